Context: an optimization exercise on an open-source flow, tuned for small area and a short achievable clock period. The choices shown serve that exercise and are no tape-out recipe. At most, simulation tests tie the RTL to the original design; equivalence was not proved. Order is by start time. A run may have started before the one above it ended, and the first run may already hold edits. Some runs may be left out. An edit can pass the tests and still lose a function that they never use. Function not checked in runs 2, 4, 19 and 24: the RTL went through the layout flow alone.

$ cat flow/design.v
`timescale 1ns / 1ps
module fmac #(
    parameter GRPSIZE = 16,
    parameter FPEXPSIZE = 8,
    parameter FPMANSIZE = 23+1,
    parameter BFPEXPSIZE = 8,
    parameter BFPMANSIZE = 3+1
) (
    input  i_clk, 
    input  i_reset_n,
    input  i_sel,
    input  [BFPEXPSIZE-1:0] i_Act_E,
    input  [GRPSIZE-1:0][BFPMANSIZE-1:0] i_Act_M,
    input  [BFPEXPSIZE-1:0] i_Weight_E,
    input  [GRPSIZE-1:0][BFPMANSIZE-1:0] i_Weight_M,
    input  [FPEXPSIZE-1:0]  i_ACC_E,
    input  [FPMANSIZE-1:0]  i_ACC_M,
    output logic [BFPEXPSIZE-1:0] o_Weight_E,
    output logic [GRPSIZE-1:0][BFPMANSIZE-1:0] o_Weight_M,
    output logic [BFPEXPSIZE-1:0] o_Act_E,
    output logic [GRPSIZE-1:0][BFPEXPSIZE-1:0] o_Act_M,
    output logic [FPEXPSIZE-1:0]  o_ACC_E,
    output logic [FPMANSIZE-1:0]  o_ACC_M
    );
    parameter levels = $clog2(GRPSIZE);
    parameter MULBFPMANSIZE = ((BFPMANSIZE-1)*2)+1;      
    logic [(BFPEXPSIZE+1)-1:0] exp_rslt;                 
    logic [BFPEXPSIZE-1:0] fp_exp;
    logic [MULBFPMANSIZE-1:0] mul_rslt [0:GRPSIZE-1];
    logic [(MULBFPMANSIZE+levels)-1:0] tmp_rslt [1:GRPSIZE-1];   
    logic [FPMANSIZE-1:0] tmp_fp_man;
    logic [FPMANSIZE-1:0] fp_man;
    always @ (*) begin
        exp_rslt = i_Act_E + i_Weight_E;
    end
    genvar mul;
    generate
        for(mul=0; mul<2**levels; mul=mul+1) begin
            always @ (*) begin
                mul_rslt[mul][MULBFPMANSIZE-1] = i_Act_M[mul][BFPMANSIZE-1] ^ i_Weight_M[mul][BFPMANSIZE-1];             
                mul_rslt[mul][MULBFPMANSIZE-2:0] = i_Act_M[mul][BFPMANSIZE-2:0] * i_Weight_M[mul][BFPMANSIZE-2:0];       
            end
        end
    endgenerate
    genvar lv, add;
    generate
        for(lv=levels-1; lv>=0; lv=lv-1) begin : level
            for(add=0; add<2**lv; add=add+1) begin : add_man
                always @ (*) begin
                    if(lv == levels-1) begin
                        if((mul_rslt[add*2][MULBFPMANSIZE-1] == 0) && (mul_rslt[add*2+1][MULBFPMANSIZE-1] == 1)) begin  
                            if(mul_rslt[add*2][MULBFPMANSIZE-2:0] >= mul_rslt[add*2+1][MULBFPMANSIZE-2:0]) begin
                                tmp_rslt[2**lv+add][(MULBFPMANSIZE+levels)-1] = 0;                                                                                            
                                tmp_rslt[2**lv+add][(MULBFPMANSIZE+levels)-2:0] = mul_rslt[add*2][MULBFPMANSIZE-2:0] - mul_rslt[add*2+1][MULBFPMANSIZE-2:0];
                            end
                            else begin
                                tmp_rslt[2**lv+add][(MULBFPMANSIZE+levels)-1] = 1;                                                                                           
                                tmp_rslt[2**lv+add][(MULBFPMANSIZE+levels)-2:0] = mul_rslt[add*2+1][MULBFPMANSIZE-2:0] - mul_rslt[add*2][MULBFPMANSIZE-2:0];
                            end
                        end
                        else if((mul_rslt[add*2][MULBFPMANSIZE-1] == 1) && (mul_rslt[add*2+1][MULBFPMANSIZE-1] == 0)) begin  
                            if(mul_rslt[add*2][MULBFPMANSIZE-2:0] >= mul_rslt[add*2+1][MULBFPMANSIZE-2:0]) begin      
                                tmp_rslt[2**lv+add][(MULBFPMANSIZE+levels)-1] = 1;                                                                                            
                                tmp_rslt[2**lv+add][(MULBFPMANSIZE+levels)-2:0] = mul_rslt[add*2][MULBFPMANSIZE-2:0] - mul_rslt[add*2+1][MULBFPMANSIZE-2:0];
                            end
                            else begin   
                                tmp_rslt[2**lv+add][(MULBFPMANSIZE+levels)-1] = 0;                                                                                           
                                tmp_rslt[2**lv+add][(MULBFPMANSIZE+levels)-2:0] = mul_rslt[add*2+1][MULBFPMANSIZE-2:0] - mul_rslt[add*2][MULBFPMANSIZE-2:0];
                            end
                        end
                        else begin
                            tmp_rslt[2**lv+add][(MULBFPMANSIZE+levels)-1] = mul_rslt[add*2][MULBFPMANSIZE-1];                                                             
                            tmp_rslt[2**lv+add][(MULBFPMANSIZE+levels)-2:0] = mul_rslt[add*2][MULBFPMANSIZE-2:0] + mul_rslt[add*2+1][MULBFPMANSIZE-2:0];
                        end
                    end
                    else begin
                        if(tmp_rslt[2**(lv+1)+add*2][(MULBFPMANSIZE+levels)-1] == 0 && tmp_rslt[2**(lv+1)+add*2+1][(MULBFPMANSIZE+levels)-1] == 1) begin    
                            if(tmp_rslt[2**(lv+1)+add*2][(MULBFPMANSIZE+levels)-2:0] >= tmp_rslt[2**(lv+1)+add*2+1][(MULBFPMANSIZE+levels)-2:0]) begin    
                                tmp_rslt[2**lv+add][(MULBFPMANSIZE+levels)-1] = 0;                                                                        
                                tmp_rslt[2**lv+add][(MULBFPMANSIZE+levels)-2:0] = tmp_rslt[2**(lv+1)+add*2][(MULBFPMANSIZE+levels)-2:0] - tmp_rslt[2**(lv+1)+add*2+1][(MULBFPMANSIZE+levels)-2:0];
                            end
                            else begin      
                                tmp_rslt[2**lv+add][(MULBFPMANSIZE+levels)-1] = 1;                                                                        
                                tmp_rslt[2**lv+add][(MULBFPMANSIZE+levels)-2:0] = tmp_rslt[2**(lv+1)+add*2+1][(MULBFPMANSIZE+levels)-2:0] - tmp_rslt[2**(lv+1)+add*2][(MULBFPMANSIZE+levels)-2:0];
                            end
                        end
                        else if(tmp_rslt[2**(lv+1)+add*2][(MULBFPMANSIZE+levels)-1] == 1 && tmp_rslt[2**(lv+1)+add*2+1][(MULBFPMANSIZE+levels)-1] == 0) begin 
                            if(tmp_rslt[2**(lv+1)+add*2][(MULBFPMANSIZE+levels)-2:0] >= tmp_rslt[2**(lv+1)+add*2+1][(MULBFPMANSIZE+levels)-2:0]) begin
                                tmp_rslt[2**lv+add][(MULBFPMANSIZE+levels)-1] = 1;                                                                        
                                tmp_rslt[2**lv+add][(MULBFPMANSIZE+levels)-2:0] = tmp_rslt[2**(lv+1)+add*2][(MULBFPMANSIZE+levels)-2:0] - tmp_rslt[2**(lv+1)+add*2+1][(MULBFPMANSIZE+levels)-2:0];
                            end
                            else begin     
                                tmp_rslt[2**lv+add][(MULBFPMANSIZE+levels)-1] = 0;                                                                        
                                tmp_rslt[2**lv+add][(MULBFPMANSIZE+levels)-2:0] = tmp_rslt[2**(lv+1)+add*2+1][(MULBFPMANSIZE+levels)-2:0] - tmp_rslt[2**(lv+1)+add*2][(MULBFPMANSIZE+levels)-2:0];
                            end
                        end
                        else begin
                            tmp_rslt[2**lv+add][(MULBFPMANSIZE+levels)-1] = tmp_rslt[2**(lv+1)+add*2][(MULBFPMANSIZE+levels)-1];                                          
                            tmp_rslt[2**lv+add][(MULBFPMANSIZE+levels)-2:0] = tmp_rslt[2**(lv+1)+add*2][(MULBFPMANSIZE+levels)-2:0] + tmp_rslt[2**(lv+1)+add*2+1][(MULBFPMANSIZE+levels)-2:0];
                        end
                    end
                end
            end
        end
    endgenerate
    always @ (*) begin
        if(tmp_rslt[1][(MULBFPMANSIZE+levels)-2] == 1'b1) begin
            if((exp_rslt + 3) > 9'b0_1111_1110) begin
                fp_exp = 8'b1111_1111;
                fp_man = 0;
            end
            else begin
                fp_exp = exp_rslt + 3;
                fp_man[23] = tmp_rslt[1][(MULBFPMANSIZE+levels)-1];
                fp_man[22:22-(MULBFPMANSIZE+levels-1)+1] = tmp_rslt[1][(MULBFPMANSIZE+levels)-2:0] << 1;
                fp_man[22-(MULBFPMANSIZE+levels-1):0] = 0;
            end
        end
        else if(tmp_rslt[1][(MULBFPMANSIZE+levels)-3] == 1'b1) begin
            if((exp_rslt + 2) > 9'b0_1111_1110) begin
                fp_exp = 8'b1111_1111;
                fp_man = 0;
            end
            else begin
                fp_exp = exp_rslt + 2;
                fp_man[23] = tmp_rslt[1][(MULBFPMANSIZE+levels)-1];
                fp_man[22:22-(MULBFPMANSIZE+levels-1)+1] = tmp_rslt[1][(MULBFPMANSIZE+levels)-2:0] << 2;
                fp_man[22-(MULBFPMANSIZE+levels-1):0] = 0;
            end
        end
        else if(tmp_rslt[1][(MULBFPMANSIZE+levels)-4] == 1'b1) begin
            if((exp_rslt + 1) > 9'b0_1111_1110) begin
                fp_exp = 8'b1111_1111;
                fp_man = 0;
            end
            else begin
                fp_exp = exp_rslt + 1;
                fp_man[23] = tmp_rslt[1][(MULBFPMANSIZE+levels)-1];
                fp_man[22:22-(MULBFPMANSIZE+levels-1)+1] = tmp_rslt[1][(MULBFPMANSIZE+levels)-2:0] << 3;
                fp_man[22-(MULBFPMANSIZE+levels-1):0] = 0;
            end
        end
        else if(tmp_rslt[1][(MULBFPMANSIZE+levels)-5] == 1'b1) begin
            if(exp_rslt > 9'b0_1111_1110) begin
                fp_exp = 8'b1111_1111;
                fp_man = 0;
            end
            else begin
                fp_exp = exp_rslt;
                fp_man[23] = tmp_rslt[1][(MULBFPMANSIZE+levels)-1];
                fp_man[22:22-(MULBFPMANSIZE+levels-1)+1] = tmp_rslt[1][(MULBFPMANSIZE+levels)-2:0] << 4;
                fp_man[22-(MULBFPMANSIZE+levels-1):0] = 0;
            end
        end
        else if(tmp_rslt[1][(MULBFPMANSIZE+levels)-6] == 1'b1) begin
            if(({1'b1, exp_rslt} - 1) > 10'b10_1111_1110) begin
                fp_exp = 8'b1111_1111;
                fp_man = 0;
            end
            else begin
                if(({1'b1, exp_rslt} - 1) < 10'b10_0000_0000) begin
                    fp_exp = 8'b0000_0000;
                    fp_man[23] = tmp_rslt[1][(MULBFPMANSIZE+levels)-1];
                    fp_man[22:22-(MULBFPMANSIZE+levels-1)+1] = tmp_rslt[1][(MULBFPMANSIZE+levels)-2:0] << exp_rslt;
                    fp_man[22-(MULBFPMANSIZE+levels-1):0] = 0;
                end
                else begin
                    fp_exp = exp_rslt - 1;
                    fp_man[23] = tmp_rslt[1][(MULBFPMANSIZE+levels)-1];
                    fp_man[22:22-(MULBFPMANSIZE+levels-1)+1] = tmp_rslt[1][(MULBFPMANSIZE+levels)-2:0] << 5;
                    fp_man[22-(MULBFPMANSIZE+levels-1):0] = 0;
                end
            end
        end
        else if(tmp_rslt[1][(MULBFPMANSIZE+levels)-7] == 1'b1) begin
            if(({1'b1, exp_rslt} - 2) > 10'b10_1111_1110) begin
                fp_exp = 8'b1111_1111;
                fp_man = 0;
            end
            else begin
                if(({1'b1, exp_rslt} - 2) < 10'b10_0000_0000) begin
                    fp_exp = 8'b0000_0000;
                    fp_man[23] = tmp_rslt[1][(MULBFPMANSIZE+levels)-1];
                    fp_man[22:22-(MULBFPMANSIZE+levels-1)+1] = tmp_rslt[1][(MULBFPMANSIZE+levels)-2:0] << exp_rslt;
                    fp_man[22-(MULBFPMANSIZE+levels-1):0] = 0;
                end
                else begin
                    fp_exp = exp_rslt - 2;
                    fp_man[23] = tmp_rslt[1][(MULBFPMANSIZE+levels)-1];
                    fp_man[22:22-(MULBFPMANSIZE+levels-1)+1] = tmp_rslt[1][(MULBFPMANSIZE+levels)-2:0] << 6;
                    fp_man[22-(MULBFPMANSIZE+levels-1):0] = 0;
                end
            end
        end
        else if(tmp_rslt[1][(MULBFPMANSIZE+levels)-8] == 1'b1) begin
            if(({1'b1, exp_rslt} - 3) > 10'b10_1111_1110) begin
                fp_exp = 8'b1111_1111;
                fp_man = 0;
            end
            else begin
                if(({1'b1, exp_rslt} - 3) < 10'b10_0000_0000) begin
                    fp_exp = 8'b0000_0000;
                    fp_man[23] = tmp_rslt[1][(MULBFPMANSIZE+levels)-1];
                    fp_man[22:22-(MULBFPMANSIZE+levels-1)+1] = tmp_rslt[1][(MULBFPMANSIZE+levels)-2:0] << exp_rslt;
                    fp_man[22-(MULBFPMANSIZE+levels-1):0] = 0;
                end
                else begin
                    fp_exp = exp_rslt - 3;
                    fp_man[23] = tmp_rslt[1][(MULBFPMANSIZE+levels)-1];
                    fp_man[22:22-(MULBFPMANSIZE+levels-1)+1] = tmp_rslt[1][(MULBFPMANSIZE+levels)-2:0] << 7;
                    fp_man[22-(MULBFPMANSIZE+levels-1):0] = 0;
                end
            end
        end
        else if(tmp_rslt[1][(MULBFPMANSIZE+levels)-9] == 1'b1) begin
            if(({1'b1, exp_rslt} - 4) > 10'b10_1111_1110) begin
                fp_exp = 8'b1111_1111;
                fp_man = 0;
            end
            else begin
                if(({1'b1, exp_rslt} - 4) < 10'b10_0000_0000) begin
                    fp_exp = 8'b0000_0000;
                    fp_man[23] = tmp_rslt[1][(MULBFPMANSIZE+levels)-1];
                    fp_man[22:22-(MULBFPMANSIZE+levels-1)+1] = tmp_rslt[1][(MULBFPMANSIZE+levels)-2:0] << exp_rslt;
                    fp_man[22-(MULBFPMANSIZE+levels-1):0] = 0;
                end
                else begin
                    fp_exp = exp_rslt - 4;
                    fp_man[23] = tmp_rslt[1][(MULBFPMANSIZE+levels)-1];
                    fp_man[22:22-(MULBFPMANSIZE+levels-1)+1] = tmp_rslt[1][(MULBFPMANSIZE+levels)-2:0] << 8;
                    fp_man[22-(MULBFPMANSIZE+levels-1):0] = 0;
                end
            end
        end
        else if(tmp_rslt[1][(MULBFPMANSIZE+levels)-10] == 1'b1) begin
            if(({1'b1, exp_rslt} - 5) > 10'b10_1111_1110) begin
                fp_exp = 8'b1111_1111;
                fp_man = 0;
            end
            else begin
                if(({1'b1, exp_rslt} - 5) < 10'b10_0000_0000) begin
                    fp_exp = 8'b0000_0000;
                    fp_man[23] = tmp_rslt[1][(MULBFPMANSIZE+levels)-1];
                    fp_man[22:22-(MULBFPMANSIZE+levels-1)+1] = tmp_rslt[1][(MULBFPMANSIZE+levels)-2:0] << exp_rslt;
                    fp_man[22-(MULBFPMANSIZE+levels-1):0] = 0;
                end
                else begin
                    fp_exp = exp_rslt - 5;
                    fp_man[23] = tmp_rslt[1][(MULBFPMANSIZE+levels)-1];
                    fp_man[22:22-(MULBFPMANSIZE+levels-1)+1] = tmp_rslt[1][(MULBFPMANSIZE+levels)-2:0] << 9;
                    fp_man[22-(MULBFPMANSIZE+levels-1):0] = 0;     
                end
            end
        end
        else if(tmp_rslt[1][(MULBFPMANSIZE+levels)-11] == 1'b1) begin
            if(({1'b1, exp_rslt} - 6) > 10'b10_1111_1110) begin
                fp_exp = 8'b1111_1111;
                fp_man = 0;
            end
            else begin
                if(({1'b1, exp_rslt} - 6) < 10'b10_0000_0000) begin
                    fp_exp = 8'b0000_0000;
                    fp_man[23] = tmp_rslt[1][(MULBFPMANSIZE+levels)-1];
                    fp_man[22:22-(MULBFPMANSIZE+levels-1)+1] = tmp_rslt[1][(MULBFPMANSIZE+levels)-2:0] << exp_rslt;
                    fp_man[22-(MULBFPMANSIZE+levels-1):0] = 0;
                end
                else begin
                    fp_exp = exp_rslt - 6;
                    fp_man[23] = tmp_rslt[1][(MULBFPMANSIZE+levels)-1];
                    fp_man[22:22-(MULBFPMANSIZE+levels-1)+1] = tmp_rslt[1][(MULBFPMANSIZE+levels)-2:0] << 10;
                    fp_man[22-(MULBFPMANSIZE+levels-1):0] = 0;     
                end
            end
        end
        else begin
            fp_exp = exp_rslt;
            fp_man[23] = tmp_rslt[1][(MULBFPMANSIZE+levels)-1];
            fp_man[22:22-(MULBFPMANSIZE+levels-1)+1] = tmp_rslt[1][(MULBFPMANSIZE+levels)-2:0];
            fp_man[22-(MULBFPMANSIZE+levels-1):0] = 0;
        end
    end
    always_ff @ (posedge i_clk or negedge i_reset_n) begin
        if(~i_reset_n) begin
            o_Act_E <= 0;
            o_Weight_E <= 0;
            o_ACC_E <= 0;
            o_ACC_M <= 0;
        end
        else begin
            o_Act_E <= i_Act_E;
            o_Weight_E <= i_Weight_E;
            o_ACC_E <= fp_exp;
            o_ACC_M <= fp_man;
        end
    end
    genvar out;
    generate
        for(out=0; out<GRPSIZE; out=out+1) begin
            always_ff @ (posedge i_clk or negedge i_reset_n) begin
                if(~i_reset_n) begin
                    o_Act_M[out] <= 0;
                    o_Weight_M[out] <= 0;
                end
                else begin
                    o_Act_M[out] <= i_Act_M[out];
                    o_Weight_M[out] <= i_Weight_M[out];
                end
            end
        end
    endgenerate
endmodule
module fmac_top (
    input          i_clk,
    input          i_reset_n,
    input          i_sel,
    input  [7:0]   i_Act_E,
    input  [63:0]  i_Act_M,
    input  [7:0]   i_Weight_E,
    input  [63:0]  i_Weight_M,
    input  [7:0]   i_ACC_E,
    input  [23:0]  i_ACC_M,
    output [7:0]   o_Weight_E,
    output [63:0]  o_Weight_M,
    output [7:0]   o_Act_E,
    output [127:0] o_Act_M,
    output [7:0]   o_ACC_E,
    output [23:0]  o_ACC_M
);
    fmac u_fmac (
        .i_clk      (i_clk),
        .i_reset_n  (i_reset_n),
        .i_sel      (i_sel),
        .i_Act_E    (i_Act_E),
        .i_Act_M    (i_Act_M),
        .i_Weight_E (i_Weight_E),
        .i_Weight_M (i_Weight_M),
        .i_ACC_E    (i_ACC_E),
        .i_ACC_M    (i_ACC_M),
        .o_Weight_E (o_Weight_E),
        .o_Weight_M (o_Weight_M),
        .o_Act_E    (o_Act_E),
        .o_Act_M    (o_Act_M),
        .o_ACC_E    (o_ACC_E),
        .o_ACC_M    (o_ACC_M)
    );
endmodule
$ cat flow/run.sh
#!/bin/bash
# synth_recipe.tcl (not shown) runs the flow's synth.tcl, then flattens the netlist and writes it again
# the make line also repeats each setting of config.mk as NAME=value (left out here)
make -C /OpenROAD-flow-scripts/flow DESIGN_CONFIG=/design/flow/config.mk WORK_HOME=/design/flow/orfs CLKGATE_MAP_FILE= SYNTH_SCRIPT=/design/flow/synth_recipe.tcl finish
$ cat flow/config.mk
export PLATFORM = sky130hd
export DESIGN_NAME = fmac_top
export DESIGN_NICKNAME = fmac_top
export VERILOG_FILES = /design/flow/design.v
export SDC_FILE = /design/flow/constraint.sdc
export NUM_CORES = 4
export LEC_CHECK = 0
export CAP_MARGIN = 20
export CORE_MARGIN = 2
export CORE_UTILIZATION = 40
export SLEW_MARGIN = 20
$ cat flow/constraint.sdc
create_clock -name core_clock -period 18.0 [get_ports {i_clk}]
set_input_delay 3.6000 -clock core_clock [delete_from_list [all_inputs] [get_ports {i_clk}]]
set_output_delay 3.6000 -clock core_clock [all_outputs]
set_load 0.01 [all_outputs]
==> results of run 1 <==
[what timing repair did]
action / 4_1_cts / 5_1_grt
gates resized for setup: 0 / 11
setup buffers: 0 / 5
setup endpoints to repair: 0 / 19
[cells by family (layout without fill, tap and decap cells)]
family	Yosys count	after routing
AOI/OAI and AO/OA	786	786
xor gates and xnor gates	190	190
adders and majority gates	509	509
buffers and inverters	530	835
DFF	163	163
muxes	161	161
other	1	77
and+or+nand+nor	767	767
[cells in the mapped netlist, types with 15 or more instances]
master / number / share of area (%)
sky130_fd_sc_hd__nand3_1: 37 / 0.72
sky130_fd_sc_hd__clkbuf_1: 70 / 1.0
sky130_fd_sc_hd__buf_4: 77 / 2.3
sky130_fd_sc_hd__nand2_1: 207 / 3.0
sky130_fd_sc_hd__o21ai_0: 146 / 2.8
sky130_fd_sc_hd__o22ai_1: 15 / 0.37
sky130_fd_sc_hd__xnor2_1: 128 / 4.4
sky130_fd_sc_hd__a221oi_1: 20 / 0.68
sky130_fd_sc_hd__and2_1: 96 / 2.3
sky130_fd_sc_hd__mux2i_1: 126 / 4.9
sky130_fd_sc_hd__nor3_1: 42 / 0.82
sky130_fd_sc_hd__a21oi_1: 222 / 4.3
sky130_fd_sc_hd__nand2b_1: 18 / 0.44
sky130_fd_sc_hd__a211oi_1: 16 / 0.47
sky130_fd_sc_hd__nor2b_1: 27 / 0.66
sky130_fd_sc_hd__nor2_1: 264 / 3.9
sky130_fd_sc_hd__o21a_1: 22 / 0.64
sky130_fd_sc_hd__dfrtp_1: 163 / 16
sky130_fd_sc_hd__o21bai_1: 62 / 1.8
sky130_fd_sc_hd__o31ai_1: 17 / 0.50
sky130_fd_sc_hd__a31oi_1: 27 / 0.66
sky130_fd_sc_hd__ha_1: 431 / 21
sky130_fd_sc_hd__fa_1: 78 / 6.1
sky130_fd_sc_hd__o211ai_1: 20 / 0.59
sky130_fd_sc_hd__mux2_2: 25 / 1.1
sky130_fd_sc_hd__inv_1: 351 / 5.1
sky130_fd_sc_hd__xor2_1: 57 / 1.9
sky130_fd_sc_hd__a21o_1: 67 / 2.0
[path summary, 6_finish.rpt]
check	startpoint	end	slack (ns)	cells after the start
setup / recovery	i_Act_M[4]	u_fmac.o_ACC_M[13]	1.16	57
hold / removal	i_reset_n	u_fmac.o_Act_E[2]	3.06	1
max in group asynchronous	i_reset_n	u_fmac.o_Act_M[43]	13.74	2
min in group core_clock	i_Weight_E[0]	u_fmac.o_Weight_E[0]	3.61	1
[stage by stage]
stage / worst slack [ns] / std cells / utilization, % / hold WS, ns / cell area [um2]
floorplan: 1.66 / 3183 / - / 3.30 / 25900
global placement: 0.245 / 4298 / 47.7 / 3.58 / 30100
detailed placement: 0.259 / 4298 / 47.7 / 3.58 / 30100
CTS: 0.738 / 4329 / 48.6 / 3.03 / 30700
global route: 0.0131 / 4334 / 48.7 / 3.07 / 30800
finish: 1.16 / 4334 / 48.7 / 3.06 / 30800
[state kept, by name, summed over array words and instances (netlist names)]
register           flops
u_fmac.o_Act_E         8
u_fmac.o_ACC_E         8
u_fmac.o_Weight_M     64
u_fmac.o_ACC_M        11
u_fmac.o_Act_M        64
u_fmac.o_Weight_E      8
[metal layers]
layer	routed length (um)	track usage, %	vias to the layer above
li1	-	-	11300
met2	32900	35.2	651
met1	31600	27.4	10600
met5	0	0	-
met3	4000	3.61	97
met4	1490	5.89	0
[layout make-up]
| cell class | count | share of cell area [%] |
|---|---|---|
| multi-input cells | 2490 | 63.7 |
| repair buffers | 447 | 13.4 |
| flip-flops and latches | 163 | 13.3 |
| inverters | 357 | 4.35 |
| well taps | 846 | 3.44 |
| clock buffers | 21 | 1.50 |
| clock inverters | 10 | 0.325 |
==> impl_results.rst, run 1 <==
.. list-table::
   :header-rows: 1

   * - Metric
     - Value
   * - Result of the run
     - timing/DRC/antenna clean
   * - Vias per std cell
     - 5.22
   * - CP startpoint kind
     - input port
   * - Total CTS buffers
     - 17
   * - Die Outline Area
     - approximately 0.066 mm2
   * - Routed length per placed instance
     - 16.2 um
   * - Initial cell density of the core
     - between 40% and 50%
   * - DRT iter0 DRCs
     - 1254
   * - Post-synthesis area per instance
     - 8.26 um2
   * - Largest stage delay on the critical path
     - around 0.62 ns
   * - Hold violation total from the final report
     - 0
   * - # port buffers
     - ~310
   * - Fraction of layout instances using a drive strength above 1
     - roughly 7.5%
   * - Number of different library cells in the post-synthesis netlist
     - 97
   * - Total detailed-routing wirelength
     - 70000 um
   * - Multiplexer area fraction after synthesis
     - ~6.9%
   * - Max Cap Violations
     - 0
   * - Share of synthesized flip-flops with an asynchronous set or reset
     - 100%
   * - Total of flip-flops plus latches after synthesis
     - approximately 160
   * - Fmax
     - around 59 MHz
   * - Classification of the worst setup path
     - input port to register
   * - Basic-gate share of the synthesized area counting and, or, nand and nor cells
     - 14.2%
   * - Data arrival time of the worst path
     - 17.20 ns
   * - Area growth from synthesis to layout
     - 20.0%
   * - Setup repair after global routing missed its margin
     - false
   * - Critical Path Fanout Max
     - 11
   * - Max-slew headroom at the worst pin
     - 32.3%
   * - Total area of sequential cells
     - 0.00408 mm2
   * - Vias
     - 22600
   * - DRC Markers
     - 0
   * - Critical Path Slowest Stage Cell
     - sky130_fd_sc_hd__or4_4
   * - Number of fillers in the final layout
     - 6146
   * - Instance count of the mapped netlist
     - a little over 3000
   * - Number of hold-repair buffers added at the cts stage
     - 0
   * - Adder and majority cell fraction of the synthesized area
     - a little over a quarter
   * - Crit path max-delay family
     - compound AO/OA/AOI/OAI gates
   * - Measured slew at the worst slew-check pin
     - 1.01 ns
   * - Count of clock tree sinks
     - approximately 160
   * - Highest-count cells in the layout ignoring fill and taps
     - sky130_fd_sc_hd__ha_1, sky130_fd_sc_hd__inv_1, sky130_fd_sc_hd__clkdlybuf4s50_1
   * - Initial DRT Pass Iterations
     - 6
   * - Global route overflow
     - 0
   * - Post-Synth XOR/XNOR Area
     - under 10%
   * - Root Buffer
     - sky130_fd_sc_hd__clkbuf_16
   * - Ant diodes
     - 0
   * - CTS tree
     - yes
   * - Buffer levels on the longest clock path
     - 2
   * - H-tree depth reported by CTS
     - 4
   * - Final Setup Violations
     - 0
   * - Number of enable flip-flop cells after synthesis
     - 0
   * - Placement Rows
     - approximately 90
   * - CORE AREA
     - 0.0632 mm2
   * - Number of max-slew violations in the final report
     - 0
   * - Global-route wire length before repair
     - 114000 um
   * - Commonest non-fill, non-tap cell in the layout
     - sky130_fd_sc_hd__ha_1
   * - Routability congestion estimate from global placement
     - 0.950
   * - Nature of the critical path endpoint
     - register
   * - Post-CTS clock slew at the launch and capture registers of the worst setup and hold paths
     - 0.07 ns
   * - Clock period minus final worst setup slack
     - around 17 ns
   * - Antenna viol nets, final
     - 0
   * - Global routing usage summed across all routing layers
     - a little over a fifth
   * - Nets@finish
     - approximately 4200
   * - Horizontal die dimension
     - between 200 and 300 um
   * - Main synth FF type
     - sky130_fd_sc_hd__dfrtp_1
   * - Required time at the worst-slack endpoint
     - 18.37 ns
   * - Classification of the worst-slack hold path
     - input port to async pin
   * - Antenna violations before repair
     - 0
   * - Compound-cell area share of the yosys netlist
     - between 20% and 30%
   * - Height of the die
     - between 200 and 300 um
   * - Fin Setup TNS
     - 0 ns
   * - Pin count of the biggest net entering global routing
     - 64
   * - Dominant combinational cell family by area after synthesis
     - adder cells
   * - Part of the Yosys area used for sequential elements
     - 15.9%
   * - Synthesis warning total
     - 3
   * - Total I/O pin count
     - 419
   * - Netlist Area Pre-Place
     - about 0.026 mm2
   * - Via count of the first global-routing pass
     - 22200
   * - Final Cycle Share
     - 93.5%
   * - Bufs and invs on worst path
     - 9
   * - Area taken by multi-input logic gates
     - 0.0196 mm2
   * - Detailed-placement wirelength estimate
     - 57300 um
Power of run 1 is not shown: default switching activity piles up to over one toggle a cycle in this logic, so the estimate is an artifact.
==> run 2: changes to the inputs <==
==> flow/design.v (replaced) <==
`timescale 1ns / 1ps
module fmac (
    input  i_clk,
    input  i_reset_n,
    input  i_sel,
    input  [7:0] i_Act_E,
    input  [15:0][3:0] i_Act_M,
    input  [7:0] i_Weight_E,
    input  [15:0][3:0] i_Weight_M,
    input  [7:0]  i_ACC_E,
    input  [23:0] i_ACC_M,
    output logic [7:0] o_Weight_E,
    output logic [15:0][3:0] o_Weight_M,
    output logic [7:0] o_Act_E,
    output logic [15:0][7:0] o_Act_M,
    output logic [7:0]  o_ACC_E,
    output logic [23:0] o_ACC_M
    );
    wire sg0_1 = i_Act_M[0][3] ^ i_Weight_M[0][3];
    wire nsg0_2 = ~sg0_1;
    wire pp0_3 = i_Act_M[0][0] & i_Weight_M[0][0];
    wire pp0_4 = i_Act_M[0][0] & i_Weight_M[0][1];
    wire pp0_5 = i_Act_M[0][0] & i_Weight_M[0][2];
    wire pp0_6 = i_Act_M[0][1] & i_Weight_M[0][0];
    wire pp0_7 = i_Act_M[0][1] & i_Weight_M[0][1];
    wire pp0_8 = i_Act_M[0][1] & i_Weight_M[0][2];
    wire pp0_9 = i_Act_M[0][2] & i_Weight_M[0][0];
    wire pp0_10 = i_Act_M[0][2] & i_Weight_M[0][1];
    wire pp0_11 = i_Act_M[0][2] & i_Weight_M[0][2];
    wire h12 = pp0_4 ^ pp0_6;
    wire k13 = pp0_4 & pp0_6;
    wire s14 = pp0_5 ^ pp0_7 ^ pp0_9;
    wire c15 = (pp0_5 & pp0_7) | (pp0_9 & (pp0_5 ^ pp0_7));
    wire h16 = k13 ^ s14;
    wire k17 = k13 & s14;
    wire s18 = pp0_8 ^ pp0_10 ^ c15;
    wire c19 = (pp0_8 & pp0_10) | (c15 & (pp0_8 ^ pp0_10));
    wire h20 = k17 ^ s18;
    wire k21 = k17 & s18;
    wire s22 = pp0_11 ^ c19 ^ k21;
    wire c23 = (pp0_11 & c19) | (k21 & (pp0_11 ^ c19));
    wire x0_24 = h12 ^ sg0_1;
    wire x0_25 = h16 ^ sg0_1;
    wire x0_26 = h20 ^ sg0_1;
    wire x0_27 = s22 ^ sg0_1;
    wire x0_28 = c23 ^ sg0_1;
    wire sg1_29 = i_Act_M[1][3] ^ i_Weight_M[1][3];
    wire nsg1_30 = ~sg1_29;
    wire pp1_31 = i_Act_M[1][0] & i_Weight_M[1][0];
    wire pp1_32 = i_Act_M[1][0] & i_Weight_M[1][1];
    wire pp1_33 = i_Act_M[1][0] & i_Weight_M[1][2];
    wire pp1_34 = i_Act_M[1][1] & i_Weight_M[1][0];
    wire pp1_35 = i_Act_M[1][1] & i_Weight_M[1][1];
    wire pp1_36 = i_Act_M[1][1] & i_Weight_M[1][2];
    wire pp1_37 = i_Act_M[1][2] & i_Weight_M[1][0];
    wire pp1_38 = i_Act_M[1][2] & i_Weight_M[1][1];
    wire pp1_39 = i_Act_M[1][2] & i_Weight_M[1][2];
    wire h40 = pp1_32 ^ pp1_34;
    wire k41 = pp1_32 & pp1_34;
    wire s42 = pp1_33 ^ pp1_35 ^ pp1_37;
    wire c43 = (pp1_33 & pp1_35) | (pp1_37 & (pp1_33 ^ pp1_35));
    wire h44 = k41 ^ s42;
    wire k45 = k41 & s42;
    wire s46 = pp1_36 ^ pp1_38 ^ c43;
    wire c47 = (pp1_36 & pp1_38) | (c43 & (pp1_36 ^ pp1_38));
    wire h48 = k45 ^ s46;
    wire k49 = k45 & s46;
    wire s50 = pp1_39 ^ c47 ^ k49;
    wire c51 = (pp1_39 & c47) | (k49 & (pp1_39 ^ c47));
    wire x1_52 = h40 ^ sg1_29;
    wire x1_53 = h44 ^ sg1_29;
    wire x1_54 = h48 ^ sg1_29;
    wire x1_55 = s50 ^ sg1_29;
    wire x1_56 = c51 ^ sg1_29;
    wire sg2_57 = i_Act_M[2][3] ^ i_Weight_M[2][3];
    wire nsg2_58 = ~sg2_57;
    wire pp2_59 = i_Act_M[2][0] & i_Weight_M[2][0];
    wire pp2_60 = i_Act_M[2][0] & i_Weight_M[2][1];
    wire pp2_61 = i_Act_M[2][0] & i_Weight_M[2][2];
    wire pp2_62 = i_Act_M[2][1] & i_Weight_M[2][0];
    wire pp2_63 = i_Act_M[2][1] & i_Weight_M[2][1];
    wire pp2_64 = i_Act_M[2][1] & i_Weight_M[2][2];
    wire pp2_65 = i_Act_M[2][2] & i_Weight_M[2][0];
    wire pp2_66 = i_Act_M[2][2] & i_Weight_M[2][1];
    wire pp2_67 = i_Act_M[2][2] & i_Weight_M[2][2];
    wire h68 = pp2_60 ^ pp2_62;
    wire k69 = pp2_60 & pp2_62;
    wire s70 = pp2_61 ^ pp2_63 ^ pp2_65;
    wire c71 = (pp2_61 & pp2_63) | (pp2_65 & (pp2_61 ^ pp2_63));
    wire h72 = k69 ^ s70;
    wire k73 = k69 & s70;
    wire s74 = pp2_64 ^ pp2_66 ^ c71;
    wire c75 = (pp2_64 & pp2_66) | (c71 & (pp2_64 ^ pp2_66));
    wire h76 = k73 ^ s74;
    wire k77 = k73 & s74;
    wire s78 = pp2_67 ^ c75 ^ k77;
    wire c79 = (pp2_67 & c75) | (k77 & (pp2_67 ^ c75));
    wire x2_80 = h68 ^ sg2_57;
    wire x2_81 = h72 ^ sg2_57;
    wire x2_82 = h76 ^ sg2_57;
    wire x2_83 = s78 ^ sg2_57;
    wire x2_84 = c79 ^ sg2_57;
    wire sg3_85 = i_Act_M[3][3] ^ i_Weight_M[3][3];
    wire nsg3_86 = ~sg3_85;
    wire pp3_87 = i_Act_M[3][0] & i_Weight_M[3][0];
    wire pp3_88 = i_Act_M[3][0] & i_Weight_M[3][1];
    wire pp3_89 = i_Act_M[3][0] & i_Weight_M[3][2];
    wire pp3_90 = i_Act_M[3][1] & i_Weight_M[3][0];
    wire pp3_91 = i_Act_M[3][1] & i_Weight_M[3][1];
    wire pp3_92 = i_Act_M[3][1] & i_Weight_M[3][2];
    wire pp3_93 = i_Act_M[3][2] & i_Weight_M[3][0];
    wire pp3_94 = i_Act_M[3][2] & i_Weight_M[3][1];
    wire pp3_95 = i_Act_M[3][2] & i_Weight_M[3][2];
    wire h96 = pp3_88 ^ pp3_90;
    wire k97 = pp3_88 & pp3_90;
    wire s98 = pp3_89 ^ pp3_91 ^ pp3_93;
    wire c99 = (pp3_89 & pp3_91) | (pp3_93 & (pp3_89 ^ pp3_91));
    wire h100 = k97 ^ s98;
    wire k101 = k97 & s98;
    wire s102 = pp3_92 ^ pp3_94 ^ c99;
    wire c103 = (pp3_92 & pp3_94) | (c99 & (pp3_92 ^ pp3_94));
    wire h104 = k101 ^ s102;
    wire k105 = k101 & s102;
    wire s106 = pp3_95 ^ c103 ^ k105;
    wire c107 = (pp3_95 & c103) | (k105 & (pp3_95 ^ c103));
    wire x3_108 = h96 ^ sg3_85;
    wire x3_109 = h100 ^ sg3_85;
    wire x3_110 = h104 ^ sg3_85;
    wire x3_111 = s106 ^ sg3_85;
    wire x3_112 = c107 ^ sg3_85;
    wire sg4_113 = i_Act_M[4][3] ^ i_Weight_M[4][3];
    wire nsg4_114 = ~sg4_113;
    wire pp4_115 = i_Act_M[4][0] & i_Weight_M[4][0];
    wire pp4_116 = i_Act_M[4][0] & i_Weight_M[4][1];
    wire pp4_117 = i_Act_M[4][0] & i_Weight_M[4][2];
    wire pp4_118 = i_Act_M[4][1] & i_Weight_M[4][0];
    wire pp4_119 = i_Act_M[4][1] & i_Weight_M[4][1];
    wire pp4_120 = i_Act_M[4][1] & i_Weight_M[4][2];
    wire pp4_121 = i_Act_M[4][2] & i_Weight_M[4][0];
    wire pp4_122 = i_Act_M[4][2] & i_Weight_M[4][1];
    wire pp4_123 = i_Act_M[4][2] & i_Weight_M[4][2];
    wire h124 = pp4_116 ^ pp4_118;
    wire k125 = pp4_116 & pp4_118;
    wire s126 = pp4_117 ^ pp4_119 ^ pp4_121;
    wire c127 = (pp4_117 & pp4_119) | (pp4_121 & (pp4_117 ^ pp4_119));
    wire h128 = k125 ^ s126;
    wire k129 = k125 & s126;
    wire s130 = pp4_120 ^ pp4_122 ^ c127;
    wire c131 = (pp4_120 & pp4_122) | (c127 & (pp4_120 ^ pp4_122));
    wire h132 = k129 ^ s130;
    wire k133 = k129 & s130;
    wire s134 = pp4_123 ^ c131 ^ k133;
    wire c135 = (pp4_123 & c131) | (k133 & (pp4_123 ^ c131));
    wire x4_136 = h124 ^ sg4_113;
    wire x4_137 = h128 ^ sg4_113;
    wire x4_138 = h132 ^ sg4_113;
    wire x4_139 = s134 ^ sg4_113;
    wire x4_140 = c135 ^ sg4_113;
    wire sg5_141 = i_Act_M[5][3] ^ i_Weight_M[5][3];
    wire nsg5_142 = ~sg5_141;
    wire pp5_143 = i_Act_M[5][0] & i_Weight_M[5][0];
    wire pp5_144 = i_Act_M[5][0] & i_Weight_M[5][1];
    wire pp5_145 = i_Act_M[5][0] & i_Weight_M[5][2];
    wire pp5_146 = i_Act_M[5][1] & i_Weight_M[5][0];
    wire pp5_147 = i_Act_M[5][1] & i_Weight_M[5][1];
    wire pp5_148 = i_Act_M[5][1] & i_Weight_M[5][2];
    wire pp5_149 = i_Act_M[5][2] & i_Weight_M[5][0];
    wire pp5_150 = i_Act_M[5][2] & i_Weight_M[5][1];
    wire pp5_151 = i_Act_M[5][2] & i_Weight_M[5][2];
    wire h152 = pp5_144 ^ pp5_146;
    wire k153 = pp5_144 & pp5_146;
    wire s154 = pp5_145 ^ pp5_147 ^ pp5_149;
    wire c155 = (pp5_145 & pp5_147) | (pp5_149 & (pp5_145 ^ pp5_147));
    wire h156 = k153 ^ s154;
    wire k157 = k153 & s154;
    wire s158 = pp5_148 ^ pp5_150 ^ c155;
    wire c159 = (pp5_148 & pp5_150) | (c155 & (pp5_148 ^ pp5_150));
    wire h160 = k157 ^ s158;
    wire k161 = k157 & s158;
    wire s162 = pp5_151 ^ c159 ^ k161;
    wire c163 = (pp5_151 & c159) | (k161 & (pp5_151 ^ c159));
    wire x5_164 = h152 ^ sg5_141;
    wire x5_165 = h156 ^ sg5_141;
    wire x5_166 = h160 ^ sg5_141;
    wire x5_167 = s162 ^ sg5_141;
    wire x5_168 = c163 ^ sg5_141;
    wire sg6_169 = i_Act_M[6][3] ^ i_Weight_M[6][3];
    wire nsg6_170 = ~sg6_169;
    wire pp6_171 = i_Act_M[6][0] & i_Weight_M[6][0];
    wire pp6_172 = i_Act_M[6][0] & i_Weight_M[6][1];
    wire pp6_173 = i_Act_M[6][0] & i_Weight_M[6][2];
    wire pp6_174 = i_Act_M[6][1] & i_Weight_M[6][0];
    wire pp6_175 = i_Act_M[6][1] & i_Weight_M[6][1];
    wire pp6_176 = i_Act_M[6][1] & i_Weight_M[6][2];
    wire pp6_177 = i_Act_M[6][2] & i_Weight_M[6][0];
    wire pp6_178 = i_Act_M[6][2] & i_Weight_M[6][1];
    wire pp6_179 = i_Act_M[6][2] & i_Weight_M[6][2];
    wire h180 = pp6_172 ^ pp6_174;
    wire k181 = pp6_172 & pp6_174;
    wire s182 = pp6_173 ^ pp6_175 ^ pp6_177;
    wire c183 = (pp6_173 & pp6_175) | (pp6_177 & (pp6_173 ^ pp6_175));
    wire h184 = k181 ^ s182;
    wire k185 = k181 & s182;
    wire s186 = pp6_176 ^ pp6_178 ^ c183;
    wire c187 = (pp6_176 & pp6_178) | (c183 & (pp6_176 ^ pp6_178));
    wire h188 = k185 ^ s186;
    wire k189 = k185 & s186;
    wire s190 = pp6_179 ^ c187 ^ k189;
    wire c191 = (pp6_179 & c187) | (k189 & (pp6_179 ^ c187));
    wire x6_192 = h180 ^ sg6_169;
    wire x6_193 = h184 ^ sg6_169;
    wire x6_194 = h188 ^ sg6_169;
    wire x6_195 = s190 ^ sg6_169;
    wire x6_196 = c191 ^ sg6_169;
    wire sg7_197 = i_Act_M[7][3] ^ i_Weight_M[7][3];
    wire nsg7_198 = ~sg7_197;
    wire pp7_199 = i_Act_M[7][0] & i_Weight_M[7][0];
    wire pp7_200 = i_Act_M[7][0] & i_Weight_M[7][1];
    wire pp7_201 = i_Act_M[7][0] & i_Weight_M[7][2];
    wire pp7_202 = i_Act_M[7][1] & i_Weight_M[7][0];
    wire pp7_203 = i_Act_M[7][1] & i_Weight_M[7][1];
    wire pp7_204 = i_Act_M[7][1] & i_Weight_M[7][2];
    wire pp7_205 = i_Act_M[7][2] & i_Weight_M[7][0];
    wire pp7_206 = i_Act_M[7][2] & i_Weight_M[7][1];
    wire pp7_207 = i_Act_M[7][2] & i_Weight_M[7][2];
    wire h208 = pp7_200 ^ pp7_202;
    wire k209 = pp7_200 & pp7_202;
    wire s210 = pp7_201 ^ pp7_203 ^ pp7_205;
    wire c211 = (pp7_201 & pp7_203) | (pp7_205 & (pp7_201 ^ pp7_203));
    wire h212 = k209 ^ s210;
    wire k213 = k209 & s210;
    wire s214 = pp7_204 ^ pp7_206 ^ c211;
    wire c215 = (pp7_204 & pp7_206) | (c211 & (pp7_204 ^ pp7_206));
    wire h216 = k213 ^ s214;
    wire k217 = k213 & s214;
    wire s218 = pp7_207 ^ c215 ^ k217;
    wire c219 = (pp7_207 & c215) | (k217 & (pp7_207 ^ c215));
    wire x7_220 = h208 ^ sg7_197;
    wire x7_221 = h212 ^ sg7_197;
    wire x7_222 = h216 ^ sg7_197;
    wire x7_223 = s218 ^ sg7_197;
    wire x7_224 = c219 ^ sg7_197;
    wire sg8_225 = i_Act_M[8][3] ^ i_Weight_M[8][3];
    wire nsg8_226 = ~sg8_225;
    wire pp8_227 = i_Act_M[8][0] & i_Weight_M[8][0];
    wire pp8_228 = i_Act_M[8][0] & i_Weight_M[8][1];
    wire pp8_229 = i_Act_M[8][0] & i_Weight_M[8][2];
    wire pp8_230 = i_Act_M[8][1] & i_Weight_M[8][0];
    wire pp8_231 = i_Act_M[8][1] & i_Weight_M[8][1];
    wire pp8_232 = i_Act_M[8][1] & i_Weight_M[8][2];
    wire pp8_233 = i_Act_M[8][2] & i_Weight_M[8][0];
    wire pp8_234 = i_Act_M[8][2] & i_Weight_M[8][1];
    wire pp8_235 = i_Act_M[8][2] & i_Weight_M[8][2];
    wire h236 = pp8_228 ^ pp8_230;
    wire k237 = pp8_228 & pp8_230;
    wire s238 = pp8_229 ^ pp8_231 ^ pp8_233;
    wire c239 = (pp8_229 & pp8_231) | (pp8_233 & (pp8_229 ^ pp8_231));
    wire h240 = k237 ^ s238;
    wire k241 = k237 & s238;
    wire s242 = pp8_232 ^ pp8_234 ^ c239;
    wire c243 = (pp8_232 & pp8_234) | (c239 & (pp8_232 ^ pp8_234));
    wire h244 = k241 ^ s242;
    wire k245 = k241 & s242;
    wire s246 = pp8_235 ^ c243 ^ k245;
    wire c247 = (pp8_235 & c243) | (k245 & (pp8_235 ^ c243));
    wire x8_248 = h236 ^ sg8_225;
    wire x8_249 = h240 ^ sg8_225;
    wire x8_250 = h244 ^ sg8_225;
    wire x8_251 = s246 ^ sg8_225;
    wire x8_252 = c247 ^ sg8_225;
    wire sg9_253 = i_Act_M[9][3] ^ i_Weight_M[9][3];
    wire nsg9_254 = ~sg9_253;
    wire pp9_255 = i_Act_M[9][0] & i_Weight_M[9][0];
    wire pp9_256 = i_Act_M[9][0] & i_Weight_M[9][1];
    wire pp9_257 = i_Act_M[9][0] & i_Weight_M[9][2];
    wire pp9_258 = i_Act_M[9][1] & i_Weight_M[9][0];
    wire pp9_259 = i_Act_M[9][1] & i_Weight_M[9][1];
    wire pp9_260 = i_Act_M[9][1] & i_Weight_M[9][2];
    wire pp9_261 = i_Act_M[9][2] & i_Weight_M[9][0];
    wire pp9_262 = i_Act_M[9][2] & i_Weight_M[9][1];
    wire pp9_263 = i_Act_M[9][2] & i_Weight_M[9][2];
    wire h264 = pp9_256 ^ pp9_258;
    wire k265 = pp9_256 & pp9_258;
    wire s266 = pp9_257 ^ pp9_259 ^ pp9_261;
    wire c267 = (pp9_257 & pp9_259) | (pp9_261 & (pp9_257 ^ pp9_259));
    wire h268 = k265 ^ s266;
    wire k269 = k265 & s266;
    wire s270 = pp9_260 ^ pp9_262 ^ c267;
    wire c271 = (pp9_260 & pp9_262) | (c267 & (pp9_260 ^ pp9_262));
    wire h272 = k269 ^ s270;
    wire k273 = k269 & s270;
    wire s274 = pp9_263 ^ c271 ^ k273;
    wire c275 = (pp9_263 & c271) | (k273 & (pp9_263 ^ c271));
    wire x9_276 = h264 ^ sg9_253;
    wire x9_277 = h268 ^ sg9_253;
    wire x9_278 = h272 ^ sg9_253;
    wire x9_279 = s274 ^ sg9_253;
    wire x9_280 = c275 ^ sg9_253;
    wire sg10_281 = i_Act_M[10][3] ^ i_Weight_M[10][3];
    wire nsg10_282 = ~sg10_281;
    wire pp10_283 = i_Act_M[10][0] & i_Weight_M[10][0];
    wire pp10_284 = i_Act_M[10][0] & i_Weight_M[10][1];
    wire pp10_285 = i_Act_M[10][0] & i_Weight_M[10][2];
    wire pp10_286 = i_Act_M[10][1] & i_Weight_M[10][0];
    wire pp10_287 = i_Act_M[10][1] & i_Weight_M[10][1];
    wire pp10_288 = i_Act_M[10][1] & i_Weight_M[10][2];
    wire pp10_289 = i_Act_M[10][2] & i_Weight_M[10][0];
    wire pp10_290 = i_Act_M[10][2] & i_Weight_M[10][1];
    wire pp10_291 = i_Act_M[10][2] & i_Weight_M[10][2];
    wire h292 = pp10_284 ^ pp10_286;
    wire k293 = pp10_284 & pp10_286;
    wire s294 = pp10_285 ^ pp10_287 ^ pp10_289;
    wire c295 = (pp10_285 & pp10_287) | (pp10_289 & (pp10_285 ^ pp10_287));
    wire h296 = k293 ^ s294;
    wire k297 = k293 & s294;
    wire s298 = pp10_288 ^ pp10_290 ^ c295;
    wire c299 = (pp10_288 & pp10_290) | (c295 & (pp10_288 ^ pp10_290));
    wire h300 = k297 ^ s298;
    wire k301 = k297 & s298;
    wire s302 = pp10_291 ^ c299 ^ k301;
    wire c303 = (pp10_291 & c299) | (k301 & (pp10_291 ^ c299));
    wire x10_304 = h292 ^ sg10_281;
    wire x10_305 = h296 ^ sg10_281;
    wire x10_306 = h300 ^ sg10_281;
    wire x10_307 = s302 ^ sg10_281;
    wire x10_308 = c303 ^ sg10_281;
    wire sg11_309 = i_Act_M[11][3] ^ i_Weight_M[11][3];
    wire nsg11_310 = ~sg11_309;
    wire pp11_311 = i_Act_M[11][0] & i_Weight_M[11][0];
    wire pp11_312 = i_Act_M[11][0] & i_Weight_M[11][1];
    wire pp11_313 = i_Act_M[11][0] & i_Weight_M[11][2];
    wire pp11_314 = i_Act_M[11][1] & i_Weight_M[11][0];
    wire pp11_315 = i_Act_M[11][1] & i_Weight_M[11][1];
    wire pp11_316 = i_Act_M[11][1] & i_Weight_M[11][2];
    wire pp11_317 = i_Act_M[11][2] & i_Weight_M[11][0];
    wire pp11_318 = i_Act_M[11][2] & i_Weight_M[11][1];
    wire pp11_319 = i_Act_M[11][2] & i_Weight_M[11][2];
    wire h320 = pp11_312 ^ pp11_314;
    wire k321 = pp11_312 & pp11_314;
    wire s322 = pp11_313 ^ pp11_315 ^ pp11_317;
    wire c323 = (pp11_313 & pp11_315) | (pp11_317 & (pp11_313 ^ pp11_315));
    wire h324 = k321 ^ s322;
    wire k325 = k321 & s322;
    wire s326 = pp11_316 ^ pp11_318 ^ c323;
    wire c327 = (pp11_316 & pp11_318) | (c323 & (pp11_316 ^ pp11_318));
    wire h328 = k325 ^ s326;
    wire k329 = k325 & s326;
    wire s330 = pp11_319 ^ c327 ^ k329;
    wire c331 = (pp11_319 & c327) | (k329 & (pp11_319 ^ c327));
    wire x11_332 = h320 ^ sg11_309;
    wire x11_333 = h324 ^ sg11_309;
    wire x11_334 = h328 ^ sg11_309;
    wire x11_335 = s330 ^ sg11_309;
    wire x11_336 = c331 ^ sg11_309;
    wire sg12_337 = i_Act_M[12][3] ^ i_Weight_M[12][3];
    wire nsg12_338 = ~sg12_337;
    wire pp12_339 = i_Act_M[12][0] & i_Weight_M[12][0];
    wire pp12_340 = i_Act_M[12][0] & i_Weight_M[12][1];
    wire pp12_341 = i_Act_M[12][0] & i_Weight_M[12][2];
    wire pp12_342 = i_Act_M[12][1] & i_Weight_M[12][0];
    wire pp12_343 = i_Act_M[12][1] & i_Weight_M[12][1];
    wire pp12_344 = i_Act_M[12][1] & i_Weight_M[12][2];
    wire pp12_345 = i_Act_M[12][2] & i_Weight_M[12][0];
    wire pp12_346 = i_Act_M[12][2] & i_Weight_M[12][1];
    wire pp12_347 = i_Act_M[12][2] & i_Weight_M[12][2];
    wire h348 = pp12_340 ^ pp12_342;
    wire k349 = pp12_340 & pp12_342;
    wire s350 = pp12_341 ^ pp12_343 ^ pp12_345;
    wire c351 = (pp12_341 & pp12_343) | (pp12_345 & (pp12_341 ^ pp12_343));
    wire h352 = k349 ^ s350;
    wire k353 = k349 & s350;
    wire s354 = pp12_344 ^ pp12_346 ^ c351;
    wire c355 = (pp12_344 & pp12_346) | (c351 & (pp12_344 ^ pp12_346));
    wire h356 = k353 ^ s354;
    wire k357 = k353 & s354;
    wire s358 = pp12_347 ^ c355 ^ k357;
    wire c359 = (pp12_347 & c355) | (k357 & (pp12_347 ^ c355));
    wire x12_360 = h348 ^ sg12_337;
    wire x12_361 = h352 ^ sg12_337;
    wire x12_362 = h356 ^ sg12_337;
    wire x12_363 = s358 ^ sg12_337;
    wire x12_364 = c359 ^ sg12_337;
    wire sg13_365 = i_Act_M[13][3] ^ i_Weight_M[13][3];
    wire nsg13_366 = ~sg13_365;
    wire pp13_367 = i_Act_M[13][0] & i_Weight_M[13][0];
    wire pp13_368 = i_Act_M[13][0] & i_Weight_M[13][1];
    wire pp13_369 = i_Act_M[13][0] & i_Weight_M[13][2];
    wire pp13_370 = i_Act_M[13][1] & i_Weight_M[13][0];
    wire pp13_371 = i_Act_M[13][1] & i_Weight_M[13][1];
    wire pp13_372 = i_Act_M[13][1] & i_Weight_M[13][2];
    wire pp13_373 = i_Act_M[13][2] & i_Weight_M[13][0];
    wire pp13_374 = i_Act_M[13][2] & i_Weight_M[13][1];
    wire pp13_375 = i_Act_M[13][2] & i_Weight_M[13][2];
    wire h376 = pp13_368 ^ pp13_370;
    wire k377 = pp13_368 & pp13_370;
    wire s378 = pp13_369 ^ pp13_371 ^ pp13_373;
    wire c379 = (pp13_369 & pp13_371) | (pp13_373 & (pp13_369 ^ pp13_371));
    wire h380 = k377 ^ s378;
    wire k381 = k377 & s378;
    wire s382 = pp13_372 ^ pp13_374 ^ c379;
    wire c383 = (pp13_372 & pp13_374) | (c379 & (pp13_372 ^ pp13_374));
    wire h384 = k381 ^ s382;
    wire k385 = k381 & s382;
    wire s386 = pp13_375 ^ c383 ^ k385;
    wire c387 = (pp13_375 & c383) | (k385 & (pp13_375 ^ c383));
    wire x13_388 = h376 ^ sg13_365;
    wire x13_389 = h380 ^ sg13_365;
    wire x13_390 = h384 ^ sg13_365;
    wire x13_391 = s386 ^ sg13_365;
    wire x13_392 = c387 ^ sg13_365;
    wire sg14_393 = i_Act_M[14][3] ^ i_Weight_M[14][3];
    wire nsg14_394 = ~sg14_393;
    wire pp14_395 = i_Act_M[14][0] & i_Weight_M[14][0];
    wire pp14_396 = i_Act_M[14][0] & i_Weight_M[14][1];
    wire pp14_397 = i_Act_M[14][0] & i_Weight_M[14][2];
    wire pp14_398 = i_Act_M[14][1] & i_Weight_M[14][0];
    wire pp14_399 = i_Act_M[14][1] & i_Weight_M[14][1];
    wire pp14_400 = i_Act_M[14][1] & i_Weight_M[14][2];
    wire pp14_401 = i_Act_M[14][2] & i_Weight_M[14][0];
    wire pp14_402 = i_Act_M[14][2] & i_Weight_M[14][1];
    wire pp14_403 = i_Act_M[14][2] & i_Weight_M[14][2];
    wire h404 = pp14_396 ^ pp14_398;
    wire k405 = pp14_396 & pp14_398;
    wire s406 = pp14_397 ^ pp14_399 ^ pp14_401;
    wire c407 = (pp14_397 & pp14_399) | (pp14_401 & (pp14_397 ^ pp14_399));
    wire h408 = k405 ^ s406;
    wire k409 = k405 & s406;
    wire s410 = pp14_400 ^ pp14_402 ^ c407;
    wire c411 = (pp14_400 & pp14_402) | (c407 & (pp14_400 ^ pp14_402));
    wire h412 = k409 ^ s410;
    wire k413 = k409 & s410;
    wire s414 = pp14_403 ^ c411 ^ k413;
    wire c415 = (pp14_403 & c411) | (k413 & (pp14_403 ^ c411));
    wire x14_416 = h404 ^ sg14_393;
    wire x14_417 = h408 ^ sg14_393;
    wire x14_418 = h412 ^ sg14_393;
    wire x14_419 = s414 ^ sg14_393;
    wire x14_420 = c415 ^ sg14_393;
    wire sg15_421 = i_Act_M[15][3] ^ i_Weight_M[15][3];
    wire nsg15_422 = ~sg15_421;
    wire pp15_423 = i_Act_M[15][0] & i_Weight_M[15][0];
    wire pp15_424 = i_Act_M[15][0] & i_Weight_M[15][1];
    wire pp15_425 = i_Act_M[15][0] & i_Weight_M[15][2];
    wire pp15_426 = i_Act_M[15][1] & i_Weight_M[15][0];
    wire pp15_427 = i_Act_M[15][1] & i_Weight_M[15][1];
    wire pp15_428 = i_Act_M[15][1] & i_Weight_M[15][2];
    wire pp15_429 = i_Act_M[15][2] & i_Weight_M[15][0];
    wire pp15_430 = i_Act_M[15][2] & i_Weight_M[15][1];
    wire pp15_431 = i_Act_M[15][2] & i_Weight_M[15][2];
    wire h432 = pp15_424 ^ pp15_426;
    wire k433 = pp15_424 & pp15_426;
    wire s434 = pp15_425 ^ pp15_427 ^ pp15_429;
    wire c435 = (pp15_425 & pp15_427) | (pp15_429 & (pp15_425 ^ pp15_427));
    wire h436 = k433 ^ s434;
    wire k437 = k433 & s434;
    wire s438 = pp15_428 ^ pp15_430 ^ c435;
    wire c439 = (pp15_428 & pp15_430) | (c435 & (pp15_428 ^ pp15_430));
    wire h440 = k437 ^ s438;
    wire k441 = k437 & s438;
    wire s442 = pp15_431 ^ c439 ^ k441;
    wire c443 = (pp15_431 & c439) | (k441 & (pp15_431 ^ c439));
    wire x15_444 = h432 ^ sg15_421;
    wire x15_445 = h436 ^ sg15_421;
    wire x15_446 = h440 ^ sg15_421;
    wire x15_447 = s442 ^ sg15_421;
    wire x15_448 = c443 ^ sg15_421;
    wire q449 = ~(pp0_3 ^ pp1_31);
    wire o450 = pp0_3 | pp1_31;
    wire s451 = pp2_59 ^ pp3_87 ^ pp4_115;
    wire c452 = (pp2_59 & pp3_87) | (pp4_115 & (pp2_59 ^ pp3_87));
    wire s453 = pp5_143 ^ pp6_171 ^ pp7_199;
    wire c454 = (pp5_143 & pp6_171) | (pp7_199 & (pp5_143 ^ pp6_171));
    wire s455 = pp8_227 ^ pp9_255 ^ pp10_283;
    wire c456 = (pp8_227 & pp9_255) | (pp10_283 & (pp8_227 ^ pp9_255));
    wire s457 = pp11_311 ^ pp12_339 ^ pp13_367;
    wire c458 = (pp11_311 & pp12_339) | (pp13_367 & (pp11_311 ^ pp12_339));
    wire s459 = pp14_395 ^ pp15_423 ^ q449;
    wire c460 = (pp14_395 & pp15_423) | (q449 & (pp14_395 ^ pp15_423));
    wire s461 = s451 ^ s453 ^ s455;
    wire c462 = (s451 & s453) | (s455 & (s451 ^ s453));
    wire s463 = s457 ^ s459 ^ s461;
    wire c464 = (s457 & s459) | (s461 & (s457 ^ s459));
    wire q465 = ~((sg0_1 & ~pp0_3) ^ (sg1_29 & ~pp1_31));
    wire o466 = (sg0_1 & ~pp0_3) | (sg1_29 & ~pp1_31);
    wire s467 = (sg2_57 & ~pp2_59) ^ (sg3_85 & ~pp3_87) ^ (sg4_113 & ~pp4_115);
    wire c468 = ((sg2_57 & ~pp2_59) & (sg3_85 & ~pp3_87)) | ((sg4_113 & ~pp4_115) & ((sg2_57 & ~pp2_59) ^ (sg3_85 & ~pp3_87)));
    wire s469 = (sg5_141 & ~pp5_143) ^ (sg6_169 & ~pp6_171) ^ (sg7_197 & ~pp7_199);
    wire c470 = ((sg5_141 & ~pp5_143) & (sg6_169 & ~pp6_171)) | ((sg7_197 & ~pp7_199) & ((sg5_141 & ~pp5_143) ^ (sg6_169 & ~pp6_171)));
    wire s471 = (sg8_225 & ~pp8_227) ^ (sg9_253 & ~pp9_255) ^ (sg10_281 & ~pp10_283);
    wire c472 = ((sg8_225 & ~pp8_227) & (sg9_253 & ~pp9_255)) | ((sg10_281 & ~pp10_283) & ((sg8_225 & ~pp8_227) ^ (sg9_253 & ~pp9_255)));
    wire s473 = (sg11_309 & ~pp11_311) ^ (sg12_337 & ~pp12_339) ^ (sg13_365 & ~pp13_367);
    wire c474 = ((sg11_309 & ~pp11_311) & (sg12_337 & ~pp12_339)) | ((sg13_365 & ~pp13_367) & ((sg11_309 & ~pp11_311) ^ (sg12_337 & ~pp12_339)));
    wire s475 = (sg14_393 & ~pp14_395) ^ (sg15_421 & ~pp15_423) ^ o450;
    wire c476 = ((sg14_393 & ~pp14_395) & (sg15_421 & ~pp15_423)) | (o450 & ((sg14_393 & ~pp14_395) ^ (sg15_421 & ~pp15_423)));
    wire s477 = c452 ^ c454 ^ c456;
    wire c478 = (c452 & c454) | (c456 & (c452 ^ c454));
    wire s479 = c458 ^ q465 ^ x0_24;
    wire c480 = (c458 & q465) | (x0_24 & (c458 ^ q465));
    wire s481 = x1_52 ^ x2_80 ^ x3_108;
    wire c482 = (x1_52 & x2_80) | (x3_108 & (x1_52 ^ x2_80));
    wire s483 = x4_136 ^ x5_164 ^ x6_192;
    wire c484 = (x4_136 & x5_164) | (x6_192 & (x4_136 ^ x5_164));
    wire s485 = x7_220 ^ x8_248 ^ x9_276;
    wire c486 = (x7_220 & x8_248) | (x9_276 & (x7_220 ^ x8_248));
    wire s487 = x10_304 ^ x11_332 ^ x12_360;
    wire c488 = (x10_304 & x11_332) | (x12_360 & (x10_304 ^ x11_332));
    wire s489 = x13_388 ^ x14_416 ^ x15_444;
    wire c490 = (x13_388 & x14_416) | (x15_444 & (x13_388 ^ x14_416));
    wire s491 = s467 ^ s469 ^ s471;
    wire c492 = (s467 & s469) | (s471 & (s467 ^ s469));
    wire s493 = s473 ^ c460 ^ s475;
    wire c494 = (s473 & c460) | (s475 & (s473 ^ c460));
    wire s495 = c462 ^ s477 ^ s479;
    wire c496 = (c462 & s477) | (s479 & (c462 ^ s477));
    wire s497 = s481 ^ s483 ^ s485;
    wire c498 = (s481 & s483) | (s485 & (s481 ^ s483));
    wire s499 = s487 ^ s489 ^ s491;
    wire c500 = (s487 & s489) | (s491 & (s487 ^ s489));
    wire s501 = s493 ^ c464 ^ s495;
    wire c502 = (s493 & c464) | (s495 & (s493 ^ c464));
    wire s503 = s497 ^ s499 ^ s501;
    wire c504 = (s497 & s499) | (s501 & (s497 ^ s499));
    wire q505 = ~(o466 ^ c468);
    wire o506 = o466 | c468;
    wire s507 = c470 ^ c472 ^ c474;
    wire c508 = (c470 & c472) | (c474 & (c470 ^ c472));
    wire s509 = c476 ^ q505 ^ c478;
    wire c510 = (c476 & q505) | (c478 & (c476 ^ q505));
    wire s511 = c480 ^ c482 ^ c484;
    wire c512 = (c480 & c482) | (c484 & (c480 ^ c482));
    wire s513 = c486 ^ c488 ^ c490;
    wire c514 = (c486 & c488) | (c490 & (c486 ^ c488));
    wire s515 = x0_25 ^ x1_53 ^ x2_81;
    wire c516 = (x0_25 & x1_53) | (x2_81 & (x0_25 ^ x1_53));
    wire s517 = x3_109 ^ x4_137 ^ x5_165;
    wire c518 = (x3_109 & x4_137) | (x5_165 & (x3_109 ^ x4_137));
    wire s519 = x6_193 ^ x7_221 ^ x8_249;
    wire c520 = (x6_193 & x7_221) | (x8_249 & (x6_193 ^ x7_221));
    wire s521 = x9_277 ^ x10_305 ^ x11_333;
    wire c522 = (x9_277 & x10_305) | (x11_333 & (x9_277 ^ x10_305));
    wire s523 = x12_361 ^ x13_389 ^ x14_417;
    wire c524 = (x12_361 & x13_389) | (x14_417 & (x12_361 ^ x13_389));
    wire s525 = x15_445 ^ c492 ^ s507;
    wire c526 = (x15_445 & c492) | (s507 & (x15_445 ^ c492));
    wire s527 = c494 ^ s509 ^ s511;
    wire c528 = (c494 & s509) | (s511 & (c494 ^ s509));
    wire s529 = s513 ^ c496 ^ c498;
    wire c530 = (s513 & c496) | (c498 & (s513 ^ c496));
    wire s531 = s515 ^ s517 ^ s519;
    wire c532 = (s515 & s517) | (s519 & (s515 ^ s517));
    wire s533 = s521 ^ s523 ^ s525;
    wire c534 = (s521 & s523) | (s525 & (s521 ^ s523));
    wire s535 = c500 ^ c502 ^ s527;
    wire c536 = (c500 & c502) | (s527 & (c500 ^ c502));
    wire s537 = s529 ^ s531 ^ s533;
    wire c538 = (s529 & s531) | (s533 & (s529 ^ s531));
    wire s539 = c504 ^ s535 ^ s537;
    wire c540 = (c504 & s535) | (s537 & (c504 ^ s535));
    wire q541 = ~(o506 ^ c508);
    wire o542 = o506 | c508;
    wire s543 = c510 ^ q541 ^ c512;
    wire c544 = (c510 & q541) | (c512 & (c510 ^ q541));
    wire s545 = c514 ^ x0_26 ^ x1_54;
    wire c546 = (c514 & x0_26) | (x1_54 & (c514 ^ x0_26));
    wire s547 = x2_82 ^ x3_110 ^ x4_138;
    wire c548 = (x2_82 & x3_110) | (x4_138 & (x2_82 ^ x3_110));
    wire s549 = x5_166 ^ x6_194 ^ x7_222;
    wire c550 = (x5_166 & x6_194) | (x7_222 & (x5_166 ^ x6_194));
    wire s551 = x8_250 ^ x9_278 ^ x10_306;
    wire c552 = (x8_250 & x9_278) | (x10_306 & (x8_250 ^ x9_278));
    wire s553 = x11_334 ^ x12_362 ^ x13_390;
    wire c554 = (x11_334 & x12_362) | (x13_390 & (x11_334 ^ x12_362));
    wire s555 = x14_418 ^ x15_446 ^ c516;
    wire c556 = (x14_418 & x15_446) | (c516 & (x14_418 ^ x15_446));
    wire s557 = c518 ^ c520 ^ c522;
    wire c558 = (c518 & c520) | (c522 & (c518 ^ c520));
    wire s559 = c524 ^ c526 ^ s543;
    wire c560 = (c524 & c526) | (s543 & (c524 ^ c526));
    wire s561 = c528 ^ c530 ^ c532;
    wire c562 = (c528 & c530) | (c532 & (c528 ^ c530));
    wire s563 = s545 ^ s547 ^ s549;
    wire c564 = (s545 & s547) | (s549 & (s545 ^ s547));
    wire s565 = s551 ^ s553 ^ s555;
    wire c566 = (s551 & s553) | (s555 & (s551 ^ s553));
    wire s567 = s557 ^ c534 ^ c536;
    wire c568 = (s557 & c534) | (c536 & (s557 ^ c534));
    wire s569 = s559 ^ s561 ^ s563;
    wire c570 = (s559 & s561) | (s563 & (s559 ^ s561));
    wire s571 = s565 ^ c538 ^ s567;
    wire c572 = (s565 & c538) | (s567 & (s565 ^ c538));
    wire s573 = s569 ^ c540 ^ s571;
    wire c574 = (s569 & c540) | (s571 & (s569 ^ c540));
    wire q575 = ~(o542 ^ c544);
    wire o576 = o542 | c544;
    wire s577 = x0_27 ^ x1_55 ^ x2_83;
    wire c578 = (x0_27 & x1_55) | (x2_83 & (x0_27 ^ x1_55));
    wire s579 = x3_111 ^ x4_139 ^ x5_167;
    wire c580 = (x3_111 & x4_139) | (x5_167 & (x3_111 ^ x4_139));
    wire s581 = x6_195 ^ x7_223 ^ x8_251;
    wire c582 = (x6_195 & x7_223) | (x8_251 & (x6_195 ^ x7_223));
    wire s583 = x9_279 ^ x10_307 ^ x11_335;
    wire c584 = (x9_279 & x10_307) | (x11_335 & (x9_279 ^ x10_307));
    wire s585 = x12_363 ^ x13_391 ^ x14_419;
    wire c586 = (x12_363 & x13_391) | (x14_419 & (x12_363 ^ x13_391));
    wire s587 = x15_447 ^ c546 ^ c548;
    wire c588 = (x15_447 & c546) | (c548 & (x15_447 ^ c546));
    wire s589 = c550 ^ c552 ^ c554;
    wire c590 = (c550 & c552) | (c554 & (c550 ^ c552));
    wire s591 = c556 ^ c558 ^ q575;
    wire c592 = (c556 & c558) | (q575 & (c556 ^ c558));
    wire s593 = c560 ^ s577 ^ s579;
    wire c594 = (c560 & s577) | (s579 & (c560 ^ s577));
    wire s595 = s581 ^ s583 ^ s585;
    wire c596 = (s581 & s583) | (s585 & (s581 ^ s583));
    wire s597 = c562 ^ c564 ^ c566;
    wire c598 = (c562 & c564) | (c566 & (c562 ^ c564));
    wire s599 = s587 ^ s589 ^ s591;
    wire c600 = (s587 & s589) | (s591 & (s587 ^ s589));
    wire s601 = c568 ^ s593 ^ s595;
    wire c602 = (c568 & s593) | (s595 & (c568 ^ s593));
    wire s603 = c570 ^ s597 ^ s599;
    wire c604 = (c570 & s597) | (s599 & (c570 ^ s597));
    wire s605 = c572 ^ s601 ^ s603;
    wire c606 = (c572 & s601) | (s603 & (c572 ^ s601));
    wire q607 = ~(x0_28 ^ x1_56);
    wire o608 = x0_28 | x1_56;
    wire s609 = x2_84 ^ x3_112 ^ x4_140;
    wire c610 = (x2_84 & x3_112) | (x4_140 & (x2_84 ^ x3_112));
    wire s611 = x5_168 ^ x6_196 ^ x7_224;
    wire c612 = (x5_168 & x6_196) | (x7_224 & (x5_168 ^ x6_196));
    wire s613 = x8_252 ^ x9_280 ^ x10_308;
    wire c614 = (x8_252 & x9_280) | (x10_308 & (x8_252 ^ x9_280));
    wire s615 = x11_336 ^ x12_364 ^ x13_392;
    wire c616 = (x11_336 & x12_364) | (x13_392 & (x11_336 ^ x12_364));
    wire s617 = x14_420 ^ x15_448 ^ o576;
    wire c618 = (x14_420 & x15_448) | (o576 & (x14_420 ^ x15_448));
    wire s619 = q607 ^ c578 ^ c580;
    wire c620 = (q607 & c578) | (c580 & (q607 ^ c578));
    wire s621 = c582 ^ c584 ^ c586;
    wire c622 = (c582 & c584) | (c586 & (c582 ^ c584));
    wire s623 = s609 ^ s611 ^ s613;
    wire c624 = (s609 & s611) | (s613 & (s609 ^ s611));
    wire s625 = s615 ^ c588 ^ c590;
    wire c626 = (s615 & c588) | (c590 & (s615 ^ c588));
    wire s627 = c592 ^ s617 ^ c594;
    wire c628 = (c592 & s617) | (c594 & (c592 ^ s617));
    wire s629 = c596 ^ s619 ^ s621;
    wire c630 = (c596 & s619) | (s621 & (c596 ^ s619));
    wire s631 = s623 ^ c598 ^ s625;
    wire c632 = (s623 & c598) | (s625 & (s623 ^ c598));
    wire s633 = c600 ^ c602 ^ s627;
    wire c634 = (c600 & c602) | (s627 & (c600 ^ c602));
    wire s635 = s629 ^ s631 ^ c604;
    wire c636 = (s629 & s631) | (c604 & (s629 ^ s631));
    wire s637 = s633 ^ c606 ^ s635;
    wire c638 = (s633 & c606) | (s635 & (s633 ^ c606));
    wire q639 = ~(nsg0_2 ^ nsg1_30);
    wire o640 = nsg0_2 | nsg1_30;
    wire s641 = nsg2_58 ^ nsg3_86 ^ nsg4_114;
    wire c642 = (nsg2_58 & nsg3_86) | (nsg4_114 & (nsg2_58 ^ nsg3_86));
    wire s643 = nsg5_142 ^ nsg6_170 ^ nsg7_198;
    wire c644 = (nsg5_142 & nsg6_170) | (nsg7_198 & (nsg5_142 ^ nsg6_170));
    wire s645 = nsg8_226 ^ nsg9_254 ^ nsg10_282;
    wire c646 = (nsg8_226 & nsg9_254) | (nsg10_282 & (nsg8_226 ^ nsg9_254));
    wire s647 = nsg11_310 ^ nsg12_338 ^ nsg13_366;
    wire c648 = (nsg11_310 & nsg12_338) | (nsg13_366 & (nsg11_310 ^ nsg12_338));
    wire s649 = nsg14_394 ^ nsg15_422 ^ q639;
    wire c650 = (nsg14_394 & nsg15_422) | (q639 & (nsg14_394 ^ nsg15_422));
    wire s651 = s641 ^ s643 ^ s645;
    wire c652 = (s641 & s643) | (s645 & (s641 ^ s643));
    wire s653 = s647 ^ s649 ^ s651;
    wire c654 = (s647 & s649) | (s651 & (s647 ^ s649));
    wire s655 = s653 ^ o608 ^ c610;
    wire c656 = (s653 & o608) | (c610 & (s653 ^ o608));
    wire s657 = c612 ^ c614 ^ c616;
    wire c658 = (c612 & c614) | (c616 & (c612 ^ c614));
    wire s659 = c618 ^ c620 ^ c622;
    wire c660 = (c618 & c620) | (c622 & (c618 ^ c620));
    wire s661 = c624 ^ s655 ^ s657;
    wire c662 = (c624 & s655) | (s657 & (c624 ^ s655));
    wire s663 = c626 ^ c628 ^ c630;
    wire c664 = (c626 & c628) | (c630 & (c626 ^ c628));
    wire s665 = s659 ^ s661 ^ c632;
    wire c666 = (s659 & s661) | (c632 & (s659 ^ s661));
    wire s667 = c634 ^ s663 ^ s665;
    wire c668 = (c634 & s663) | (s665 & (c634 ^ s663));
    wire s669 = c636 ^ s667 ^ c638;
    wire c670 = (c636 & s667) | (c638 & (c636 ^ s667));
    wire q671 = ~(o640 ^ c642);
    wire o672 = o640 | c642;
    wire s673 = c644 ^ c646 ^ c648;
    wire c674 = (c644 & c646) | (c648 & (c644 ^ c646));
    wire s675 = c650 ^ q671 ^ c652;
    wire c676 = (c650 & q671) | (c652 & (c650 ^ q671));
    wire s677 = s673 ^ s675 ^ c654;
    wire c678 = (s673 & s675) | (c654 & (s673 ^ s675));
    wire s679 = s677 ^ c656 ^ c658;
    wire c680 = (s677 & c656) | (c658 & (s677 ^ c656));
    wire s681 = c660 ^ c662 ^ s679;
    wire c682 = (c660 & c662) | (s679 & (c660 ^ c662));
    wire s683 = c664 ^ s681 ^ c666;
    wire c684 = (c664 & s681) | (c666 & (c664 ^ s681));
    wire s685 = c668 ^ s683 ^ c670;
    wire c686 = (c668 & s683) | (c670 & (c668 ^ s683));
    wire q687 = ~(o672 ^ c674);
    wire o688 = o672 | c674;
    wire s689 = q687 ^ c676 ^ c678;
    wire c690 = (q687 & c676) | (c678 & (q687 ^ c676));
    wire s691 = s689 ^ c680 ^ c682;
    wire c692 = (s689 & c680) | (c682 & (s689 ^ c680));
    wire s693 = s691 ^ c684 ^ c686;
    wire c694 = (s691 & c684) | (c686 & (s691 ^ c684));
    wire q695 = ~(o688 ^ c690);
    wire o696 = o688 | c690;
    wire s697 = q695 ^ c692 ^ c694;
    wire c698 = (q695 & c692) | (c694 & (q695 ^ c692));
    wire [10:0] X = {o696, s697, s693, s685, s669, s637, c574, s573, s539, s503, s463};
    wire [10:0] Y = {c698, 1'b0, 1'b0, 1'b0, 1'b0, 1'b0, s605, 1'b0, 1'b0, 1'b0, 1'b0};
    wire [10:0] cg = X & Y;
    wire [10:0] cp = X ^ Y;
    wire gg699 = cg[1] | (cp[1] & cg[0]);
    wire gp700 = cp[1] & cp[0];
    wire gg701 = cg[2] | (cp[2] & cg[1]);
    wire gp702 = cp[2] & cp[1];
    wire gg703 = cg[3] | (cp[3] & cg[2]);
    wire gp704 = cp[3] & cp[2];
    wire gg705 = cg[4] | (cp[4] & cg[3]);
    wire gp706 = cp[4] & cp[3];
    wire gg707 = cg[5] | (cp[5] & cg[4]);
    wire gp708 = cp[5] & cp[4];
    wire gg709 = cg[6] | (cp[6] & cg[5]);
    wire gp710 = cp[6] & cp[5];
    wire gg711 = cg[7] | (cp[7] & cg[6]);
    wire gp712 = cp[7] & cp[6];
    wire gg713 = cg[8] | (cp[8] & cg[7]);
    wire gp714 = cp[8] & cp[7];
    wire gg715 = cg[9] | (cp[9] & cg[8]);
    wire gp716 = cp[9] & cp[8];
    wire gg717 = cg[10] | (cp[10] & cg[9]);
    wire gp718 = cp[10] & cp[9];
    wire gg719 = gg701 | (gp702 & cg[0]);
    wire gp720 = gp702 & cp[0];
    wire gg721 = gg703 | (gp704 & gg699);
    wire gp722 = gp704 & gp700;
    wire gg723 = gg705 | (gp706 & gg701);
    wire gp724 = gp706 & gp702;
    wire gg725 = gg707 | (gp708 & gg703);
    wire gp726 = gp708 & gp704;
    wire gg727 = gg709 | (gp710 & gg705);
    wire gp728 = gp710 & gp706;
    wire gg729 = gg711 | (gp712 & gg707);
    wire gp730 = gp712 & gp708;
    wire gg731 = gg713 | (gp714 & gg709);
    wire gp732 = gp714 & gp710;
    wire gg733 = gg715 | (gp716 & gg711);
    wire gp734 = gp716 & gp712;
    wire gg735 = gg717 | (gp718 & gg713);
    wire gp736 = gp718 & gp714;
    wire gg737 = gg723 | (gp724 & cg[0]);
    wire gp738 = gp724 & cp[0];
    wire gg739 = gg725 | (gp726 & gg699);
    wire gp740 = gp726 & gp700;
    wire gg741 = gg727 | (gp728 & gg719);
    wire gp742 = gp728 & gp720;
    wire gg743 = gg729 | (gp730 & gg721);
    wire gp744 = gp730 & gp722;
    wire gg745 = gg731 | (gp732 & gg723);
    wire gp746 = gp732 & gp724;
    wire gg747 = gg733 | (gp734 & gg725);
    wire gp748 = gp734 & gp726;
    wire gg749 = gg735 | (gp736 & gg727);
    wire gp750 = gp736 & gp728;
    wire gg751 = gg745 | (gp746 & cg[0]);
    wire gp752 = gp746 & cp[0];
    wire gg753 = gg747 | (gp748 & gg699);
    wire gp754 = gp748 & gp700;
    wire gg755 = gg749 | (gp750 & gg719);
    wire gp756 = gp750 & gp720;
    wire [10:0] T = {(cp[10] ^ gg753), (cp[9] ^ gg751), (cp[8] ^ gg743), (cp[7] ^ gg741), (cp[6] ^ gg739), (cp[5] ^ gg737), (cp[4] ^ gg721), (cp[3] ^ gg719), (cp[2] ^ gg699), (cp[1] ^ cg[0]), (cp[0])};
    wire [10:0] U = {(cp[10] ^ (gg753 | gp754)), (cp[9] ^ (gg751 | gp752)), (cp[8] ^ (gg743 | gp744)), (cp[7] ^ (gg741 | gp742)), (cp[6] ^ (gg739 | gp740)), (cp[5] ^ (gg737 | gp738)), (cp[4] ^ (gg721 | gp722)), (cp[3] ^ (gg719 | gp720)), (cp[2] ^ (gg699 | gp700)), (cp[1] ^ (cg[0] | cp[0])), (~cp[0])};
    wire       sgn  = U[10];
    wire [9:0] mag  = sgn ? ~T[9:0] : U[9:0];
    wire       zero = &(X ^ Y);                 
    wire       z8 = sgn ? (&T[9:2]) : ~|U[9:2];
    wire [9:0] m1 = z8 ? {mag[1:0], 8'd0} : mag;
    wire       z4 = ~|m1[9:6];
    wire [9:0] m2 = z4 ? {m1[5:0], 4'd0} : m1;
    wire       z2 = ~|m2[9:8];
    wire [9:0] m3 = z2 ? {m2[7:0], 2'd0} : m2;
    wire       z1 = ~m3[9];
    wire [9:0] m4 = z1 ? {m3[8:0], 1'b0} : m3;
    wire [3:0] lz = {z8, z4, z2, z1};
    wire [8:0] e   = {1'b0, i_Act_E} + {1'b0, i_Weight_E};
    wire [9:0] e3  = {1'b0, e} + 10'd3;
    wire [5:0] eh  = e3[9:4];
    wire [5:0] ehm = e3[9:4] - 6'd1;
    wire [4:0] xl  = {1'b0, e3[3:0]} - {1'b0, lz};
    wire       bw  = xl[4];
    wire [7:0] xe  = {bw ? ehm[3:0] : eh[3:0], xl[3:0]};
    wire       lo15 = &xl[3:0];
    wire       ovf0 = (eh  >= 6'd16) | ((eh  == 6'd15) & lo15);
    wire       ovf1 = (ehm >= 6'd16) & (eh != 6'd0) | ((ehm == 6'd15) & lo15);
    wire       ovf = bw ? ovf1 : ovf0;                
    wire       unf = bw & (eh == 6'd0);               
    wire [9:0] fu  = mag << e[2:0];                   
    logic [7:0]  fp_exp;
    logic [23:0] fp_man;
    always_comb begin
        if (zero) begin
            fp_exp = e[7:0];
            fp_man = 24'd0;
        end else if (ovf) begin
            fp_exp = 8'hFF;
            fp_man = 24'd0;
        end else if (unf) begin
            fp_exp = 8'd0;
            fp_man = {sgn, fu, 13'd0};
        end else begin
            fp_exp = xe;
            fp_man = {sgn, m4[8:0], 1'b0, 13'd0};
        end
    end
    always_ff @ (posedge i_clk or negedge i_reset_n) begin
        if (~i_reset_n) begin
            o_Act_E    <= 0;
            o_Weight_E <= 0;
            o_ACC_E    <= 0;
            o_ACC_M    <= 0;
            o_Act_M    <= 0;
            o_Weight_M <= 0;
        end else begin
            o_Act_E    <= i_Act_E;
            o_Weight_E <= i_Weight_E;
            o_ACC_E    <= fp_exp;
            o_ACC_M    <= fp_man;
            for (int j = 0; j < 16; j = j + 1) begin
                o_Act_M[j]    <= {4'd0, i_Act_M[j]};
                o_Weight_M[j] <= i_Weight_M[j];
            end
        end
    end
endmodule
module fmac_top (
    input          i_clk,
    input          i_reset_n,
    input          i_sel,
    input  [7:0]   i_Act_E,
    input  [63:0]  i_Act_M,
    input  [7:0]   i_Weight_E,
    input  [63:0]  i_Weight_M,
    input  [7:0]   i_ACC_E,
    input  [23:0]  i_ACC_M,
    output [7:0]   o_Weight_E,
    output [63:0]  o_Weight_M,
    output [7:0]   o_Act_E,
    output [127:0] o_Act_M,
    output [7:0]   o_ACC_E,
    output [23:0]  o_ACC_M
);
    fmac u_fmac (
        .i_clk      (i_clk),
        .i_reset_n  (i_reset_n),
        .i_sel      (i_sel),
        .i_Act_E    (i_Act_E),
        .i_Act_M    (i_Act_M),
        .i_Weight_E (i_Weight_E),
        .i_Weight_M (i_Weight_M),
        .i_ACC_E    (i_ACC_E),
        .i_ACC_M    (i_ACC_M),
        .o_Weight_E (o_Weight_E),
        .o_Weight_M (o_Weight_M),
        .o_Act_E    (o_Act_E),
        .o_Act_M    (o_Act_M),
        .o_ACC_E    (o_ACC_E),
        .o_ACC_M    (o_ACC_M)
    );
endmodule
==> flow/flow/run.sh (new file) <==
#!/bin/bash
# Own layout flow: the standard ORFS flow, with two changes:
#  - synthesis leaves adders to ABC (no full/half-adder cell extraction),
#  - port buffers use the smallest buffer cell.
set -euo pipefail
bash standard.sh ADDER_MAP_FILE= \
  "BUFFER_PORTS_ARGS=-buffer_cell sky130_fd_sc_hd__buf_1" \
  finish > run_flow.log 2>&1
==> flow/standard.sh (new file) <==
#!/bin/bash
# synth_recipe.tcl (not shown) runs the flow's synth.tcl, then flattens the netlist and writes it again
# the make line also repeats each setting of config.mk as NAME=value (left out here)
make -C /OpenROAD-flow-scripts/flow DESIGN_CONFIG=/design/flow/config.mk WORK_HOME=/design/flow/orfs CLKGATE_MAP_FILE= SYNTH_SCRIPT=/design/flow/synth_recipe.tcl "${@:-finish}"
--- a/flow/config.mk
+++ b/flow/config.mk
@@ -7,2 +7,3 @@
 export LEC_CHECK = 0
+export ABC_AREA = 1
 export CAP_MARGIN = 20
removed: flow/run.sh
==> impl_results.rst, run 2 <==
.. list-table::
   :header-rows: 1

   * - Metric
     - Value
   * - Result of the run
     - timing/DRC/antenna clean
   * - Global-route wire length before repair
     - 70300 um
   * - Inst Count DP
     - approximately 3500
   * - Crit path max-delay family
     - simple AND/OR/NAND/NOR gates
   * - Number of max-slew violations in the final report
     - 0
   * - Final Setup Violations
     - 0
   * - Detailed-placement wirelength estimate
     - approximately 37000 um
   * - Global route overflow
     - 0
   * - Compound-cell area share of the yosys netlist
     - 8.26%
   * - Final Cycle Share
     - 55.3%
   * - Initial cell density of the core
     - around two fifths
   * - Area growth from synthesis to layout
     - 12.6%
   * - Commonest non-fill, non-tap cell in the layout
     - sky130_fd_sc_hd__nand2_1
   * - Share of synthesized flip-flops with an asynchronous set or reset
     - between 90% and 100%
   * - Largest stage delay on the critical path
     - 0.59 ns
   * - Top cell type by total area after synthesis
     - sky130_fd_sc_hd__nand2_1
   * - Classification of the worst setup path
     - input port to register
   * - Utilization after layout
     - 45.8%
   * - Most frequent cell after synthesis
     - sky130_fd_sc_hd__nand2_1
   * - CP startpoint kind
     - input port
   * - Smallest hold slack
     - 3.08 ns
   * - Top cells by area, synth
     - sky130_fd_sc_hd__nand2_1, sky130_fd_sc_hd__dfrtp_1, sky130_fd_sc_hd__nand3_1
   * - Number of enable flip-flop cells after synthesis
     - 0
   * - Count of buffers added by post-CTS timing repair for setup
     - 0
   * - Basic-gate share of the synthesized area counting and, or, nand and nor cells
     - 49.0%
   * - Dominant combinational cell family by area after synthesis
     - simple AND/OR/NAND/NOR gates
   * - Number of cells upsized or downsized after cts
     - 0
   * - Max Cap Violations
     - 0
   * - Initial DRT Pass Iterations
     - 5
   * - # port buffers
     - between 300 and 400
   * - Vias
     - 16700
   * - Horizontal die dimension
     - 203 um
   * - Post-Synth XOR/XNOR Area
     - 4.49%
   * - Root Buffer
     - sky130_fd_sc_hd__clkbuf_16
   * - Instance count of the mapped netlist
     - 2694
   * - Pin count of the biggest net entering global routing
     - 70
   * - Antenna violations before repair
     - 0
   * - Number of hold-repair buffers added at the cts stage
     - 0
   * - CORE AREA
     - 0.0389 mm2
   * - Part of the Yosys area used for sequential elements
     - 25.7%
   * - Die Outline Area
     - 0.0412 mm2
   * - Main synth FF type
     - sky130_fd_sc_hd__dfrtp_1
   * - Number of different library cells in the post-synthesis netlist
     - between 50 and 60
   * - Share of the synthesized area in the top cell type
     - 28.4%
   * - Highest-count cells in the layout ignoring fill and taps
     - sky130_fd_sc_hd__nand2_1, sky130_fd_sc_hd__inv_1, sky130_fd_sc_hd__buf_1
   * - Synthesis warning total
     - 1
   * - Area taken by multi-input logic gates
     - 0.0101 mm2
   * - Number of fillers in the final layout
     - 4195
   * - Routed length per placed instance
     - between 10 and 15 um
   * - Antenna viol nets, final
     - 0
   * - Critical Path Slowest Stage Cell
     - sky130_fd_sc_hd__a21oi_1
   * - Classification of the worst-slack hold path
     - input port to async pin
   * - Clock period minus final worst setup slack
     - 9.95 ns
   * - H-tree depth reported by CTS
     - 4
   * - Nature of the critical path endpoint
     - register
   * - Multiplexer area fraction after synthesis
     - 0%
   * - DRC Markers
     - 0
   * - Count of clock tree sinks
     - ~160
   * - Total of flip-flops plus latches after synthesis
     - between 150 and 200
   * - Required time at the worst-slack endpoint
     - 18.35 ns
   * - Adder and majority cell fraction of the synthesized area
     - less than 1%
   * - Fmax
     - 101 MHz
   * - Measured slew at the worst slew-check pin
     - 0.849 ns
   * - Placement Rows
     - 72
   * - Post-synthesis area per instance
     - 5.88 um2
   * - Max-slew headroom at the worst pin
     - 43.4%
   * - Fin Setup TNS
     - 0 ns
   * - Post-CTS clock slew at the launch and capture registers of the worst setup and hold paths
     - 0.06 ns
   * - Global routing usage summed across all routing layers
     - 21.1%
   * - Height of the die
     - 203 um
   * - Cell with the most instances on the worst path
     - sky130_fd_sc_hd__nand2_1
   * - Critical Path Fanout Max
     - 17
   * - Hold violation total from the final report
     - 0
   * - Via count of the first global-routing pass
     - 14900
   * - Leading registers by flop count
     - u_fmac.o_Act_M x64, u_fmac.o_Weight_M x64, u_fmac.o_ACC_M x11
   * - Total area of sequential cells
     - 0.00408 mm2
   * - CTS tree
     - yes
   * - Ant diodes
     - 0
   * - Fraction of layout instances using a drive strength above 1
     - 6.14%
   * - Total detailed-routing wirelength
     - 43700 um
   * - Routability congestion estimate from global placement
     - between 0.8 and 0.9
   * - Bufs and invs on worst path
     - 6
   * - Data arrival time of the worst path
     - roughly 10 ns
   * - Setup repair after global routing missed its margin
     - false
   * - Final cell count without fillers
     - 3546
   * - Nets@finish
     - 3195
   * - Buffer levels on the longest clock path
     - 2
   * - Total I/O pin count
     - 419
   * - Total CTS buffers
     - 17
   * - Netlist Area Pre-Place
     - 0.0159 mm2
   * - Ranking of synthesized cells by instance count
     - sky130_fd_sc_hd__nand2_1, sky130_fd_sc_hd__inv_1, sky130_fd_sc_hd__nand3_1
   * - DRT iter0 DRCs
     - 696
   * - Vias per std cell
     - 4.71
[run 2: cell types whose count changed after synthesis, moves of 58 or more]
cell / before / now
sky130_fd_sc_hd__and2_1: 96 / 3
sky130_fd_sc_hd__clkbuf_1: 70 / 0
sky130_fd_sc_hd__fa_1: 78 / 0
sky130_fd_sc_hd__nand3_1: 37 / 262
sky130_fd_sc_hd__nand2_1: 207 / 1200
sky130_fd_sc_hd__a21o_1: 67 / 9
sky130_fd_sc_hd__nand2_2: 0 / 58
sky130_fd_sc_hd__nor2_1: 264 / 138
sky130_fd_sc_hd__xnor2_1: 128 / 15
sky130_fd_sc_hd__ha_1: 431 / 0
sky130_fd_sc_hd__o21ai_0: 146 / 84
sky130_fd_sc_hd__o21bai_1: 62 / 1
sky130_fd_sc_hd__mux2i_1: 126 / 0
sky130_fd_sc_hd__a21oi_1: 222 / 50
[run 2: logic make-up (layout without fill, tap and decap cells)]
| group | after synthesis | after routing |
|---|---|---|
| fa+ha+maj | 5 | 5 |
| flops | 163 | 163 |
| simple gates | 1795 | 1795 |
| compound gates | 223 | 223 |
| other cells | 1 | 77 |
| xor+xnor | 77 | 77 |
| buf+inv | 430 | 688 |
[run 2: metal layers]
metal | GRT usage, % | wire length (um)
met1 | 27.5 | 20600
met5 | 0 | 0
met2 | 36.3 | 20200
met3 | 3.47 | 2280
met4 | 5.08 | 637
[run 2: path summary, 6_finish.rpt]
| path | startpoint | endpoint | cells past startpoint |
|---|---|---|---|
| worst max-delay path | i_Weight_M[43] | u_fmac.o_ACC_M[15] | 55 |
| worst min-delay path | i_reset_n | u_fmac.o_Act_M[57] | 1 |
| max in group asynchronous | i_reset_n | u_fmac.o_Act_M[113] | 2 |
| min in group core_clock | i_Act_M[59] | u_fmac.o_Act_M[115] | 1 |
[run 2: cell type report]
| cell class | instances | share of cell area (%) |
|---|---|---|
| multi-input combinational | 2177 | 56.7 |
| sequential | 163 | 22.9 |
| inverter | 347 | 7.33 |
| timing repair buffer | 310 | 6.58 |
| tap | 518 | 3.63 |
| clock buffer | 21 | 2.52 |
| clock inverter | 10 | 0.351 |
[run 2: through the flow]
step	setup slack (ns)	area [um2]
after detailed placement	7.70	17300
after floorplan	9.47	16100
after CTS	8.19	17800
final	8.05	17800
after global routing	7.27	17800
after global placement	7.83	17300
Power of run 2 is left out for the same reason.
==> run 3: changes to the inputs <==
--- a/flow/design.v
+++ b/flow/design.v
@@ -783,11 +783,11 @@
     wire       zero = &(X ^ Y);                 
-    wire       z8 = sgn ? (&T[9:2]) : ~|U[9:2];
-    wire [9:0] m1 = z8 ? {mag[1:0], 8'd0} : mag;
-    wire       z4 = ~|m1[9:6];
-    wire [9:0] m2 = z4 ? {m1[5:0], 4'd0} : m1;
-    wire       z2 = ~|m2[9:8];
-    wire [9:0] m3 = z2 ? {m2[7:0], 2'd0} : m2;
-    wire       z1 = ~m3[9];
-    wire [9:0] m4 = z1 ? {m3[8:0], 1'b0} : m3;
-    wire [3:0] lz = {z8, z4, z2, z1};
+    function automatic [3:0] lzc10(input [9:0] v);
+        lzc10 = 4'd9;
+        for (int k = 0; k < 10; k = k + 1)
+            if (v[k]) lzc10 = 4'(9 - k);
+    endfunction
+    wire [3:0] lz_p = lzc10(U[9:0]);
+    wire [3:0] lz_n = lzc10(~T[9:0]);
+    wire [3:0] lz   = sgn ? lz_n : lz_p;
+    wire [9:0] m4 = mag << lz;
     wire [8:0] e   = {1'b0, i_Act_E} + {1'b0, i_Weight_E};
==> impl_results.rst, run 3 <==
.. list-table::
   :header-rows: 1

   * - Metric
     - Value
   * - Result of the run
     - timing/DRC/antenna clean
   * - Area growth from synthesis to layout
     - 13.3%
   * - Die Outline Area
     - 0.0409 mm2
   * - Share of the synthesized area in the top cell type
     - 29.0%
   * - Measured slew at the worst slew-check pin
     - 0.940 ns
   * - Critical Path Slowest Stage Cell
     - sky130_fd_sc_hd__nand3b_1
   * - Nature of the critical path endpoint
     - register
   * - Largest stage delay on the critical path
     - 0.50 ns
   * - Global routing usage summed across all routing layers
     - 20.8%
   * - Max-slew headroom at the worst pin
     - 37.4%
   * - Most frequent cell after synthesis
     - sky130_fd_sc_hd__nand2_1
   * - Setup repair after global routing missed its margin
     - false
   * - Top cells by area, synth
     - sky130_fd_sc_hd__nand2_1, sky130_fd_sc_hd__dfrtp_1, sky130_fd_sc_hd__nand3_1
   * - Highest-count cells in the layout ignoring fill and taps
     - sky130_fd_sc_hd__nand2_1, sky130_fd_sc_hd__inv_1, sky130_fd_sc_hd__buf_1
   * - Count of buffers added by post-CTS timing repair for setup
     - 0
   * - Hold violation total from the final report
     - 0
   * - Leading registers by flop count
     - u_fmac.o_Act_M x64, u_fmac.o_Weight_M x64, u_fmac.o_ACC_M x11
   * - DRC Markers
     - 0
   * - Via count of the first global-routing pass
     - about 15000
   * - Horizontal die dimension
     - just over 200 um
   * - Max Cap Violations
     - 0
   * - Initial cell density of the core
     - 40.6%
   * - # port buffers
     - roughly 310
   * - Root Buffer
     - sky130_fd_sc_hd__clkbuf_16
   * - Nets@finish
     - 3183
   * - Share of synthesized flip-flops with an asynchronous set or reset
     - 100%
   * - Antenna viol nets, final
     - 0
   * - Fmax
     - 106 MHz
   * - CORE AREA
     - 0.0387 mm2
   * - Post-synthesis area per instance
     - 5.85 um2
   * - Clock period minus final worst setup slack
     - 9.41 ns
   * - Total CTS buffers
     - 17
   * - Antenna violations before repair
     - 0
   * - Classification of the worst-slack hold path
     - input port to async pin
   * - Netlist Area Pre-Place
     - 0.0157 mm2
   * - Classification of the worst setup path
     - input port to register
   * - Global route overflow
     - 0
   * - Vias
     - 16800
   * - Ant diodes
     - 0
   * - Vias per std cell
     - 4.76
   * - Routability congestion estimate from global placement
     - 0.880
   * - Ranking of synthesized cells by instance count
     - sky130_fd_sc_hd__nand2_1, sky130_fd_sc_hd__inv_1, sky130_fd_sc_hd__nand3_1
   * - H-tree depth reported by CTS
     - 4
   * - Total of flip-flops plus latches after synthesis
     - 163
   * - Number of cells upsized or downsized after cts
     - 0
   * - Pin count of the biggest net entering global routing
     - 77
   * - Commonest non-fill, non-tap cell in the layout
     - sky130_fd_sc_hd__nand2_1
   * - Instance count of the mapped netlist
     - around 2700
   * - Final Cycle Share
     - 52.3%
   * - Top cell type by total area after synthesis
     - sky130_fd_sc_hd__nand2_1
   * - Data arrival time of the worst path
     - approximately 10 ns
   * - Detailed-placement wirelength estimate
     - 36200 um
   * - Placement Rows
     - 72
   * - Total I/O pin count
     - between 400 and 500
   * - Initial DRT Pass Iterations
     - 6
   * - Final Setup Violations
     - 0
   * - Fin Setup TNS
     - 0 ns
   * - CTS tree
     - yes
   * - Number of hold-repair buffers added at the cts stage
     - 0
   * - Main synth FF type
     - sky130_fd_sc_hd__dfrtp_1
   * - Number of enable flip-flop cells after synthesis
     - 0
   * - Height of the die
     - slightly above 200 um
   * - Synthesis warning total
     - 1
   * - Number of different library cells in the post-synthesis netlist
     - 53
   * - Required time at the worst-slack endpoint
     - 18.35 ns
   * - Part of the Yosys area used for sequential elements
     - 26.0%
   * - Routed length per placed instance
     - 12.1 um
   * - Cell with the most instances on the worst path
     - sky130_fd_sc_hd__nand2_1
   * - Fraction of layout instances using a drive strength above 1
     - 5.77%
   * - Post-CTS clock slew at the launch and capture registers of the worst setup and hold paths
     - about 0.070 ns
   * - CP startpoint kind
     - input port
   * - Total detailed-routing wirelength
     - between 40000 and 50000 um
   * - Number of max-slew violations in the final report
     - 0
   * - Global-route wire length before repair
     - 69100 um
   * - Critical Path Fanout Max
     - 20
   * - Count of clock tree sinks
     - 163
   * - DRT iter0 DRCs
     - 800
   * - Buffer levels on the longest clock path
     - 2
[run 3: cell types whose count changed in the layout (fill, tap and decap cells not counted), moves of 8 or more]
cell,delta
sky130_fd_sc_hd__a21oi_1,-8
sky130_fd_sc_hd__nand2_2,-11
sky130_fd_sc_hd__a21boi_0,+8
sky130_fd_sc_hd__nand2_1,+15
sky130_fd_sc_hd__a21boi_1,-8
sky130_fd_sc_hd__inv_1,-22
sky130_fd_sc_hd__nor2_1,+15
sky130_fd_sc_hd__nor2_2,-12
sky130_fd_sc_hd__nand3b_1,+10
[run 3: worst max path at each step]
stage | start | endpoint
final | i_Weight_M[37] | u_fmac.o_ACC_M[15]
after global routing | i_Act_M[28] | u_fmac.o_ACC_E[6]
after CTS | i_Weight_M[37] | u_fmac.o_ACC_M[15]
after detailed placement | i_Weight_M[37] | u_fmac.o_ACC_M[15]
after global placement | i_Weight_M[36] | u_fmac.o_ACC_M[14]
after floorplan | i_Weight_M[55] | u_fmac.o_ACC_M[19]
[run 3: final cells by class]
class	count	area, um2
fillers	4144	20900
multi-input cells	2182	10100
flip-flops and latches	163	4080
inverters	330	1240
repair buffers	310	1170
well taps	518	648
clock buffers	17	425
clock inverters	15	181
[run 3: worst max-delay path: cells and delay by family]
| family | cells | cell delay, ns |
|---|---|---|
| simple gates | 35 | 4.39 |
| compound gates | 3 | 1.05 |
| buf+inv | 4 | 0.36 |
| xor+xnor | 1 | 0.30 |
[run 3: kinds of logic after synthesis]
| kind of cell | count (synthesis) | synth area share, % |
|---|---|---|
| adders and majority gates | 5 | 0.326 |
| other | 1 | 0.0239 |
| xor gates and xnor gates | 77 | 4.53 |
| AOI/OAI and AO/OA | 215 | 8.06 |
| DFF | 163 | 26.0 |
| and+or+nand+nor | 1808 | 49.2 |
| buffers and inverters | 415 | 11.9 |
[run 3: through the flow]
step	cells	hold slack (ns)	setup slack, ns	utilization [%]	area (um2)
2_1_floorplan	2760	3.30	10.03	-	16000
3_3_place_gp	3503	3.55	8.34	44.4	17200
3_5_place_dp	3503	3.54	8.25	44.4	17200
4_1_cts	3535	3.02	8.75	46.0	17800
5_1_grt	3535	3.04	7.91	46.0	17800
6_report	3535	3.05	8.59	46.0	17800
[run 3: routing by layer]
layer	global-route usage (%)	routed length [um]	share of wire [%]	vias up
met4	5.45	671	1.6	0
li1	-	-	-	8891
met1	27.3	20300	47	7474
met3	4.21	2740	6.4	35
met2	34.9	19200	45	412
met5	0	0	0	-
Power of run 3 is left out for the same reason.
==> run 4: changes to the inputs <==
--- a/flow/design.v
+++ b/flow/design.v
@@ -783,11 +783,11 @@
     wire       zero = &(X ^ Y);                 
-    function automatic [3:0] lzc10(input [9:0] v);
-        lzc10 = 4'd9;
-        for (int k = 0; k < 10; k = k + 1)
-            if (v[k]) lzc10 = 4'(9 - k);
-    endfunction
-    wire [3:0] lz_p = lzc10(U[9:0]);
-    wire [3:0] lz_n = lzc10(~T[9:0]);
-    wire [3:0] lz   = sgn ? lz_n : lz_p;
-    wire [9:0] m4 = mag << lz;
+    wire       z8 = sgn ? (&T[9:2]) : ~|U[9:2];
+    wire [9:0] m1 = z8 ? {mag[1:0], 8'd0} : mag;
+    wire       z4 = ~|m1[9:6];
+    wire [9:0] m2 = z4 ? {m1[5:0], 4'd0} : m1;
+    wire       z2 = ~|m2[9:8];
+    wire [9:0] m3 = z2 ? {m2[7:0], 2'd0} : m2;
+    wire       z1 = ~m3[9];
+    wire [9:0] m4 = z1 ? {m3[8:0], 1'b0} : m3;
+    wire [3:0] lz = {z8, z4, z2, z1};
     wire [8:0] e   = {1'b0, i_Act_E} + {1'b0, i_Weight_E};
--- a/flow/config.mk
+++ b/flow/config.mk
@@ -11,2 +11,3 @@
 export CORE_UTILIZATION = 40
+export CTS_BUF_LIST = sky130_fd_sc_hd__clkbuf_8
 export SLEW_MARGIN = 20
==> impl_results.rst, run 4 <==
.. list-table::
   :header-rows: 1

   * - Metric
     - Value
   * - Result of the run
     - timing/DRC/antenna clean
   * - Count of clock tree sinks
     - 163
   * - Data arrival time of the worst path
     - 10.26 ns
   * - Highest-count cells in the layout ignoring fill and taps
     - sky130_fd_sc_hd__nand2_1, sky130_fd_sc_hd__inv_1, sky130_fd_sc_hd__buf_1
   * - Hold violation total from the final report
     - 0
   * - Detailed-placement wirelength estimate
     - 37100 um
   * - CTS tree
     - yes
   * - Measured slew at the worst slew-check pin
     - 0.852 ns
   * - Max Cap Violations
     - 0
   * - H-tree depth reported by CTS
     - 4
   * - DRC Markers
     - 0
   * - Final Cycle Share
     - 54.7%
   * - Utilization after layout
     - 45.4%
   * - Leading registers by flop count
     - u_fmac.o_Act_M x64, u_fmac.o_Weight_M x64, u_fmac.o_ACC_M x11
   * - Share of the synthesized area in the top cell type
     - 28.4%
   * - Nature of the critical path endpoint
     - register
   * - Total CTS buffers
     - 17
   * - Top cells by area, synth
     - sky130_fd_sc_hd__nand2_1, sky130_fd_sc_hd__dfrtp_1, sky130_fd_sc_hd__nand3_1
   * - Final Setup Violations
     - 0
   * - Main synth FF type
     - sky130_fd_sc_hd__dfrtp_1
   * - Root Buffer
     - sky130_fd_sc_hd__clkbuf_8
   * - Placement Rows
     - 72
   * - Vias per std cell
     - roughly 4.7
   * - Routed length per placed instance
     - 12.3 um
   * - Number of hold-repair buffers added at the cts stage
     - 0
   * - Cell with the most instances on the worst path
     - sky130_fd_sc_hd__nand2_1
   * - Post-CTS clock slew at the launch and capture registers of the worst setup and hold paths
     - about 0.080 ns
   * - Antenna viol nets, final
     - 0
   * - Largest stage delay on the critical path
     - 0.56 ns
   * - Height of the die
     - roughly 200 um
   * - Number of enable flip-flop cells after synthesis
     - 0
   * - Fraction of layout instances using a drive strength above 1
     - 6.14%
   * - Instance count of the mapped netlist
     - ~2700
   * - Netlist Area Pre-Place
     - 0.0159 mm2
   * - Synthesis warning total
     - 1
   * - Setup Slack @ Placement
     - 7.70 ns
   * - Nets@finish
     - about 3200
   * - Routability congestion estimate from global placement
     - 0.881
   * - # port buffers
     - 308
   * - Initial DRT Pass Iterations
     - 5
   * - CP startpoint kind
     - input port
   * - Post-synthesis area per instance
     - 5.88 um2
   * - Part of the Yosys area used for sequential elements
     - between 20 and 30%
   * - Via count of the first global-routing pass
     - 14900
   * - Share of synthesized flip-flops with an asynchronous set or reset
     - 100%
   * - Number of cells upsized or downsized after cts
     - 0
   * - Max-slew headroom at the worst pin
     - 43.2%
   * - Critical Path Fanout Max
     - 17
   * - Total of flip-flops plus latches after synthesis
     - 163
   * - Placement-stage cell area
     - 0.0173 mm2
   * - Fmax
     - ~100 MHz
   * - CORE AREA
     - 0.0389 mm2
   * - Commonest non-fill, non-tap cell in the layout
     - sky130_fd_sc_hd__nand2_1
   * - Final WS setup
     - 8.15 ns
   * - Classification of the worst-slack hold path
     - input port to async pin
   * - Required time at the worst-slack endpoint
     - 18.41 ns
   * - Post-route cell area
     - 0.0177 mm2
   * - Area growth from synthesis to layout
     - 11.4%
   * - Total I/O pin count
     - 419
   * - Global route overflow
     - 0
   * - Pin count of the biggest net entering global routing
     - 70
   * - Die Outline Area
     - 0.0412 mm2
   * - Number of max-slew violations in the final report
     - 0
   * - Ant diodes
     - 0
   * - Total detailed-routing wirelength
     - 43600 um
   * - Setup repair after global routing missed its margin
     - false
   * - Most frequent cell after synthesis
     - sky130_fd_sc_hd__nand2_1
   * - Top cell type by total area after synthesis
     - sky130_fd_sc_hd__nand2_1
   * - Classification of the worst setup path
     - input port to register
   * - Fin Setup TNS
     - 0 ns
   * - Number of fillers in the final layout
     - 4235
   * - Vias
     - 16700
   * - Count of buffers added by post-CTS timing repair for setup
     - 0
   * - DRT iter0 DRCs
     - ~650
   * - Number of different library cells in the post-synthesis netlist
     - 52
   * - Initial cell density of the core
     - 40.7%
   * - Buffer levels on the longest clock path
     - 2
   * - Global-route wire length before repair
     - 70200 um
   * - Global routing usage summed across all routing layers
     - 21.1%
   * - Antenna violations before repair
     - 0
   * - Critical Path Slowest Stage Cell
     - sky130_fd_sc_hd__a21oi_1
   * - Horizontal die dimension
     - 203 um
   * - Clock period minus final worst setup slack
     - around 9.9 ns
   * - Ranking of synthesized cells by instance count
     - sky130_fd_sc_hd__nand2_1, sky130_fd_sc_hd__inv_1, sky130_fd_sc_hd__nand3_1
-- run 4: worst max-delay path, delay by kind of cell --
| family | cells | cell delay (ns) |
|---|---|---|
| simple gates | 42 | 4.40 |
| compound gates | 7 | 1.60 |
| buf+inv | 6 | 0.64 |
-- run 4: worst max-delay path by stage --
| stage | slack [ns] | start | end |
|---|---|---|---|
| 2_1_floorplan | 9.47 | i_Act_M[43] | u_fmac.o_ACC_M[15] |
| 3_5_place_dp | 7.70 | i_Weight_M[43] | u_fmac.o_ACC_M[15] |
| 6_report | 8.15 | i_Weight_M[43] | u_fmac.o_ACC_M[15] |
| 5_1_grt | 7.35 | i_Weight_M[44] | u_fmac.o_ACC_M[15] |
| 4_1_cts | 8.28 | i_Act_M[43] | u_fmac.o_ACC_M[15] |
| 3_3_place_gp | 7.83 | i_Act_M[53] | u_fmac.o_ACC_M[15] |
-- run 4: per-layer routing --
layer / part of all wire (%) / vias up / track usage, %
met5: 0 / - / 0
met4: 1.3 / 0 / 5.40
met3: 5.0 / 31 / 3.68
met2: 46 / 366 / 36.1
met1: 48 / 7394 / 27.5
li1: - / 8885 / -
-- run 4: cell type report --
cell class | count | area (um2) | area share, %
clock buffer | 18 | 248 | 1.40
clock inverter | 13 | 73.8 | 0.418
inverter | 347 | 1310 | 7.41
multi-input combinational | 2177 | 10100 | 57.3
sequential | 163 | 4080 | 23.1
tap | 518 | 648 | 3.67
timing repair buffer | 310 | 1170 | 6.66
-- run 4: cells by family (layout without fill, tap and decap cells) --
| group | after synthesis | after routing | share of synthesized area [%] |
|---|---|---|---|
| other cells | 1 | 77 | 0.0237 |
| xor+xnor | 77 | 77 | 4.49 |
| simple gates | 1795 | 1795 | 49.0 |
| compound gates | 223 | 223 | 8.26 |
| flops | 163 | 163 | 25.7 |
| fa+ha+maj | 5 | 5 | 0.316 |
| buf+inv | 430 | 688 | 12.2 |
-- run 4: through the flow --
stage / std cells / hold slack [ns]
finish: 3546 / 3.02
global route: 3546 / 2.99
CTS: 3546 / 2.97
detailed placement: 3515 / 3.57
floorplan: 2770 / 3.30
global placement: 3515 / 3.56
Power of run 4 is left out for the same reason.
==> run 5: changes to the inputs <==
--- a/flow/design.v
+++ b/flow/design.v
@@ -783,11 +783,11 @@
     wire       zero = &(X ^ Y);                 
-    wire       z8 = sgn ? (&T[9:2]) : ~|U[9:2];
-    wire [9:0] m1 = z8 ? {mag[1:0], 8'd0} : mag;
-    wire       z4 = ~|m1[9:6];
-    wire [9:0] m2 = z4 ? {m1[5:0], 4'd0} : m1;
-    wire       z2 = ~|m2[9:8];
-    wire [9:0] m3 = z2 ? {m2[7:0], 2'd0} : m2;
-    wire       z1 = ~m3[9];
-    wire [9:0] m4 = z1 ? {m3[8:0], 1'b0} : m3;
-    wire [3:0] lz = {z8, z4, z2, z1};
+    function automatic [3:0] lzc10(input [9:0] v);
+        lzc10 = 4'd9;
+        for (int k = 0; k < 10; k = k + 1)
+            if (v[k]) lzc10 = 4'(9 - k);
+    endfunction
+    wire [3:0] lz_p = lzc10(U[9:0]);
+    wire [3:0] lz_n = lzc10(~T[9:0]);
+    wire [3:0] lz   = sgn ? lz_n : lz_p;
+    wire [9:0] m4 = mag << lz;
     wire [8:0] e   = {1'b0, i_Act_E} + {1'b0, i_Weight_E};
--- a/flow/config.mk
+++ b/flow/config.mk
@@ -10,3 +10,3 @@
 export CORE_MARGIN = 2
-export CORE_UTILIZATION = 40
+export CORE_UTILIZATION = 60
 export CTS_BUF_LIST = sky130_fd_sc_hd__clkbuf_8
==> impl_results.rst, run 5 <==
.. list-table::
   :header-rows: 1

   * - Metric
     - Value
   * - Final Cycle Share
     - between 50 and 60%
   * - Adder and majority cell fraction of the synthesized area
     - less than 1%
   * - Global route overflow
     - 0
   * - Horizontal die dimension
     - 166 um
   * - Global routing usage summed across all routing layers
     - 29.4%
   * - Hold violation total from the final report
     - 0
   * - Final Setup Violations
     - 0
   * - CTS tree
     - yes
   * - Detailed-placement wirelength estimate
     - 34100 um
   * - Total detailed-routing wirelength
     - between 40000 and 50000 um
   * - Highest-count cells in the layout ignoring fill and taps
     - sky130_fd_sc_hd__nand2_1, sky130_fd_sc_hd__inv_1, sky130_fd_sc_hd__buf_1
   * - Nets@finish
     - about 3200
   * - Fraction of layout instances using a drive strength above 1
     - 5.77%
   * - Placement-stage cell area
     - 0.0170 mm2
   * - Measured slew at the worst slew-check pin
     - 0.934 ns
   * - Required time at the worst-slack endpoint
     - 18.37 ns
   * - Pin count of the biggest net entering global routing
     - just under 80
   * - Critical Path Fanout Max
     - 20
   * - Post-synthesis area per instance
     - 5.85 um2
   * - CORE AREA
     - 0.0259 mm2
   * - Top cells by area, synth
     - sky130_fd_sc_hd__nand2_1, sky130_fd_sc_hd__dfrtp_1, sky130_fd_sc_hd__nand3_1
   * - Total I/O pin count
     - 419
   * - Buffer levels on the longest clock path
     - 2
   * - Basic-gate share of the synthesized area counting and, or, nand and nor cells
     - 49.2%
   * - Classification of the worst-slack hold path
     - input port to async pin
   * - Area growth from synthesis to layout
     - 10.6%
   * - Antenna viol nets, final
     - 0
   * - Top cell type by total area after synthesis
     - sky130_fd_sc_hd__nand2_1
   * - Ranking of synthesized cells by instance count
     - sky130_fd_sc_hd__nand2_1, sky130_fd_sc_hd__inv_1, sky130_fd_sc_hd__nand3_1
   * - Share of the synthesized area in the top cell type
     - 29.0%
   * - Via count of the first global-routing pass
     - 15100
   * - Height of the die
     - 166 um
   * - Netlist Area Pre-Place
     - 0.0157 mm2
   * - Number of max-slew violations in the final report
     - 0
   * - Count of buffers added by post-CTS timing repair for setup
     - 0
   * - Multiplexer area fraction after synthesis
     - 0%
   * - Leading registers by flop count
     - u_fmac.o_Act_M x64, u_fmac.o_Weight_M x64, u_fmac.o_ACC_M x11
   * - Most frequent cell after synthesis
     - sky130_fd_sc_hd__nand2_1
   * - Data arrival time of the worst path
     - 9.97 ns
   * - Part of the Yosys area used for sequential elements
     - 26.0%
   * - Fin Setup TNS
     - 0 ns
   * - Setup repair after global routing missed its margin
     - false
   * - Placement Rows
     - 59
   * - Post-route cell area
     - 0.0174 mm2
   * - Synthesis warning total
     - 1
   * - Dominant combinational cell family by area after synthesis
     - simple AND/OR/NAND/NOR gates
   * - Global-route wire length before repair
     - 67900 um
   * - H-tree depth reported by CTS
     - 4
   * - Die Outline Area
     - 0.0275 mm2
   * - DRT iter0 DRCs
     - 1225
   * - Classification of the worst setup path
     - input port to register
   * - Fmax
     - approximately 100 MHz
   * - Number of cells upsized or downsized after cts
     - 0
   * - Initial cell density of the core
     - 60.6%
   * - Critical Path Slowest Stage Cell
     - sky130_fd_sc_hd__nand3b_1
   * - Max-slew headroom at the worst pin
     - 37.8%
   * - Nature of the critical path endpoint
     - register
   * - Total of flip-flops plus latches after synthesis
     - 163
   * - Count of clock tree sinks
     - around 160
   * - Vias
     - 17100
   * - Post-CTS clock slew at the launch and capture registers of the worst setup and hold paths
     - roughly 0.11 ns
   * - Cell with the most instances on the worst path
     - sky130_fd_sc_hd__nand2_1
   * - Result of the run
     - timing/DRC/antenna clean
   * - Routability congestion estimate from global placement
     - 0.921
   * - Ant diodes
     - 0
   * - Total CTS buffers
     - 17
   * - Routed length per placed instance
     - 12.3 um
   * - Number of enable flip-flop cells after synthesis
     - 0
   * - Compound-cell area share of the yosys netlist
     - 8.06%
   * - Number of hold-repair buffers added at the cts stage
     - 0
   * - # port buffers
     - 308
   * - Max Cap Violations
     - 0
   * - Main synth FF type
     - sky130_fd_sc_hd__dfrtp_1
   * - Number of different library cells in the post-synthesis netlist
     - 53
   * - Initial DRT Pass Iterations
     - 5
   * - CP startpoint kind
     - input port
   * - Vias per std cell
     - 5.10
   * - Largest stage delay on the critical path
     - 0.50 ns
   * - Commonest non-fill, non-tap cell in the layout
     - sky130_fd_sc_hd__nand2_1
   * - Root Buffer
     - sky130_fd_sc_hd__clkbuf_8
   * - Instance count of the mapped netlist
     - 2684
   * - Share of synthesized flip-flops with an asynchronous set or reset
     - 100%
   * - Utilization after layout
     - 67.0%
   * - Post-Synth XOR/XNOR Area
     - 4.53%
   * - Antenna violations before repair
     - 0
   * - DRC Markers
     - 0
   * - Clock period minus final worst setup slack
     - 9.60 ns
## run 5: cells by family (layout without fill, tap and decap cells)
| family | count (synthesis) | in the layout |
|---|---|---|
| compound gates | 215 | 215 |
| xor+xnor | 77 | 77 |
| fa+ha+maj | 5 | 5 |
| buf+inv | 415 | 672 |
| flops | 163 | 163 |
| other cells | 1 | 77 |
| simple gates | 1808 | 1808 |
## run 5: per-stage QoR
stage	cells	setup WS, ns	hold slack [ns]
final	3352	8.40	2.95
after global routing	3352	7.77	2.95
after CTS	3352	8.57	2.94
after detailed placement	3320	8.08	3.47
after global placement	3320	8.21	3.46
after floorplan	2760	10.03	3.30
## run 5: layout make-up
cell class | instances | area (um2)
repair buffers | 310 | 1170
well taps | 335 | 419
fillers | 2504 | 8540
multi-input cells | 2182 | 10100
flip-flops and latches | 163 | 4080
inverters | 330 | 1240
clock buffers | 17 | 234
clock inverters | 15 | 169
## run 5: critical path: cells and delay by family
kind | cells | cell delay (ns)
buffers and inverters | 3 | 0.31
AO/OA/AOI/OAI | 6 | 1.73
AND/OR/NAND/NOR | 35 | 4.29
## run 5: path summary, 6_finish.rpt
path	start	endpoint	slack, ns	cells past startpoint
worst max-delay path	i_Act_M[40]	u_fmac.o_ACC_M[15]	8.40	44
worst min-delay path	i_reset_n	u_fmac.o_Act_M[49]	2.95	1
max in group asynchronous	i_reset_n	u_fmac.o_Weight_M[59]	13.89	2
min in group core_clock	i_Act_E[0]	u_fmac.o_Act_E[0]	3.24	1
## run 5: routing by layer
| layer | share of wire (%) | wire [um] | vias up | GRT usage [%] |
|---|---|---|---|---|
| met2 | 47 | 19200 | 501 | 50.8 |
| met5 | 0 | 0 | - | 0 |
| met1 | 46 | 18900 | 7637 | 39.2 |
| met4 | 1.8 | 751 | 0 | 7.52 |
| li1 | - | - | 8893 | - |
| met3 | 5.8 | 2400 | 50 | 3.34 |
Power of run 5 is left out for the same reason.
==> run 6: changes to the inputs <==
--- a/flow/config.mk
+++ b/flow/config.mk
@@ -10,3 +10,3 @@
 export CORE_MARGIN = 2
-export CORE_UTILIZATION = 60
+export CORE_UTILIZATION = 75
 export CTS_BUF_LIST = sky130_fd_sc_hd__clkbuf_8
==> impl_results.rst, run 6 <==
.. list-table::
   :header-rows: 1

   * - Metric
     - Value
   * - Result of the run
     - timing/DRC/antenna clean
   * - Nature of the critical path endpoint
     - register
   * - Top cell type by total area after synthesis
     - sky130_fd_sc_hd__nand2_1
   * - Number of fillers in the final layout
     - about 1400
   * - Inst Count DP
     - 3255
   * - Logic depth of the worst setup path including buffers
     - 47
   * - Classification of the worst-slack hold path
     - input port to async pin
   * - Classification of the worst setup path
     - input port to register
   * - Global-route wire length before repair
     - approximately 75000 um
   * - Data arrival time of the worst path
     - 10.33 ns
   * - Fin Setup TNS
     - 0 ns
   * - Number of cells upsized or downsized after cts
     - 0
   * - Synthesis warning total
     - 1
   * - Crit path max-delay family
     - simple AND/OR/NAND/NOR gates
   * - Via count of the first global-routing pass
     - 16900
   * - Most frequent cell after synthesis
     - sky130_fd_sc_hd__nand2_1
   * - Detailed-placement wirelength estimate
     - 37100 um
   * - Cell with the most instances on the worst path
     - sky130_fd_sc_hd__nand2_1
   * - Fraction of layout instances using a drive strength above 1
     - 5.77%
   * - Total of flip-flops plus latches after synthesis
     - 163
   * - Part of the Yosys area used for sequential elements
     - about a quarter
   * - Placement Rows
     - 52
   * - Buffer levels on the longest clock path
     - 2
   * - Initial DRT Pass Iterations
     - 8
   * - Commonest non-fill, non-tap cell in the layout
     - sky130_fd_sc_hd__nand2_1
   * - Critical Path Slowest Stage Cell
     - sky130_fd_sc_hd__nand3b_1
   * - Max-slew headroom at the worst pin
     - between 30% and 40%
   * - Routed length per placed instance
     - 14.3 um
   * - Netlist Area Pre-Place
     - approximately 0.016 mm2
   * - Fmax
     - 100 MHz
   * - Antenna viol nets, final
     - 0
   * - Ranking of synthesized cells by instance count
     - sky130_fd_sc_hd__nand2_1, sky130_fd_sc_hd__inv_1, sky130_fd_sc_hd__nand3_1
   * - Global routing usage summed across all routing layers
     - 41.5%
   * - Number of max-slew violations in the final report
     - 0
   * - CORE AREA
     - 0.0204 mm2
   * - Final Setup Violations
     - 0
   * - Count of clock tree sinks
     - roughly 160
   * - Setup Slack @ Placement
     - roughly 8 ns
   * - Critical path origin
     - i_Weight_M[41]
   * - Highest-count cells in the layout ignoring fill and taps
     - sky130_fd_sc_hd__nand2_1, sky130_fd_sc_hd__inv_1, sky130_fd_sc_hd__buf_1
   * - DRT iter0 DRCs
     - 1897
   * - Number of hold-repair buffers added at the cts stage
     - 0
   * - H-tree depth reported by CTS
     - 4
   * - Count of buffers added by post-CTS timing repair for setup
     - 0
   * - Ant diodes
     - 0
   * - Share of the synthesized area in the top cell type
     - roughly 29%
   * - Height of the die
     - 149 um
   * - Bufs and invs on worst path
     - 3
   * - Die Outline Area
     - 0.0221 mm2
   * - Final WS setup
     - 8.04 ns
   * - Setup repair after global routing missed its margin
     - false
   * - CTS tree
     - yes
   * - Root Buffer
     - sky130_fd_sc_hd__clkbuf_8
   * - Instance count of the mapped netlist
     - roughly 2700
   * - Largest stage delay on the critical path
     - 0.65 ns
   * - Vias per std cell
     - about 5.6
   * - Area taken by multi-input logic gates
     - just over 0.01 mm2
   * - Number of different library cells in the post-synthesis netlist
     - 53
   * - Leading registers by flop count
     - u_fmac.o_Act_M x64, u_fmac.o_Weight_M x64, u_fmac.o_ACC_M x11
   * - Nets@finish
     - 3184
   * - Critical path capture point
     - u_fmac.o_ACC_M[16]
   * - CP startpoint kind
     - input port
   * - Smallest hold slack
     - 2.94 ns
   * - Number of enable flip-flop cells after synthesis
     - 0
   * - Hold violation total from the final report
     - 0
   * - Antenna violations before repair
     - 0
   * - Horizontal die dimension
     - 149 um
   * - Required time at the worst-slack endpoint
     - ~18 ns
   * - Area growth from synthesis to layout
     - 10.4%
   * - Final Cycle Share
     - 55.4%
   * - Post-CTS clock slew at the launch and capture registers of the worst setup and hold paths
     - 0.10 ns
   * - Clock period minus final worst setup slack
     - approximately 10 ns
   * - Main synth FF type
     - sky130_fd_sc_hd__dfrtp_1
   * - Pin count of the biggest net entering global routing
     - 82
   * - Share of synthesized flip-flops with an asynchronous set or reset
     - 100%
   * - Total area of sequential cells
     - 0.00408 mm2
   * - Total I/O pin count
     - between 400 and 500
   * - Post-synthesis area per instance
     - slightly below 6 um2
   * - Initial cell density of the core
     - roughly three quarters
   * - Total CTS buffers
     - 17
   * - # port buffers
     - just over 300
   * - Vias
     - between 15000 and 20000
   * - Total detailed-routing wirelength
     - 47100 um
   * - Routability congestion estimate from global placement
     - 0.953
   * - Max Cap Violations
     - 0
   * - Top cells by area, synth
     - sky130_fd_sc_hd__nand2_1, sky130_fd_sc_hd__dfrtp_1, sky130_fd_sc_hd__nand3_1
   * - Global route overflow
     - 0
   * - DRC Markers
     - 0
   * - Critical Path Fanout Max
     - 20
   * - Measured slew at the worst slew-check pin
     - 0.937 ns
   * - Final cell count without fillers
     - 3287
[run 6: logic make-up after synthesis]
group | count (synthesis) | share of synthesized area [%]
other | 1 | 0.0239
buffers and inverters | 415 | 11.9
and+or+nand+nor | 1808 | 49.2
AOI/OAI and AO/OA | 215 | 8.06
xor gates and xnor gates | 77 | 4.53
DFF | 163 | 26.0
adders and majority gates | 5 | 0.326
[run 6: worst min path at each step]
stage / start / to / slack, ns / cells past startpoint
floorplan: i_reset_n / u_fmac.o_ACC_E[0] / 3.30 / 0
global placement: i_reset_n / u_fmac.o_Act_M[56] / 3.44 / 1
detailed placement: i_reset_n / u_fmac.o_Act_M[56] / 3.44 / 1
CTS: i_reset_n / u_fmac.o_Act_M[57] / 2.93 / 1
global route: i_reset_n / u_fmac.o_Act_M[57] / 2.94 / 1
finish: i_reset_n / u_fmac.o_Weight_M[29] / 2.94 / 1
[run 6: cell type report]
| class | instances | share of cell area [%] |
|---|---|---|
| Multi-Input combinational cell | 2182 | 58.0 |
| Sequential cell | 163 | 23.5 |
| Inverter | 330 | 7.17 |
| Timing Repair Buffer | 311 | 6.93 |
| Tap cell | 270 | 1.95 |
| Clock buffer | 17 | 1.35 |
| Clock inverter | 14 | 1.12 |
[run 6: per-stage QoR]
stage | cell area [um2] | util (%)
after CTS | 17300 | 84.8
after floorplan | 16000 | -
after detailed placement | 16900 | 82.7
after global routing | 17300 | 84.9
after global placement | 16900 | 82.7
final | 17300 | 84.9
[run 6: layer usage]
metal	vias up	routed length (um)	share of wire (%)	GRT usage, %
met2	1172	22300	47	71.3
met3	229	5050	11	7.92
met1	8200	17500	37	49.5
li1	8886	-	-	-
met4	0	2240	4.8	21.5
met5	-	0	0	0
Power of run 6 is left out for the same reason.
==> run 7: changes to the inputs <==
--- a/flow/flow/run.sh
+++ b/flow/flow/run.sh
@@ -7,2 +7,2 @@
   "BUFFER_PORTS_ARGS=-buffer_cell sky130_fd_sc_hd__buf_1" \
-  finish > run_flow.log 2>&1
+  SETUP_SLACK_MARGIN=9.4 finish > run_flow.log 2>&1
--- a/flow/config.mk
+++ b/flow/config.mk
@@ -10,4 +10,3 @@
 export CORE_MARGIN = 2
-export CORE_UTILIZATION = 75
-export CTS_BUF_LIST = sky130_fd_sc_hd__clkbuf_8
+export CORE_UTILIZATION = 40
 export SLEW_MARGIN = 20
==> impl_results.rst, run 7 <==
.. list-table::
   :header-rows: 1

   * - Metric
     - Value
   * - Share of synthesized flip-flops with an asynchronous set or reset
     - 100%
   * - Fraction of layout instances using a drive strength above 1
     - 31.3%
   * - Total of flip-flops plus latches after synthesis
     - 163
   * - Ranking of synthesized cells by instance count
     - sky130_fd_sc_hd__nand2_1, sky130_fd_sc_hd__inv_1, sky130_fd_sc_hd__nand3_1
   * - CTS tree
     - yes
   * - Leading registers by flop count
     - u_fmac.o_Act_M x64, u_fmac.o_Weight_M x64, u_fmac.o_ACC_M x11
   * - Total CTS buffers
     - 17
   * - Commonest non-fill, non-tap cell in the layout
     - sky130_fd_sc_hd__nand2_1
   * - Routability congestion estimate from global placement
     - 0.880
   * - Root Buffer
     - sky130_fd_sc_hd__clkbuf_16
   * - Pin count of the biggest net entering global routing
     - 77
   * - Routed length per placed instance
     - 13.1 um
   * - Netlist Area Pre-Place
     - 0.0157 mm2
   * - Die Outline Area
     - around 0.04 mm2
   * - Total I/O pin count
     - around 420
   * - Nets@finish
     - 3300
   * - Number of max-slew violations in the final report
     - 0
   * - # port buffers
     - 308
   * - Share of the synthesized area in the top cell type
     - around 29%
   * - Main synth FF type
     - sky130_fd_sc_hd__dfrtp_1
   * - Horizontal die dimension
     - 202 um
   * - Nature of the critical path endpoint
     - register
   * - Setup repair after global routing missed its margin
     - true
   * - DRC Markers
     - 0
   * - Global routing usage summed across all routing layers
     - a little over a fifth
   * - Number of hold-repair buffers added at the cts stage
     - 0
   * - Result of the run
     - timing/DRC/antenna clean
   * - Global-route wire length before repair
     - 69700 um
   * - Post-synthesis area per instance
     - 5.85 um2
   * - Ant diodes
     - 0
   * - Critical Path Fanout Max
     - 7
   * - DRT iter0 DRCs
     - a little under 800
   * - Initial cell density of the core
     - about two fifths
   * - Top cell type by total area after synthesis
     - sky130_fd_sc_hd__nand2_1
   * - Hold violation total from the final report
     - 0
   * - Initial DRT Pass Iterations
     - 7
   * - Data arrival time of the worst path
     - around 8.9 ns
   * - Fin Setup TNS
     - 0 ns
   * - Final cell count without fillers
     - 3652
   * - Placement Rows
     - 72
   * - Post-CTS clock slew at the launch and capture registers of the worst setup and hold paths
     - 0.07 ns
   * - Antenna viol nets, final
     - 0
   * - H-tree depth reported by CTS
     - 4
   * - Vias
     - 17800
   * - Global route overflow
     - 0
   * - Classification of the worst setup path
     - input port to register
   * - Part of the Yosys area used for sequential elements
     - 26.0%
   * - Antenna violations before repair
     - 0
   * - Instance count of the mapped netlist
     - 2684
   * - Max-slew headroom at the worst pin
     - 37.3%
   * - Top cells by area, synth
     - sky130_fd_sc_hd__nand2_1, sky130_fd_sc_hd__dfrtp_1, sky130_fd_sc_hd__nand3_1
   * - Largest stage delay on the critical path
     - 0.28 ns
   * - Inst Count DP
     - ~3500
   * - Critical Path Slowest Stage Cell
     - sky130_fd_sc_hd__or2_4
   * - Total detailed-routing wirelength
     - 47900 um
   * - Most frequent cell after synthesis
     - sky130_fd_sc_hd__nand2_1
   * - Buffer levels on the longest clock path
     - 2
   * - Via count of the first global-routing pass
     - between 10000 and 15000
   * - Final Cycle Share
     - roughly 47%
   * - Height of the die
     - 202 um
   * - Final Setup Violations
     - 0
   * - CORE AREA
     - 0.0387 mm2
   * - Fmax
     - 117 MHz
   * - Measured slew at the worst slew-check pin
     - about 0.94 ns
   * - Max Cap Violations
     - 0
   * - Classification of the worst-slack hold path
     - input port to async pin
   * - Number of different library cells in the post-synthesis netlist
     - 53
   * - Clock period minus final worst setup slack
     - 8.53 ns
   * - Required time at the worst-slack endpoint
     - 18.41 ns
   * - Number of enable flip-flop cells after synthesis
     - 0
   * - Count of clock tree sinks
     - 163
   * - Vias per std cell
     - 4.87
   * - Bufs and invs on worst path
     - 5
   * - Crit path max-delay family
     - simple AND/OR/NAND/NOR gates
   * - Highest-count cells in the layout ignoring fill and taps
     - sky130_fd_sc_hd__nand2_1, sky130_fd_sc_hd__inv_1, sky130_fd_sc_hd__nand2_2
   * - CP startpoint kind
     - input port
   * - Area growth from synthesis to layout
     - 40.9%
   * - Detailed-placement wirelength estimate
     - 36200 um
   * - Synthesis warning total
     - 1
   * - Cell with the most instances on the worst path
     - sky130_fd_sc_hd__nand2_2
-- run 7: cell types whose count changed in the layout (fill, tap and decap cells not counted), sizes merged --
cell      previous run  this run
clkbuf              18       106
buf                310       334
inv                337       340
clkinv               3         1
nand2             1269      1271
bufinv               3         2
clkinvlp             1         2
nand3              289       290
nand3b              31        32
-- run 7: how the worst max path moves through the flow --
stage,start,endpoint,slack (ns),cells past startpoint
2_1_floorplan,i_Weight_M[55],u_fmac.o_ACC_M[19],10.03,44
3_3_place_gp,i_Weight_M[36],u_fmac.o_ACC_M[14],8.34,46
3_5_place_dp,i_Weight_M[37],u_fmac.o_ACC_M[15],8.25,43
4_1_cts,i_Weight_M[41],u_fmac.o_ACC_E[0],9.40,50
5_1_grt,i_Weight_M[35],u_fmac.o_ACC_E[5],9.19,48
6_report,i_Act_M[49],u_fmac.o_ACC_E[2],9.47,45
-- run 7: per-stage QoR --
| step | util (%) | instance area (um2) | setup WS, ns | hold WS (ns) |
|---|---|---|---|---|
| 3_3_place_gp | 44.4 | 17200 | 8.34 | 3.55 |
| 3_5_place_dp | 44.4 | 17200 | 8.25 | 3.54 |
| 6_report | 57.1 | 22100 | 9.47 | 3.04 |
| 2_1_floorplan | - | 16000 | 10.03 | 3.30 |
| 4_1_cts | 46.5 | 18000 | 9.40 | 3.02 |
| 5_1_grt | 57.1 | 22100 | 9.19 | 3.04 |
-- run 7: routing by layer --
layer  wire, um  GRT usage (%)  vias up
li1           -              -     9136
met1      21500           27.6     8189
met2      23400           35.1      419
met3       2470           4.21       36
met4        574           5.76        0
met5          0              0        -
-- run 7: logic make-up (layout without fill, tap and decap cells) --
logic type               after synthesis  count (layout)  synth area share, %
AND/OR/NAND/NOR                     1808            1812                 49.2
XOR/XNOR                              77              77                 4.53
adder cells (fa/ha/maj)                5               5                0.326
buffers and inverters                415             785                 11.9
AO/OA/AOI/OAI                        215             215                 8.06
flip-flops                           163             163                 26.0
other                                  1              77               0.0239
-- run 7: area by class of cell --
type,count,area (um2)
clock inverters,15,181
inverters,330,1290
repair buffers,423,2310
well taps,518,648
flip-flops and latches,163,4080
multi-input cells,2186,13200
clock buffers,17,425
fillers,3733,16600
-- run 7: timing repair --
action / in CTS / in global routing
buffers inserted: 8 / 104
cloned: 1 / 4
resized for setup: 38 / 1002
setup endpoints to repair: 19 / 19
pin swaps: 7 / 205
Power of run 7 is left out for the same reason.
==> run 8: changes to the inputs <==
--- a/flow/flow/run.sh
+++ b/flow/flow/run.sh
@@ -7,2 +7,2 @@
   "BUFFER_PORTS_ARGS=-buffer_cell sky130_fd_sc_hd__buf_1" \
-  SETUP_SLACK_MARGIN=9.4 finish > run_flow.log 2>&1
+  SETUP_SLACK_MARGIN=8.9 finish > run_flow.log 2>&1
==> impl_results.rst, run 8 <==
.. list-table::
   :header-rows: 1

   * - Metric
     - Value
   * - Total I/O pin count
     - 419
   * - Count of clock tree sinks
     - 163
   * - Main synth FF type
     - sky130_fd_sc_hd__dfrtp_1
   * - Part of the Yosys area used for sequential elements
     - 26.0%
   * - DRT iter0 DRCs
     - 835
   * - Commonest non-fill, non-tap cell in the layout
     - sky130_fd_sc_hd__nand2_1
   * - Top cell type by total area after synthesis
     - sky130_fd_sc_hd__nand2_1
   * - Pin count of the biggest net entering global routing
     - 77
   * - Number of enable flip-flop cells after synthesis
     - 0
   * - CTS tree
     - yes
   * - Die Outline Area
     - between 0.04 and 0.05 mm2
   * - Final Cycle Share
     - 48.4%
   * - Initial cell density of the core
     - 40.6%
   * - Number of hold-repair buffers added at the cts stage
     - 0
   * - Vias
     - around 17000
   * - Number of fillers in the final layout
     - between 4000 and 5000
   * - Top cells by area, synth
     - sky130_fd_sc_hd__nand2_1, sky130_fd_sc_hd__dfrtp_1, sky130_fd_sc_hd__nand3_1
   * - CP startpoint kind
     - input port
   * - Ranking of synthesized cells by instance count
     - sky130_fd_sc_hd__nand2_1, sky130_fd_sc_hd__inv_1, sky130_fd_sc_hd__nand3_1
   * - Root Buffer
     - sky130_fd_sc_hd__clkbuf_16
   * - Area growth from synthesis to layout
     - 18.3%
   * - Number of max-slew violations in the final report
     - 0
   * - Synthesis warning total
     - 1
   * - Netlist Area Pre-Place
     - 0.0157 mm2
   * - Bufs and invs on worst path
     - 5
   * - Number of different library cells in the post-synthesis netlist
     - 53
   * - Leading registers by flop count
     - u_fmac.o_Act_M x64, u_fmac.o_Weight_M x64, u_fmac.o_ACC_M x11
   * - Max-slew headroom at the worst pin
     - 37.3%
   * - Nature of the critical path endpoint
     - register
   * - Critical Path Slowest Stage Cell
     - sky130_fd_sc_hd__maj3_2
   * - Routed length per placed instance
     - 12.3 um
   * - Max Cap Violations
     - 0
   * - Crit path max-delay family
     - simple AND/OR/NAND/NOR gates
   * - Fin Setup TNS
     - 0 ns
   * - Most frequent cell after synthesis
     - sky130_fd_sc_hd__nand2_1
   * - Initial DRT Pass Iterations
     - 6
   * - CORE AREA
     - 0.0387 mm2
   * - Total of flip-flops plus latches after synthesis
     - 163
   * - Hold violation total from the final report
     - 0
   * - DRC Markers
     - 0
   * - Routability congestion estimate from global placement
     - between 0.8 and 0.9
   * - Cell with the most instances on the worst path
     - sky130_fd_sc_hd__nand2_2
   * - Classification of the worst setup path
     - input port to register
   * - Vias per std cell
     - 4.77
   * - Global routing usage summed across all routing layers
     - 20.9%
   * - Total CTS buffers
     - 17
   * - Fraction of layout instances using a drive strength above 1
     - 11.2%
   * - Antenna viol nets, final
     - 0
   * - Ant diodes
     - 0
   * - Setup repair after global routing missed its margin
     - false
   * - Data arrival time of the worst path
     - approximately 9 ns
   * - Post-synthesis area per instance
     - 5.85 um2
   * - Placement Rows
     - 72
   * - Detailed-placement wirelength estimate
     - around 36000 um
   * - Classification of the worst-slack hold path
     - input port to async pin
   * - Logic depth of the worst setup path including buffers
     - 39
   * - Required time at the worst-slack endpoint
     - 18.35 ns
   * - Final Setup Violations
     - 0
   * - Clock period minus final worst setup slack
     - 8.72 ns
   * - Height of the die
     - 202 um
   * - H-tree depth reported by CTS
     - 4
   * - Total detailed-routing wirelength
     - 43800 um
   * - Measured slew at the worst slew-check pin
     - around 0.94 ns
   * - Instance count of the mapped netlist
     - 2684
   * - Buffer levels on the longest clock path
     - 2
   * - Result of the run
     - timing/DRC/antenna clean
   * - # port buffers
     - 308
   * - Highest-count cells in the layout ignoring fill and taps
     - sky130_fd_sc_hd__nand2_1, sky130_fd_sc_hd__inv_1, sky130_fd_sc_hd__buf_1
   * - Nets@finish
     - ~3200
   * - Antenna violations before repair
     - 0
   * - Critical Path Fanout Max
     - 9
   * - Fmax
     - 115 MHz
   * - Share of the synthesized area in the top cell type
     - 29.0%
   * - Horizontal die dimension
     - 202 um
   * - Largest stage delay on the critical path
     - 0.43 ns
   * - Via count of the first global-routing pass
     - ~15000
   * - Global route overflow
     - 0
   * - Global-route wire length before repair
     - 69300 um
   * - Share of synthesized flip-flops with an asynchronous set or reset
     - between 90% and 100%
   * - Post-CTS clock slew at the launch and capture registers of the worst setup and hold paths
     - around 0.07 ns
run 8: cell counts after synthesis:
Identical to the previous run, type by type.
run 8: per-layer routing:
metal	up-vias	wire length, um	track usage (%)
li1	8929	-	-
met1	7557	20800	27.5
met2	425	19800	35.0
met3	43	2570	4.21
met4	0	748	5.53
met5	-	0	0
run 8: timing repair:
item                                    CTS  global route
resized for setup                         0           191
endpoints found under the setup margin   15            19
buffers inserted                          0            18
cloned                                    1             2
pin swaps                                 1            28
endpoints found under the hold margin     0             0
run 8: how the worst max path moves through the flow:
stage | from | to | slack, ns
finish | i_Act_M[49] | u_fmac.o_ACC_M[15] | 9.28
global route | i_Weight_M[45] | u_fmac.o_ACC_E[0] | 8.86
CTS | i_Weight_M[37] | u_fmac.o_ACC_M[15] | 8.99
detailed placement | i_Weight_M[37] | u_fmac.o_ACC_M[15] | 8.25
global placement | i_Weight_M[36] | u_fmac.o_ACC_M[14] | 8.34
floorplan | i_Weight_M[55] | u_fmac.o_ACC_M[19] | 10.03
run 8: kinds of logic (layout without fill, tap and decap cells):
family,Yosys count,after routing,share of synthesized area [%]
compound gates,215,215,8.06
xor+xnor,77,77,4.53
fa+ha+maj,5,5,0.326
buf+inv,415,690,11.9
flops,163,163,26.0
other cells,1,77,0.0239
simple gates,1808,1811,49.2
run 8: cell type report:
type,instances,area (um2),share of cell area (%)
multi-input combinational,2185,10600,57.2
inverter,330,1250,6.72
clock inverter,15,181,0.976
clock buffer,17,425,2.29
timing repair buffer,328,1370,7.37
sequential,163,4080,21.9
tap,518,648,3.49
run 8: stage by stage:
stage          util [%]  instances  instance area, um2  setup slack [ns]  hold slack, ns
3_3_place_gp       44.4       3503               17200              8.34            3.55
5_1_grt            48.0       3556               18600              8.86            3.04
4_1_cts            46.0       3536               17800              8.99            3.02
6_report           48.0       3556               18600              9.28            3.05
2_1_floorplan         -       2760               16000             10.03            3.30
3_5_place_dp       44.4       3503               17200              8.25            3.54
Power of run 8 is left out for the same reason.
==> run 9: changes to the inputs <==
--- a/flow/config.mk
+++ b/flow/config.mk
@@ -11,2 +11,3 @@
 export CORE_UTILIZATION = 40
+export CTS_BUF_LIST = sky130_fd_sc_hd__clkbuf_8
 export SLEW_MARGIN = 20
==> impl_results.rst, run 9 <==
.. list-table::
   :header-rows: 1

   * - Metric
     - Value
   * - Global-route wire length before repair
     - 69300 um
   * - Final cell count without fillers
     - between 3000 and 4000
   * - Measured slew at the worst slew-check pin
     - around 0.94 ns
   * - Synthesis warning total
     - 1
   * - Crit path max-delay family
     - simple AND/OR/NAND/NOR gates
   * - Vias per std cell
     - between 4 and 5
   * - Height of the die
     - between 200 and 250 um
   * - Via count of the first global-routing pass
     - 14900
   * - Inst Count DP
     - 3503
   * - Result of the run
     - timing/DRC/antenna clean
   * - Final Cycle Share
     - 48.1%
   * - Top cells by area, synth
     - sky130_fd_sc_hd__nand2_1, sky130_fd_sc_hd__dfrtp_1, sky130_fd_sc_hd__nand3_1
   * - Fmax
     - 115 MHz
   * - Post-synthesis area per instance
     - 5.85 um2
   * - Largest stage delay on the critical path
     - 0.30 ns
   * - Commonest non-fill, non-tap cell in the layout
     - sky130_fd_sc_hd__nand2_1
   * - Fraction of layout instances using a drive strength above 1
     - 10.3%
   * - Initial cell density of the core
     - 40.6%
   * - Cell with the most instances on the worst path
     - sky130_fd_sc_hd__nand2_1
   * - CP startpoint kind
     - input port
   * - Top cell type by total area after synthesis
     - sky130_fd_sc_hd__nand2_1
   * - Routed length per placed instance
     - 12.3 um
   * - Part of the Yosys area used for sequential elements
     - between 20 and 30%
   * - CTS tree
     - yes
   * - Leading registers by flop count
     - u_fmac.o_Act_M x64, u_fmac.o_Weight_M x64, u_fmac.o_ACC_M x11
   * - Highest-count cells in the layout ignoring fill and taps
     - sky130_fd_sc_hd__nand2_1, sky130_fd_sc_hd__inv_1, sky130_fd_sc_hd__buf_1
   * - Detailed-placement wirelength estimate
     - 36200 um
   * - Total detailed-routing wirelength
     - between 40000 and 50000 um
   * - Nature of the critical path endpoint
     - register
   * - Nets@finish
     - 3200
   * - Fin Setup TNS
     - 0 ns
   * - Length of routed met2 wiring
     - 19600 um
   * - Max-slew headroom at the worst pin
     - between 30 and 40%
   * - DRT iter0 DRCs
     - ~800
   * - Classification of the worst setup path
     - input port to register
   * - # port buffers
     - 308
   * - Total of flip-flops plus latches after synthesis
     - 163
   * - Placement Rows
     - 72
   * - Count of clock tree sinks
     - about 160
   * - Classification of the worst-slack hold path
     - input port to async pin
   * - Initial DRT Pass Iterations
     - 5
   * - Number of different library cells in the post-synthesis netlist
     - 53
   * - Netlist Area Pre-Place
     - approximately 0.016 mm2
   * - Antenna viol nets, final
     - 0
   * - Antenna violations before repair
     - 0
   * - Die Outline Area
     - between 0.04 and 0.05 mm2
   * - Clock period minus final worst setup slack
     - 8.66 ns
   * - Smallest hold slack
     - ~3.0 ns
   * - Placement-stage cell area
     - 0.0172 mm2
   * - Highest metal layer used by the detailed router
     - met4
   * - Share of the synthesized area in the top cell type
     - 29.0%
   * - Critical Path Fanout Max
     - 9
   * - Number of hold-repair buffers added at the cts stage
     - 0
   * - Routed wl met3
     - roughly 2900 um
   * - H-tree depth reported by CTS
     - 4
   * - Critical Path Slowest Stage Cell
     - sky130_fd_sc_hd__nand3b_1
   * - Required time at the worst-slack endpoint
     - approximately 18 ns
   * - Hold violation total from the final report
     - 0
   * - Post-CTS clock slew at the launch and capture registers of the worst setup and hold paths
     - 0.09 ns
   * - Buffer levels on the longest clock path
     - 2
   * - Horizontal die dimension
     - 202 um
   * - Vias
     - 16900
   * - Max Cap Violations
     - 0
   * - Ant diodes
     - 0
   * - CORE AREA
     - just under 0.04 mm2
   * - Instance count of the mapped netlist
     - between 2000 and 3000
   * - Number of enable flip-flop cells after synthesis
     - 0
   * - Pin count of the biggest net entering global routing
     - 77
   * - DRC Markers
     - 0
   * - Area growth from synthesis to layout
     - 16.3%
   * - Ranking of synthesized cells by instance count
     - sky130_fd_sc_hd__nand2_1, sky130_fd_sc_hd__inv_1, sky130_fd_sc_hd__nand3_1
   * - Main synth FF type
     - sky130_fd_sc_hd__dfrtp_1
   * - Data arrival time of the worst path
     - 9.08 ns
   * - Bufs and invs on worst path
     - 5
   * - Total I/O pin count
     - 419
   * - Most frequent cell after synthesis
     - sky130_fd_sc_hd__nand2_1
   * - Total CTS buffers
     - 17
   * - Share of synthesized flip-flops with an asynchronous set or reset
     - 100%
   * - Number of max-slew violations in the final report
     - 0
   * - Global route overflow
     - 0
   * - Number of fillers in the final layout
     - 4144
   * - Final Setup Violations
     - 0
   * - Setup repair after global routing missed its margin
     - true
   * - Root Buffer
     - sky130_fd_sc_hd__clkbuf_8
   * - Met1 Routed Length
     - 20400 um
   * - Post-route cell area
     - 0.0183 mm2
   * - Global routing usage summed across all routing layers
     - 20.9%
   * - Routability congestion estimate from global placement
     - 0.880
==> run 9: what timing repair did <==
item,CTS,global route
buffers inserted,0,14
pin swaps,1,25
endpoints found under the setup margin,10,19
gates cloned,1,2
resized for setup,0,159
==> run 9: per-stage QoR <==
stage	util, %	worst slack, ns
floorplan	-	10.03
global placement	44.4	8.34
detailed placement	44.4	8.25
CTS	45.5	9.07
global route	47.2	8.83
finish	47.2	9.34
==> run 9: per-layer routing <==
layer	vias up	global-route usage, %
li1	8918	-
met1	7533	27.5
met2	452	34.7
met3	42	4.16
met4	0	6.36
met5	-	0
==> run 9: cell type report <==
class	count	area (um2)	area share, %
timing repair buffer	324	1330	7.30
clock inverter	15	181	0.993
tap	518	648	3.55
multi-input combinational	2185	10500	57.7
clock buffer	17	234	1.28
sequential	163	4080	22.3
inverter	330	1250	6.82
==> run 9: final timing paths <==
kind                           startpoint             endpoint  slack, ns  cells past startpoint
max in group asynchronous       i_reset_n  u_fmac.o_Act_M[104]      13.78                      2
min in group core_clock       i_Act_M[19]   u_fmac.o_Act_M[35]       3.19                      1
min                             i_reset_n   u_fmac.o_Act_M[48]       2.97                      1
max                        i_Weight_M[49]    u_fmac.o_ACC_E[0]       9.34                     42
==> run 9: kinds of logic after synthesis <==
kind of cell / Yosys count / share of synthesized area [%]
buffers and inverters: 415 / 11.9
AOI/OAI and AO/OA: 215 / 8.06
DFF: 163 / 26.0
other: 1 / 0.0239
xor gates and xnor gates: 77 / 4.53
adders and majority gates: 5 / 0.326
and+or+nand+nor: 1808 / 49.2
Power of run 9 is left out for the same reason.
==> run 10: changes to the inputs <==
--- a/flow/flow/run.sh
+++ b/flow/flow/run.sh
@@ -7,2 +7,2 @@
   "BUFFER_PORTS_ARGS=-buffer_cell sky130_fd_sc_hd__buf_1" \
-  SETUP_SLACK_MARGIN=8.9 finish > run_flow.log 2>&1
+  SETUP_SLACK_MARGIN=8.9 RECOVER_POWER=100 finish > run_flow.log 2>&1
--- a/flow/config.mk
+++ b/flow/config.mk
@@ -11,3 +11,2 @@
 export CORE_UTILIZATION = 40
-export CTS_BUF_LIST = sky130_fd_sc_hd__clkbuf_8
 export SLEW_MARGIN = 20
==> impl_results.rst, run 10 <==
.. list-table::
   :header-rows: 1

   * - Metric
     - Value
   * - Result of the run
     - failed layout checks
   * - Checks failing in the layout checks
     - capacitance limit, slew limit
   * - Vias
     - 17000
   * - Main synth FF type
     - sky130_fd_sc_hd__dfrtp_1
   * - Nets@finish
     - 3204
   * - Depth of the worst hold-timing path
     - 1
   * - Global-route wire length before repair
     - 69300 um
   * - Highest-count cells in the layout ignoring fill and taps
     - sky130_fd_sc_hd__nand2_1, sky130_fd_sc_hd__inv_1, sky130_fd_sc_hd__nand3_1
   * - Top cell type by total area after synthesis
     - sky130_fd_sc_hd__nand2_1
   * - CTS tree
     - yes
   * - Initial cell density of the core
     - 40.6%
   * - Post-CTS clock slew at the launch and capture registers of the worst setup and hold paths
     - 0.07 ns
   * - Hold violation total from the final report
     - 0
   * - Max-slew headroom at the worst pin
     - -158%
   * - H-tree depth reported by CTS
     - 4
   * - Data arrival time of the worst path
     - around 10 ns
   * - Leading registers by flop count
     - u_fmac.o_Act_M x64, u_fmac.o_Weight_M x64, u_fmac.o_ACC_M x11
   * - Post-route cell area
     - 0.0184 mm2
   * - Required time at the worst-slack endpoint
     - 18.34 ns
   * - Fmax
     - 103 MHz
   * - Height of the die
     - 202 um
   * - Placement-stage cell area
     - 0.0172 mm2
   * - Routed length per placed instance
     - 12.3 um
   * - Synthesis warning total
     - 1
   * - Cell with the most instances on the worst path
     - sky130_fd_sc_hd__nand2_1
   * - Pin count of the biggest net entering global routing
     - 77
   * - Detailed-placement wirelength estimate
     - 36200 um
   * - DRC Markers
     - 0
   * - Routability congestion estimate from global placement
     - 0.880
   * - Share of synthesized flip-flops with an asynchronous set or reset
     - between 90% and 100%
   * - Area growth from synthesis to layout
     - 17.3%
   * - Setup repair after global routing missed its margin
     - false
   * - Ranking of synthesized cells by instance count
     - sky130_fd_sc_hd__nand2_1, sky130_fd_sc_hd__inv_1, sky130_fd_sc_hd__nand3_1
   * - Horizontal die dimension
     - 202 um
   * - DRT iter0 DRCs
     - 844
   * - Number of different library cells in the post-synthesis netlist
     - 53
   * - Utilization after layout
     - 47.6%
   * - CP startpoint kind
     - input port
   * - Buffer levels on the longest clock path
     - 2
   * - Root Buffer
     - sky130_fd_sc_hd__clkbuf_16
   * - Total I/O pin count
     - between 400 and 500
   * - Max Cap Violations
     - 2
   * - Via count of the first global-routing pass
     - approximately 15000
   * - Most frequent cell after synthesis
     - sky130_fd_sc_hd__nand2_1
   * - Fraction of layout instances using a drive strength above 1
     - 9.35%
   * - Total of flip-flops plus latches after synthesis
     - 163
   * - Number of fillers in the final layout
     - about 4200
   * - Share of the synthesized area in the top cell type
     - slightly below 30%
   * - Ant diodes
     - 0
   * - Classification of the worst setup path
     - input port to register
   * - Placement Rows
     - 72
   * - Fin Setup TNS
     - 0 ns
   * - Total detailed-routing wirelength
     - 43800 um
   * - Global routing usage summed across all routing layers
     - 20.9%
   * - Part of the Yosys area used for sequential elements
     - 26.0%
   * - Clock period minus final worst setup slack
     - between 9 and 10 ns
   * - Largest stage delay on the critical path
     - between 0.3 and 0.4 ns
   * - Initial DRT Pass Iterations
     - 6
   * - Critical Path Slowest Stage Cell
     - sky130_fd_sc_hd__nand2_1
   * - Final Cycle Share
     - 53.8%
   * - # port buffers
     - 308
   * - Netlist Area Pre-Place
     - 0.0157 mm2
   * - CORE AREA
     - 0.0387 mm2
   * - Measured slew at the worst slew-check pin
     - ~3.9 ns
   * - Classification of the worst-slack hold path
     - input port to register
   * - Count of clock tree sinks
     - approximately 160
   * - Nature of the critical path endpoint
     - register
   * - Top cells by area, synth
     - sky130_fd_sc_hd__nand2_1, sky130_fd_sc_hd__dfrtp_1, sky130_fd_sc_hd__nand3_1
   * - Antenna violations before repair
     - 0
   * - Number of max-slew violations in the final report
     - 142
   * - Final Setup Violations
     - 0
   * - Post-synthesis area per instance
     - approximately 6 um2
   * - Die Outline Area
     - 0.0409 mm2
   * - Critical Path Fanout Max
     - 8
   * - Number of enable flip-flop cells after synthesis
     - 0
   * - Global route overflow
     - 0
   * - Commonest non-fill, non-tap cell in the layout
     - sky130_fd_sc_hd__nand2_1
   * - Vias per std cell
     - approximately 4.8
   * - Antenna viol nets, final
     - 0
   * - Instance count of the mapped netlist
     - 2684
   * - Total CTS buffers
     - 17
-- run 10: final cells by class --
| cell class | instances | area, um2 | area share, % |
|---|---|---|---|
| timing repair buffer | 328 | 1310 | 7.11 |
| multi-input combinational | 2185 | 10500 | 57.2 |
| clock buffer | 17 | 425 | 2.31 |
| clock inverter | 15 | 181 | 0.984 |
| tap | 518 | 648 | 3.52 |
| sequential | 163 | 4080 | 22.1 |
| inverter | 330 | 1250 | 6.77 |
-- run 10: critical path, delay by kind of cell --
family / cells / cell delay [ns]
and+or+nand+nor: 36 / 5.61
buffers and inverters: 2 / 0.32
xor gates and xnor gates: 1 / 0.18
AOI/OAI and AO/OA: 2 / 0.33
-- run 10: path summary, 6_finish.rpt --
path	start	end	slack (ns)
setup / recovery	i_Act_M[4]	u_fmac.o_ACC_M[23]	8.31
hold / removal	i_Act_M[3]	u_fmac.o_Act_M[3]	3.27
max in group asynchronous	i_reset_n	u_fmac.o_Act_M[104]	10.32
min in group asynchronous	i_reset_n	u_fmac.o_Act_M[48]	3.37
-- run 10: timing repair --
action,CTS,global route
pin swaps,1,28
setup buffers,0,18
hold buffers,0,0
endpoints found under the setup margin,15,19
cloned,1,2
resized for setup,0,191
-- run 10: stage by stage --
step                setup WS [ns]  hold WS (ns)  instances
finish                       8.31          3.27       3556
global route                 7.47          3.24       3556
CTS                          8.99          3.02       3536
detailed placement           8.25          3.54       3503
global placement             8.34          3.55       3503
floorplan                   10.03          3.30       2760
-- run 10: routing by layer --
metal,up-vias,track usage [%],wire [um]
li1,8929,-,-
met4,0,5.53,729
met3,39,4.21,2700
met1,7577,27.5,20600
met5,-,0,0
met2,448,35.0,19700
-- run 10: cells by family (layout without fill, tap and decap cells) --
family,after synthesis,in the layout,share of synthesized area [%]
AND/OR/NAND/NOR,1808,1811,49.2
XOR/XNOR,77,77,4.53
AO/OA/AOI/OAI,215,215,8.06
flip-flops,163,163,26.0
other,1,77,0.0239
adder cells (fa/ha/maj),5,5,0.326
buffers and inverters,415,690,11.9
Power of run 10 is left out for the same reason.
==> run 11: changes to the inputs <==
==> flow/flow/run.sh (replaced) <==
#!/bin/bash
# Own layout flow: the standard ORFS flow (standard.sh) with three changes:
#  - synthesis leaves adders to ABC (no full/half-adder cell extraction),
#  - port buffers use the smallest buffer cell,
#  - timing repair aims at a setup slack margin of 8.9 ns.
# Each tool's full output stays in orfs/logs/; make's output in run_flow.log.
set -euo pipefail
bash standard.sh ADDER_MAP_FILE= \
  "BUFFER_PORTS_ARGS=-buffer_cell sky130_fd_sc_hd__buf_1" \
  SETUP_SLACK_MARGIN=8.9 finish > run_flow.log 2>&1
--- a/flow/config.mk
+++ b/flow/config.mk
@@ -11,2 +11,3 @@
 export CORE_UTILIZATION = 40
+export CTS_BUF_LIST = sky130_fd_sc_hd__clkbuf_8
 export SLEW_MARGIN = 20
==> impl_results.rst, run 11 <==
.. list-table::
   :header-rows: 1

   * - Metric
     - Value
   * - Total detailed-routing wirelength
     - ~44000 um
   * - Routed length per placed instance
     - 12.3 um
   * - Synthesis warning total
     - 1
   * - Commonest non-fill, non-tap cell in the layout
     - sky130_fd_sc_hd__nand2_1
   * - Final Cycle Share
     - 48.1%
   * - Count of clock tree sinks
     - around 160
   * - Clock period minus final worst setup slack
     - 8.66 ns
   * - H-tree depth reported by CTS
     - 4
   * - Ant diodes
     - 0
   * - Buffer levels on the longest clock path
     - 2
   * - Share of synthesized flip-flops with an asynchronous set or reset
     - 100%
   * - Number of max-slew violations in the final report
     - 0
   * - Main synth FF type
     - sky130_fd_sc_hd__dfrtp_1
   * - Max Cap Violations
     - 0
   * - Highest-count cells in the layout ignoring fill and taps
     - sky130_fd_sc_hd__nand2_1, sky130_fd_sc_hd__inv_1, sky130_fd_sc_hd__buf_1
   * - Via count of the first global-routing pass
     - 14900
   * - Global routing usage summed across all routing layers
     - 20.9%
   * - Top cell type by total area after synthesis
     - sky130_fd_sc_hd__nand2_1
   * - Instance count of the mapped netlist
     - around 2700
   * - Required time at the worst-slack endpoint
     - about 18 ns
   * - Ranking of synthesized cells by instance count
     - sky130_fd_sc_hd__nand2_1, sky130_fd_sc_hd__inv_1, sky130_fd_sc_hd__nand3_1
   * - Total I/O pin count
     - ~420
   * - Classification of the worst-slack hold path
     - input port to async pin
   * - Routability congestion estimate from global placement
     - 0.880
   * - Number of fillers in the final layout
     - 4144
   * - Number of hold-repair buffers added at the cts stage
     - 0
   * - Top cells by area, synth
     - sky130_fd_sc_hd__nand2_1, sky130_fd_sc_hd__dfrtp_1, sky130_fd_sc_hd__nand3_1
   * - DRC Markers
     - 0
   * - Fin Setup TNS
     - 0 ns
   * - Placement Rows
     - 72
   * - Setup repair after global routing missed its margin
     - true
   * - CTS tree
     - yes
   * - # port buffers
     - 308
   * - Antenna violations before repair
     - 0
   * - Total of flip-flops plus latches after synthesis
     - 163
   * - Most frequent cell after synthesis
     - sky130_fd_sc_hd__nand2_1
   * - Nets@finish
     - 3200
   * - DRT iter0 DRCs
     - 814
   * - Total CTS buffers
     - 17
   * - Largest stage delay on the critical path
     - 0.30 ns
   * - CORE AREA
     - slightly below 0.04 mm2
   * - Netlist Area Pre-Place
     - between 0.015 and 0.02 mm2
   * - Result of the run
     - timing/DRC/antenna clean
   * - Final Setup Violations
     - 0
   * - Post-CTS clock slew at the launch and capture registers of the worst setup and hold paths
     - ~0.09 ns
   * - Die Outline Area
     - between 0.04 and 0.05 mm2
   * - Nature of the critical path endpoint
     - register
   * - Initial cell density of the core
     - a little over 40%
   * - Leading registers by flop count
     - u_fmac.o_Act_M x64, u_fmac.o_Weight_M x64, u_fmac.o_ACC_M x11
   * - Global-route wire length before repair
     - 69300 um
   * - Critical Path Slowest Stage Cell
     - sky130_fd_sc_hd__nand3b_1
   * - Post-synthesis area per instance
     - a little under 6 um2
   * - Fmax
     - 115 MHz
   * - Max-slew headroom at the worst pin
     - 37.5%
   * - Height of the die
     - 202 um
   * - Initial DRT Pass Iterations
     - 5
   * - Critical Path Fanout Max
     - 9
   * - CP startpoint kind
     - input port
   * - Root Buffer
     - sky130_fd_sc_hd__clkbuf_8
   * - Number of enable flip-flop cells after synthesis
     - 0
   * - Fraction of layout instances using a drive strength above 1
     - ~10%
   * - Area growth from synthesis to layout
     - 16.3%
   * - Pin count of the biggest net entering global routing
     - 77
   * - Horizontal die dimension
     - about 200 um
   * - Detailed-placement wirelength estimate
     - 36200 um
   * - Number of different library cells in the post-synthesis netlist
     - 53
   * - Cell with the most instances on the worst path
     - sky130_fd_sc_hd__nand2_1
   * - Vias per std cell
     - 4.77
   * - Share of the synthesized area in the top cell type
     - 29.0%
   * - Vias
     - 16900
   * - Global route overflow
     - 0
   * - Classification of the worst setup path
     - input port to register
   * - Hold violation total from the final report
     - 0
   * - Measured slew at the worst slew-check pin
     - 0.938 ns
   * - Part of the Yosys area used for sequential elements
     - 26.0%
   * - Data arrival time of the worst path
     - 9.08 ns
   * - Antenna viol nets, final
     - 0
[run 11: final timing paths]
check	startpoint	end	slack [ns]	cells past startpoint
setup / recovery	i_Weight_M[49]	u_fmac.o_ACC_E[0]	9.34	42
hold / removal	i_reset_n	u_fmac.o_Act_M[48]	2.97	1
max in group asynchronous	i_reset_n	u_fmac.o_Act_M[104]	13.78	2
min in group core_clock	i_Act_M[19]	u_fmac.o_Act_M[35]	3.19	1
[run 11: repair_timing]
action,4_1_cts,5_1_grt
pin swaps,1,25
cloned,1,2
endpoints found under the setup margin,10,19
gates resized for setup,0,159
setup buffers,0,14
[run 11: critical path: cells and delay by family]
| kind | cells | cell delay (ns) |
|---|---|---|
| xor gates and xnor gates | 1 | 0.24 |
| buffers and inverters | 5 | 0.58 |
| and+or+nand+nor | 35 | 4.56 |
| AOI/OAI and AO/OA | 1 | 0.06 |
[run 11: metrics by stage]
| step | worst slack [ns] | instances | cell area [um2] | util [%] | hold WS [ns] |
|---|---|---|---|---|---|
| floorplan | 10.03 | 2760 | 16000 | - | 3.30 |
| global placement | 8.34 | 3503 | 17200 | 44.4 | 3.55 |
| detailed placement | 8.25 | 3503 | 17200 | 44.4 | 3.54 |
| CTS | 9.07 | 3536 | 17600 | 45.5 | 2.93 |
| global route | 8.83 | 3552 | 18300 | 47.2 | 2.96 |
| finish | 9.34 | 3552 | 18300 | 47.2 | 2.97 |
[run 11: metal layers]
| layer | share of wire [%] | vias up | track usage [%] |
|---|---|---|---|
| met4 | 1.8 | 0 | 6.36 |
| met2 | 45 | 452 | 34.7 |
| met5 | 0 | - | 0 |
| met3 | 6.6 | 42 | 4.16 |
| li1 | - | 8918 | - |
| met1 | 47 | 7533 | 27.5 |
[run 11: cell families after synthesis]
group	count (synthesis)	synth area share [%]
flip-flops	163	26.0
adder cells (fa/ha/maj)	5	0.326
buffers and inverters	415	11.9
AND/OR/NAND/NOR	1808	49.2
AO/OA/AOI/OAI	215	8.06
other	1	0.0239
XOR/XNOR	77	4.53
[run 11: cell type report]
type	count	area (um2)	share of cell area, %
multi-input combinational	2185	10500	57.7
inverter	330	1250	6.82
tap	518	648	3.55
clock buffer	17	234	1.28
timing repair buffer	324	1330	7.30
clock inverter	15	181	0.993
sequential	163	4080	22.3
Power of run 11 is left out for the same reason.
==> run 12: changes to the inputs <==
--- a/flow/flow/run.sh
+++ b/flow/flow/run.sh
@@ -4,3 +4,3 @@
 #  - port buffers use the smallest buffer cell,
-#  - timing repair aims at a setup slack margin of 8.9 ns.
+#  - timing repair aims at a setup slack margin of 9.5 ns.
 # Each tool's full output stays in orfs/logs/; make's output in run_flow.log.
@@ -9,2 +9,2 @@
   "BUFFER_PORTS_ARGS=-buffer_cell sky130_fd_sc_hd__buf_1" \
-  SETUP_SLACK_MARGIN=8.9 finish > run_flow.log 2>&1
+  SETUP_SLACK_MARGIN=9.5 finish > run_flow.log 2>&1
==> impl_results.rst, run 12 <==
.. list-table::
   :header-rows: 1

   * - Metric
     - Value
   * - Initial cell density of the core
     - 40.6%
   * - Smallest hold slack
     - 2.97 ns
   * - Vias per std cell
     - 4.86
   * - Count of clock tree sinks
     - approximately 160
   * - Total I/O pin count
     - 419
   * - Post-synthesis area per instance
     - roughly 6 um2
   * - Share of synthesized flip-flops with an asynchronous set or reset
     - 100%
   * - Fin Setup TNS
     - 0 ns
   * - Number of enable flip-flop cells after synthesis
     - 0
   * - Vias
     - 17700
   * - Clock period minus final worst setup slack
     - between 8 and 9 ns
   * - CP startpoint kind
     - input port
   * - Classification of the worst-slack hold path
     - input port to async pin
   * - Die Outline Area
     - 0.0409 mm2
   * - Cell with the most instances on the worst path
     - sky130_fd_sc_hd__nand2_4
   * - Most frequent cell after synthesis
     - sky130_fd_sc_hd__nand2_1
   * - # port buffers
     - 308
   * - Highest-count cells in the layout ignoring fill and taps
     - sky130_fd_sc_hd__nand2_1, sky130_fd_sc_hd__inv_1, sky130_fd_sc_hd__nand2_2
   * - CTS tree
     - yes
   * - Data arrival time of the worst path
     - just under 9 ns
   * - Commonest non-fill, non-tap cell in the layout
     - sky130_fd_sc_hd__nand2_1
   * - Routability congestion estimate from global placement
     - 0.880
   * - CORE AREA
     - 0.0387 mm2
   * - Max Cap Violations
     - 0
   * - Leading registers by flop count
     - u_fmac.o_Act_M x64, u_fmac.o_Weight_M x64, u_fmac.o_ACC_M x11
   * - Final cell count without fillers
     - 3647
   * - Netlist Area Pre-Place
     - 0.0157 mm2
   * - Top cells by area, synth
     - sky130_fd_sc_hd__nand2_1, sky130_fd_sc_hd__dfrtp_1, sky130_fd_sc_hd__nand3_1
   * - Buffer levels on the longest clock path
     - 2
   * - H-tree depth reported by CTS
     - 4
   * - Number of different library cells in the post-synthesis netlist
     - 53
   * - Height of the die
     - 202 um
   * - Ranking of synthesized cells by instance count
     - sky130_fd_sc_hd__nand2_1, sky130_fd_sc_hd__inv_1, sky130_fd_sc_hd__nand3_1
   * - Nets@finish
     - 3293
   * - Synthesis warning total
     - 1
   * - DRT iter0 DRCs
     - 755
   * - Hold violation total from the final report
     - 0
   * - Fmax
     - 119 MHz
   * - Root Buffer
     - sky130_fd_sc_hd__clkbuf_8
   * - Share of the synthesized area in the top cell type
     - 29.0%
   * - Initial DRT Pass Iterations
     - 7
   * - Pin count of the biggest net entering global routing
     - 77
   * - Detailed-placement wirelength estimate
     - ~36000 um
   * - Area growth from synthesis to layout
     - 36.5%
   * - Post-CTS clock slew at the launch and capture registers of the worst setup and hold paths
     - 0.09 ns
   * - Number of hold-repair buffers added at the cts stage
     - 0
   * - Nature of the critical path endpoint
     - register
   * - Required time at the worst-slack endpoint
     - 18.47 ns
   * - Measured slew at the worst slew-check pin
     - 0.941 ns
   * - Inst Count DP
     - roughly 3500
   * - Instance count of the mapped netlist
     - 2684
   * - Largest stage delay on the critical path
     - between 0.4 and 0.5 ns
   * - Total of flip-flops plus latches after synthesis
     - around 160
   * - Fraction of layout instances using a drive strength above 1
     - around 29%
   * - Classification of the worst setup path
     - input port to register
   * - Post-route cell area
     - 0.0214 mm2
   * - Global route overflow
     - 0
   * - DRC Markers
     - 0
   * - Global routing usage summed across all routing layers
     - 21.0%
   * - Total detailed-routing wirelength
     - 47700 um
   * - Global-route wire length before repair
     - 69700 um
   * - Final Setup Violations
     - 0
   * - Max-slew headroom at the worst pin
     - a little under two fifths
   * - Via count of the first global-routing pass
     - around 15000
   * - Top cell type by total area after synthesis
     - sky130_fd_sc_hd__nand2_1
   * - Number of max-slew violations in the final report
     - 0
   * - Placement Rows
     - 72
   * - Placement-stage cell area
     - 0.0172 mm2
   * - Total CTS buffers
     - 17
   * - Final Cycle Share
     - a little under half
   * - Antenna viol nets, final
     - 0
   * - Routed length per placed instance
     - 13.1 um
   * - Antenna violations before repair
     - 1
   * - Part of the Yosys area used for sequential elements
     - 26.0%
   * - Setup repair after global routing missed its margin
     - true
   * - Main synth FF type
     - sky130_fd_sc_hd__dfrtp_1
   * - Critical Path Fanout Max
     - 7
   * - Result of the run
     - timing/DRC/antenna clean
   * - Horizontal die dimension
     - 202 um
   * - Critical Path Slowest Stage Cell
     - sky130_fd_sc_hd__maj3_4
[run 12: cell types whose count changed in the layout (fill, tap and decap cells not counted), sizes merged]
| cell | before | now |
|---|---|---|
| clkinv | 0 | 1 |
| nand2 | 1270 | 1271 |
| inv | 341 | 340 |
| clkbuf | 50 | 109 |
| buf | 291 | 324 |
| diode | 0 | 2 |
[run 12: what timing repair did]
item,in CTS,in global routing
cloned,1,4
setup endpoints to repair,19,19
gates resized for setup,42,860
buffers inserted,7,98
pin swaps,7,190
[run 12: cells by family after synthesis]
group,Yosys count,share of synthesized area [%]
AND/OR/NAND/NOR,1808,49.2
AO/OA/AOI/OAI,215,8.06
other,1,0.0239
XOR/XNOR,77,4.53
adder cells (fa/ha/maj),5,0.326
flip-flops,163,26.0
buffers and inverters,415,11.9
[run 12: worst max path at each step]
stage	startpoint	slack, ns	end
floorplan	i_Weight_M[55]	10.03	u_fmac.o_ACC_M[19]
global placement	i_Weight_M[36]	8.34	u_fmac.o_ACC_M[14]
detailed placement	i_Weight_M[37]	8.25	u_fmac.o_ACC_M[15]
CTS	i_Act_M[28]	9.50	u_fmac.o_ACC_E[0]
global route	i_Weight_M[23]	9.26	u_fmac.o_ACC_E[4]
finish	i_Act_M[40]	9.58	u_fmac.o_ACC_E[0]
[run 12: metal layers]
| layer | up-vias | global-route usage [%] | share of wire [%] |
|---|---|---|---|
| met3 | 47 | 4.42 | 5.7 |
| met5 | - | 0 | 0 |
| met1 | 8099 | 27.5 | 45 |
| met4 | 0 | 6.44 | 1.7 |
| li1 | 9109 | - | - |
| met2 | 457 | 34.8 | 48 |
[run 12: worst max-delay path, delay by kind of cell]
family / cells / cell delay, ns
AOI/OAI and AO/OA: 5 / 0.91
adders and majority gates: 1 / 0.42
buffers and inverters: 5 / 0.49
and+or+nand+nor: 36 / 3.41
[run 12: metrics by stage]
stage / setup slack, ns / utilization (%)
floorplan: 10.03 / -
global placement: 8.34 / 44.4
detailed placement: 8.25 / 44.4
CTS: 9.50 / 46.0
global route: 9.26 / 55.4
finish: 9.58 / 55.4
[run 12: final cells by class]
class	count	area, um2
Fill cell	3858	17300
Multi-Input combinational cell	2186	12800
Sequential cell	163	4080
Timing Repair Buffer	416	2190
Inverter	330	1270
Tap cell	518	648
Clock buffer	17	234
Clock inverter	15	181
Antenna cell	2	5.00
Power of run 12 is left out for the same reason.
==> run 13: changes to the inputs <==
--- a/flow/flow/run.sh
+++ b/flow/flow/run.sh
@@ -4,3 +4,3 @@
 #  - port buffers use the smallest buffer cell,
-#  - timing repair aims at a setup slack margin of 9.5 ns.
+#  - timing repair aims at a setup slack margin of 9.2 ns.
 # Each tool's full output stays in orfs/logs/; make's output in run_flow.log.
@@ -9,2 +9,2 @@
   "BUFFER_PORTS_ARGS=-buffer_cell sky130_fd_sc_hd__buf_1" \
-  SETUP_SLACK_MARGIN=9.5 finish > run_flow.log 2>&1
+  SETUP_SLACK_MARGIN=9.2 finish > run_flow.log 2>&1
==> impl_results.rst, run 13 <==
.. list-table::
   :header-rows: 1

   * - Metric
     - Value
   * - Length of routed met2 wiring
     - ~21000 um
   * - Result of the run
     - timing/DRC/antenna clean
   * - Share of the synthesized area in the top cell type
     - 29.0%
   * - Leading registers by flop count
     - u_fmac.o_Act_M x64, u_fmac.o_Weight_M x64, u_fmac.o_ACC_M x11
   * - Basic-gate share of the synthesized area counting and, or, nand and nor cells
     - about half
   * - Initial cell density of the core
     - 40.6%
   * - Highest-count cells in the layout ignoring fill and taps
     - sky130_fd_sc_hd__nand2_1, sky130_fd_sc_hd__inv_1, sky130_fd_sc_hd__nand3_1
   * - Part of the Yosys area used for sequential elements
     - 26.0%
   * - Number of enable flip-flop cells after synthesis
     - 0
   * - Detailed-placement wirelength estimate
     - 36200 um
   * - Nets@finish
     - 3243
   * - Vias
     - 17200
   * - Number of hold-repair buffers added at the cts stage
     - 0
   * - Total CTS buffers
     - 17
   * - Top cell type by total area after synthesis
     - sky130_fd_sc_hd__nand2_1
   * - Total detailed-routing wirelength
     - 45000 um
   * - Via count of the first global-routing pass
     - 14900
   * - Total of flip-flops plus latches after synthesis
     - 163
   * - Netlist Area Pre-Place
     - 0.0157 mm2
   * - Routed length per placed instance
     - ~13 um
   * - Number of different library cells in the post-synthesis netlist
     - 53
   * - DRT iter0 DRCs
     - 737
   * - Cell with the most instances on the worst path
     - sky130_fd_sc_hd__nand2_1
   * - Required time at the worst-slack endpoint
     - 18.42 ns
   * - Max-slew headroom at the worst pin
     - a little under two fifths
   * - CP startpoint kind
     - input port
   * - Setup repair after global routing missed its margin
     - true
   * - Max Cap Violations
     - 0
   * - Fin Setup TNS
     - 0 ns
   * - Adder and majority cell fraction of the synthesized area
     - 0.326%
   * - Pin count of the biggest net entering global routing
     - 77
   * - Bufs and invs on worst path
     - 8
   * - CORE AREA
     - 0.0387 mm2
   * - Area growth from synthesis to layout
     - 25.7%
   * - Global route overflow
     - 0
   * - CTS tree
     - yes
   * - Largest stage delay on the critical path
     - 0.41 ns
   * - Buffer levels on the longest clock path
     - 2
   * - Nature of the critical path endpoint
     - register
   * - Placement Rows
     - 72
   * - Post-synthesis area per instance
     - roughly 6 um2
   * - Initial DRT Pass Iterations
     - 5
   * - Measured slew at the worst slew-check pin
     - 0.934 ns
   * - Area taken by multi-input logic gates
     - 0.0116 mm2
   * - Share of synthesized flip-flops with an asynchronous set or reset
     - 100%
   * - Data arrival time of the worst path
     - 8.85 ns
   * - Total I/O pin count
     - 419
   * - Most frequent cell after synthesis
     - sky130_fd_sc_hd__nand2_1
   * - Hold violation total from the final report
     - 0
   * - Vias per std cell
     - 4.79
   * - Horizontal die dimension
     - approximately 200 um
   * - Compound-cell area share of the yosys netlist
     - 8.06%
   * - Clock period minus final worst setup slack
     - 8.43 ns
   * - Number of fillers in the final layout
     - 4024
   * - Fmax
     - 119 MHz
   * - Classification of the worst setup path
     - input port to register
   * - Root Buffer
     - sky130_fd_sc_hd__clkbuf_8
   * - Global routing usage summed across all routing layers
     - 20.9%
   * - Highest metal layer used by the detailed router
     - met4
   * - Synthesis warning total
     - 1
   * - Critical Path Slowest Stage Cell
     - sky130_fd_sc_hd__o21ai_0
   * - Post-Synth XOR/XNOR Area
     - 4.53%
   * - Die Outline Area
     - 0.0409 mm2
   * - Routability congestion estimate from global placement
     - 0.880
   * - Number of max-slew violations in the final report
     - 0
   * - Met1 Routed Length
     - 20900 um
   * - DRC Markers
     - 0
   * - Antenna violations before repair
     - 1
   * - Fraction of layout instances using a drive strength above 1
     - 20.1%
   * - Instance count of the mapped netlist
     - 2684
   * - Top cells by area, synth
     - sky130_fd_sc_hd__nand2_1, sky130_fd_sc_hd__dfrtp_1, sky130_fd_sc_hd__nand3_1
   * - Height of the die
     - around 200 um
   * - Dominant combinational cell family by area after synthesis
     - simple AND/OR/NAND/NOR gates
   * - Count of clock tree sinks
     - ~160
   * - Final Setup Violations
     - 0
   * - Total area of sequential cells
     - 0.00408 mm2
   * - # port buffers
     - 308
   * - Crit path max-delay family
     - simple AND/OR/NAND/NOR gates
   * - H-tree depth reported by CTS
     - 4
   * - Routed wl met3
     - 2510 um
   * - Utilization after layout
     - ~51%
   * - Global-route wire length before repair
     - a little under 70000 um
   * - Ranking of synthesized cells by instance count
     - sky130_fd_sc_hd__nand2_1, sky130_fd_sc_hd__inv_1, sky130_fd_sc_hd__nand3_1
   * - Antenna viol nets, final
     - 0
   * - Main synth FF type
     - sky130_fd_sc_hd__dfrtp_1
   * - Commonest non-fill, non-tap cell in the layout
     - sky130_fd_sc_hd__nand2_1
   * - Critical Path Fanout Max
     - 8
   * - Multiplexer area fraction after synthesis
     - 0%
   * - Classification of the worst-slack hold path
     - input port to async pin
   * - Final Cycle Share
     - 46.8%
   * - Post-CTS clock slew at the launch and capture registers of the worst setup and hold paths
     - roughly 0.090 ns
==> run 13: layout make-up <==
| class | instances | share of cell area (%) |
|---|---|---|
| clock inverter | 15 | 0.919 |
| inverter | 330 | 6.40 |
| antenna | 2 | 0.0253 |
| tap | 518 | 3.28 |
| clock buffer | 17 | 1.19 |
| timing repair buffer | 366 | 8.80 |
| multi-input combinational | 2186 | 58.7 |
| sequential | 163 | 20.7 |
==> run 13: how the worst max path moves through the flow <==
stage / cells past startpoint / endpoint / start / slack (ns)
global placement: 46 / u_fmac.o_ACC_M[14] / i_Weight_M[36] / 8.34
detailed placement: 43 / u_fmac.o_ACC_M[15] / i_Weight_M[37] / 8.25
global route: 47 / u_fmac.o_ACC_M[23] / i_Weight_M[32] / 9.13
CTS: 44 / u_fmac.o_ACC_E[0] / i_Weight_M[55] / 9.21
floorplan: 44 / u_fmac.o_ACC_M[19] / i_Weight_M[55] / 10.03
finish: 45 / u_fmac.o_ACC_M[18] / i_Weight_M[49] / 9.57
==> run 13: cells by family after synthesis <==
logic type / count (synthesis)
AO/OA/AOI/OAI: 215
XOR/XNOR: 77
adder cells (fa/ha/maj): 5
buffers and inverters: 415
flip-flops: 163
other: 1
AND/OR/NAND/NOR: 1808
==> run 13: per-layer routing <==
layer | global-route usage [%] | up-vias
li1 | - | 9000
met2 | 34.7 | 394
met1 | 27.5 | 7791
met4 | 6.18 | 0
met3 | 4.31 | 49
met5 | 0 | -
==> run 13: timing repair <==
action	CTS	global route
gates cloned	1	3
pin swaps	1	113
gates resized for setup	6	519
endpoints found under the setup margin	19	19
setup buffers	1	55
==> run 13: metrics by stage <==
stage                     area, um2  instances  setup WS, ns  hold WS (ns)
final                         19700       3597          9.57          2.98
after global routing          19700       3597          9.13          2.95
after CTS                     17600       3537          9.21          2.93
after detailed placement      17200       3503          8.25          3.54
after global placement        17200       3503          8.34          3.55
after floorplan               16000       2760         10.03          3.30
Power of run 13 is left out for the same reason.
==> run 14: changes to the inputs <==
--- a/flow/flow/run.sh
+++ b/flow/flow/run.sh
@@ -4,3 +4,3 @@
 #  - port buffers use the smallest buffer cell,
-#  - timing repair aims at a setup slack margin of 9.2 ns.
+#  - timing repair aims at a setup slack margin of 8.7 ns.
 # Each tool's full output stays in orfs/logs/; make's output in run_flow.log.
@@ -9,2 +9,2 @@
   "BUFFER_PORTS_ARGS=-buffer_cell sky130_fd_sc_hd__buf_1" \
-  SETUP_SLACK_MARGIN=9.2 finish > run_flow.log 2>&1
+  SETUP_SLACK_MARGIN=8.7 finish > run_flow.log 2>&1
==> impl_results.rst, run 14 <==
.. list-table::
   :header-rows: 1

   * - Metric
     - Value
   * - Bufs and invs on worst path
     - 6
   * - # port buffers
     - between 300 and 400
   * - Antenna viol nets, final
     - 0
   * - Nets@finish
     - around 3200
   * - Via count of the first global-routing pass
     - roughly 15000
   * - Synthesis warning total
     - 1
   * - Global-route wire length before repair
     - 69000 um
   * - Netlist Area Pre-Place
     - 0.0157 mm2
   * - Global route overflow
     - 0
   * - Critical Path Fanout Max
     - 15
   * - Number of hold-repair buffers added at the cts stage
     - 0
   * - Result of the run
     - timing/DRC/antenna clean
   * - Max Cap Violations
     - 0
   * - Part of the Yosys area used for sequential elements
     - 26.0%
   * - DRT iter0 DRCs
     - 894
   * - Clock period minus final worst setup slack
     - 8.76 ns
   * - Fin Setup TNS
     - 0 ns
   * - Main synth FF type
     - sky130_fd_sc_hd__dfrtp_1
   * - Fraction of layout instances using a drive strength above 1
     - under 10%
   * - Highest-count cells in the layout ignoring fill and taps
     - sky130_fd_sc_hd__nand2_1, sky130_fd_sc_hd__inv_1, sky130_fd_sc_hd__buf_1
   * - CP startpoint kind
     - input port
   * - Final Cycle Share
     - 48.7%
   * - Hold violation total from the final report
     - 0
   * - Initial cell density of the core
     - between 40% and 50%
   * - Total CTS buffers
     - 17
   * - Height of the die
     - 202 um
   * - CORE AREA
     - 0.0387 mm2
   * - Setup repair after global routing missed its margin
     - false
   * - Final cell count without fillers
     - 3541
   * - Global routing usage summed across all routing layers
     - around a fifth
   * - Inst Count DP
     - about 3500
   * - Instance count of the mapped netlist
     - 2684
   * - Pin count of the biggest net entering global routing
     - 77
   * - Total detailed-routing wirelength
     - 43300 um
   * - Number of max-slew violations in the final report
     - 0
   * - Total of flip-flops plus latches after synthesis
     - 163
   * - Smallest hold slack
     - 2.98 ns
   * - Commonest non-fill, non-tap cell in the layout
     - sky130_fd_sc_hd__nand2_1
   * - Top cells by area, synth
     - sky130_fd_sc_hd__nand2_1, sky130_fd_sc_hd__dfrtp_1, sky130_fd_sc_hd__nand3_1
   * - Share of synthesized flip-flops with an asynchronous set or reset
     - 100%
   * - CTS tree
     - yes
   * - Top cell type by total area after synthesis
     - sky130_fd_sc_hd__nand2_1
   * - Max-slew headroom at the worst pin
     - 35.7%
   * - Data arrival time of the worst path
     - 9.18 ns
   * - Utilization after layout
     - 46.1%
   * - Ranking of synthesized cells by instance count
     - sky130_fd_sc_hd__nand2_1, sky130_fd_sc_hd__inv_1, sky130_fd_sc_hd__nand3_1
   * - Final Setup Violations
     - 0
   * - Vias per std cell
     - 4.78
   * - Fmax
     - approximately 110 MHz
   * - Post-synthesis area per instance
     - approximately 5.9 um2
   * - Placement Rows
     - 72
   * - Share of the synthesized area in the top cell type
     - 29.0%
   * - Routed length per placed instance
     - between 10 and 15 um
   * - Critical Path Slowest Stage Cell
     - sky130_fd_sc_hd__maj3_2
   * - Root Buffer
     - sky130_fd_sc_hd__clkbuf_8
   * - Area growth from synthesis to layout
     - 13.7%
   * - Most frequent cell after synthesis
     - sky130_fd_sc_hd__nand2_1
   * - Measured slew at the worst slew-check pin
     - 0.954 ns
   * - Routability congestion estimate from global placement
     - 0.880
   * - Crit path max-delay family
     - simple AND/OR/NAND/NOR gates
   * - Number of enable flip-flop cells after synthesis
     - 0
   * - Number of different library cells in the post-synthesis netlist
     - between 50 and 60
   * - Horizontal die dimension
     - roughly 200 um
   * - Detailed-placement wirelength estimate
     - 36200 um
   * - Die Outline Area
     - 0.0409 mm2
   * - Buffer levels on the longest clock path
     - 2
   * - Cell with the most instances on the worst path
     - sky130_fd_sc_hd__nand2_1
   * - Antenna violations before repair
     - 1
   * - Count of clock tree sinks
     - 163
   * - Vias
     - between 15000 and 20000
   * - Initial DRT Pass Iterations
     - 5
   * - Classification of the worst-slack hold path
     - input port to async pin
   * - Classification of the worst setup path
     - input port to register
   * - Largest stage delay on the critical path
     - 0.42 ns
   * - H-tree depth reported by CTS
     - 4
   * - Required time at the worst-slack endpoint
     - 18.42 ns
   * - Leading registers by flop count
     - u_fmac.o_Act_M x64, u_fmac.o_Weight_M x64, u_fmac.o_ACC_M x11
   * - Post-CTS clock slew at the launch and capture registers of the worst setup and hold paths
     - approximately 0.090 ns
   * - Nature of the critical path endpoint
     - register
   * - Total I/O pin count
     - ~420
   * - DRC Markers
     - 0
[run 14: cell types whose count changed in the layout (fill, tap and decap cells not counted), sizes merged]
cell    delta
nand2      -1
diode      -1
clkbuf    -76
nand3b     -1
buf       +23
[run 14: worst max path at each step]
stage	cells after the start	slack, ns	endpoint	from
after detailed placement	43	8.25	u_fmac.o_ACC_M[15]	i_Weight_M[37]
final	40	9.24	u_fmac.o_ACC_M[23]	i_Act_M[49]
after CTS	43	8.84	u_fmac.o_ACC_M[15]	i_Weight_M[37]
after global routing	51	8.69	u_fmac.o_ACC_E[0]	i_Weight_M[43]
after floorplan	44	10.03	u_fmac.o_ACC_M[19]	i_Weight_M[55]
after global placement	46	8.34	u_fmac.o_ACC_M[14]	i_Weight_M[36]
[run 14: final cells by class]
| class | instances | area (um2) |
|---|---|---|
| fill | 4154 | 20900 |
| multi-input combinational | 2184 | 10300 |
| sequential | 163 | 4080 |
| inverter | 330 | 1240 |
| timing repair buffer | 313 | 1210 |
| tap | 518 | 648 |
| clock buffer | 17 | 234 |
| clock inverter | 15 | 181 |
| antenna | 1 | 2.50 |
[run 14: routing by layer]
metal	part of all wire [%]	track usage, %
met5	0	0
met4	1.8	6.05
met3	6.2	4.31
met2	45	34.6
met1	47	27.3
[run 14: kinds of logic (layout without fill, tap and decap cells)]
logic type / Yosys count / after routing / share of synthesized area (%)
adder cells (fa/ha/maj): 5 / 5 / 0.326
other: 1 / 78 / 0.0239
flip-flops: 163 / 163 / 26.0
AO/OA/AOI/OAI: 215 / 215 / 8.06
buffers and inverters: 415 / 675 / 11.9
XOR/XNOR: 77 / 77 / 4.53
AND/OR/NAND/NOR: 1808 / 1810 / 49.2
[run 14: what timing repair did]
item / in CTS / in global routing
setup buffers: 0 / 3
endpoints found under the setup margin: 0 / 19
gates resized for setup: 0 / 63
[run 14: per-stage QoR]
| step | cell area (um2) | setup slack, ns |
|---|---|---|
| 2_1_floorplan | 16000 | 10.03 |
| 3_3_place_gp | 17200 | 8.34 |
| 6_report | 17900 | 9.24 |
| 3_5_place_dp | 17200 | 8.25 |
| 4_1_cts | 17600 | 8.84 |
| 5_1_grt | 17900 | 8.69 |
Power of run 14 is left out for the same reason.
==> run 15: changes to the inputs <==
--- a/flow/flow/run.sh
+++ b/flow/flow/run.sh
@@ -4,3 +4,3 @@
 #  - port buffers use the smallest buffer cell,
-#  - timing repair aims at a setup slack margin of 8.7 ns.
+#  - timing repair aims at a setup slack margin of 8.9 ns.
 # Each tool's full output stays in orfs/logs/; make's output in run_flow.log.
@@ -9,2 +9,3 @@
   "BUFFER_PORTS_ARGS=-buffer_cell sky130_fd_sc_hd__buf_1" \
-  SETUP_SLACK_MARGIN=8.7 finish > run_flow.log 2>&1
+  "CTS_ARGS=-sink_clustering_enable -repair_clock_nets -buf_list sky130_fd_sc_hd__clkbuf_8 -dont_use_dummy_load" \
+  SETUP_SLACK_MARGIN=8.9 finish > run_flow.log 2>&1
==> impl_results.rst, run 15 <==
.. list-table::
   :header-rows: 1

   * - Metric
     - Value
   * - Leading registers by flop count
     - u_fmac.o_Act_M x64, u_fmac.o_Weight_M x64, u_fmac.o_ACC_M x11
   * - Area growth from synthesis to layout
     - 15.8%
   * - Total CTS buffers
     - 17
   * - Total I/O pin count
     - around 420
   * - Number of different library cells in the post-synthesis netlist
     - between 50 and 60
   * - Classification of the worst-slack hold path
     - input port to async pin
   * - Die Outline Area
     - 0.0409 mm2
   * - Length of routed met2 wiring
     - about 20000 um
   * - Pin count of the biggest net entering global routing
     - 77
   * - Measured slew at the worst slew-check pin
     - 0.940 ns
   * - Routed wl met3
     - 2880 um
   * - Met1 Routed Length
     - 20300 um
   * - CP startpoint kind
     - input port
   * - Most frequent cell after synthesis
     - sky130_fd_sc_hd__nand2_1
   * - Fin Setup TNS
     - 0 ns
   * - CORE AREA
     - around 0.039 mm2
   * - H-tree depth reported by CTS
     - 4
   * - Final Cycle Share
     - 48.2%
   * - Crit path max-delay family
     - simple AND/OR/NAND/NOR gates
   * - DRT iter0 DRCs
     - 791
   * - Data arrival time of the worst path
     - 9.12 ns
   * - Initial cell density of the core
     - between 40% and 50%
   * - Final Setup Violations
     - 0
   * - Commonest non-fill, non-tap cell in the layout
     - sky130_fd_sc_hd__nand2_1
   * - Critical Path Slowest Stage Cell
     - sky130_fd_sc_hd__maj3_2
   * - Initial DRT Pass Iterations
     - 5
   * - Post-synthesis area per instance
     - 5.85 um2
   * - Ranking of synthesized cells by instance count
     - sky130_fd_sc_hd__nand2_1, sky130_fd_sc_hd__inv_1, sky130_fd_sc_hd__nand3_1
   * - Required time at the worst-slack endpoint
     - 18.44 ns
   * - Antenna viol nets, final
     - 0
   * - Nature of the critical path endpoint
     - register
   * - Number of max-slew violations in the final report
     - 0
   * - Height of the die
     - 202 um
   * - Number of hold-repair buffers added at the cts stage
     - 0
   * - Total detailed-routing wirelength
     - 43600 um
   * - Main synth FF type
     - sky130_fd_sc_hd__dfrtp_1
   * - Netlist Area Pre-Place
     - ~0.016 mm2
   * - Count of clock tree sinks
     - 163
   * - Hold violation total from the final report
     - 0
   * - Largest stage delay on the critical path
     - 0.42 ns
   * - Clock period minus final worst setup slack
     - 8.68 ns
   * - Placement Rows
     - 72
   * - Max Cap Violations
     - 0
   * - Share of synthesized flip-flops with an asynchronous set or reset
     - 100%
   * - Vias per std cell
     - 4.79
   * - Buffer levels on the longest clock path
     - 2
   * - Logic depth of the worst setup path including buffers
     - 40
   * - Top cell type by total area after synthesis
     - sky130_fd_sc_hd__nand2_1
   * - Global routing usage summed across all routing layers
     - 20.9%
   * - Setup repair after global routing missed its margin
     - false
   * - Area taken by multi-input logic gates
     - roughly 0.011 mm2
   * - # port buffers
     - 308
   * - Via count of the first global-routing pass
     - 14800
   * - Post-CTS clock slew at the launch and capture registers of the worst setup and hold paths
     - 0.09 ns
   * - Classification of the worst setup path
     - input port to register
   * - Total of flip-flops plus latches after synthesis
     - ~160
   * - Max-slew headroom at the worst pin
     - between 30% and 40%
   * - Fraction of layout instances using a drive strength above 1
     - a little over a tenth
   * - Vias
     - 17000
   * - Fmax
     - roughly 120 MHz
   * - Antenna violations before repair
     - 0
   * - Critical Path Fanout Max
     - 8
   * - Synthesis warning total
     - 1
   * - Detailed-placement wirelength estimate
     - 36200 um
   * - Routed length per placed instance
     - 12.3 um
   * - Number of fillers in the final layout
     - 4152
   * - DRC Markers
     - 0
   * - Instance count of the mapped netlist
     - 2684
   * - Nets@finish
     - 3204
   * - CTS tree
     - yes
   * - Top cells by area, synth
     - sky130_fd_sc_hd__nand2_1, sky130_fd_sc_hd__dfrtp_1, sky130_fd_sc_hd__nand3_1
   * - Highest-count cells in the layout ignoring fill and taps
     - sky130_fd_sc_hd__nand2_1, sky130_fd_sc_hd__inv_1, sky130_fd_sc_hd__buf_1
   * - Ant diodes
     - 0
   * - Highest metal layer used by the detailed router
     - met4
   * - Root Buffer
     - sky130_fd_sc_hd__clkbuf_8
   * - Result of the run
     - timing/DRC/antenna clean
   * - Global route overflow
     - 0
   * - Number of enable flip-flop cells after synthesis
     - 0
   * - Part of the Yosys area used for sequential elements
     - 26.0%
   * - Routability congestion estimate from global placement
     - 0.880
   * - Share of the synthesized area in the top cell type
     - 29.0%
   * - Global-route wire length before repair
     - 69100 um
   * - Bufs and invs on worst path
     - 5
   * - Total area of sequential cells
     - 0.00408 mm2
   * - Horizontal die dimension
     - 202 um
==> run 15: cell counts after synthesis <==
No cell type changed its count.
==> run 15: timing repair <==
item,in CTS,in global routing
cloned,1,2
pin swaps,1,27
setup endpoints to repair,12,19
buffers inserted,0,18
resized for setup,0,186
==> run 15: stage by stage <==
stage	instance area [um2]	setup WS [ns]	utilization, %	hold WS, ns	instances
global placement	17200	8.34	44.4	3.55	3503
floorplan	16000	10.03	-	3.30	2760
CTS	17400	9.03	45.0	2.95	3521
global route	18200	8.86	47.0	2.97	3541
finish	18200	9.32	47.0	3.00	3541
detailed placement	17200	8.25	44.4	3.54	3503
==> run 15: logic make-up after synthesis <==
group / count (synthesis) / share of synthesized area, %
buffers and inverters: 415 / 11.9
xor gates and xnor gates: 77 / 4.53
AOI/OAI and AO/OA: 215 / 8.06
other: 1 / 0.0239
adders and majority gates: 5 / 0.326
and+or+nand+nor: 1808 / 49.2
DFF: 163 / 26.0
==> run 15: final timing paths <==
kind,from,endpoint,slack (ns)
max,i_Weight_M[49],u_fmac.o_ACC_E[0],9.32
min,i_reset_n,u_fmac.o_Act_M[75],3.00
max in group asynchronous,i_reset_n,u_fmac.o_Act_M[104],13.73
min in group core_clock,i_Act_M[19],u_fmac.o_Act_M[35],3.22
==> run 15: per-layer routing <==
metal | global-route usage [%] | up-vias
met3 | 4.16 | 38
met2 | 34.6 | 452
met1 | 27.4 | 7560
met5 | 0 | -
li1 | - | 8914
met4 | 6.13 | 0
==> run 15: area by class of cell <==
type / count / share of cell area (%)
inverters: 330 / 6.85
well taps: 518 / 3.56
flip-flops and latches: 163 / 22.4
repair buffers: 328 / 7.46
multi-input cells: 2185 / 58.4
clock buffers: 17 / 1.29
Power of run 15 is left out for the same reason.
==> run 16: changes to the inputs <==
==> flow/flow/run.sh (replaced) <==
#!/bin/bash
# Own layout flow: the standard ORFS flow (standard.sh) with these changes:
#  - synthesis leaves adders to ABC (no full/half-adder cell extraction),
#  - port buffers use the smallest buffer cell,
#  - timing repair aims at a setup slack margin of 8.7 ns.
# Each tool's full output stays in orfs/logs/; make's output in run_flow.log.
set -euo pipefail
bash standard.sh ADDER_MAP_FILE= \
  "BUFFER_PORTS_ARGS=-buffer_cell sky130_fd_sc_hd__buf_1" \
  "CTS_ARGS=-sink_clustering_enable -repair_clock_nets -buf_list sky130_fd_sc_hd__clkbuf_8 -dont_use_dummy_load" \
  SETUP_SLACK_MARGIN=8.7 finish > run_flow.log 2>&1
==> impl_results.rst, run 16 <==
.. list-table::
   :header-rows: 1

   * - Metric
     - Value
   * - Post-Synth XOR/XNOR Area
     - under 10%
   * - Hold violation total from the final report
     - 0
   * - Result of the run
     - timing/DRC/antenna clean
   * - Fmax
     - 114 MHz
   * - Dominant combinational cell family by area after synthesis
     - simple AND/OR/NAND/NOR gates
   * - Largest stage delay on the critical path
     - 0.42 ns
   * - Required time at the worst-slack endpoint
     - 18.39 ns
   * - Antenna viol nets, final
     - 0
   * - Classification of the worst setup path
     - input port to register
   * - Die Outline Area
     - 0.0409 mm2
   * - Final Cycle Share
     - 48.9%
   * - Crit path max-delay family
     - simple AND/OR/NAND/NOR gates
   * - DRC Markers
     - 0
   * - Basic-gate share of the synthesized area counting and, or, nand and nor cells
     - 49.2%
   * - Leading registers by flop count
     - u_fmac.o_Act_M x64, u_fmac.o_Weight_M x64, u_fmac.o_ACC_M x11
   * - Critical path origin
     - i_Act_M[49]
   * - Total of flip-flops plus latches after synthesis
     - 163
   * - Synthesis warning total
     - 1
   * - Max-slew headroom at the worst pin
     - 36.5%
   * - Critical Path Fanout Max
     - 15
   * - Highest-count cells in the layout ignoring fill and taps
     - sky130_fd_sc_hd__nand2_1, sky130_fd_sc_hd__inv_1, sky130_fd_sc_hd__buf_1
   * - Vias per std cell
     - roughly 4.8
   * - Global route overflow
     - 0
   * - # port buffers
     - 308
   * - Clock period minus final worst setup slack
     - 8.80 ns
   * - CTS tree
     - yes
   * - Critical path capture point
     - u_fmac.o_ACC_M[23]
   * - Nets@finish
     - 3188
   * - Global-route wire length before repair
     - 68800 um
   * - Via count of the first global-routing pass
     - 14800
   * - Detailed-placement wirelength estimate
     - 36200 um
   * - Post-route cell area
     - ~0.018 mm2
   * - Share of the synthesized area in the top cell type
     - 29.0%
   * - Vias
     - 16800
   * - Fraction of layout instances using a drive strength above 1
     - 7.12%
   * - Max Cap Violations
     - 0
   * - Global routing usage summed across all routing layers
     - between 20% and 30%
   * - Classification of the worst-slack hold path
     - input port to async pin
   * - Post-CTS clock slew at the launch and capture registers of the worst setup and hold paths
     - ~0.080 ns
   * - Nature of the critical path endpoint
     - register
   * - CORE AREA
     - 0.0387 mm2
   * - Commonest non-fill, non-tap cell in the layout
     - sky130_fd_sc_hd__nand2_1
   * - Placement Rows
     - 72
   * - Final Setup Violations
     - 0
   * - Routability congestion estimate from global placement
     - 0.880
   * - H-tree depth reported by CTS
     - 4
   * - Placement-stage cell area
     - 0.0172 mm2
   * - Setup repair after global routing missed its margin
     - false
   * - Fin Setup TNS
     - 0 ns
   * - Bufs and invs on worst path
     - 6
   * - Height of the die
     - 202 um
   * - Buffer levels on the longest clock path
     - 2
   * - Main synth FF type
     - sky130_fd_sc_hd__dfrtp_1
   * - Compound-cell area share of the yosys netlist
     - under 10%
   * - Count of clock tree sinks
     - between 150 and 200
   * - DRT iter0 DRCs
     - 851
   * - Antenna violations before repair
     - 1
   * - Share of synthesized flip-flops with an asynchronous set or reset
     - 100%
   * - Number of hold-repair buffers added at the cts stage
     - 0
   * - Measured slew at the worst slew-check pin
     - around 0.94 ns
   * - Cell with the most instances on the worst path
     - sky130_fd_sc_hd__nand2_1
   * - Total CTS buffers
     - 17
   * - Critical Path Slowest Stage Cell
     - sky130_fd_sc_hd__maj3_2
   * - Data arrival time of the worst path
     - 9.19 ns
   * - Netlist Area Pre-Place
     - 0.0157 mm2
   * - Part of the Yosys area used for sequential elements
     - 26.0%
   * - Pin count of the biggest net entering global routing
     - 77
   * - Instance count of the mapped netlist
     - 2684
   * - Adder and majority cell fraction of the synthesized area
     - 0.326%
   * - Top cells by area, synth
     - sky130_fd_sc_hd__nand2_1, sky130_fd_sc_hd__dfrtp_1, sky130_fd_sc_hd__nand3_1
   * - Number of enable flip-flop cells after synthesis
     - 0
   * - Initial cell density of the core
     - 40.6%
   * - Most frequent cell after synthesis
     - sky130_fd_sc_hd__nand2_1
   * - CP startpoint kind
     - input port
   * - Ranking of synthesized cells by instance count
     - sky130_fd_sc_hd__nand2_1, sky130_fd_sc_hd__inv_1, sky130_fd_sc_hd__nand3_1
   * - Logic depth of the worst setup path including buffers
     - 40
   * - Multiplexer area fraction after synthesis
     - 0%
   * - Root Buffer
     - sky130_fd_sc_hd__clkbuf_8
   * - Number of max-slew violations in the final report
     - 0
   * - Total detailed-routing wirelength
     - 43300 um
   * - Routed length per placed instance
     - ~12 um
   * - Smallest hold slack
     - 3.00 ns
   * - Initial DRT Pass Iterations
     - 5
   * - Area growth from synthesis to layout
     - 12.6%
   * - Top cell type by total area after synthesis
     - sky130_fd_sc_hd__nand2_1
   * - Post-synthesis area per instance
     - 5.85 um2
   * - Total I/O pin count
     - 419
   * - Number of different library cells in the post-synthesis netlist
     - 53
   * - Horizontal die dimension
     - 202 um
[run 16: cell counts after synthesis]
No cell type changed its count.
[run 16: worst min-delay path by stage]
| stage | start | to | slack (ns) | depth (start not counted) |
|---|---|---|---|---|
| after global placement | i_reset_n | u_fmac.o_Act_M[40] | 3.55 | 1 |
| final | i_reset_n | u_fmac.o_Act_M[48] | 3.00 | 1 |
| after detailed placement | i_reset_n | u_fmac.o_Act_M[48] | 3.54 | 1 |
| after CTS | i_reset_n | u_fmac.o_Act_M[75] | 2.95 | 1 |
| after global routing | i_reset_n | u_fmac.o_Act_M[75] | 2.96 | 1 |
| after floorplan | i_reset_n | u_fmac.o_ACC_E[0] | 3.30 | 0 |
[run 16: metal layers]
| layer | part of all wire, % | global-route usage (%) | up-vias |
|---|---|---|---|
| met2 | 45 | 34.6 | 417 |
| met1 | 47 | 27.3 | 7480 |
| met3 | 6.2 | 4.21 | 38 |
| met5 | 0 | 0 | - |
| li1 | - | - | 8878 |
| met4 | 1.9 | 6.05 | 0 |
[run 16: logic make-up (layout without fill, tap and decap cells)]
kind of cell,count (synthesis),in the layout
buffers and inverters,415,660
AOI/OAI and AO/OA,215,215
DFF,163,163
adders and majority gates,5,5
and+or+nand+nor,1808,1810
xor gates and xnor gates,77,77
other,1,78
[run 16: metrics by stage]
stage	utilization, %	worst slack [ns]	instances
final	45.7	9.20	3526
after global routing	45.7	8.69	3526
after CTS	45.0	8.80	3520
after detailed placement	44.4	8.25	3503
after global placement	44.4	8.34	3503
after floorplan	-	10.03	2760
[run 16: timing repair]
| item | CTS | global route |
|---|---|---|
| endpoints found under the hold margin | 0 | 0 |
| endpoints found under the setup margin | 0 | 19 |
| resized for setup | 0 | 65 |
| buffers inserted | 0 | 3 |
[run 16: area by class of cell]
class | instances | area, um2
diodes | 1 | 2.50
well taps | 518 | 648
inverters | 330 | 1240
fillers | 4170 | 21100
repair buffers | 313 | 1210
flip-flops and latches | 163 | 4080
clock buffers | 17 | 234
multi-input cells | 2184 | 10300
Power of run 16 is left out for the same reason.
==> run 17: changes to the inputs <==
--- a/flow/config.mk
+++ b/flow/config.mk
@@ -12,2 +12,3 @@
 export CTS_BUF_LIST = sky130_fd_sc_hd__clkbuf_8
+export PLACE_DENSITY = 0.75
 export SLEW_MARGIN = 20
==> impl_results.rst, run 17 <==
.. list-table::
   :header-rows: 1

   * - Metric
     - Value
   * - Total of flip-flops plus latches after synthesis
     - 163
   * - Share of synthesized flip-flops with an asynchronous set or reset
     - 100%
   * - Largest stage delay on the critical path
     - approximately 0.33 ns
   * - Antenna viol nets, final
     - 0
   * - Inst Count DP
     - 3503
   * - Count of clock tree sinks
     - 163
   * - Area growth from synthesis to layout
     - 12.3%
   * - Routability congestion estimate from global placement
     - 0.937
   * - Critical Path Fanout Max
     - 15
   * - Total detailed-routing wirelength
     - 41200 um
   * - Antenna violations before repair
     - 1
   * - Initial cell density of the core
     - 40.6%
   * - Netlist Area Pre-Place
     - 0.0157 mm2
   * - Classification of the worst-slack hold path
     - input port to async pin
   * - Max-slew headroom at the worst pin
     - 45.5%
   * - Main synth FF type
     - sky130_fd_sc_hd__dfrtp_1
   * - Fmax
     - 116 MHz
   * - CP startpoint kind
     - input port
   * - Post-CTS clock slew at the launch and capture registers of the worst setup and hold paths
     - ~0.07 ns
   * - Leading registers by flop count
     - u_fmac.o_Act_M x64, u_fmac.o_Weight_M x64, u_fmac.o_ACC_M x11
   * - Required time at the worst-slack endpoint
     - 18.44 ns
   * - Critical Path Slowest Stage Cell
     - sky130_fd_sc_hd__o21ai_1
   * - Max Cap Violations
     - 0
   * - Final cell count without fillers
     - between 3000 and 4000
   * - # port buffers
     - a little over 300
   * - Share of the synthesized area in the top cell type
     - 29.0%
   * - Compound-cell area share of the yosys netlist
     - 8.06%
   * - Routed length per placed instance
     - 11.7 um
   * - Classification of the worst setup path
     - input port to register
   * - Final Setup Violations
     - 0
   * - Number of fillers in the final layout
     - 4210
   * - Ant diodes
     - 0
   * - Basic-gate share of the synthesized area counting and, or, nand and nor cells
     - 49.2%
   * - Post-Synth XOR/XNOR Area
     - 4.53%
   * - Top cells by area, synth
     - sky130_fd_sc_hd__nand2_1, sky130_fd_sc_hd__dfrtp_1, sky130_fd_sc_hd__nand3_1
   * - CORE AREA
     - 0.0387 mm2
   * - Setup repair after global routing missed its margin
     - false
   * - Final Cycle Share
     - about 48%
   * - Global-route wire length before repair
     - a little under 70000 um
   * - Total CTS buffers
     - 17
   * - DRT iter0 DRCs
     - 887
   * - Result of the run
     - timing/DRC/antenna clean
   * - Detailed-placement wirelength estimate
     - 34800 um
   * - Instance count of the mapped netlist
     - 2684
   * - Number of different library cells in the post-synthesis netlist
     - 53
   * - Buffer levels on the longest clock path
     - 2
   * - Ranking of synthesized cells by instance count
     - sky130_fd_sc_hd__nand2_1, sky130_fd_sc_hd__inv_1, sky130_fd_sc_hd__nand3_1
   * - CTS tree
     - yes
   * - Via count of the first global-routing pass
     - 14600
   * - Global route overflow
     - 0
   * - Dominant combinational cell family by area after synthesis
     - simple AND/OR/NAND/NOR gates
   * - Synthesis warning total
     - 1
   * - Height of the die
     - 202 um
   * - Root Buffer
     - sky130_fd_sc_hd__clkbuf_8
   * - Post-synthesis area per instance
     - 5.85 um2
   * - Highest-count cells in the layout ignoring fill and taps
     - sky130_fd_sc_hd__nand2_1, sky130_fd_sc_hd__inv_1, sky130_fd_sc_hd__buf_1
   * - Total I/O pin count
     - roughly 420
   * - Placement Rows
     - 72
   * - Pin count of the biggest net entering global routing
     - a little under 70
   * - Hold violation total from the final report
     - 0
   * - Clock period minus final worst setup slack
     - approximately 8.6 ns
   * - Top cell type by total area after synthesis
     - sky130_fd_sc_hd__nand2_1
   * - DRC Markers
     - 0
   * - Part of the Yosys area used for sequential elements
     - 26.0%
   * - Vias
     - 16400
   * - Number of enable flip-flop cells after synthesis
     - 0
   * - Cell with the most instances on the worst path
     - sky130_fd_sc_hd__nand2_1
   * - Measured slew at the worst slew-check pin
     - 0.818 ns
   * - Number of max-slew violations in the final report
     - 0
   * - Fraction of layout instances using a drive strength above 1
     - between 6 and 7%
   * - Commonest non-fill, non-tap cell in the layout
     - sky130_fd_sc_hd__nand2_1
   * - Die Outline Area
     - 0.0409 mm2
   * - Multiplexer area fraction after synthesis
     - 0%
   * - Fin Setup TNS
     - 0 ns
   * - Nature of the critical path endpoint
     - register
   * - Adder and majority cell fraction of the synthesized area
     - less than 1%
   * - Nets@finish
     - between 3000 and 4000
   * - Most frequent cell after synthesis
     - sky130_fd_sc_hd__nand2_1
   * - Horizontal die dimension
     - a little over 200 um
   * - Initial DRT Pass Iterations
     - 5
   * - Global routing usage summed across all routing layers
     - around a fifth
   * - Data arrival time of the worst path
     - between 9 and 10 ns
   * - Vias per std cell
     - 4.64
   * - H-tree depth reported by CTS
     - 4
==> run 17: cell counts after synthesis <==
No cell type changed its count.
==> run 17: layer usage <==
metal  global-route usage, %  share of wire [%]  up-vias
met5                       0              0.032        -
met2                    34.9                 46      363
met4                    5.87                1.8        2
met3                    3.66                5.1       34
li1                        -                  -     8887
met1                    25.7                 47     7086
==> run 17: critical path, delay by kind of cell <==
family,cells,cell delay (ns)
xor gates and xnor gates,1,0.32
and+or+nand+nor,35,3.78
buffers and inverters,7,0.53
AOI/OAI and AO/OA,4,0.87
==> run 17: final timing paths <==
kind / from / to / slack, ns / depth (start not counted)
min in group core_clock: i_Weight_M[51] / u_fmac.o_Weight_M[51] / 3.23 / 1
max in group asynchronous: i_reset_n / u_fmac.o_Act_M[107] / 13.69 / 2
worst min-delay path: i_reset_n / u_fmac.o_Act_M[75] / 3.09 / 1
worst max-delay path: i_Weight_M[60] / u_fmac.o_ACC_E[4] / 9.35 / 47
==> run 17: final cells by class <==
type / count / area [um2] / area share, %
clock buffer: 17 / 234 / 1.33
inverter: 330 / 1250 / 7.06
multi-input combinational: 2183 / 10200 / 57.7
sequential: 163 / 4080 / 23.1
tap: 518 / 648 / 3.67
timing repair buffer: 318 / 1250 / 7.10
==> run 17: cell families after synthesis <==
group / after synthesis
simple gates: 1808
buf+inv: 415
compound gates: 215
flops: 163
xor+xnor: 77
fa+ha+maj: 5
other cells: 1
==> run 17: metrics by stage <==
| stage | utilization, % | hold slack (ns) | area [um2] | worst slack (ns) |
|---|---|---|---|---|
| after detailed placement | 44.4 | 3.62 | 17200 | 8.36 |
| after floorplan | - | 3.30 | 16000 | 10.03 |
| final | 45.6 | 3.09 | 17600 | 9.35 |
| after global routing | 45.6 | 3.08 | 17600 | 8.67 |
| after CTS | 45.0 | 3.04 | 17400 | 8.91 |
| after global placement | 44.4 | 3.62 | 17200 | 8.40 |
==> run 17: timing repair <==
action,4_1_cts,5_1_grt
hold buffers,0,0
buffers inserted,0,8
gates resized for setup,0,50
setup endpoints to repair,0,19
Power of run 17 is left out for the same reason.
==> run 18: changes to the inputs <==
--- a/flow/config.mk
+++ b/flow/config.mk
@@ -12,3 +12,3 @@
 export CTS_BUF_LIST = sky130_fd_sc_hd__clkbuf_8
-export PLACE_DENSITY = 0.75
+export PLACE_DENSITY = 0.9
 export SLEW_MARGIN = 20
==> impl_results.rst, run 18 <==
.. list-table::
   :header-rows: 1

   * - Metric
     - Value
   * - Result of the run
     - timing/DRC/antenna clean
   * - Fraction of layout instances using a drive strength above 1
     - 6.62%
   * - Part of the Yosys area used for sequential elements
     - 26.0%
   * - Detailed-placement wirelength estimate
     - 34700 um
   * - Data arrival time of the worst path
     - slightly above 9 ns
   * - Critical Path Fanout Max
     - 15
   * - Final Cycle Share
     - 48.3%
   * - Initial DRT Pass Iterations
     - 8
   * - Top cell type by total area after synthesis
     - sky130_fd_sc_hd__nand2_1
   * - Routability congestion estimate from global placement
     - between 0.9 and 1
   * - Total I/O pin count
     - 419
   * - Antenna violations before repair
     - 0
   * - Total area of sequential cells
     - 0.00408 mm2
   * - Placement Rows
     - 72
   * - Routed length per placed instance
     - 11.7 um
   * - Final cell count without fillers
     - between 3000 and 4000
   * - Cell with the most instances on the worst path
     - sky130_fd_sc_hd__nand2_1
   * - DRT iter0 DRCs
     - 1020
   * - Area growth from synthesis to layout
     - 12.3%
   * - Vias
     - 16800
   * - Fin Setup TNS
     - 0 ns
   * - Instance count of the mapped netlist
     - roughly 2700
   * - # port buffers
     - roughly 310
   * - Nets@finish
     - 3187
   * - Most frequent cell after synthesis
     - sky130_fd_sc_hd__nand2_1
   * - Pin count of the biggest net entering global routing
     - 73
   * - Ranking of synthesized cells by instance count
     - sky130_fd_sc_hd__nand2_1, sky130_fd_sc_hd__inv_1, sky130_fd_sc_hd__nand3_1
   * - Netlist Area Pre-Place
     - 0.0157 mm2
   * - Classification of the worst-slack hold path
     - input port to async pin
   * - Leading registers by flop count
     - u_fmac.o_Act_M x64, u_fmac.o_Weight_M x64, u_fmac.o_ACC_M x11
   * - Setup repair after global routing missed its margin
     - false
   * - Vias per std cell
     - 4.75
   * - Classification of the worst setup path
     - input port to register
   * - Buffer levels on the longest clock path
     - 2
   * - Root Buffer
     - sky130_fd_sc_hd__clkbuf_8
   * - Via count of the first global-routing pass
     - 14800
   * - Area taken by multi-input logic gates
     - slightly above 0.01 mm2
   * - Number of enable flip-flop cells after synthesis
     - 0
   * - Synthesis warning total
     - 1
   * - Commonest non-fill, non-tap cell in the layout
     - sky130_fd_sc_hd__nand2_1
   * - CTS tree
     - yes
   * - Largest stage delay on the critical path
     - around 0.32 ns
   * - Global routing usage summed across all routing layers
     - about 20%
   * - DRC Markers
     - 0
   * - Top cells by area, synth
     - sky130_fd_sc_hd__nand2_1, sky130_fd_sc_hd__dfrtp_1, sky130_fd_sc_hd__nand3_1
   * - GR met3 Demand/Resource
     - 3.61%
   * - Share of the synthesized area in the top cell type
     - 29.0%
   * - Number of max-slew violations in the final report
     - 0
   * - Max-slew headroom at the worst pin
     - roughly two fifths
   * - Hold violation total from the final report
     - 0
   * - Highest-count cells in the layout ignoring fill and taps
     - sky130_fd_sc_hd__nand2_1, sky130_fd_sc_hd__inv_1, sky130_fd_sc_hd__buf_1
   * - Max Cap Violations
     - 0
   * - Inst Count DP
     - around 3500
   * - Fmax
     - ~110 MHz
   * - CORE AREA
     - 0.0387 mm2
   * - Main synth FF type
     - sky130_fd_sc_hd__dfrtp_1
   * - Post-synthesis area per instance
     - 5.85 um2
   * - Met1 global-route usage
     - approximately a quarter
   * - Post-CTS clock slew at the launch and capture registers of the worst setup and hold paths
     - approximately 0.070 ns
   * - Number of fillers in the final layout
     - 4043
   * - Antenna viol nets, final
     - 0
   * - Horizontal die dimension
     - 202 um
   * - Number of different library cells in the post-synthesis netlist
     - 53
   * - Share of synthesized flip-flops with an asynchronous set or reset
     - 100%
   * - Total of flip-flops plus latches after synthesis
     - 163
   * - Total CTS buffers
     - 17
   * - Required time at the worst-slack endpoint
     - around 18 ns
   * - Met2 usage in global routing
     - 34.9%
   * - Final Setup Violations
     - 0
   * - Crit path max-delay family
     - simple AND/OR/NAND/NOR gates
   * - CP startpoint kind
     - input port
   * - H-tree depth reported by CTS
     - 4
   * - Number of hold-repair buffers added at the cts stage
     - 0
   * - Global route overflow
     - 0
   * - Clock period minus final worst setup slack
     - between 8 and 9 ns
   * - Total detailed-routing wirelength
     - 41200 um
   * - Die Outline Area
     - 0.0409 mm2
   * - Bufs and invs on worst path
     - 2
   * - Busiest grt layer
     - met2
   * - Initial cell density of the core
     - between 40 and 50%
   * - Critical Path Slowest Stage Cell
     - sky130_fd_sc_hd__nand3b_1
   * - Height of the die
     - 202 um
   * - Global-route wire length before repair
     - 66800 um
   * - Nature of the critical path endpoint
     - register
   * - Count of clock tree sinks
     - 163
   * - Measured slew at the worst slew-check pin
     - 0.877 ns
==> run 18: cell counts after synthesis <==
Identical to the previous run, type by type.
==> run 18: worst paths after layout <==
path                                          to  cells past startpoint            from  slack [ns]
setup / recovery               u_fmac.o_ACC_E[1]                     44     i_Act_M[28]        9.30
hold / removal                u_fmac.o_Act_M[72]                      1       i_reset_n        3.01
max in group asynchronous  u_fmac.o_Weight_M[63]                      2       i_reset_n       13.79
min in group core_clock    u_fmac.o_Weight_M[21]                      1  i_Weight_M[21]        3.22
==> run 18: through the flow <==
step | hold WS, ns | util, % | cell area, um2 | setup WS (ns)
floorplan | 3.30 | - | 16000 | 10.03
global placement | 3.54 | 44.4 | 17200 | 8.45
detailed placement | 3.54 | 44.4 | 17200 | 8.36
CTS | 2.96 | 45.0 | 17400 | 8.92
global route | 2.98 | 45.5 | 17600 | 8.65
finish | 3.01 | 45.5 | 17600 | 9.30
==> run 18: logic make-up (layout without fill, tap and decap cells) <==
group	count (synthesis)	count (layout)	share of synthesized area, %
DFF	163	163	26.0
and+or+nand+nor	1808	1809	49.2
AOI/OAI and AO/OA	215	215	8.06
xor gates and xnor gates	77	77	4.53
adders and majority gates	5	5	0.326
buffers and inverters	415	660	11.9
other	1	78	0.0239
==> run 18: layer usage <==
layer / part of all wire, % / wire length (um)
met1: 45 / 18400
met2: 48 / 19700
met3: 5.3 / 2190
met4: 2.4 / 1010
met5: 0 / 0
==> run 18: repair_timing <==
item | in CTS | in global routing
resized for setup | 0 | 48
setup endpoints to repair | 0 | 19
buffers inserted | 0 | 3
==> run 18: final cells by class <==
type / count / area share (%)
multi-input cells: 2183 / 58.0
clock buffers: 17 / 1.33
well taps: 518 / 3.67
inverters: 330 / 7.05
repair buffers: 313 / 6.85
diodes: 1 / 0.0142
flip-flops and latches: 163 / 23.1
Power of run 18 is left out for the same reason.
==> run 19: changes to the inputs <==
--- a/flow/design.v
+++ b/flow/design.v
@@ -508,6 +508,6 @@
     wire c490 = (x13_388 & x14_416) | (x15_444 & (x13_388 ^ x14_416));
-    wire s491 = s467 ^ s469 ^ s471;
-    wire c492 = (s467 & s469) | (s471 & (s467 ^ s469));
-    wire s493 = s473 ^ c460 ^ s475;
-    wire c494 = (s473 & c460) | (s475 & (s473 ^ c460));
+    wire s491 = c460 ^ s467 ^ s469;
+    wire c492 = (c460 & s467) | (s469 & (c460 ^ s467));
+    wire s493 = s471 ^ s473 ^ s475;
+    wire c494 = (s471 & s473) | (s475 & (s471 ^ s473));
     wire s495 = c462 ^ s477 ^ s479;
@@ -544,12 +544,12 @@
     wire c526 = (x15_445 & c492) | (s507 & (x15_445 ^ c492));
-    wire s527 = c494 ^ s509 ^ s511;
-    wire c528 = (c494 & s509) | (s511 & (c494 ^ s509));
-    wire s529 = s513 ^ c496 ^ c498;
-    wire c530 = (s513 & c496) | (c498 & (s513 ^ c496));
+    wire s527 = c494 ^ s509 ^ c496;
+    wire c528 = (c494 & s509) | (c496 & (c494 ^ s509));
+    wire s529 = c498 ^ s511 ^ s513;
+    wire c530 = (c498 & s511) | (s513 & (c498 ^ s511));
     wire s531 = s515 ^ s517 ^ s519;
     wire c532 = (s515 & s517) | (s519 & (s515 ^ s517));
-    wire s533 = s521 ^ s523 ^ s525;
-    wire c534 = (s521 & s523) | (s525 & (s521 ^ s523));
-    wire s535 = c500 ^ c502 ^ s527;
-    wire c536 = (c500 & c502) | (s527 & (c500 ^ c502));
+    wire s533 = s521 ^ s523 ^ c500;
+    wire c534 = (s521 & s523) | (c500 & (s521 ^ s523));
+    wire s535 = s525 ^ c502 ^ s527;
+    wire c536 = (s525 & c502) | (s527 & (s525 ^ c502));
     wire s537 = s529 ^ s531 ^ s533;
@@ -576,6 +576,6 @@
     wire c558 = (c518 & c520) | (c522 & (c518 ^ c520));
-    wire s559 = c524 ^ c526 ^ s543;
-    wire c560 = (c524 & c526) | (s543 & (c524 ^ c526));
-    wire s561 = c528 ^ c530 ^ c532;
-    wire c562 = (c528 & c530) | (c532 & (c528 ^ c530));
+    wire s559 = c524 ^ c526 ^ c528;
+    wire c560 = (c524 & c526) | (c528 & (c524 ^ c526));
+    wire s561 = c530 ^ s543 ^ c532;
+    wire c562 = (c530 & s543) | (c532 & (c530 ^ s543));
     wire s563 = s545 ^ s547 ^ s549;
@@ -594,30 +594,30 @@
     wire o576 = o542 | c544;
-    wire s577 = x0_27 ^ x1_55 ^ x2_83;
-    wire c578 = (x0_27 & x1_55) | (x2_83 & (x0_27 ^ x1_55));
-    wire s579 = x3_111 ^ x4_139 ^ x5_167;
-    wire c580 = (x3_111 & x4_139) | (x5_167 & (x3_111 ^ x4_139));
-    wire s581 = x6_195 ^ x7_223 ^ x8_251;
-    wire c582 = (x6_195 & x7_223) | (x8_251 & (x6_195 ^ x7_223));
-    wire s583 = x9_279 ^ x10_307 ^ x11_335;
-    wire c584 = (x9_279 & x10_307) | (x11_335 & (x9_279 ^ x10_307));
-    wire s585 = x12_363 ^ x13_391 ^ x14_419;
-    wire c586 = (x12_363 & x13_391) | (x14_419 & (x12_363 ^ x13_391));
-    wire s587 = x15_447 ^ c546 ^ c548;
-    wire c588 = (x15_447 & c546) | (c548 & (x15_447 ^ c546));
-    wire s589 = c550 ^ c552 ^ c554;
-    wire c590 = (c550 & c552) | (c554 & (c550 ^ c552));
-    wire s591 = c556 ^ c558 ^ q575;
-    wire c592 = (c556 & c558) | (q575 & (c556 ^ c558));
-    wire s593 = c560 ^ s577 ^ s579;
-    wire c594 = (c560 & s577) | (s579 & (c560 ^ s577));
-    wire s595 = s581 ^ s583 ^ s585;
-    wire c596 = (s581 & s583) | (s585 & (s581 ^ s583));
-    wire s597 = c562 ^ c564 ^ c566;
-    wire c598 = (c562 & c564) | (c566 & (c562 ^ c564));
+    wire s577 = c546 ^ c548 ^ c550;
+    wire c578 = (c546 & c548) | (c550 & (c546 ^ c548));
+    wire s579 = c552 ^ c554 ^ c556;
+    wire c580 = (c552 & c554) | (c556 & (c552 ^ c554));
+    wire s581 = c558 ^ q575 ^ x0_27;
+    wire c582 = (c558 & q575) | (x0_27 & (c558 ^ q575));
+    wire s583 = x1_55 ^ x2_83 ^ x3_111;
+    wire c584 = (x1_55 & x2_83) | (x3_111 & (x1_55 ^ x2_83));
+    wire s585 = x4_139 ^ x5_167 ^ x6_195;
+    wire c586 = (x4_139 & x5_167) | (x6_195 & (x4_139 ^ x5_167));
+    wire s587 = x7_223 ^ x8_251 ^ x9_279;
+    wire c588 = (x7_223 & x8_251) | (x9_279 & (x7_223 ^ x8_251));
+    wire s589 = x10_307 ^ x11_335 ^ x12_363;
+    wire c590 = (x10_307 & x11_335) | (x12_363 & (x10_307 ^ x11_335));
+    wire s591 = x13_391 ^ x14_419 ^ x15_447;
+    wire c592 = (x13_391 & x14_419) | (x15_447 & (x13_391 ^ x14_419));
+    wire s593 = c560 ^ c562 ^ c564;
+    wire c594 = (c560 & c562) | (c564 & (c560 ^ c562));
+    wire s595 = c566 ^ s577 ^ s579;
+    wire c596 = (c566 & s577) | (s579 & (c566 ^ s577));
+    wire s597 = s581 ^ s583 ^ s585;
+    wire c598 = (s581 & s583) | (s585 & (s581 ^ s583));
     wire s599 = s587 ^ s589 ^ s591;
     wire c600 = (s587 & s589) | (s591 & (s587 ^ s589));
-    wire s601 = c568 ^ s593 ^ s595;
-    wire c602 = (c568 & s593) | (s595 & (c568 ^ s593));
-    wire s603 = c570 ^ s597 ^ s599;
-    wire c604 = (c570 & s597) | (s599 & (c570 ^ s597));
+    wire s601 = c568 ^ c570 ^ s593;
+    wire c602 = (c568 & c570) | (s593 & (c568 ^ c570));
+    wire s603 = s595 ^ s597 ^ s599;
+    wire c604 = (s595 & s597) | (s599 & (s595 ^ s597));
     wire s605 = c572 ^ s601 ^ s603;
@@ -640,18 +640,18 @@
     wire c622 = (c582 & c584) | (c586 & (c582 ^ c584));
-    wire s623 = s609 ^ s611 ^ s613;
-    wire c624 = (s609 & s611) | (s613 & (s609 ^ s611));
-    wire s625 = s615 ^ c588 ^ c590;
-    wire c626 = (s615 & c588) | (c590 & (s615 ^ c588));
-    wire s627 = c592 ^ s617 ^ c594;
-    wire c628 = (c592 & s617) | (c594 & (c592 ^ s617));
-    wire s629 = c596 ^ s619 ^ s621;
-    wire c630 = (c596 & s619) | (s621 & (c596 ^ s619));
-    wire s631 = s623 ^ c598 ^ s625;
-    wire c632 = (s623 & c598) | (s625 & (s623 ^ c598));
-    wire s633 = c600 ^ c602 ^ s627;
-    wire c634 = (c600 & c602) | (s627 & (c600 ^ c602));
-    wire s635 = s629 ^ s631 ^ c604;
-    wire c636 = (s629 & s631) | (c604 & (s629 ^ s631));
-    wire s637 = s633 ^ c606 ^ s635;
-    wire c638 = (s633 & c606) | (s635 & (s633 ^ c606));
+    wire s623 = c588 ^ c590 ^ c592;
+    wire c624 = (c588 & c590) | (c592 & (c588 ^ c590));
+    wire s625 = s609 ^ s611 ^ s613;
+    wire c626 = (s609 & s611) | (s613 & (s609 ^ s611));
+    wire s627 = s615 ^ s617 ^ c594;
+    wire c628 = (s615 & s617) | (c594 & (s615 ^ s617));
+    wire s629 = c596 ^ s619 ^ c598;
+    wire c630 = (c596 & s619) | (c598 & (c596 ^ s619));
+    wire s631 = c600 ^ s621 ^ s623;
+    wire c632 = (c600 & s621) | (s623 & (c600 ^ s621));
+    wire s633 = s625 ^ c602 ^ s627;
+    wire c634 = (s625 & c602) | (s627 & (s625 ^ c602));
+    wire s635 = c604 ^ s629 ^ s631;
+    wire c636 = (c604 & s629) | (s631 & (c604 ^ s629));
+    wire s637 = s633 ^ s635 ^ c606;
+    wire c638 = (s633 & s635) | (c606 & (s633 ^ s635));
     wire q639 = ~(nsg0_2 ^ nsg1_30);
@@ -678,12 +678,12 @@
     wire c660 = (c618 & c620) | (c622 & (c618 ^ c620));
-    wire s661 = c624 ^ s655 ^ s657;
-    wire c662 = (c624 & s655) | (s657 & (c624 ^ s655));
-    wire s663 = c626 ^ c628 ^ c630;
-    wire c664 = (c626 & c628) | (c630 & (c626 ^ c628));
-    wire s665 = s659 ^ s661 ^ c632;
-    wire c666 = (s659 & s661) | (c632 & (s659 ^ s661));
-    wire s667 = c634 ^ s663 ^ s665;
-    wire c668 = (c634 & s663) | (s665 & (c634 ^ s663));
-    wire s669 = c636 ^ s667 ^ c638;
-    wire c670 = (c636 & s667) | (c638 & (c636 ^ s667));
+    wire s661 = c624 ^ c626 ^ s655;
+    wire c662 = (c624 & c626) | (s655 & (c624 ^ c626));
+    wire s663 = s657 ^ c628 ^ c630;
+    wire c664 = (s657 & c628) | (c630 & (s657 ^ c628));
+    wire s665 = c632 ^ s659 ^ s661;
+    wire c666 = (c632 & s659) | (s661 & (c632 ^ s659));
+    wire s667 = c634 ^ s663 ^ c636;
+    wire c668 = (c634 & s663) | (c636 & (c634 ^ s663));
+    wire s669 = s665 ^ s667 ^ c638;
+    wire c670 = (s665 & s667) | (c638 & (s665 ^ s667));
     wire q671 = ~(o640 ^ c642);
@@ -694,4 +694,4 @@
     wire c676 = (c650 & q671) | (c652 & (c650 ^ q671));
-    wire s677 = s673 ^ s675 ^ c654;
-    wire c678 = (s673 & s675) | (c654 & (s673 ^ s675));
+    wire s677 = s673 ^ c654 ^ s675;
+    wire c678 = (s673 & c654) | (s675 & (s673 ^ c654));
     wire s679 = s677 ^ c656 ^ c658;
@@ -700,6 +700,6 @@
     wire c682 = (c660 & c662) | (s679 & (c660 ^ c662));
-    wire s683 = c664 ^ s681 ^ c666;
-    wire c684 = (c664 & s681) | (c666 & (c664 ^ s681));
-    wire s685 = c668 ^ s683 ^ c670;
-    wire c686 = (c668 & s683) | (c670 & (c668 ^ s683));
+    wire s683 = c664 ^ c666 ^ s681;
+    wire c684 = (c664 & c666) | (s681 & (c664 ^ c666));
+    wire s685 = s683 ^ c668 ^ c670;
+    wire c686 = (s683 & c668) | (c670 & (s683 ^ c668));
     wire q687 = ~(o672 ^ c674);
--- a/flow/config.mk
+++ b/flow/config.mk
@@ -12,3 +12,3 @@
 export CTS_BUF_LIST = sky130_fd_sc_hd__clkbuf_8
-export PLACE_DENSITY = 0.9
+export PLACE_DENSITY = 0.75
 export SLEW_MARGIN = 20
==> impl_results.rst, run 19 <==
.. list-table::
   :header-rows: 1

   * - Metric
     - Value
   * - Met2 usage in global routing
     - about 34%
   * - Clock period minus final worst setup slack
     - a little under 9 ns
   * - H-tree depth reported by CTS
     - 4
   * - Ant diodes
     - 0
   * - Horizontal die dimension
     - 199 um
   * - Global-route wire length before repair
     - between 60000 and 70000 um
   * - Number of hold-repair buffers added at the cts stage
     - 0
   * - GR met3 Demand/Resource
     - 3.38%
   * - Highest-count cells in the layout ignoring fill and taps
     - sky130_fd_sc_hd__nand2_1, sky130_fd_sc_hd__inv_1, sky130_fd_sc_hd__buf_1
   * - Routability congestion estimate from global placement
     - 0.922
   * - Most frequent cell after synthesis
     - sky130_fd_sc_hd__nand2_1
   * - Total of flip-flops plus latches after synthesis
     - 163
   * - Total detailed-routing wirelength
     - between 30000 and 40000 um
   * - CP startpoint kind
     - input port
   * - Synthesis warning total
     - 1
   * - Post-CTS clock slew at the launch and capture registers of the worst setup and hold paths
     - ~0.070 ns
   * - Critical Path Fanout Max
     - 11
   * - Nature of the critical path endpoint
     - register
   * - Top cell type by total area after synthesis
     - sky130_fd_sc_hd__dfrtp_1
   * - # port buffers
     - 308
   * - Detailed-placement wirelength estimate
     - 32700 um
   * - Classification of the worst-slack hold path
     - input port to async pin
   * - Die Outline Area
     - 0.0397 mm2
   * - Root Buffer
     - sky130_fd_sc_hd__clkbuf_8
   * - Hold violation total from the final report
     - 0
   * - Part of the Yosys area used for sequential elements
     - 26.7%
   * - Nets@finish
     - 3059
   * - Critical Path Slowest Stage Cell
     - sky130_fd_sc_hd__or2_4
   * - Final Setup Violations
     - 0
   * - Pin count of the biggest net entering global routing
     - 72
   * - Max Cap Violations
     - 0
   * - Cell with the most instances on the worst path
     - sky130_fd_sc_hd__nand2_1
   * - Required time at the worst-slack endpoint
     - 18.39 ns
   * - Max-slew headroom at the worst pin
     - 42.9%
   * - Vias
     - 15500
   * - Initial DRT Pass Iterations
     - 7
   * - Busiest grt layer
     - met2
   * - Result of the run
     - timing/DRC/antenna clean
   * - Commonest non-fill, non-tap cell in the layout
     - sky130_fd_sc_hd__nand2_1
   * - Setup repair after global routing missed its margin
     - false
   * - Placement Rows
     - 71
   * - Number of enable flip-flop cells after synthesis
     - 0
   * - Height of the die
     - roughly 200 um
   * - Fraction of layout instances using a drive strength above 1
     - 9.21%
   * - Met1 global-route usage
     - 25.3%
   * - Global routing usage summed across all routing layers
     - 19.7%
   * - Initial cell density of the core
     - 40.6%
   * - DRT iter0 DRCs
     - between 700 and 800
   * - Antenna violations before repair
     - 0
   * - Data arrival time of the worst path
     - 9.13 ns
   * - Area growth from synthesis to layout
     - 15.2%
   * - Measured slew at the worst slew-check pin
     - ~0.86 ns
   * - Largest stage delay on the critical path
     - 0.27 ns
   * - Classification of the worst setup path
     - input port to register
   * - DRC Markers
     - 0
   * - CORE AREA
     - 0.0376 mm2
   * - Netlist Area Pre-Place
     - approximately 0.015 mm2
   * - Ranking of synthesized cells by instance count
     - sky130_fd_sc_hd__nand2_1, sky130_fd_sc_hd__inv_1, sky130_fd_sc_hd__nand3_1
   * - Count of clock tree sinks
     - 163
   * - Fmax
     - 114 MHz
   * - Share of synthesized flip-flops with an asynchronous set or reset
     - 100%
   * - Instance count of the mapped netlist
     - 2539
   * - Global route overflow
     - 0
   * - Share of the synthesized area in the top cell type
     - 26.7%
   * - Vias per std cell
     - 4.58
   * - Fin Setup TNS
     - 0 ns
   * - Total CTS buffers
     - 17
   * - Main synth FF type
     - sky130_fd_sc_hd__dfrtp_1
   * - Post-synthesis area per instance
     - 6.01 um2
   * - Final Cycle Share
     - between 40% and 50%
   * - Via count of the first global-routing pass
     - 13600
   * - Antenna viol nets, final
     - 0
   * - Top cells by area, synth
     - sky130_fd_sc_hd__dfrtp_1, sky130_fd_sc_hd__nand2_1, sky130_fd_sc_hd__nand3_1
   * - Number of max-slew violations in the final report
     - 0
   * - Total I/O pin count
     - 419
   * - Routed length per placed instance
     - 11.6 um
   * - Number of different library cells in the post-synthesis netlist
     - 50
   * - Buffer levels on the longest clock path
     - 2
   * - Leading registers by flop count
     - u_fmac.o_Act_M x64, u_fmac.o_Weight_M x64, u_fmac.o_ACC_M x11
   * - CTS tree
     - yes
run 19: area by class of cell:
| cell class | count | area [um2] |
|---|---|---|
| inverter | 327 | 1230 |
| fill | 3937 | 20000 |
| sequential | 163 | 4080 |
| multi-input combinational | 2042 | 10000 |
| timing repair buffer | 329 | 1360 |
| clock buffer | 17 | 234 |
| tap | 511 | 639 |
run 19: per-stage QoR:
stage / instance area, um2 / setup slack (ns) / hold slack [ns] / cells / util, %
after CTS: 17000 / 8.75 / 2.99 / 3369 / 45.2
final: 17600 / 9.26 / 3.02 / 3389 / 46.8
after floorplan: 15500 / 9.76 / 3.30 / 2615 / -
after detailed placement: 16700 / 8.23 / 3.55 / 3352 / 44.5
after global routing: 17600 / 8.64 / 3.01 / 3389 / 46.8
after global placement: 16700 / 8.25 / 3.55 / 3352 / 44.5
run 19: cell families after synthesis:
family,synth area share (%)
flops,26.7
simple gates,44.9
mux,0.262
buf+inv,12.1
xor+xnor,7.10
compound gates,8.15
fa+ha+maj,0.722
other cells,0.0246
run 19: worst max-delay path, delay by kind of cell:
kind                      cells  cell delay [ns]
AOI/OAI and AO/OA             5             0.97
xor gates and xnor gates      1             0.17
buffers and inverters         6             0.56
and+or+nand+nor              36             3.85
run 19: layer usage:
| layer | share of wire, % | vias to the layer above |
|---|---|---|
| li1 | - | 8400 |
| met1 | 46 | 6742 |
| met2 | 47 | 328 |
| met3 | 4.7 | 39 |
| met4 | 1.8 | 0 |
| met5 | 0 | - |
run 19: worst max-delay path by stage:
stage | startpoint | end | slack, ns
final | i_Weight_M[41] | u_fmac.o_ACC_E[7] | 9.26
after CTS | i_Weight_M[48] | u_fmac.o_ACC_E[7] | 8.75
after global routing | i_Act_M[47] | u_fmac.o_ACC_E[7] | 8.64
after global placement | i_Act_M[48] | u_fmac.o_ACC_M[15] | 8.25
after floorplan | i_Weight_M[47] | u_fmac.o_ACC_E[7] | 9.76
after detailed placement | i_Weight_M[48] | u_fmac.o_ACC_E[0] | 8.23
run 19: repair_timing:
item | CTS | global route
gates resized for setup | 0 | 123
buffers inserted | 0 | 19
endpoints found under the setup margin | 0 | 19
Power of run 19 is left out for the same reason.
==> run 20: changes to the inputs <==
==> flow/design.v: back to that of run 3 <==
==> impl_results.rst, run 20 <==
.. list-table::
   :header-rows: 1

   * - Metric
     - Value
   * - Netlist Area Pre-Place
     - 0.0157 mm2
   * - Height of the die
     - just over 200 um
   * - Nature of the critical path endpoint
     - register
   * - Post-route cell area
     - 0.0176 mm2
   * - Total CTS buffers
     - 17
   * - Pin count of the biggest net entering global routing
     - 68
   * - Horizontal die dimension
     - 202 um
   * - Max-slew headroom at the worst pin
     - 45.5%
   * - Nets@finish
     - 3192
   * - Count of clock tree sinks
     - 163
   * - Antenna violations before repair
     - 1
   * - Area growth from synthesis to layout
     - 12.3%
   * - CP startpoint kind
     - input port
   * - Leading registers by flop count
     - u_fmac.o_Act_M x64, u_fmac.o_Weight_M x64, u_fmac.o_ACC_M x11
   * - Detailed-placement wirelength estimate
     - 34800 um
   * - Antenna viol nets, final
     - 0
   * - Buffer levels on the longest clock path
     - 2
   * - Final WS setup
     - 9.35 ns
   * - Fraction of layout instances using a drive strength above 1
     - 6.97%
   * - Max Cap Violations
     - 0
   * - Number of enable flip-flop cells after synthesis
     - 0
   * - Number of fillers in the final layout
     - 4210
   * - # port buffers
     - approximately 310
   * - Vias per std cell
     - 4.64
   * - Instance count of the mapped netlist
     - 2684
   * - Global route overflow
     - 0
   * - Required time at the worst-slack endpoint
     - 18.44 ns
   * - Number of hold-repair buffers added at the cts stage
     - 0
   * - Global-route wire length before repair
     - 67400 um
   * - Highest-count cells in the layout ignoring fill and taps
     - sky130_fd_sc_hd__nand2_1, sky130_fd_sc_hd__inv_1, sky130_fd_sc_hd__buf_1
   * - Routability congestion estimate from global placement
     - between 0.9 and 1
   * - Compound-cell area share of the yosys netlist
     - 8.06%
   * - Ranking of synthesized cells by instance count
     - sky130_fd_sc_hd__nand2_1, sky130_fd_sc_hd__inv_1, sky130_fd_sc_hd__nand3_1
   * - Cell with the most instances on the worst path
     - sky130_fd_sc_hd__nand2_1
   * - Ant diodes
     - 0
   * - Smallest hold slack
     - 3.09 ns
   * - CTS tree
     - yes
   * - Data arrival time of the worst path
     - 9.09 ns
   * - Via count of the first global-routing pass
     - 14600
   * - Placement Rows
     - 72
   * - Measured slew at the worst slew-check pin
     - 0.818 ns
   * - Commonest non-fill, non-tap cell in the layout
     - sky130_fd_sc_hd__nand2_1
   * - Top cells by area, synth
     - sky130_fd_sc_hd__nand2_1, sky130_fd_sc_hd__dfrtp_1, sky130_fd_sc_hd__nand3_1
   * - Total I/O pin count
     - 419
   * - Post-synthesis area per instance
     - 5.85 um2
   * - Largest stage delay on the critical path
     - 0.33 ns
   * - Number of max-slew violations in the final report
     - 0
   * - Global routing usage summed across all routing layers
     - 20.2%
   * - Classification of the worst setup path
     - input port to register
   * - Post-Synth XOR/XNOR Area
     - under 10%
   * - Initial DRT Pass Iterations
     - 5
   * - Basic-gate share of the synthesized area counting and, or, nand and nor cells
     - between 40% and 50%
   * - Most frequent cell after synthesis
     - sky130_fd_sc_hd__nand2_1
   * - Setup Slack @ Placement
     - 8.36 ns
   * - Synthesis warning total
     - 1
   * - Top cell type by total area after synthesis
     - sky130_fd_sc_hd__nand2_1
   * - Critical Path Slowest Stage Cell
     - sky130_fd_sc_hd__o21ai_1
   * - Root Buffer
     - sky130_fd_sc_hd__clkbuf_8
   * - Total detailed-routing wirelength
     - slightly above 40000 um
   * - Post-CTS clock slew at the launch and capture registers of the worst setup and hold paths
     - 0.07 ns
   * - Multiplexer area fraction after synthesis
     - 0%
   * - Fmax
     - 116 MHz
   * - Final Cycle Share
     - 48.1%
   * - Classification of the worst-slack hold path
     - input port to async pin
   * - Number of different library cells in the post-synthesis netlist
     - 53
   * - Total of flip-flops plus latches after synthesis
     - 163
   * - DRT iter0 DRCs
     - 887
   * - Placement-stage cell area
     - approximately 0.017 mm2
   * - Dominant combinational cell family by area after synthesis
     - simple AND/OR/NAND/NOR gates
   * - DRC Markers
     - 0
   * - CORE AREA
     - 0.0387 mm2
   * - Part of the Yosys area used for sequential elements
     - 26.0%
   * - Routed length per placed instance
     - about 12 um
   * - Adder and majority cell fraction of the synthesized area
     - less than 1%
   * - Clock period minus final worst setup slack
     - approximately 8.6 ns
   * - Main synth FF type
     - sky130_fd_sc_hd__dfrtp_1
   * - Critical Path Fanout Max
     - 15
   * - Hold violation total from the final report
     - 0
   * - Result of the run
     - timing/DRC/antenna clean
   * - Fin Setup TNS
     - 0 ns
   * - Setup repair after global routing missed its margin
     - false
   * - Die Outline Area
     - 0.0409 mm2
   * - Share of synthesized flip-flops with an asynchronous set or reset
     - 100%
   * - H-tree depth reported by CTS
     - 4
   * - Share of the synthesized area in the top cell type
     - about 29%
   * - Vias
     - 16400
   * - Initial cell density of the core
     - 40.6%
   * - Final Setup Violations
     - 0
==> run 20: changes by cell type after synthesis, moves of 8 or more <==
cell	previous run	this run
sky130_fd_sc_hd__nand3_1	230	268
sky130_fd_sc_hd__a21boi_0	5	13
sky130_fd_sc_hd__inv_1	289	308
sky130_fd_sc_hd__inv_2	35	20
sky130_fd_sc_hd__xnor2_1	30	17
sky130_fd_sc_hd__nand2_1	1085	1215
sky130_fd_sc_hd__o21ai_0	79	91
sky130_fd_sc_hd__a21oi_1	58	42
sky130_fd_sc_hd__nand2_2	31	47
sky130_fd_sc_hd__nand4_1	12	21
sky130_fd_sc_hd__xor2_1	85	55
sky130_fd_sc_hd__nor2_1	166	153
==> run 20: final timing paths <==
| check | start | endpoint | slack [ns] |
|---|---|---|---|
| setup / recovery | i_Weight_M[60] | u_fmac.o_ACC_E[4] | 9.35 |
| hold / removal | i_reset_n | u_fmac.o_Act_M[75] | 3.09 |
| max in group asynchronous | i_reset_n | u_fmac.o_Act_M[107] | 13.69 |
| min in group core_clock | i_Weight_M[51] | u_fmac.o_Weight_M[51] | 3.23 |
==> run 20: stage by stage <==
stage / util [%] / std cells
floorplan: - / 2760
global placement: 44.4 / 3503
detailed placement: 44.4 / 3503
CTS: 45.0 / 3520
global route: 45.6 / 3529
finish: 45.6 / 3529
==> run 20: worst max-delay path: cells and delay by family <==
family                    cells  cell delay [ns]
AOI/OAI and AO/OA             4             0.87
buffers and inverters         7             0.53
xor gates and xnor gates      1             0.32
and+or+nand+nor              35             3.78
==> run 20: final cells by class <==
cell class              count  area, um2  share of cell area, %
flip-flops and latches    163       4080                   23.1
multi-input cells        2183      10200                   57.7
well taps                 518        648                   3.67
repair buffers            318       1250                   7.10
inverters                 330       1250                   7.06
clock buffers              17        234                   1.33
==> run 20: per-layer routing <==
| layer | GRT usage, % | up-vias | wire (um) |
|---|---|---|---|
| met2 | 34.9 | 363 | 19100 |
| li1 | - | 8887 | - |
| met4 | 5.87 | 2 | 745 |
| met3 | 3.66 | 34 | 2100 |
| met1 | 25.7 | 7086 | 19200 |
| met5 | 0 | - | 13 |
==> run 20: logic make-up after synthesis <==
kind of cell,Yosys count
buffers and inverters,415
adder cells (fa/ha/maj),5
flip-flops,163
AO/OA/AOI/OAI,215
other,1
AND/OR/NAND/NOR,1808
XOR/XNOR,77
==> run 20: repair_timing <==
action,CTS,global route
setup endpoints to repair,0,19
buffers inserted,0,8
gates resized for setup,0,50
Power of run 20 is left out for the same reason.
==> run 21: changes to the inputs <==
--- a/flow/flow/run.sh
+++ b/flow/flow/run.sh
@@ -10,2 +10,2 @@
   "CTS_ARGS=-sink_clustering_enable -repair_clock_nets -buf_list sky130_fd_sc_hd__clkbuf_8 -dont_use_dummy_load" \
-  SETUP_SLACK_MARGIN=8.7 finish > run_flow.log 2>&1
+  SETUP_MOVE_SEQUENCE=sizeup,swap SETUP_SLACK_MARGIN=8.7 finish > run_flow.log 2>&1
==> impl_results.rst, run 21 <==
.. list-table::
   :header-rows: 1

   * - Metric
     - Value
   * - Routed length per placed instance
     - 11.9 um
   * - CTS tree
     - yes
   * - Data arrival time of the worst path
     - just over 9 ns
   * - Critical Path Fanout Max
     - 20
   * - Share of the synthesized area in the top cell type
     - 29.0%
   * - Total detailed-routing wirelength
     - 41700 um
   * - Post-synthesis area per instance
     - just under 6 um2
   * - Max Cap Violations
     - 0
   * - Global route overflow
     - 0
   * - DRT iter0 DRCs
     - 931
   * - Leading registers by flop count
     - u_fmac.o_Act_M x64, u_fmac.o_Weight_M x64, u_fmac.o_ACC_M x11
   * - Utilization after layout
     - 47.4%
   * - Global-route wire length before repair
     - 67400 um
   * - Fmax
     - 113 MHz
   * - Total I/O pin count
     - 419
   * - Max-slew headroom at the worst pin
     - 44.3%
   * - Part of the Yosys area used for sequential elements
     - 26.0%
   * - Ranking of synthesized cells by instance count
     - sky130_fd_sc_hd__nand2_1, sky130_fd_sc_hd__inv_1, sky130_fd_sc_hd__nand3_1
   * - Met1 global-route usage
     - 25.7%
   * - Synthesis warning total
     - 1
   * - Initial DRT Pass Iterations
     - 5
   * - Setup repair after global routing missed its margin
     - false
   * - Share of synthesized flip-flops with an asynchronous set or reset
     - 100%
   * - Initial cell density of the core
     - 40.6%
   * - Required time at the worst-slack endpoint
     - 18.38 ns
   * - Vias
     - 16500
   * - Count of clock tree sinks
     - about 160
   * - Top cells by area, synth
     - sky130_fd_sc_hd__nand2_1, sky130_fd_sc_hd__dfrtp_1, sky130_fd_sc_hd__nand3_1
   * - Via count of the first global-routing pass
     - 14600
   * - Nature of the critical path endpoint
     - register
   * - Clock period minus final worst setup slack
     - 8.88 ns
   * - GR met3 Demand/Resource
     - approximately 3.7%
   * - Top cell type by total area after synthesis
     - sky130_fd_sc_hd__nand2_1
   * - Largest stage delay on the critical path
     - 0.54 ns
   * - Pin count of the biggest net entering global routing
     - 68
   * - Horizontal die dimension
     - between 200 and 250 um
   * - Total CTS buffers
     - 17
   * - Nets@finish
     - 3183
   * - Main synth FF type
     - sky130_fd_sc_hd__dfrtp_1
   * - Cell with the most instances on the worst path
     - sky130_fd_sc_hd__nand2_2
   * - Height of the die
     - 202 um
   * - Die Outline Area
     - 0.0409 mm2
   * - Hold violation total from the final report
     - 0
   * - Vias per std cell
     - 4.68
   * - Classification of the worst setup path
     - input port to register
   * - Routability congestion estimate from global placement
     - 0.937
   * - Most frequent cell after synthesis
     - sky130_fd_sc_hd__nand2_1
   * - Root Buffer
     - sky130_fd_sc_hd__clkbuf_8
   * - Placement Rows
     - between 70 and 80
   * - Global routing usage summed across all routing layers
     - 20.2%
   * - Met2 usage in global routing
     - 34.9%
   * - DRC Markers
     - 0
   * - Number of different library cells in the post-synthesis netlist
     - 53
   * - Buffer levels on the longest clock path
     - 2
   * - H-tree depth reported by CTS
     - 4
   * - Area growth from synthesis to layout
     - 16.8%
   * - Fraction of layout instances using a drive strength above 1
     - 12.7%
   * - Antenna violations before repair
     - 1
   * - Antenna viol nets, final
     - 0
   * - Final Cycle Share
     - 49.3%
   * - Instance count of the mapped netlist
     - between 2000 and 3000
   * - Number of max-slew violations in the final report
     - 0
   * - Busiest grt layer
     - met2
   * - Detailed-placement wirelength estimate
     - 34800 um
   * - Commonest non-fill, non-tap cell in the layout
     - sky130_fd_sc_hd__nand2_1
   * - Total of flip-flops plus latches after synthesis
     - approximately 160
   * - Fin Setup TNS
     - 0 ns
   * - Netlist Area Pre-Place
     - 0.0157 mm2
   * - Ant diodes
     - 0
   * - Classification of the worst-slack hold path
     - input port to async pin
   * - Measured slew at the worst slew-check pin
     - 0.835 ns
   * - Post-CTS clock slew at the launch and capture registers of the worst setup and hold paths
     - 0.07 ns
   * - Count of buffers added by post-CTS timing repair for setup
     - 0
   * - # port buffers
     - 308
   * - Highest-count cells in the layout ignoring fill and taps
     - sky130_fd_sc_hd__nand2_1, sky130_fd_sc_hd__inv_1, sky130_fd_sc_hd__nand3_1
   * - Final Setup Violations
     - 0
   * - Critical Path Slowest Stage Cell
     - sky130_fd_sc_hd__nand3b_1
   * - CP startpoint kind
     - input port
   * - Result of the run
     - timing/DRC/antenna clean
   * - Number of enable flip-flop cells after synthesis
     - 0
   * - CORE AREA
     - 0.0387 mm2
## run 21: cell counts after synthesis
No cell type changed its count.
## run 21: critical path, delay by kind of cell
kind	cells	cell delay (ns)
AO/OA/AOI/OAI	7	1.19
XOR/XNOR	2	0.58
adder cells (fa/ha/maj)	1	0.39
buffers and inverters	5	0.46
AND/OR/NAND/NOR	27	2.99
## run 21: path summary, 6_finish.rpt
kind                        startpoint  depth (start not counted)                     to  slack [ns]
max in group asynchronous    i_reset_n                          2  u_fmac.o_Weight_M[55]       13.68
max                        i_Act_M[55]                         42     u_fmac.o_ACC_M[14]        9.12
min in group core_clock    i_Act_M[19]                          1     u_fmac.o_Act_M[35]        3.23
min                          i_reset_n                          1     u_fmac.o_Act_M[75]        3.08
## run 21: cells by family after synthesis
logic type | after synthesis | synth area share, %
buffers and inverters | 415 | 11.9
other | 1 | 0.0239
DFF | 163 | 26.0
xor gates and xnor gates | 77 | 4.53
and+or+nand+nor | 1808 | 49.2
adders and majority gates | 5 | 0.326
AOI/OAI and AO/OA | 215 | 8.06
## run 21: stage by stage
stage | hold WS (ns) | cell area (um2) | setup WS [ns] | cells
after detailed placement | 3.62 | 17200 | 8.36 | 3503
after CTS | 3.04 | 17400 | 8.91 | 3520
after global placement | 3.62 | 17200 | 8.40 | 3503
final | 3.08 | 18400 | 9.12 | 3520
after global routing | 3.08 | 18400 | 8.57 | 3520
after floorplan | 3.30 | 16000 | 10.03 | 2760
## run 21: layout make-up
| class | count | area, um2 |
|---|---|---|
| inverters | 330 | 1260 |
| well taps | 518 | 648 |
| clock buffers | 17 | 234 |
| flip-flops and latches | 163 | 4080 |
| multi-input cells | 2182 | 10900 |
| repair buffers | 310 | 1260 |
| fillers | 4124 | 20400 |
## run 21: timing repair
action	CTS	global route
endpoints found under the setup margin	0	19
hold buffers	0	0
gates resized for setup	0	290
## run 21: routing by layer
layer | routed length [um] | vias up
met2 | 19600 | 367
met1 | 18900 | 7210
met3 | 2330 | 38
met5 | 13 | -
met4 | 839 | 2
li1 | - | 8859
Power of run 21 is left out for the same reason.
==> run 22: changes to the inputs <==
--- a/flow/flow/run.sh
+++ b/flow/flow/run.sh
@@ -10,2 +10,2 @@
   "CTS_ARGS=-sink_clustering_enable -repair_clock_nets -buf_list sky130_fd_sc_hd__clkbuf_8 -dont_use_dummy_load" \
-  SETUP_MOVE_SEQUENCE=sizeup,swap SETUP_SLACK_MARGIN=8.7 finish > run_flow.log 2>&1
+  SETUP_SLACK_MARGIN=8.9 finish > run_flow.log 2>&1
==> impl_results.rst, run 22 <==
.. list-table::
   :header-rows: 1

   * - Metric
     - Value
   * - Total of flip-flops plus latches after synthesis
     - 163
   * - Share of the synthesized area in the top cell type
     - 29.0%
   * - Global route overflow
     - 0
   * - Total CTS buffers
     - 17
   * - # port buffers
     - a little over 300
   * - Number of hold-repair buffers added at the cts stage
     - 0
   * - Fin Setup TNS
     - 0 ns
   * - Detailed-placement wirelength estimate
     - around 35000 um
   * - DRC Markers
     - 0
   * - Inst Count DP
     - 3503
   * - Nature of the critical path endpoint
     - register
   * - Ranking of synthesized cells by instance count
     - sky130_fd_sc_hd__nand2_1, sky130_fd_sc_hd__inv_1, sky130_fd_sc_hd__nand3_1
   * - Total I/O pin count
     - 419
   * - CTS tree
     - yes
   * - Routability congestion estimate from global placement
     - 0.937
   * - Post-synthesis area per instance
     - 5.85 um2
   * - Area growth from synthesis to layout
     - 14.3%
   * - Classification of the worst-slack hold path
     - input port to async pin
   * - Top cell type by total area after synthesis
     - sky130_fd_sc_hd__nand2_1
   * - Antenna violations before repair
     - 1
   * - Largest stage delay on the critical path
     - just under 0.3 ns
   * - Placement Rows
     - 72
   * - Post-route cell area
     - 0.0180 mm2
   * - Highest-count cells in the layout ignoring fill and taps
     - sky130_fd_sc_hd__nand2_1, sky130_fd_sc_hd__inv_1, sky130_fd_sc_hd__buf_1
   * - H-tree depth reported by CTS
     - 4
   * - CORE AREA
     - 0.0387 mm2
   * - Cell with the most instances on the worst path
     - sky130_fd_sc_hd__nand2_1
   * - Data arrival time of the worst path
     - approximately 9 ns
   * - Instance count of the mapped netlist
     - 2684
   * - Total detailed-routing wirelength
     - 41400 um
   * - Number of max-slew violations in the final report
     - 0
   * - DRT iter0 DRCs
     - 1003
   * - Height of the die
     - 202 um
   * - Nets@finish
     - 3200
   * - Routed length per placed instance
     - roughly 12 um
   * - Synthesis warning total
     - 1
   * - Most frequent cell after synthesis
     - sky130_fd_sc_hd__nand2_1
   * - Fmax
     - 117 MHz
   * - Ant diodes
     - 0
   * - Die Outline Area
     - 0.0409 mm2
   * - Measured slew at the worst slew-check pin
     - 0.824 ns
   * - Via count of the first global-routing pass
     - ~15000
   * - CP startpoint kind
     - input port
   * - Number of enable flip-flop cells after synthesis
     - 0
   * - Global routing usage summed across all routing layers
     - 20.2%
   * - Main synth FF type
     - sky130_fd_sc_hd__dfrtp_1
   * - Buffer levels on the longest clock path
     - 2
   * - Vias per std cell
     - 4.65
   * - Post-CTS clock slew at the launch and capture registers of the worst setup and hold paths
     - 0.07 ns
   * - Count of clock tree sinks
     - between 150 and 200
   * - Netlist Area Pre-Place
     - 0.0157 mm2
   * - Horizontal die dimension
     - 202 um
   * - Top cells by area, synth
     - sky130_fd_sc_hd__nand2_1, sky130_fd_sc_hd__dfrtp_1, sky130_fd_sc_hd__nand3_1
   * - Clock period minus final worst setup slack
     - 8.57 ns
   * - Hold violation total from the final report
     - 0
   * - Number of different library cells in the post-synthesis netlist
     - 53
   * - Max-slew headroom at the worst pin
     - 45.1%
   * - Setup repair after global routing missed its margin
     - false
   * - Fraction of layout instances using a drive strength above 1
     - 9.57%
   * - Global-route wire length before repair
     - 67400 um
   * - Critical Path Slowest Stage Cell
     - sky130_fd_sc_hd__a21oi_2
   * - Max Cap Violations
     - 0
   * - Leading registers by flop count
     - u_fmac.o_Act_M x64, u_fmac.o_Weight_M x64, u_fmac.o_ACC_M x11
   * - Result of the run
     - timing/DRC/antenna clean
   * - Share of synthesized flip-flops with an asynchronous set or reset
     - 100%
   * - Initial DRT Pass Iterations
     - 5
   * - Classification of the worst setup path
     - input port to register
   * - Final cell count without fillers
     - 3537
   * - Utilization after layout
     - 46.4%
   * - Placement-stage cell area
     - about 0.017 mm2
   * - Commonest non-fill, non-tap cell in the layout
     - sky130_fd_sc_hd__nand2_1
   * - Antenna viol nets, final
     - 0
   * - Part of the Yosys area used for sequential elements
     - roughly a quarter
   * - Vias
     - 16500
   * - Critical Path Fanout Max
     - 15
   * - Final Setup Violations
     - 0
   * - Required time at the worst-slack endpoint
     - 18.39 ns
   * - Final Cycle Share
     - 47.6%
   * - Pin count of the biggest net entering global routing
     - 68
   * - Root Buffer
     - sky130_fd_sc_hd__clkbuf_8
   * - Initial cell density of the core
     - 40.6%
[run 22: cell counts after synthesis]
No cell type changed its count.
[run 22: logic make-up (layout without fill, tap and decap cells)]
family / Yosys count / after routing / share of synthesized area, %
xor gates and xnor gates: 77 / 77 / 4.53
adders and majority gates: 5 / 5 / 0.326
and+or+nand+nor: 1808 / 1809 / 49.2
other: 1 / 77 / 0.0239
AOI/OAI and AO/OA: 215 / 215 / 8.06
buffers and inverters: 415 / 673 / 11.9
DFF: 163 / 163 / 26.0
[run 22: how the worst max path moves through the flow]
stage,slack (ns),depth (start not counted),endpoint,startpoint
detailed placement,8.36,38,u_fmac.o_ACC_E[7],i_Weight_M[55]
CTS,8.91,43,u_fmac.o_ACC_E[7],i_Weight_M[55]
global route,8.85,51,u_fmac.o_ACC_E[3],i_Act_M[41]
finish,9.43,51,u_fmac.o_ACC_E[4],i_Act_M[39]
global placement,8.40,43,u_fmac.o_ACC_E[4],i_Weight_M[55]
floorplan,10.03,44,u_fmac.o_ACC_M[19],i_Weight_M[55]
[run 22: timing repair]
action	CTS	global route
endpoints found under the setup margin	0	19
buffers inserted	0	16
resized for setup	0	141
[run 22: layout make-up]
cell class | count | area (um2)
clock buffers | 17 | 234
fillers | 4179 | 20800
inverters | 330 | 1250
multi-input cells | 2183 | 10400
flip-flops and latches | 163 | 4080
well taps | 518 | 648
repair buffers | 326 | 1350
[run 22: per-layer routing]
| metal | GRT usage, % | part of all wire, % | vias to the layer above |
|---|---|---|---|
| met1 | 25.7 | 46 | 7191 |
| li1 | - | - | 8898 |
| met5 | 0 | 0.031 | - |
| met2 | 34.9 | 47 | 337 |
| met4 | 5.87 | 2.0 | 2 |
| met3 | 3.66 | 5.0 | 36 |
[run 22: metrics by stage]
stage          worst slack [ns]  hold slack, ns
6_report                   9.43            3.09
5_1_grt                    8.85            3.08
4_1_cts                    8.91            3.04
3_5_place_dp               8.36            3.62
3_3_place_gp               8.40            3.62
2_1_floorplan             10.03            3.30
[run 22: worst max-delay path: cells and delay by family]
kind            cells  cell delay (ns)
buf+inv             3             0.38
xor+xnor            1             0.21
simple gates       43             3.86
compound gates      4             0.87
Power of run 22 is left out for the same reason.
==> run 23: changes to the inputs <==
--- a/flow/flow/run.sh
+++ b/flow/flow/run.sh
@@ -10,2 +10,2 @@
   "CTS_ARGS=-sink_clustering_enable -repair_clock_nets -buf_list sky130_fd_sc_hd__clkbuf_8 -dont_use_dummy_load" \
-  SETUP_SLACK_MARGIN=8.9 finish > run_flow.log 2>&1
+  SETUP_SLACK_MARGIN=8.5 finish > run_flow.log 2>&1
==> impl_results.rst, run 23 <==
.. list-table::
   :header-rows: 1

   * - Metric
     - Value
   * - Nature of the critical path endpoint
     - register
   * - Post-synthesis area per instance
     - 5.85 um2
   * - Most frequent cell after synthesis
     - sky130_fd_sc_hd__nand2_1
   * - Ant diodes
     - 0
   * - Netlist Area Pre-Place
     - roughly 0.016 mm2
   * - Total detailed-routing wirelength
     - 41000 um
   * - Share of synthesized flip-flops with an asynchronous set or reset
     - 100%
   * - Post-CTS clock slew at the launch and capture registers of the worst setup and hold paths
     - 0.07 ns
   * - DRC Markers
     - 0
   * - Height of the die
     - 202 um
   * - Total of flip-flops plus latches after synthesis
     - 163
   * - Number of hold-repair buffers added at the cts stage
     - 0
   * - Total area of sequential cells
     - between 0.004 and 0.005 mm2
   * - Root Buffer
     - sky130_fd_sc_hd__clkbuf_8
   * - Measured slew at the worst slew-check pin
     - 0.834 ns
   * - Busiest grt layer
     - met2
   * - Max-slew headroom at the worst pin
     - between 40% and 50%
   * - Vias
     - 16300
   * - Vias per std cell
     - 4.64
   * - Horizontal die dimension
     - 202 um
   * - H-tree depth reported by CTS
     - 4
   * - Placement Rows
     - roughly 70
   * - DRT iter0 DRCs
     - 1026
   * - Setup repair after global routing missed its margin
     - false
   * - Via count of the first global-routing pass
     - 14600
   * - Ranking of synthesized cells by instance count
     - sky130_fd_sc_hd__nand2_1, sky130_fd_sc_hd__inv_1, sky130_fd_sc_hd__nand3_1
   * - Main synth FF type
     - sky130_fd_sc_hd__dfrtp_1
   * - Pin count of the biggest net entering global routing
     - roughly 70
   * - Global routing usage summed across all routing layers
     - 20.2%
   * - Total CTS buffers
     - 17
   * - Antenna viol nets, final
     - 0
   * - Clock period minus final worst setup slack
     - 8.83 ns
   * - Detailed-placement wirelength estimate
     - 34800 um
   * - Result of the run
     - timing/DRC/antenna clean
   * - Classification of the worst setup path
     - input port to register
   * - Met1 global-route usage
     - 25.7%
   * - Hold violation total from the final report
     - 0
   * - Routability congestion estimate from global placement
     - between 0.9 and 1
   * - Global route overflow
     - 0
   * - Nets@finish
     - 3187
   * - Final cell count without fillers
     - 3524
   * - Fmax
     - 113 MHz
   * - Number of enable flip-flop cells after synthesis
     - 0
   * - Share of the synthesized area in the top cell type
     - 29.0%
   * - Commonest non-fill, non-tap cell in the layout
     - sky130_fd_sc_hd__nand2_1
   * - Routed length per placed instance
     - 11.6 um
   * - GR met3 Demand/Resource
     - under 10%
   * - Initial DRT Pass Iterations
     - 6
   * - CTS tree
     - yes
   * - Leading registers by flop count
     - u_fmac.o_Act_M x64, u_fmac.o_Weight_M x64, u_fmac.o_ACC_M x11
   * - Final Cycle Share
     - 49.1%
   * - Synthesis warning total
     - 1
   * - Number of different library cells in the post-synthesis netlist
     - 53
   * - Fraction of layout instances using a drive strength above 1
     - 5.56%
   * - Inst Count DP
     - approximately 3500
   * - Required time at the worst-slack endpoint
     - about 18 ns
   * - Fin Setup TNS
     - 0 ns
   * - Bufs and invs on worst path
     - 4
   * - Critical path origin
     - i_Act_M[37]
   * - Total I/O pin count
     - 419
   * - Final Setup Violations
     - 0
   * - Instance count of the mapped netlist
     - 2684
   * - Area taken by multi-input logic gates
     - 0.0101 mm2
   * - Count of clock tree sinks
     - 163
   * - # port buffers
     - 308
   * - CP startpoint kind
     - input port
   * - Number of fillers in the final layout
     - 4207
   * - Critical Path Fanout Max
     - 15
   * - Cell with the most instances on the worst path
     - sky130_fd_sc_hd__nand2_1
   * - CORE AREA
     - 0.0387 mm2
   * - Part of the Yosys area used for sequential elements
     - around a quarter
   * - Number of max-slew violations in the final report
     - 0
   * - Data arrival time of the worst path
     - around 9 ns
   * - Smallest hold slack
     - around 3.1 ns
   * - Largest stage delay on the critical path
     - around 0.28 ns
   * - Initial cell density of the core
     - 40.6%
   * - Classification of the worst-slack hold path
     - input port to async pin
   * - Max Cap Violations
     - 0
   * - Crit path max-delay family
     - simple AND/OR/NAND/NOR gates
   * - Critical Path Slowest Stage Cell
     - sky130_fd_sc_hd__a21oi_1
   * - Buffer levels on the longest clock path
     - 2
   * - Antenna violations before repair
     - 1
   * - Die Outline Area
     - around 0.041 mm2
   * - Global-route wire length before repair
     - 67400 um
   * - Area growth from synthesis to layout
     - 11.3%
   * - Highest-count cells in the layout ignoring fill and taps
     - sky130_fd_sc_hd__nand2_1, sky130_fd_sc_hd__inv_1, sky130_fd_sc_hd__buf_1
   * - Top cell type by total area after synthesis
     - sky130_fd_sc_hd__nand2_1
   * - Top cells by area, synth
     - sky130_fd_sc_hd__nand2_1, sky130_fd_sc_hd__dfrtp_1, sky130_fd_sc_hd__nand3_1
   * - Met2 usage in global routing
     - between 30% and 40%
==> run 23: changes by cell type in the layout (fill, tap and decap cells not counted), sizes merged <==
cell / before / now
clkbuf: 60 / 20
buf: 283 / 310
==> run 23: area by class of cell <==
class                           count  area share [%]
Tap cell                          518            3.71
Inverter                          330            7.11
Sequential cell                   163            23.3
Multi-Input combinational cell   2183            57.6
Clock buffer                       17            1.34
Timing Repair Buffer              313            6.86
==> run 23: worst paths after layout <==
check / end / slack [ns] / cells past startpoint
setup / recovery: u_fmac.o_ACC_E[3] / 9.17 / 48
hold / removal: u_fmac.o_Act_M[75] / 3.09 / 1
max in group asynchronous: u_fmac.o_Act_M[107] / 13.67 / 2
min in group core_clock: u_fmac.o_Act_M[35] / 3.23 / 1
==> run 23: per-layer routing <==
layer	vias up	share of wire [%]
met5	-	0.032
met1	7092	47
met4	2	1.7
met3	32	5.0
met2	341	46
li1	8882	-
==> run 23: stage by stage <==
step / worst slack [ns] / utilization, % / area, um2
2_1_floorplan: 10.03 / - / 16000
3_3_place_gp: 8.40 / 44.4 / 17200
3_5_place_dp: 8.36 / 44.4 / 17200
4_1_cts: 8.91 / 45.0 / 17400
5_1_grt: 8.51 / 45.1 / 17500
6_report: 9.17 / 45.1 / 17500
==> run 23: cell families after synthesis <==
logic type / count (synthesis) / synth area share, %
compound gates: 215 / 8.06
xor+xnor: 77 / 4.53
fa+ha+maj: 5 / 0.326
buf+inv: 415 / 11.9
flops: 163 / 26.0
other cells: 1 / 0.0239
simple gates: 1808 / 49.2
==> run 23: what timing repair did <==
action / 4_1_cts / 5_1_grt
resized for setup: 0 / 6
setup endpoints to repair: 0 / 19
setup buffers: 0 / 3
Power of run 23 is left out for the same reason.
==> run 24: changes to the inputs <==
--- a/flow/design.v
+++ b/flow/design.v
@@ -722,60 +722,36 @@
     wire gp700 = cp[1] & cp[0];
-    wire gg701 = cg[2] | (cp[2] & cg[1]);
-    wire gp702 = cp[2] & cp[1];
-    wire gg703 = cg[3] | (cp[3] & cg[2]);
-    wire gp704 = cp[3] & cp[2];
-    wire gg705 = cg[4] | (cp[4] & cg[3]);
-    wire gp706 = cp[4] & cp[3];
-    wire gg707 = cg[5] | (cp[5] & cg[4]);
-    wire gp708 = cp[5] & cp[4];
-    wire gg709 = cg[6] | (cp[6] & cg[5]);
-    wire gp710 = cp[6] & cp[5];
-    wire gg711 = cg[7] | (cp[7] & cg[6]);
-    wire gp712 = cp[7] & cp[6];
-    wire gg713 = cg[8] | (cp[8] & cg[7]);
-    wire gp714 = cp[8] & cp[7];
-    wire gg715 = cg[9] | (cp[9] & cg[8]);
-    wire gp716 = cp[9] & cp[8];
-    wire gg717 = cg[10] | (cp[10] & cg[9]);
-    wire gp718 = cp[10] & cp[9];
-    wire gg719 = gg701 | (gp702 & cg[0]);
-    wire gp720 = gp702 & cp[0];
-    wire gg721 = gg703 | (gp704 & gg699);
-    wire gp722 = gp704 & gp700;
-    wire gg723 = gg705 | (gp706 & gg701);
-    wire gp724 = gp706 & gp702;
-    wire gg725 = gg707 | (gp708 & gg703);
-    wire gp726 = gp708 & gp704;
-    wire gg727 = gg709 | (gp710 & gg705);
-    wire gp728 = gp710 & gp706;
-    wire gg729 = gg711 | (gp712 & gg707);
-    wire gp730 = gp712 & gp708;
-    wire gg731 = gg713 | (gp714 & gg709);
-    wire gp732 = gp714 & gp710;
-    wire gg733 = gg715 | (gp716 & gg711);
-    wire gp734 = gp716 & gp712;
-    wire gg735 = gg717 | (gp718 & gg713);
-    wire gp736 = gp718 & gp714;
-    wire gg737 = gg723 | (gp724 & cg[0]);
-    wire gp738 = gp724 & cp[0];
-    wire gg739 = gg725 | (gp726 & gg699);
-    wire gp740 = gp726 & gp700;
-    wire gg741 = gg727 | (gp728 & gg719);
-    wire gp742 = gp728 & gp720;
-    wire gg743 = gg729 | (gp730 & gg721);
-    wire gp744 = gp730 & gp722;
-    wire gg745 = gg731 | (gp732 & gg723);
-    wire gp746 = gp732 & gp724;
-    wire gg747 = gg733 | (gp734 & gg725);
-    wire gp748 = gp734 & gp726;
-    wire gg749 = gg735 | (gp736 & gg727);
-    wire gp750 = gp736 & gp728;
-    wire gg751 = gg745 | (gp746 & cg[0]);
-    wire gp752 = gp746 & cp[0];
-    wire gg753 = gg747 | (gp748 & gg699);
-    wire gp754 = gp748 & gp700;
-    wire gg755 = gg749 | (gp750 & gg719);
-    wire gp756 = gp750 & gp720;
-    wire [10:0] T = {(cp[10] ^ gg753), (cp[9] ^ gg751), (cp[8] ^ gg743), (cp[7] ^ gg741), (cp[6] ^ gg739), (cp[5] ^ gg737), (cp[4] ^ gg721), (cp[3] ^ gg719), (cp[2] ^ gg699), (cp[1] ^ cg[0]), (cp[0])};
-    wire [10:0] U = {(cp[10] ^ (gg753 | gp754)), (cp[9] ^ (gg751 | gp752)), (cp[8] ^ (gg743 | gp744)), (cp[7] ^ (gg741 | gp742)), (cp[6] ^ (gg739 | gp740)), (cp[5] ^ (gg737 | gp738)), (cp[4] ^ (gg721 | gp722)), (cp[3] ^ (gg719 | gp720)), (cp[2] ^ (gg699 | gp700)), (cp[1] ^ (cg[0] | cp[0])), (~cp[0])};
+    wire gg701 = cg[3] | (cp[3] & cg[2]);
+    wire gp702 = cp[3] & cp[2];
+    wire gg703 = cg[5] | (cp[5] & cg[4]);
+    wire gp704 = cp[5] & cp[4];
+    wire gg705 = cg[7] | (cp[7] & cg[6]);
+    wire gp706 = cp[7] & cp[6];
+    wire gg707 = cg[9] | (cp[9] & cg[8]);
+    wire gp708 = cp[9] & cp[8];
+    wire gg709 = cg[2] | (cp[2] & gg699);
+    wire gp710 = cp[2] & gp700;
+    wire gg711 = gg701 | (gp702 & gg699);
+    wire gp712 = gp702 & gp700;
+    wire gg713 = cg[6] | (cp[6] & gg703);
+    wire gp714 = cp[6] & gp704;
+    wire gg715 = gg705 | (gp706 & gg703);
+    wire gp716 = gp706 & gp704;
+    wire gg717 = cg[10] | (cp[10] & gg707);
+    wire gp718 = cp[10] & gp708;
+    wire gg719 = cg[4] | (cp[4] & gg711);
+    wire gp720 = cp[4] & gp712;
+    wire gg721 = gg703 | (gp704 & gg711);
+    wire gp722 = gp704 & gp712;
+    wire gg723 = gg713 | (gp714 & gg711);
+    wire gp724 = gp714 & gp712;
+    wire gg725 = gg715 | (gp716 & gg711);
+    wire gp726 = gp716 & gp712;
+    wire gg727 = cg[8] | (cp[8] & gg725);
+    wire gp728 = cp[8] & gp726;
+    wire gg729 = gg707 | (gp708 & gg725);
+    wire gp730 = gp708 & gp726;
+    wire gg731 = gg717 | (gp718 & gg725);
+    wire gp732 = gp718 & gp726;
+    wire [10:0] T = {(cp[10] ^ gg729), (cp[9] ^ gg727), (cp[8] ^ gg725), (cp[7] ^ gg723), (cp[6] ^ gg721), (cp[5] ^ gg719), (cp[4] ^ gg711), (cp[3] ^ gg709), (cp[2] ^ gg699), (cp[1] ^ cg[0]), (cp[0])};
+    wire [10:0] U = {(cp[10] ^ (gg729 | gp730)), (cp[9] ^ (gg727 | gp728)), (cp[8] ^ (gg725 | gp726)), (cp[7] ^ (gg723 | gp724)), (cp[6] ^ (gg721 | gp722)), (cp[5] ^ (gg719 | gp720)), (cp[4] ^ (gg711 | gp712)), (cp[3] ^ (gg709 | gp710)), (cp[2] ^ (gg699 | gp700)), (cp[1] ^ (cg[0] | cp[0])), (~cp[0])};
     wire       sgn  = U[10];
--- a/flow/flow/run.sh
+++ b/flow/flow/run.sh
@@ -10,2 +10,2 @@
   "CTS_ARGS=-sink_clustering_enable -repair_clock_nets -buf_list sky130_fd_sc_hd__clkbuf_8 -dont_use_dummy_load" \
-  SETUP_SLACK_MARGIN=8.5 finish > run_flow.log 2>&1
+  SETUP_SLACK_MARGIN=8.7 finish > run_flow.log 2>&1
==> impl_results.rst, run 24 <==
.. list-table::
   :header-rows: 1

   * - Metric
     - Value
   * - Result of the run
     - timing/DRC/antenna clean
   * - Share of the synthesized area in the top cell type
     - 29.5%
   * - Nature of the critical path endpoint
     - register
   * - Netlist Area Pre-Place
     - 0.0160 mm2
   * - Placement Rows
     - 73
   * - Top cell type by total area after synthesis
     - sky130_fd_sc_hd__nand2_1
   * - CORE AREA
     - 0.0396 mm2
   * - Setup repair after global routing missed its margin
     - false
   * - Highest-count cells in the layout ignoring fill and taps
     - sky130_fd_sc_hd__nand2_1, sky130_fd_sc_hd__inv_1, sky130_fd_sc_hd__buf_1
   * - Placement-stage cell area
     - 0.0175 mm2
   * - Data arrival time of the worst path
     - ~9.2 ns
   * - Vias per std cell
     - 4.64
   * - Total CTS buffers
     - 17
   * - Most frequent cell after synthesis
     - sky130_fd_sc_hd__nand2_1
   * - Cell with the most instances on the worst path
     - sky130_fd_sc_hd__nand2_1
   * - Antenna viol nets, final
     - 0
   * - Total of flip-flops plus latches after synthesis
     - 163
   * - Height of the die
     - 204 um
   * - Max-slew headroom at the worst pin
     - between 30% and 40%
   * - Routed length per placed instance
     - roughly 12 um
   * - Hold violation total from the final report
     - 0
   * - DRC Markers
     - 0
   * - Max Cap Violations
     - 0
   * - Leading registers by flop count
     - u_fmac.o_Act_M x64, u_fmac.o_Weight_M x64, u_fmac.o_ACC_M x11
   * - Clock period minus final worst setup slack
     - 8.76 ns
   * - Die Outline Area
     - ~0.042 mm2
   * - Number of different library cells in the post-synthesis netlist
     - between 50 and 60
   * - Global route overflow
     - 0
   * - Horizontal die dimension
     - 204 um
   * - Post-CTS clock slew at the launch and capture registers of the worst setup and hold paths
     - 0.08 ns
   * - CP startpoint kind
     - input port
   * - Required time at the worst-slack endpoint
     - 18.40 ns
   * - Number of hold-repair buffers added at the cts stage
     - 0
   * - Main synth FF type
     - sky130_fd_sc_hd__dfrtp_1
   * - Post-synthesis area per instance
     - 5.83 um2
   * - Count of clock tree sinks
     - between 150 and 200
   * - Antenna violations before repair
     - 0
   * - CTS tree
     - yes
   * - Routability congestion estimate from global placement
     - 0.914
   * - Vias
     - 16700
   * - Buffer levels on the longest clock path
     - 2
   * - Total detailed-routing wirelength
     - 41500 um
   * - Ranking of synthesized cells by instance count
     - sky130_fd_sc_hd__nand2_1, sky130_fd_sc_hd__inv_1, sky130_fd_sc_hd__nand3_1
   * - Critical Path Fanout Max
     - 8
   * - Share of synthesized flip-flops with an asynchronous set or reset
     - between 90% and 100%
   * - Final Setup Violations
     - 0
   * - # port buffers
     - 308
   * - Largest stage delay on the critical path
     - between 0.4 and 0.5 ns
   * - Synthesis warning total
     - 1
   * - Part of the Yosys area used for sequential elements
     - 25.5%
   * - Pin count of the biggest net entering global routing
     - 77
   * - Area growth from synthesis to layout
     - 13.2%
   * - Final Cycle Share
     - 48.7%
   * - Ant diodes
     - 0
   * - Instance count of the mapped netlist
     - approximately 2700
   * - Detailed-placement wirelength estimate
     - 34900 um
   * - Global-route wire length before repair
     - 67200 um
   * - Fmax
     - about 110 MHz
   * - Via count of the first global-routing pass
     - 14500
   * - Initial DRT Pass Iterations
     - 9
   * - Total I/O pin count
     - around 420
   * - Classification of the worst-slack hold path
     - input port to async pin
   * - Fin Setup TNS
     - 0 ns
   * - Root Buffer
     - sky130_fd_sc_hd__clkbuf_8
   * - Measured slew at the worst slew-check pin
     - slightly above 0.9 ns
   * - Fraction of layout instances using a drive strength above 1
     - 8.74%
   * - Number of max-slew violations in the final report
     - 0
   * - Utilization after layout
     - between 40% and 50%
   * - Nets@finish
     - 3258
   * - Classification of the worst setup path
     - input port to register
   * - Number of enable flip-flop cells after synthesis
     - 0
   * - DRT iter0 DRCs
     - 956
   * - Critical Path Slowest Stage Cell
     - sky130_fd_sc_hd__o21ai_0
   * - Initial cell density of the core
     - 40.4%
   * - Top cells by area, synth
     - sky130_fd_sc_hd__nand2_1, sky130_fd_sc_hd__dfrtp_1, sky130_fd_sc_hd__nand3_1
   * - Global routing usage summed across all routing layers
     - 19.9%
   * - H-tree depth reported by CTS
     - 4
   * - Post-route cell area
     - approximately 0.018 mm2
   * - Commonest non-fill, non-tap cell in the layout
     - sky130_fd_sc_hd__nand2_1
-- run 24: cell count changes after synthesis, moves of 13 or more --
cell                      before   now
sky130_fd_sc_hd__inv_1       308   323
sky130_fd_sc_hd__inv_2        20    40
sky130_fd_sc_hd__nor2_1      153   140
sky130_fd_sc_hd__nand2_1    1215  1257
sky130_fd_sc_hd__o21ai_0      91    68
-- run 24: worst paths after layout --
kind                                 from                     to  slack, ns  cells after the start
max                        i_Weight_M[20]     u_fmac.o_ACC_M[22]       9.24                     48
min in group core_clock    i_Weight_M[33]  u_fmac.o_Weight_M[33]       3.23                      1
min                             i_reset_n     u_fmac.o_Act_M[83]       2.97                      1
max in group asynchronous       i_reset_n     u_fmac.o_Act_M[11]      13.84                      2
-- run 24: kinds of logic after synthesis --
logic type / after synthesis / synth area share (%)
simple gates: 1848 / 49.9
buf+inv: 452 / 12.6
compound gates: 201 / 7.49
flops: 163 / 25.5
xor+xnor: 72 / 4.18
fa+ha+maj: 5 / 0.313
other cells: 1 / 0.0234
mux: 1 / 0.0626
-- run 24: metal layers --
metal / share of wire [%] / track usage [%] / vias to the layer above
li1: - / - / 9008
met1: 47 / 26.1 / 7293
met2: 45 / 33.6 / 380
met3: 5.0 / 3.32 / 46
met4: 2.3 / 6.16 / 0
met5: 0 / 0 / -
-- run 24: timing repair --
item,4_1_cts,5_1_grt
gates resized for setup,0,76
setup buffers,0,14
endpoints found under the setup margin,0,19
-- run 24: final cells by class --
| class | instances | area (um2) |
|---|---|---|
| Multi-Input combinational cell | 2205 | 10400 |
| Inverter | 368 | 1390 |
| Sequential cell | 163 | 4080 |
| Timing Repair Buffer | 324 | 1310 |
| Fill cell | 4263 | 21500 |
| Tap cell | 525 | 657 |
| Clock buffer | 17 | 234 |
-- run 24: through the flow --
step / cells / setup slack (ns) / hold WS (ns)
2_1_floorplan: 2819 / 9.83 / 3.30
3_3_place_gp: 3570 / 8.39 / 3.51
3_5_place_dp: 3570 / 8.30 / 3.51
4_1_cts: 3587 / 8.88 / 2.92
5_1_grt: 3602 / 8.66 / 2.94
6_report: 3602 / 9.24 / 2.97
-- run 24: critical path: cells and delay by family --
kind                   cells  cell delay [ns]
AO/OA/AOI/OAI              7             1.48
buffers and inverters      3             0.41
AND/OR/NAND/NOR           38             3.68
Power of run 24 is left out for the same reason.

## what the ideal ports hide
No port has a modelled driver above. Below, the same layouts with a new extraction and two added sets of constraints.
Step 1: set_driving_cell puts a clkbuf_16 on i_clk and a buf_2 on each other input, an assumption about the parent block.
Step 2 adds t to the input delays and takes it off the output delays; t is the mean of the earliest and latest rising clock arrival at the registers after step 1. Input paths then give back, and output paths get back, about the clock's delay inside the block.
a / b / c = ideal ports / drivers / drivers and shift; a / b = the first two.
run	shift t [ns]	slack for setup (ns)	worst setup path at the end
run 1	0.537	1.163 / 1.184 / 0.647	input to register
run 2	0.512	8.051 / 8.073 / 7.561	input to register
run 3	0.517	8.595 / 8.622 / 8.105	input to register
run 4	0.562	8.150 / 8.172 / 7.610	input to register
run 5	0.520	8.400 / 8.407 / 7.888	input to register
run 6	0.524	8.035 / 8.053 / 7.528	input to register
run 7	0.522	9.473 / 9.488 / 8.965	input to register
run 8	0.517	9.281 / 9.287 / 8.770	input to register
run 9	0.585	9.339 / 9.348 / 8.763	input to register
run 10	0.517	8.314 / 8.344 / 7.827	input to register
run 11	0.585	9.339 / 9.348 / 8.763	input to register
run 12	0.586	9.576 / 9.595 / 9.009	input to register
run 13	0.582	9.571 / 9.588 / 9.006	input to register
run 14	0.579	9.236 / 9.245 / 8.666	input to register
run 15	0.555	9.317 / 9.322 / 8.766	input to register
run 16	0.553	9.197 / 9.202 / 8.649	input to register
run 17	0.544	9.351 / 9.363 / 8.820	input to register
run 18	0.559	9.299 / 9.317 / 8.758	input to register
run 19	0.544	9.258 / 9.275 / 8.731	input to register
run 20	0.544	9.351 / 9.363 / 8.820	input to register
run 21	0.544	9.118 / 9.125 / 8.581	input to register
run 22	0.544	9.429 / 9.432 / 8.889	input to register
run 23	0.544	9.167 / 9.180 / 8.636	input to register
run 24	0.552	9.236 / 9.251 / 8.699	input to register
